This is an optimization exercise on Yosys and OpenROAD, whose aim is small area, not a production implementation. RTL that was checked went through simulation tests only; none was proved equivalent to the original. The runs stand in the order in which they began. Some may have run side by side, so a run need not build on the results above it, and the first need not be the original design. Some runs may be left out. An edit can pass the tests and still lose a function that they never use. The RTL of run 3 was laid out without a check of its function. In runs 12 to 22 the design's own scripts or RTL, not TritonCTS, make the clock network. The flow treats the clock pin as an ideal source. Dropping or thinning the clock tree relies on that and would not hold on a real chip. Power and IR drop assume default switching activity.

[design/flow/config.mk]
export PLATFORM = sky130hd
export DESIGN_NAME = pixel_source
export DESIGN_NICKNAME = pixel_source
export VERILOG_FILES = /design/flow/design.v
export SDC_FILE = /design/flow/constraint.sdc
export NUM_CORES = 4
export LEC_CHECK = 0
export CAP_MARGIN = 20
export CORE_MARGIN = 2
export CORE_UTILIZATION = 40
export SLEW_MARGIN = 20
[design/flow/constraint.sdc]
create_clock -name core_clock -period 5.0 [get_ports {clk}]
set_input_delay 1.0000 -clock core_clock [delete_from_list [all_inputs] [get_ports {clk}]]
set_output_delay 1.0000 -clock core_clock [all_outputs]
set_load 0.01 [all_outputs]
[design/flow/design.v]
module test_pattern_lcd (
		clk,
		reset,
		vsync,
		hsync,
		active,  
		rgb
	);
	input wire clk;
	input wire reset;
	input wire vsync, hsync, active;
	output wire [4*3*8-1:0] rgb; 
	reg [10:0] x, y, px, py;
	reg del_active, act;
	always @(posedge clk) begin
		del_active <= active;
		act <= del_active; 
		py <= ( vsync ) ? 0 : ( del_active && !active ) ? py + 1 : py;  
		px <= ( hsync ) ? 0 : ( del_active &&  active ) ? px + 4 : px;  
		x <= px;
		y <= py;
	end
	wire [8:0] xl;
	assign xl = x[10:2];  
	smpte_test i_test0( clk, act, {xl,2'd0}, y, rgb[ 7: 0], rgb[15: 8], rgb[23:16] );
	smpte_test i_test1( clk, act, {xl,2'd1}, y, rgb[31:24], rgb[39:32], rgb[47:40] );
	smpte_test i_test2( clk, act, {xl,2'd2}, y, rgb[55:48], rgb[63:56], rgb[71:64] );
	smpte_test i_test3( clk, act, {xl,2'd3}, y, rgb[79:72], rgb[87:80], rgb[95:88] );	
endmodule
module smpte_test(	clk, act, x,	y,	r,	g, b );
	parameter VID_HEIGHT 	= 1600;
	parameter VID_WIDTH		= 1600;
	input wire clk;
	input wire [10:0] x, y;
	output wire [7:0] r, g, b;
	input wire act;
	localparam SMPTE_Argent 		= 24'hc0c0c0;
	localparam SMPTE_Acid_Green 	= 24'hc0c000;
	localparam SMPTE_Turquise_Surf 	= 24'h00c0c0;
	localparam SMPTE_Islamic_Green 	= 24'h00c000;
	localparam SMPTE_Deep_Magenta 	= 24'hc000c0;
	localparam SMPTE_UE_Red 		= 24'hc00000;
	localparam SMPTE_Medium_Blue 	= 24'h0000c0;
	localparam SMPTE_Oxford_Blue 	= 24'h00214c;
	localparam SMPTE_White 			= 24'hffffff;
	localparam SMPTE_Deep_Violet 	= 24'h32006a;
	localparam SMPTE_Eerie_Black 	= 24'h1d1d1d;
	localparam SMPTE_Chineese_Black = 24'h131313;
	localparam SMPTE_Vampire_Black 	= 24'h090909;
	reg [23:0] rgb;
	always @(posedge clk) begin
		if( !act ) begin
			rgb <= 0;
		end else if( x == 0 || y == 0 || x == VID_HEIGHT-1 || y == VID_WIDTH-1 ) begin  
			rgb <= SMPTE_White;
		end else if ( (x == 500 || x == 1099 ) && y >= 500 && y < 1100 ||
		              (y == 500 || y == 1099 ) && x >= 500 && x < 1100 ) begin  
			rgb <= SMPTE_White;
		end else if ( x == y || x == VID_HEIGHT-y-1 ) begin  
			rgb <= SMPTE_White;
		end else if ( y <= ((VID_HEIGHT*3)/4)) begin  
			if( x < ((VID_WIDTH*1)/7)) begin
				rgb <= SMPTE_Argent;
			end else if( x < ((VID_WIDTH*2)/7)) begin
				rgb <= SMPTE_Acid_Green;
			end else if( x < ((VID_WIDTH*3)/7)) begin
				rgb <= SMPTE_Turquise_Surf;
			end else if( x < ((VID_WIDTH*4)/7)) begin
				rgb <= SMPTE_Islamic_Green;
			end else if( x < ((VID_WIDTH*5)/7)) begin
				rgb <= SMPTE_Deep_Magenta;
			end else if( x < ((VID_WIDTH*6)/7)) begin
				rgb <= SMPTE_UE_Red;
			end else begin
				rgb <= SMPTE_Medium_Blue;
			end
		end else begin  
			if( x < ((VID_WIDTH*1)/6) ) begin
				rgb <= SMPTE_Oxford_Blue;
			end else if( x < ((VID_WIDTH*2)/6) ) begin
				rgb <= SMPTE_White;
			end else if( x < ((VID_WIDTH*3)/6) ) begin
				rgb <= SMPTE_Deep_Violet;
			end else if( x < ((VID_WIDTH*4)/6) ) begin
				rgb <= SMPTE_Eerie_Black;
			end else if( x < ((VID_WIDTH*5)/6) ) begin
				rgb <= SMPTE_Chineese_Black;
			end else begin
				rgb <= SMPTE_Vampire_Black;
			end
		end
	end
	assign {r,g,b} = rgb;
endmodule
module hex_font4 (
		clk,
		reset,
		vsync,
		hsync,
		active,  
		char_x, 
		char_y,
		hex_char   
	);
	input wire clk;
	input wire reset;
	input wire vsync, hsync, active;
	output wire [7:0] char_x;
	output wire [7:0] char_y;
	output wire [63:0] hex_char;   
	reg [10:0] x, y;
	reg del_active;
	always @(posedge clk) begin
		del_active <= active;
		y <= ( vsync ) ? 11'd0 : ( del_active && !active ) ? y + 11'd1 : y;
		x <= ( hsync ) ? 11'd0 : ( active ) ? x + 11'd1 : x;
	end
	assign char_x = x[8:1]; 
	assign char_y = { 1'b0, y[10:4]};
	reg [16*5-1:0] hex_char_row;
	always @(y) begin
		case ( y[3:1] ) 
		3'd0: hex_char_row = 80'b01110_00100_01110_11110_10001_11111_01110_11111_01110_01110_01110_11110_01110_11110_11111_11111;
		3'd1: hex_char_row = 80'b10001_01100_10001_00001_10001_10000_10001_00001_10001_10001_10001_10001_10001_10001_10000_10000;
		3'd2: hex_char_row = 80'b10011_00100_00001_00001_10001_10000_10000_00001_10001_10001_10001_10001_10000_10001_10000_10000;
		3'd3: hex_char_row = 80'b10101_00100_00010_01110_11111_11110_11110_00010_01110_01111_10001_11110_10000_10001_11110_11110;
		3'd4: hex_char_row = 80'b11001_00100_00100_00001_00001_00001_10001_00100_10001_00001_11111_10001_10000_10001_10000_10000;
		3'd5: hex_char_row = 80'b10001_00100_01000_00001_00001_00001_10001_00100_10001_10001_10001_10001_10001_10001_10000_10000;
		3'd6: hex_char_row = 80'b01110_01110_11111_11110_00001_11110_01110_00100_01110_01110_10001_11110_01110_11110_11111_10000;
		default: hex_char_row = 80'b0;
		endcase
	end
	reg [16*4-1:0] exp_row;
	integer ii;
	always @(x, hex_char_row) begin
		for( ii = 0; ii < 16; ii = ii + 1 ) begin
			exp_row[ii*4+3-:4] = (!x[0]) ? { hex_char_row[80-ii*5-4], hex_char_row[80-ii*5-5], hex_char_row[80-ii*5-5], 1'b0 } 
			                             : { hex_char_row[80-ii*5-1], hex_char_row[80-ii*5-1], hex_char_row[80-ii*5-2], hex_char_row[80-ii*5-3] };
		end
	end
	reg [63:0] hex_reg;
	always @(posedge clk)
		hex_reg <= exp_row;
	assign hex_char = hex_reg;
endmodule
module hex_overlay4
#( 
	parameter LEN = 1 
)
(
	clk,
	reset,
	char_x,
	char_y,
	hex_char,  
	in,  
	x,
	y,
	out
);	
	input wire clk, reset;
	input wire [7:0] char_x, char_y;
	input wire [63:0] hex_char;  
	input wire [LEN*4-1:0] in;  
	input wire [7:0] x;
	input wire [7:0] y;
	output wire [3:0] out;
	reg [LEN-1:0] cov0, cov1, cov2, cov3;
	integer ii;
	always @(char_x, char_y, hex_char, in, x, y) begin
		for( ii = 0; ii < LEN; ii = ii + 1 ) begin
			{ cov3[ii], cov2[ii], 
			  cov1[ii], cov0[ii] }  = ( char_x != ( x + ii ) ) ? 4'b0000 :
			                           ( char_y !=   y        ) ? 4'b0000 :
									   ( in[(LEN-ii)*4-1-:4] == 4'h0 ) ? hex_char[0*4+3-:4] :
									   ( in[(LEN-ii)*4-1-:4] == 4'h1 ) ? hex_char[1*4+3-:4] :
									   ( in[(LEN-ii)*4-1-:4] == 4'h2 ) ? hex_char[2*4+3-:4] :
									   ( in[(LEN-ii)*4-1-:4] == 4'h3 ) ? hex_char[3*4+3-:4] :
									   ( in[(LEN-ii)*4-1-:4] == 4'h4 ) ? hex_char[4*4+3-:4] :
									   ( in[(LEN-ii)*4-1-:4] == 4'h5 ) ? hex_char[5*4+3-:4] :
									   ( in[(LEN-ii)*4-1-:4] == 4'h6 ) ? hex_char[6*4+3-:4] :
									   ( in[(LEN-ii)*4-1-:4] == 4'h7 ) ? hex_char[7*4+3-:4] :
									   ( in[(LEN-ii)*4-1-:4] == 4'h8 ) ? hex_char[8*4+3-:4] :
									   ( in[(LEN-ii)*4-1-:4] == 4'h9 ) ? hex_char[9*4+3-:4] :
									   ( in[(LEN-ii)*4-1-:4] == 4'hA ) ? hex_char[10*4+3-:4] :
									   ( in[(LEN-ii)*4-1-:4] == 4'hB ) ? hex_char[11*4+3-:4] :
									   ( in[(LEN-ii)*4-1-:4] == 4'hC ) ? hex_char[12*4+3-:4] :
									   ( in[(LEN-ii)*4-1-:4] == 4'hD ) ? hex_char[13*4+3-:4] :
									   ( in[(LEN-ii)*4-1-:4] == 4'hE ) ? hex_char[14*4+3-:4] :
									     hex_char[15*4+3-:4] ;
		end
	end
	reg [3:0] oreg;
	always @(posedge clk)
		oreg <= { |cov3, |cov2, |cov1, |cov0 };  
	assign out = oreg;
endmodule
module commit_overlay
#( 
	parameter R =  29
)
( 
		clk,
		reset,
		vsync,
		hsync,
		active,
		out,
		blink
	);
	input wire clk;
	input wire reset;
	input wire vsync, hsync, active;
	output wire [3:0] out;
	output wire blink;
	reg [10:0] x, y;
	reg del_active;
	always @(posedge clk) begin
		del_active <= active;
		y <= ( vsync ) ? 0 : ( del_active && !active ) ? y + 1 : y;  
		x <= ( hsync ) ? 0 : ( active ) ? x + 1 : x;  
	end 
	reg [7:0] commit_rom [63:0];  
	initial $readmemb("commit.mem", commit_rom );
	wire window;
	assign window = ( y[10:4] == 7'd50 && x[10:4] == 7'd1 ) ? 1'b1 : 1'b0;
	reg [29:0] bcnt;  
	always @(posedge clk)
		bcnt <= ( reset ) ? 30'd0 : bcnt + 1;
	wire [5:0] raddr;
	reg [7:0] rdata;
	assign raddr[5:0] = ( window ) ? { x[3:1], y[3:1] } :  
						              { bcnt[R-:3], 3'b111 };  
	always @(posedge clk) rdata <= commit_rom[ raddr ];  
	reg del_x0;
	reg del_window;
	reg [3:0] oreg;
	always @(posedge clk) begin
		del_window <= window;
		del_x0 <= x[0];
		oreg <= ( !del_window ) ? 4'b0000 :  
				 ( y[3:1] == 3'b111 ) ? 4'b0000 :  
	             ( del_x0 ) ? { rdata[1], {2{rdata[0]}}, 1'b0 } :
	                          { {2{rdata[4]}}, rdata[3:2] };
	end
	assign out = oreg;
	assign blink = ( bcnt[R-:3] == 3'd7 ) ? 1'b0 :  
	               ( bcnt[R-5-:3] == 3'd0 ) ? 1'b1 :
	               ( bcnt[R-5-:3] == 3'd2 ) ? 1'b1 :
	               ( bcnt[R-5-:3] == 3'd3 ) ? 1'b0 :
	               ( bcnt[R-5-:3] == 3'd4 ) ? 1'b0 :
	               ( bcnt[R-5-:3] == 3'd5 ) ? 1'b0 :
	               ( bcnt[R-5-:3] == 3'd6 ) ? 1'b0 :
	               ( bcnt[R-5-:3] == 3'd7 ) ? 1'b0 :
				   ( bcnt[R-3-:2] == 2'd0 ) ? rdata[3] :  
				   ( bcnt[R-3-:2] == 2'd1 ) ? rdata[2] :
				   ( bcnt[R-3-:2] == 2'd2 ) ? rdata[1] :
				     rdata[0] ;
endmodule
module pixel_source (
	clk,
	reset,
	vsync,
	hsync,
	active,
	rgb,
	ovl,
	led0
	);
	input wire clk;
	input wire reset;
	input wire vsync, hsync, active;
	output wire [95:0] rgb;
	output wire [3:0] ovl;
	output wire led0;
	wire [3:0] ovl0, ovl1, ovl2;
	test_pattern_lcd i_test_pat (
		.clk	( clk ),
		.reset  ( reset ),
		.vsync	( vsync ),
		.hsync	( hsync ),
		.active ( active ),
		.rgb( rgb )
	);
	wire [7:0] char_x, char_y;
	wire [63:0] hex_char;
	hex_font4 i_font (
		.clk	( clk ),
		.reset  ( reset ),
		.vsync	( vsync ),
		.hsync	( hsync ),
		.active ( active ),
		.char_x ( char_x ),
		.char_y ( char_y ),
		.hex_char ( hex_char )
	);
	commit_overlay i_com_ovl( clk, reset, vsync, hsync, active, ovl0, led0 );
	reg [31:0] frame_count;
	always @(posedge clk) begin
		frame_count <= ( reset ) ? 0 : ( vsync ) ? frame_count + 1 : frame_count;
	end
	hex_overlay4 #( 8 ) i_hex1( clk, reset, char_x, char_y, hex_char, frame_count, 8'd90, 8'd4, ovl1 );
	reg [31:0] clk_count;
	always @(posedge clk)
		clk_count <= ( reset ) ? 0 : clk_count + 1;
	hex_overlay4 #( 8 ) i_hex2( clk, reset, char_x, char_y, hex_char, clk_count, 8'd90, 8'd6, ovl2 );
	assign ovl = ovl0 | ovl1 | ovl2;
endmodule
[design/flow/commit.mem]
00001110
00010001
00010001
00010001
00011111
00010001
00010001
00001010
00011110
00010001
00010001
00011110
00010001
00010001
00011110
00001011
00001110
00010001
00010000
00010000
00010000
00010001
00001110
00001100
00001110
00010001
00010011
00010101
00011001
00010001
00001110
00000000
00000100
00001100
00000100
00000100
00000100
00000100
00001110
00000001
00001110
00010001
00000001
00000010
00000100
00001000
00011111
00000010
00011110
00000001
00000001
00001110
00000001
00000001
00011110
00000011
00000000
00000000
00000000
00000000
00000000
00000000
00000000
00000000
[design/flow/run.sh]
#!/bin/bash
# synth_recipe.tcl (not shown) runs the flow's synth.tcl, then flattens the netlist and writes it again
# the make line also repeats each setting of config.mk as NAME=value (left out here)
make -C /OpenROAD-flow-scripts/flow DESIGN_CONFIG=/design/flow/config.mk WORK_HOME=/design/flow/orfs CLKGATE_MAP_FILE= SYNTH_SCRIPT=/design/flow/synth_recipe.tcl finish
==> results of run 1 <==
[power by group through the flow]
stage	registers (mW)	clock network [mW]	logic, mW
floorplan	2.70	0	0.725
global route	2.76	3.15	1.36
global placement	2.80	0	1.24
finish	2.76	3.00	1.32
CTS	2.74	3.06	1.25
detailed placement	2.80	0	1.25
[worst max-delay path, stage by stage (launching register included)]
cell and delay (ns):
dfxtp_1 0.41, inv_1 0.18, ha_1 0.42, nor3b_1 0.74, mux2i_1 0.24, a211oi_1 0.46
o21a_1 0.19, o22a_1 0.32, nor3_4 0.09, a221o_1 0.49, o31a_1 0.34
[cell families after synthesis]
logic type | Yosys count | share of synthesized area, %
DFF | 311 | 22.9
and+or+nand+nor | 1431 | 25.4
xor gates and xnor gates | 149 | 4.86
adders and majority gates | 28 | 1.25
muxes | 117 | 5.10
AOI/OAI and AO/OA | 1363 | 32.6
buffers and inverters | 538 | 7.93
[layer usage]
layer	vias up	GRT usage (%)	part of all wire (%)
met4	2	25.9	9.0
met1	14400	41.1	38
met2	2082	47.5	41
li1	14100	-	-
met5	-	0	0.011
met3	632	9.03	12
[worst max-delay path by stage]
stage	cells after the start	slack [ns]	to	startpoint
5_1_grt	10	0.75	i_test_pat.i_test2.rgb[7]	i_test_pat.y[0]
3_3_place_gp	9	1.16	frame_count[27]	vsync
2_1_floorplan	13	1.69	i_test_pat.i_test2.rgb[12]	i_test_pat.y[0]
3_5_place_dp	10	1.12	i_test_pat.i_test2.rgb[7]	i_test_pat.y[0]
4_1_cts	10	1.09	i_test_pat.i_test2.rgb[7]	i_test_pat.y[1]
6_report	10	1.03	i_test_pat.i_test2.rgb[7]	i_test_pat.y[1]
[cell type report]
cell class,instances,area [um2]
well taps,873,1090
multi-input cells,3088,18800
flip-flops and latches,311,6230
inverters,105,394
clock inverters,16,268
repair buffers,232,2000
diodes,8,20.0
fillers,6962,37300
clock buffers,49,1060
[synthesized netlist by cell type (36+ instances only)]
cell type | instances | area share (%)
a211oi_1 | 40 | 1.1
a21oi_1 | 371 | 6.8
a221oi_1 | 43 | 1.4
a22oi_1 | 36 | 0.99
a31oi_1 | 70 | 1.6
and3_1 | 43 | 0.99
buf_1 | 68 | 0.94
clkbuf_1 | 328 | 4.5
dfxtp_1 | 311 | 23
inv_1 | 88 | 1.2
mux2i_1 | 83 | 3.1
nand2_1 | 403 | 5.6
nand2b_1 | 90 | 2.1
nand3_1 | 93 | 1.7
nand4_1 | 52 | 1.2
nor2_1 | 405 | 5.6
nor2b_1 | 79 | 1.8
nor3_1 | 77 | 1.4
o211ai_1 | 42 | 1.2
o21ai_0 | 298 | 5.5
o22ai_1 | 100 | 2.3
or3_1 | 50 | 1.2
xnor2_1 | 66 | 2.1
xor2_1 | 82 | 2.6
[through the flow]
step,worst slack [ns],util [%]
global route,0.752,44.4
global placement,1.16,42.4
floorplan,1.69,-
finish,1.03,44.5
detailed placement,1.12,42.4
CTS,1.09,44.4
==> impl_metrics.tcl, run 1 <==
set metrics [dict create \
    drt_iter0_markers 4996 \
    die_width_um 265 \
    via_count 31200 \
    syn_nets 3966 \
    grt_pass1_vias 28000 \
    drv_cap 0 \
    power_frac_clock_pct 42.4 \
    hpwl_um 76700 \
    pwr-share-seq_pct 38.9 \
    ys_seq_area_share_pct 22.9 \
    relSlewSlack_pct 10.6 \
    hold_path.class "reg2reg" \
    grt_pass1_wl_um 178000 \
    cts_hold_buf 0 \
    place_area_um2 28500 \
    drc_errors 0 \
    gp_congestion 1.00 \
    cts_tree "yes" \
    antenna_found_initial 4 \
    io_pins 106 \
    r2r_start "i_test_pat.y[1]" \
    grt_setup_unrepaired "false" \
    path_class "reg2reg" \
    root_buffer "clkbuf_16" \
    ir_drop_uv 211 \
    routed_wl_um 120000 \
    postCtsResizedCells 0 \
    p_leak_nw 10.3 \
    syn_inst 3937 \
    worst_pin_slew_ns 1.33 \
    fmax_mhz 252 \
    via_per_inst 6.66 \
    finalCriticalPeriod_ns 3.97 \
    layout_commonest_cell "nor2_1" \
    fp.dieH_um 265 \
    power.density_nw_per_um2 237 \
    required_ns 5.46 \
    min-delay-start "i_test_pat.py[10]" \
    ant_nets 0 \
    clkSlewWorstSetupHoldPaths_ns 0.06 \
    end_kind "flip-flop" \
    setup_tns_ns 0 \
    clock_path_buffers 3 \
    worstSetupStartpointType "flip-flop" \
    h-tree-depth 2 \
    synth_edf_count 0 \
    numCtsBuffers 39 \
    skew_ns 0.0343 \
    clock_latency_ns 0.59 \
    final_cells 4682 \
    postCtsSetupBuffers 0 \
    synth_cell_type_count 96 \
    crit_arrival_ns 4.43 \
    core_region_area_um2 67200 \
    combPwrFrac_pct 18.7 \
    numPortBuffers 105 \
    async_reset_ff_share_pct 0 \
    yosys_register_bits 311 \
    yosysWarnings 6 \
    rr_worst_depth 10 \
    whs_path_depth 0 \
    rrSetupSlack_ns 1.03 \
    critPathMaxFanout 13 \
    status "complete, no violations" \
    row_count 95 \
    dieArea_um2 70000 \
    drive_above_1_share_pct 7.16 \
    setup_viol 0 \
    worstHoldEndpoint "i_test_pat.y[10]" \
    total_power_mw 7.09 \
    grt_max_degree 64 \
    nets 3806 \
    fin_crit_sh_pct 79.4 \
    place_inst 4609 \
    finalHoldViolations 0 \
    synth.avg_cell_area_um2 6.90 \
    swShare_pct 31.7 \
    grt_use_total_pct 32.9 \
    r2r_end "i_test_pat.i_test2.rgb[7]" \
    cell_internal_pwr_mw 4.84 \
    most-common-layout-cells "nor2_1, nand2_1, a21oi_1" \
    drt-wirelength-per-cell_um 25.5 \
    synth-main-ff-cell "dfxtp_1" \
    syn_area_um2 27200 \
    start_util_pct 40.5 \
    largest_reg_flops 50 \
    cts.sinks 311 \
    dr.pass1.iters 9 \
    p_switching_mw 2.25 \
    overflow 0 \
    finalInstanceArea_um2 29900 \
    timing.hold.ws_ns 0.363 \
    slew_viol_final 0 \
    synthToLayoutAreaGrowth_pct 9.90 \
]
==> run 2: changes to the inputs <==
==> design/flow/design.v (replaced) <==
module test_pattern4 (
	input  wire        act,
	input  wire [8:0]  xl,
	input  wire [10:0] y,
	output wire [95:0] rgb
);
	wire [8:0] yh = y[10:2];
	wire [1:0] yl = y[1:0];
	wire y_edge  = ( y == 11'd0 ) || ( y == 11'd1599 );
	wire y_sqh   = ( y == 11'd500 ) || ( y == 11'd1099 );
	wire y_sqin  = ( y >= 11'd500 ) && ( y < 11'd1100 );
	wire x_sqin  = ( xl >= 9'd125 ) && ( xl < 9'd275 );
	wire upper   = ( y <= 11'd1200 );
	wire diag    = ( xl == yh );
	localparam [9:0] AD = 10'd399;
	wire [8:0] ap = xl ^ yh;
	wire [8:0] ag = xl & yh;
	wire [9:0] cneed = { 1'b0, ap ^ AD[8:0] };
	wire [8:0] cmade;
	genvar i;
	generate for( i = 0; i < 9; i = i + 1 ) begin : g_ad
		assign cmade[i] = AD[i] ? ag[i] : ( xl[i] | yh[i] );
	end endgenerate
	wire adiag = ( cneed[0] == 1'b0 ) && ( cmade == cneed[9:1] );
	wire lt57 = xl < 9'd57;
	wire lt114 = xl < 9'd114,  eq114 = xl == 9'd114;
	wire lt171 = xl < 9'd171,  eq171 = xl == 9'd171;
	wire lt228 = xl < 9'd228,  eq228 = xl == 9'd228;
	wire lt285 = xl < 9'd285,  eq285 = xl == 9'd285;
	wire lt342 = xl < 9'd342,  eq342 = xl == 9'd342;
	wire lt66  = xl < 9'd66,   eq66  = xl == 9'd66;
	wire lt133 = xl < 9'd133,  eq133 = xl == 9'd133;
	wire lt200 = xl < 9'd200;
	wire lt266 = xl < 9'd266,  eq266 = xl == 9'd266;
	wire lt333 = xl < 9'd333,  eq333 = xl == 9'd333;
	wire wcom = y_edge || ( y_sqh && x_sqin );
	generate for( i = 0; i < 4; i = i + 1 ) begin : g_pix
		localparam [1:0] K = i;
		wire white = wcom ||
		             ( K == 2'd0 && ( xl == 9'd0 || ( xl == 9'd125 && y_sqin ) ) ) ||
		             ( K == 2'd3 && ( xl == 9'd399 || ( xl == 9'd274 && y_sqin ) ) ) ||
		             ( diag && yl == K ) || ( adiag && yl == ~K );
		wire t1 = !( lt57 );
		wire t2 = !( lt114 || ( eq114 && K < 1 ) );
		wire t3 = !( lt171 || ( eq171 && K < 1 ) );
		wire t4 = !( lt228 || ( eq228 && K < 2 ) );
		wire t5 = !( lt285 || ( eq285 && K < 2 ) );
		wire t6 = !( lt342 || ( eq342 && K < 3 ) );
		wire s1 = !( lt66  || ( eq66  && K < 2 ) );
		wire s2 = !( lt133 || ( eq133 && K < 1 ) );
		wire s3 = !( lt200 );
		wire s4 = !( lt266 || ( eq266 && K < 2 ) );
		wire s5 = !( lt333 || ( eq333 && K < 1 ) );
		wire ron = !t2 || ( t4 && !t6 );
		wire gon = !t4;
		wire bon = !t1 || ( t2 && !t3 ) || ( t4 && !t5 ) || t6;
		wire l1 = s1 && !s2;
		wire r7 = upper ? ron : l1;
		wire g7 = upper ? gon : l1;
		wire b7 = upper ? bon : l1;
		wire b6 = upper ? bon : !s3;
		wire r5 = !upper && s1 && !s3;
		wire r4 = !upper && s1 && !s5;
		wire r3 = !upper && ( l1 || ( s3 && !s4 ) || s5 );
		wire r2 = !upper && ( l1 || ( s3 && !s4 ) );
		wire r1 = !upper && ( ( s1 && !s3 ) || ( s4 && !s5 ) );
		wire r0 = !upper && ( l1 || s3 );
		wire g5 = !upper && !s2;
		wire g4 = !upper && ( l1 || ( s3 && !s5 ) );
		wire g1 = !upper && ( l1 || ( s4 && !s5 ) );
		wire g0 = !upper && ( !s2 || s3 );
		wire b3 = !upper && ( !s4 || s5 );
		wire b2 = !upper && ( !s2 || ( s3 && !s4 ) );
		wire [7:0] r = { r7, r7, r5, r4, r3, r2, r1, r0 };
		wire [7:0] g = { g7, g7, g5, g4, r3, r2, g1, g0 };
		wire [7:0] b = { b7, b6, r5, g4, b3, b2, r1, r0 };
		assign rgb[24*i+23:24*i] = {24{ act }} & ( {24{ white }} | { b, g, r } );
	end endgenerate
endmodule
module pixel_source (
	clk,
	reset,
	vsync,
	hsync,
	active,
	rgb,
	ovl,
	led0
	);
	input wire clk;
	input wire reset;
	input wire vsync, hsync, active;
	output wire [95:0] rgb;
	output wire [3:0] ovl;
	output wire led0;
	reg a1, a2, a3, h1, h2, v1, v2, r1;
	always @(posedge clk) begin
		a1 <= active;
		a2 <= a1;
		a3 <= a2;
		h1 <= hsync;
		h2 <= h1;
		v1 <= vsync;
		v2 <= v1;
		r1 <= reset;
	end
	reg [10:0] y2;
	wire inc_m1 = a3 & ~a2;
	wire inc_0  = a2 & ~a1;
	wire [10:0] ym1 = v2 ? 11'd0 : y2 + { 10'd0, inc_m1 };
	wire [10:0] y0  = v1 ? 11'd0 : ym1 + { 10'd0, inc_0 };
	always @(posedge clk) y2 <= ym1;
	reg [8:0] px2;
	always @(posedge clk)
		px2 <= h2 ? 9'd0 : ( a2 & a3 ) ? px2 + 9'd1 : px2;
	test_pattern4 i_test_pat( .act( a3 ), .xl( px2 ), .y( y2 ), .rgb( rgb ) );
	reg [10:0] x1;
	wire [10:0] x0 = h1 ? 11'd0 : a1 ? x1 + 11'd1 : x1;
	always @(posedge clk) x1 <= x0;
	reg [31:0] cc1;
	wire [32:0] ct;
	assign ct[0] = 1'b1;
	genvar i;
	generate for( i = 0; i < 32; i = i + 1 ) begin : g_cc
		assign ct[i+1] = ct[i] & cc1[i];
	end endgenerate
	wire [31:0] cc0 = ~{ 32{ r1 } } & ( cc1 ^ ct[31:0] );
	always @(posedge clk) cc1 <= cc0;
	reg [31:0] frame_count;
	wire [32:0] ft;
	assign ft[0] = vsync;
	generate for( i = 0; i < 32; i = i + 1 ) begin : g_fc
		assign ft[i+1] = ft[i] & frame_count[i];
	end endgenerate
	always @(posedge clk)
		frame_count <= ~{ 32{ reset } } & ( frame_count ^ ft[31:0] );
	reg [7:0] commit_rom [63:0];
	initial $readmemb("commit.mem", commit_rom );
	wire win_m1 = ( ym1[10:4] == 7'd50 ) && ( x1[10:4] == 7'd1 );
	wire [5:0] raddr = win_m1 ? { x1[3:1], ym1[3:1] } : { cc1[29:27], 3'b111 };
	wire [7:0] rdata = commit_rom[ raddr ];
	function [4:0] font;
		input [3:0] d;
		input [2:0] r;
		begin
			case ( { d, r } )
			7'h00: font = 5'b01110;
			7'h01: font = 5'b10001;
			7'h02: font = 5'b10011;
			7'h03: font = 5'b10101;
			7'h04: font = 5'b11001;
			7'h05: font = 5'b10001;
			7'h06: font = 5'b01110;
			7'h07: font = 5'b00000;
			7'h08: font = 5'b00100;
			7'h09: font = 5'b01100;
			7'h0a: font = 5'b00100;
			7'h0b: font = 5'b00100;
			7'h0c: font = 5'b00100;
			7'h0d: font = 5'b00100;
			7'h0e: font = 5'b01110;
			7'h0f: font = 5'b00000;
			7'h10: font = 5'b01110;
			7'h11: font = 5'b10001;
			7'h12: font = 5'b00001;
			7'h13: font = 5'b00010;
			7'h14: font = 5'b00100;
			7'h15: font = 5'b01000;
			7'h16: font = 5'b11111;
			7'h17: font = 5'b00000;
			7'h18: font = 5'b11110;
			7'h19: font = 5'b00001;
			7'h1a: font = 5'b00001;
			7'h1b: font = 5'b01110;
			7'h1c: font = 5'b00001;
			7'h1d: font = 5'b00001;
			7'h1e: font = 5'b11110;
			7'h1f: font = 5'b00000;
			7'h20: font = 5'b10001;
			7'h21: font = 5'b10001;
			7'h22: font = 5'b10001;
			7'h23: font = 5'b11111;
			7'h24: font = 5'b00001;
			7'h25: font = 5'b00001;
			7'h26: font = 5'b00001;
			7'h27: font = 5'b00000;
			7'h28: font = 5'b11111;
			7'h29: font = 5'b10000;
			7'h2a: font = 5'b10000;
			7'h2b: font = 5'b11110;
			7'h2c: font = 5'b00001;
			7'h2d: font = 5'b00001;
			7'h2e: font = 5'b11110;
			7'h2f: font = 5'b00000;
			7'h30: font = 5'b01110;
			7'h31: font = 5'b10001;
			7'h32: font = 5'b10000;
			7'h33: font = 5'b11110;
			7'h34: font = 5'b10001;
			7'h35: font = 5'b10001;
			7'h36: font = 5'b01110;
			7'h37: font = 5'b00000;
			7'h38: font = 5'b11111;
			7'h39: font = 5'b00001;
			7'h3a: font = 5'b00001;
			7'h3b: font = 5'b00010;
			7'h3c: font = 5'b00100;
			7'h3d: font = 5'b00100;
			7'h3e: font = 5'b00100;
			7'h3f: font = 5'b00000;
			7'h40: font = 5'b01110;
			7'h41: font = 5'b10001;
			7'h42: font = 5'b10001;
			7'h43: font = 5'b01110;
			7'h44: font = 5'b10001;
			7'h45: font = 5'b10001;
			7'h46: font = 5'b01110;
			7'h47: font = 5'b00000;
			7'h48: font = 5'b01110;
			7'h49: font = 5'b10001;
			7'h4a: font = 5'b10001;
			7'h4b: font = 5'b01111;
			7'h4c: font = 5'b00001;
			7'h4d: font = 5'b10001;
			7'h4e: font = 5'b01110;
			7'h4f: font = 5'b00000;
			7'h50: font = 5'b01110;
			7'h51: font = 5'b10001;
			7'h52: font = 5'b10001;
			7'h53: font = 5'b10001;
			7'h54: font = 5'b11111;
			7'h55: font = 5'b10001;
			7'h56: font = 5'b10001;
			7'h57: font = 5'b00000;
			7'h58: font = 5'b11110;
			7'h59: font = 5'b10001;
			7'h5a: font = 5'b10001;
			7'h5b: font = 5'b11110;
			7'h5c: font = 5'b10001;
			7'h5d: font = 5'b10001;
			7'h5e: font = 5'b11110;
			7'h5f: font = 5'b00000;
			7'h60: font = 5'b01110;
			7'h61: font = 5'b10001;
			7'h62: font = 5'b10000;
			7'h63: font = 5'b10000;
			7'h64: font = 5'b10000;
			7'h65: font = 5'b10001;
			7'h66: font = 5'b01110;
			7'h67: font = 5'b00000;
			7'h68: font = 5'b11110;
			7'h69: font = 5'b10001;
			7'h6a: font = 5'b10001;
			7'h6b: font = 5'b10001;
			7'h6c: font = 5'b10001;
			7'h6d: font = 5'b10001;
			7'h6e: font = 5'b11110;
			7'h6f: font = 5'b00000;
			7'h70: font = 5'b11111;
			7'h71: font = 5'b10000;
			7'h72: font = 5'b10000;
			7'h73: font = 5'b11110;
			7'h74: font = 5'b10000;
			7'h75: font = 5'b10000;
			7'h76: font = 5'b11111;
			7'h77: font = 5'b00000;
			7'h78: font = 5'b11111;
			7'h79: font = 5'b10000;
			7'h7a: font = 5'b10000;
			7'h7b: font = 5'b11110;
			7'h7c: font = 5'b10000;
			7'h7d: font = 5'b10000;
			7'h7e: font = 5'b10000;
			7'h7f: font = 5'b00000;
			default: font = 5'b00000;
			endcase
		end
	endfunction
	wire [7:0] cx = x0[8:1];
	wire [6:0] cy = y0[10:4];
	wire hexwin = ( cx >= 8'd90 ) && ( cx <= 8'd97 ) && ( cy == 7'd4 || cy == 7'd6 );
	wire [31:0] num = ( cy[1] ) ? cc0 : frame_count;
	wire [2:0] nsel = 3'd1 - cx[2:0];
	wire [3:0] digit = num[ nsel*4 +: 4 ];
	wire [4:0] hglyph = font( digit, ym1[3:1] );
	wire [4:0] hg = hexwin ? hglyph : 5'd0;
	wire cwin = win_m1 && ( y0[3:1] != 3'b111 );
	wire [4:0] cg = cwin ? rdata[4:0] : 5'd0;
	reg [3:0] oreg;
	always @(posedge clk)
		oreg <= x1[0] ? ( { cg[1], cg[0], cg[0], 1'b0 } | { hg[4], hg[4], hg[3], hg[2] } )
		              : ( { cg[4], cg[4], cg[3], cg[2] } | { hg[1], hg[0], hg[0], 1'b0 } );
	assign ovl = oreg;
	wire [29:0] bcnt = cc0[29:0];
	assign led0 = ( bcnt[29:27] == 3'd7 ) ? 1'b0 :
	              ( bcnt[24:22] == 3'd0 ) ? 1'b1 :
	              ( bcnt[24:22] == 3'd2 ) ? 1'b1 :
	              ( bcnt[24:22] != 3'd1 ) ? 1'b0 :
	              ( bcnt[26:25] == 2'd0 ) ? rdata[3] :
	              ( bcnt[26:25] == 2'd1 ) ? rdata[2] :
	              ( bcnt[26:25] == 2'd2 ) ? rdata[1] :
	                                        rdata[0] ;
endmodule
==> run 2 against run 1 <==
Effect of this change:
- the layout now fails its checks (setup timing)
- largest power group is now registers
- maximum frequency shrank 44%
- flip-flop and latch count shrank 204
- hold slack gained 0.083 ns
- combinational power shrank 66%
- highest routed layer is now met4
- critical endpoint is now led0
==> impl_metrics.tcl, run 2 <==
set metrics [dict create \
    status "complete, but fails checks" \
    violations "setup timing" \
    fillers 1920 \
    core_region_area_um2 21000 \
    power.density_nw_per_um2 173 \
    drc_errors 0 \
    path_class "reg2out" \
    wl_met1_um 11700 \
    p_leak_nw 4.82 \
    synth.avg_cell_area_um2 8.08 \
    grt_setup_unrepaired "true" \
    ir_drop_uv 165 \
    synth-main-ff-cell "dfxtp_1" \
    slew_viol_final 0 \
    syn_nets 1155 \
    nets 1334 \
    ant_nets 0 \
    drt-wirelength-per-cell_um 17.4 \
    fp.dieH_um 150 \
    clkSlewWorstSetupHoldPaths_ns 0.07 \
    h-tree-depth 3 \
    die_width_um 150 \
    grt_pass1_vias 8141 \
    route.met3.wl_um 1380 \
    via_per_inst 5.52 \
    synthToLayoutAreaGrowth_pct 39.2 \
    synth_top_area_share_pct 25.0 \
    yosysWarnings 1 \
    finalCriticalPeriod_ns 7.07 \
    ys_seq_area_share_pct 25.0 \
    n_antenna_cell 0 \
    critPathMaxFanout 2 \
    gp_congestion 0.951 \
    numPortBuffers 105 \
    clock_path_buffers 2 \
    most-common-layout-cells "buf_4, nand2_1, dfxtp_1" \
    relSlewSlack_pct 44.7 \
    netlist_top_cells_count "dfxtp_1, nand2_1, nor2_1, ha_1, nor2b_1" \
    worstSetupStartpointType "flip-flop" \
    routed_wl_um 26400 \
    grt_max_degree 34 \
    cts_hold_buf 0 \
    row_count 53 \
    finalHoldViolations 0 \
    dr.pass1.iters 8 \
    hold_path.class "reg2reg" \
    cts.sinks 107 \
    setup_viol 16 \
    syn_area_um2 8570 \
    slowest_stage "dfxtp_2" \
    fmax_mhz 142 \
    clock_latency_ns 0.36 \
    root_buffer "clkbuf_16" \
    synth_cell_type_count 92 \
    start_util_pct 40.8 \
    hpwl_um 20900 \
    async_reset_ff_share_pct 0 \
    drt_iter0_markers 383 \
    worst_pin_slew_ns 0.819 \
    cpPeakStageDelay_ns 0.34 \
    grt_pass1_wl_um 41800 \
    io_pins 106 \
    highest_layer "met4" \
    antenna_found_initial 0 \
    synth_edf_count 0 \
    fin_ws_ns -2.07 \
    syn_inst 1061 \
    end_kind "output port" \
    required_ns 4.00 \
    numCtsBuffers 9 \
    total_power_mw 2.06 \
    yosys.area.top_type "dfxtp_1" \
    setup_tns_ns -14.60 \
    drv_cap 0 \
    synth_area_leaders "dfxtp_1, ha_1, nor2b_1, nand2_1, nor2_1" \
    cts_tree "yes" \
    via_count 8393 \
    fin_crit_sh_pct 141 \
    drive_above_1_share_pct 24.4 \
    skew_ns 0.0117 \
    layout_commonest_cell "buf_4" \
    overflow 0 \
    grt_use_total_pct 23.3 \
    yosys_register_bits 107 \
    yosysMostFrequentCell "dfxtp_1" \
    crit_arrival_ns 6.07 \
    dieArea_um2 22600 \
    wl_met2_um 12600 \
    cp_common_cell "ha_4" \
]
==> run 2: cell types whose count changed in the layout (fill, tap and decap cells not counted), moves of 54 or more <==
cell,delta
nand2b_1,-84
xor2_1,-66
nand2_1,-298
nor2_1,-314
a31oi_1,-54
ha_4,+61
dfxtp_1,-200
o21ai_0,-257
o22ai_1,-97
nand3_1,-63
a21oi_1,-322
mux2i_1,-62
==> run 2: path summary, 6_finish.rpt <==
path	endpoint	cells past startpoint	start	slack [ns]
setup / recovery	led0	33	cc1[0]	-2.07
hold / removal	cc1[0]	1	cc1[0]	0.45
setup reg to reg	oreg[3]	39	cc1[0]	-2.03
hold reg to reg	cc1[0]	1	cc1[0]	0.45
==> run 2: per-layer routing <==
metal / global-route usage [%] / up-vias
met5: 0 / -
met4: 7.55 / 0
met3: 3.06 / 58
met2: 40.5 / 261
met1: 29.6 / 3908
li1: - / 4166
==> run 2: worst max-delay path, delay by kind of cell, from the launching register on <==
family | cells | cell delay, ns
compound gates | 2 | 0.47
fa+ha+maj | 29 | 4.59
buf+inv | 1 | 0.18
simple gates | 1 | 0.12
flops | 1 | 0.34
==> run 2: per-stage QoR <==
step | cells | worst slack, ns | area [um2] | utilization [%] | hold WS (ns)
floorplan | 1061 | -1.77 | 9390 | - | 0.329
CTS | 1517 | -2.11 | 11800 | 56.1 | 0.444
detailed placement | 1498 | -2.22 | 11400 | 54.1 | 0.434
finish | 1520 | -2.07 | 11900 | 56.8 | 0.445
global route | 1520 | -2.25 | 11900 | 56.8 | 0.467
global placement | 1498 | -2.17 | 11400 | 54.1 | 0.427
==> run 2: what timing repair did <==
| action | CTS | global route |
|---|---|---|
| resized for setup | 30 | 26 |
| pin swaps | 38 | 20 |
| endpoints found under the setup margin | 21 | 17 |
| buffers inserted | 4 | 4 |
==> run 2: where the power goes <==
group	internal [mW]	switching [mW]	total (mW)	leakage (nW)
Clock	0.368	0.360	0.728	0.151
Combinational	0.227	0.222	0.449	3.81
Sequential	0.865	0.0204	0.886	0.868
==> run 2: cells by family after synthesis <==
| kind of cell | count (synthesis) | share of synthesized area, % |
|---|---|---|
| and+or+nand+nor | 417 | 24.8 |
| DFF | 107 | 25.0 |
| buffers and inverters | 134 | 8.07 |
| AOI/OAI and AO/OA | 241 | 20.2 |
| xor gates and xnor gates | 34 | 3.47 |
| adders and majority gates | 90 | 13.1 |
| muxes | 38 | 5.33 |
==> run 2: final cells by class <==
cell class	count	area, um2	area share (%)
Inverter	47	176	1.48
Clock inverter	6	70.1	0.587
Timing Repair Buffer	255	2220	18.6
Multi-Input combinational cell	820	6740	56.5
Sequential cell	107	2140	18.0
Clock buffer	10	239	2.00
Tap cell	275	344	2.88
==> run 3: changes to the inputs <==
--- a/design/flow/design.v
+++ b/design/flow/design.v
@@ -107,33 +107,33 @@
 	reg [10:0] y2;
 	wire inc_m1 = a3 & ~a2;
 	wire inc_0  = a2 & ~a1;
-	wire [10:0] ym1 = v2 ? 11'd0 : y2 + { 10'd0, inc_m1 };
-	wire [10:0] y0  = v1 ? 11'd0 : ym1 + { 10'd0, inc_0 };
+	wire [11:0] yp;
+	prefix_and #( 11 ) i_yp( .x( y2 ), .p( yp ) );
+	wire [10:0] ym1 = v2 ? 11'd0 : y2 ^ ( { 11{ inc_m1 } } & yp[10:0] );
+	wire [10:0] y0  = v1 ? 11'd0 :
+	                  v2 ? { 10'd0, inc_0 } : y2 ^ ( { 11{ inc_m1 | inc_0 } } & yp[10:0] );
 	always @(posedge clk) y2 <= ym1;
 	reg [8:0] px2;
+	wire [9:0] pxp;
+	prefix_and #( 9 ) i_pxp( .x( px2 ), .p( pxp ) );
 	always @(posedge clk)
-		px2 <= h2 ? 9'd0 : ( a2 & a3 ) ? px2 + 9'd1 : px2;
+		px2 <= h2 ? 9'd0 : px2 ^ ( { 9{ a2 & a3 } } & pxp[8:0] );
 	test_pattern4 i_test_pat( .act( a3 ), .xl( px2 ), .y( y2 ), .rgb( rgb ) );
 	reg [10:0] x1;
-	wire [10:0] x0 = h1 ? 11'd0 : a1 ? x1 + 11'd1 : x1;
+	wire [11:0] xp;
+	prefix_and #( 11 ) i_xp( .x( x1 ), .p( xp ) );
+	wire [10:0] x0 = h1 ? 11'd0 : x1 ^ ( { 11{ a1 } } & xp[10:0] );
 	always @(posedge clk) x1 <= x0;
 	reg [31:0] cc1;
 	wire [32:0] ct;
-	assign ct[0] = 1'b1;
-	genvar i;
-	generate for( i = 0; i < 32; i = i + 1 ) begin : g_cc
-		assign ct[i+1] = ct[i] & cc1[i];
-	end endgenerate
+	prefix_and #( 32 ) i_ccp( .x( cc1 ), .p( ct ) );
 	wire [31:0] cc0 = ~{ 32{ r1 } } & ( cc1 ^ ct[31:0] );
 	always @(posedge clk) cc1 <= cc0;
 	reg [31:0] frame_count;
 	wire [32:0] ft;
-	assign ft[0] = vsync;
-	generate for( i = 0; i < 32; i = i + 1 ) begin : g_fc
-		assign ft[i+1] = ft[i] & frame_count[i];
-	end endgenerate
+	prefix_and #( 32 ) i_fcp( .x( frame_count ), .p( ft ) );
 	always @(posedge clk)
-		frame_count <= ~{ 32{ reset } } & ( frame_count ^ ft[31:0] );
+		frame_count <= ~{ 32{ reset } } & ( frame_count ^ ( { 32{ vsync } } & ft[31:0] ) );
 	reg [7:0] commit_rom [63:0];
 	initial $readmemb("commit.mem", commit_rom );
 	wire win_m1 = ( ym1[10:4] == 7'd50 ) && ( x1[10:4] == 7'd1 );
@@ -301,3 +301,20 @@
 	              ( bcnt[26:25] == 2'd2 ) ? rdata[1] :
 	                                        rdata[0] ;
 endmodule
+module prefix_and #( parameter N = 32 ) ( input wire [N-1:0] x, output wire [N:0] p );
+	localparam G = ( N + 3 ) / 4;
+	wire [4*G-1:0] xx = { { ( 4*G - N ){ 1'b1 } }, x };
+	wire [G:0] gp;
+	assign gp[0] = 1'b1;
+	wire [4*G:0] pp;
+	genvar j;
+	generate for( j = 0; j < G; j = j + 1 ) begin : g_grp
+		assign gp[j+1] = gp[j] & ( &xx[4*j+3:4*j] );
+		assign pp[4*j]   = gp[j];
+		assign pp[4*j+1] = gp[j] & xx[4*j];
+		assign pp[4*j+2] = gp[j] & ( &xx[4*j+1:4*j] );
+		assign pp[4*j+3] = gp[j] & ( &xx[4*j+2:4*j] );
+	end endgenerate
+	assign pp[4*G] = gp[G];
+	assign p = pp[N:0];
+endmodule
==> run 3 against run 2 <==
Effect of this change:
- the run now finishes clean
- final area is 12% lower
- core utilization fell by 6.7 points
- register-to-register slack improved by 2.3 ns
- hold slack got worse by 0.0020 ns
- routed wire length fell by 1.2%
- global-route usage decreased by 0.12 points
==> impl_metrics.tcl, run 3 <==
set metrics [dict create \
    ys_seq_area_share_pct 25.2 \
    ant_nets 0 \
    r2r_end "oreg[2]" \
    register_area_um2 2140 \
    drive_above_1_share_pct 13.3 \
    drt-wirelength-per-cell_um 17.2 \
    layout_commonest_cell "nor2_1" \
    synth-main-ff-cell "dfxtp_1" \
    required_ns 4.00 \
    yosys.area.top_type "dfxtp_1" \
    status "complete, no violations" \
    pwr-share-seq_pct 43.8 \
    yosys_register_bits 107 \
    io_pins 106 \
    finalHoldViolations 0 \
    routed_wl_um 26100 \
    numCtsBuffers 9 \
    synth_edf_count 0 \
    dieArea_um2 22400 \
    synth_top_area_share_pct 25.2 \
    whs_path_depth 0 \
    async_reset_ff_share_pct 0 \
    multi_input_area_um2 5900 \
    p_leak_nw 4.05 \
    clock_path_buffers 2 \
    combPwrFrac_pct 18.7 \
    drt_iter0_markers 719 \
    hpwl_um 19600 \
    dr.pass1.iters 5 \
    critPathMaxFanout 7 \
    fin_ws_ns 0.0694 \
    crit_arrival_ns 3.93 \
    finalCriticalPeriod_ns 4.93 \
    yosysMostFrequentCell "nor2_1" \
    fin_crit_sh_pct 98.6 \
    netlist_top_cells_count "nor2_1, nand2_1, dfxtp_1, o21ai_0, xnor2_1" \
    synth_cell_type_count 80 \
    syn_area_um2 8510 \
    swShare_pct 30.0 \
    cts.sinks 107 \
    cp_common_cell "buf_4" \
    skew_ns 0.0135 \
    end_kind "output port" \
    row_count 53 \
    slew_viol_final 0 \
    most-common-layout-cells "nor2_1, nand2_1, dfxtp_1" \
    worstSetupStartpointType "flip-flop" \
    rrSetupSlack_ns 0.32 \
    core_region_area_um2 21000 \
    cpPeakStageDelay_ns 0.50 \
    start_util_pct 40.6 \
    worst_pin_slew_ns 0.805 \
    drv_cap 0 \
    hold_path.class "reg2reg" \
    fmax_mhz 203 \
    cts_tree "yes" \
    r2r_start "cc1[0]" \
    n_antenna_cell 0 \
    grt_pass1_wl_um 42200 \
    setup_viol 0 \
    pre_cts_slack_ns -0.0712 \
    synth.avg_cell_area_um2 7.47 \
    worstPathCellList "nand4b_1 -> buf_4 -> or4_4 -> a221oi_4 -> and4b_2 -> nand2_4 -> ha_4 -> buf_4 -> nand3_1 -> a22oi_1 -> a221oi_2 -> a41o_1 -> o221ai_2 -> o21ai_1 -> a21boi_1 -> buf_2" \
    grt_pass1_vias 8079 \
    slowest_stage "or4_4" \
    syn_nets 1179 \
    fillers 2089 \
    overflow 0 \
    power.density_nw_per_um2 193 \
    via_per_inst 5.72 \
    cts_hold_buf 0 \
    synth_area_leaders "dfxtp_1, nor2_1, nand2_1, ha_1, xnor2_1" \
    drc_errors 0 \
    yosysWarnings 1 \
    syn_inst 1138 \
    relSlewSlack_pct 46.3 \
    finalInstanceArea_um2 10500 \
    synthToLayoutAreaGrowth_pct 23.3 \
    grt_max_degree 35 \
    ir_drop_uv 154 \
    place_area_um2 9830 \
    gp_congestion 0.905 \
    h-tree-depth 3 \
    antenna_found_initial 0 \
    clkSlewWorstSetupHoldPaths_ns 0.08 \
    nets 1276 \
    clock_latency_ns 0.37 \
    grt_use_total_pct 23.1 \
    numPortBuffers 105 \
    worstHoldEndpoint "v2" \
    path_class "reg2out" \
    p_switching_mw 0.608 \
    power_frac_clock_pct 37.5 \
    min-delay-start "v1" \
    cell_internal_pwr_mw 1.42 \
    root_buffer "clkbuf_16" \
    fp.dieH_um 150 \
    grt_setup_unrepaired "true" \
    via_count 8664 \
    rr_worst_depth 18 \
    die_width_um 150 \
]
run 3: kinds of logic (layout without fill, tap and decap cells):
family                     Yosys count  count (layout)  share of synthesized area (%)
AOI/OAI and AO/OA                  260             260                           21.4
muxes                               28              28                           3.69
adders and majority gates           36              36                           5.30
buffers and inverters              138             240                           7.97
DFF                                107             107                           25.2
xor gates and xnor gates            75              75                           7.72
and+or+nand+nor                    494             494                           28.8
run 3: timing repair:
action                     CTS  global route
setup endpoints to repair    1            27
gates resized for setup     12            41
pin swaps                    6            15
buffers inserted             9             8
run 3: cell type report:
cell class | instances | share of cell area, %
timing repair buffer | 181 | 15.4
inverter | 43 | 1.54
sequential | 107 | 20.4
tap | 275 | 3.28
clock inverter | 7 | 0.919
multi-input combinational | 893 | 56.2
clock buffer | 9 | 2.15
run 3: worst max-delay path by stage:
stage                     depth (start not counted)  startpoint    to  slack (ns)
after floorplan                                  18       y2[0]  led0         0.1
after detailed placement                         16          a2  led0       -0.07
final                                            16          a2  led0        0.07
after global placement                           14          a2  led0       -0.01
after global routing                             15       y2[6]  led0       -0.11
after CTS                                        17          a2  led0        0.04
run 3: routing by layer:
metal | vias up | routed length (um) | global-route usage [%]
met5 | - | 0 | 0
met4 | 0 | 410 | 6.37
met3 | 37 | 1270 | 2.93
met2 | 271 | 12600 | 39.5
met1 | 4104 | 11800 | 30.6
li1 | 4252 | - | -
run 3: stage by stage:
step	util [%]	power [mW]	instances	hold slack [ns]	TNS (ns)
CTS	48.9	2.04	1507	0.448	0
finish	50.0	2.03	1515	0.443	0
global placement	46.9	1.28	1482	0.414	-0.0106
global route	50.0	2.11	1515	0.458	-0.146
detailed placement	46.9	1.29	1482	0.438	-0.0712
floorplan	-	1.11	1138	0.329	0
run 3: power by group through the flow:
stage | Sequential (mW) | Combinational (mW) | Clock [mW]
after floorplan | 0.894 | 0.219 | 0
after global placement | 0.907 | 0.378 | 0
after detailed placement | 0.907 | 0.378 | 0
after CTS | 0.887 | 0.380 | 0.777
after global routing | 0.890 | 0.410 | 0.813
final | 0.888 | 0.380 | 0.760
run 3: worst max-delay path: cells and delay by family, from the launching register on:
kind	cells	cell delay, ns
AO/OA/AOI/OAI	7	1.27
adder cells (fa/ha/maj)	1	0.27
buffers and inverters	3	0.47
flip-flops	1	0.32
AND/OR/NAND/NOR	5	1.22
==> run 4: changes to the inputs <==
--- a/design/flow/design.v
+++ b/design/flow/design.v
@@ -93,7 +93,7 @@
 	output wire [95:0] rgb;
 	output wire [3:0] ovl;
 	output wire led0;
-	reg a1, a2, a3, h1, h2, v1, v2, r1;
+	reg a1, a2, a3, h1, h2, v1, v2;
 	always @(posedge clk) begin
 		a1 <= active;
 		a2 <= a1;
@@ -102,7 +102,6 @@
 		h2 <= h1;
 		v1 <= vsync;
 		v2 <= v1;
-		r1 <= reset;
 	end
 	reg [10:0] y2;
 	wire inc_m1 = a3 & ~a2;
@@ -119,16 +118,18 @@
 	always @(posedge clk)
 		px2 <= h2 ? 9'd0 : px2 ^ ( { 9{ a2 & a3 } } & pxp[8:0] );
 	test_pattern4 i_test_pat( .act( a3 ), .xl( px2 ), .y( y2 ), .rgb( rgb ) );
-	reg [10:0] x1;
+	reg [10:0] x;
 	wire [11:0] xp;
-	prefix_and #( 11 ) i_xp( .x( x1 ), .p( xp ) );
-	wire [10:0] x0 = h1 ? 11'd0 : x1 ^ ( { 11{ a1 } } & xp[10:0] );
-	always @(posedge clk) x1 <= x0;
-	reg [31:0] cc1;
+	prefix_and #( 11 ) i_xp( .x( x ), .p( xp ) );
+	always @(posedge clk)
+		x <= hsync ? 11'd0 : x ^ ( { 11{ active } } & xp[10:0] );
+	reg del_x0;
+	always @(posedge clk) del_x0 <= x[0];
+	reg [31:0] clk_count;
 	wire [32:0] ct;
-	prefix_and #( 32 ) i_ccp( .x( cc1 ), .p( ct ) );
-	wire [31:0] cc0 = ~{ 32{ r1 } } & ( cc1 ^ ct[31:0] );
-	always @(posedge clk) cc1 <= cc0;
+	prefix_and #( 32 ) i_ccp( .x( clk_count ), .p( ct ) );
+	always @(posedge clk)
+		clk_count <= ~{ 32{ reset } } & ( clk_count ^ ct[31:0] );
 	reg [31:0] frame_count;
 	wire [32:0] ft;
 	prefix_and #( 32 ) i_fcp( .x( frame_count ), .p( ft ) );
@@ -136,9 +137,15 @@
 		frame_count <= ~{ 32{ reset } } & ( frame_count ^ ( { 32{ vsync } } & ft[31:0] ) );
 	reg [7:0] commit_rom [63:0];
 	initial $readmemb("commit.mem", commit_rom );
-	wire win_m1 = ( ym1[10:4] == 7'd50 ) && ( x1[10:4] == 7'd1 );
-	wire [5:0] raddr = win_m1 ? { x1[3:1], ym1[3:1] } : { cc1[29:27], 3'b111 };
-	wire [7:0] rdata = commit_rom[ raddr ];
+	wire window = ( y0[10:4] == 7'd50 ) && ( x[10:4] == 7'd1 );
+	wire [5:0] raddr = window ? { x[3:1], y0[3:1] } : { clk_count[29:27], 3'b111 };
+	wire [7:0] rom_q = commit_rom[ raddr ];
+	reg [4:0] rdata;
+	reg del_window;
+	always @(posedge clk) begin
+		rdata <= rom_q[4:0];
+		del_window <= window;
+	end
 	function [4:0] font;
 		input [3:0] d;
 		input [2:0] r;
@@ -276,22 +283,22 @@
 			endcase
 		end
 	endfunction
-	wire [7:0] cx = x0[8:1];
+	wire [7:0] cx = x[8:1];
 	wire [6:0] cy = y0[10:4];
 	wire hexwin = ( cx >= 8'd90 ) && ( cx <= 8'd97 ) && ( cy == 7'd4 || cy == 7'd6 );
-	wire [31:0] num = ( cy[1] ) ? cc0 : frame_count;
+	wire [31:0] num = ( cy[1] ) ? clk_count : frame_count;
 	wire [2:0] nsel = 3'd1 - cx[2:0];
 	wire [3:0] digit = num[ nsel*4 +: 4 ];
 	wire [4:0] hglyph = font( digit, ym1[3:1] );
 	wire [4:0] hg = hexwin ? hglyph : 5'd0;
-	wire cwin = win_m1 && ( y0[3:1] != 3'b111 );
-	wire [4:0] cg = cwin ? rdata[4:0] : 5'd0;
+	wire cwin = del_window && ( y0[3:1] != 3'b111 );
+	wire [4:0] cg = cwin ? rdata : 5'd0;
 	reg [3:0] oreg;
 	always @(posedge clk)
-		oreg <= x1[0] ? ( { cg[1], cg[0], cg[0], 1'b0 } | { hg[4], hg[4], hg[3], hg[2] } )
-		              : ( { cg[4], cg[4], cg[3], cg[2] } | { hg[1], hg[0], hg[0], 1'b0 } );
+		oreg <= del_x0 ? ( { cg[1], cg[0], cg[0], 1'b0 } | { hg[4], hg[4], hg[3], hg[2] } )
+		               : ( { cg[4], cg[4], cg[3], cg[2] } | { hg[1], hg[0], hg[0], 1'b0 } );
 	assign ovl = oreg;
-	wire [29:0] bcnt = cc0[29:0];
+	wire [29:0] bcnt = clk_count[29:0];
 	assign led0 = ( bcnt[29:27] == 3'd7 ) ? 1'b0 :
 	              ( bcnt[24:22] == 3'd0 ) ? 1'b1 :
 	              ( bcnt[24:22] == 3'd2 ) ? 1'b1 :
==> run 4 against run 3 <==
Effect of this change:
- clock power grew 96%
- maximum frequency grew 5.5%
- final area fell by 2.5%
- register-to-register slack improved by 0.53 ns
- critical path type unchanged
- critical endpoint is now rgb[26]
==> impl_metrics.tcl, run 4 <==
set metrics [dict create \
    status "complete, no violations" \
    hpwl_um 18300 \
    setup_tns_ns 0 \
    antenna_found_initial 0 \
    nets 1211 \
    p_leak_nw 3.89 \
    clock_latency_ns 0.42 \
    cts_tree "yes" \
    ys_seq_area_share_pct 26.8 \
    rr_worst_depth 12 \
    ir_drop_uv 249 \
    setup_viol 0 \
    numCtsBuffers 17 \
    dieArea_um2 22300 \
    grt_setup_unrepaired "false" \
    synthToLayoutAreaGrowth_pct 21.2 \
    overflow 0 \
    routed_wl_um 23900 \
    register_area_um2 2270 \
    die_width_um 149 \
    synth_cell_type_count 80 \
    fin_crit_sh_pct 93.5 \
    slew_viol_final 0 \
    clkSlewWorstSetupHoldPaths_ns 0.05 \
    postCtsResizedCells 0 \
    yosysMostFrequentCell "nand2_1" \
    syn_area_um2 8430 \
    postCtsSetupBuffers 0 \
    finalCriticalPeriod_ns 4.67 \
    whs_path_depth 0 \
    multi_input_area_um2 5500 \
    path_class "reg2out" \
    via_per_inst 5.55 \
    grt_pass1_wl_um 38200 \
    via_count 8086 \
    synth_area_leaders "dfxtp_1, nand2_1, xnor2_1, nor2_1, ha_1" \
    async_reset_ff_share_pct 0 \
    syn_nets 1158 \
    synth_top_area_share_pct 26.8 \
    drt-wirelength-per-cell_um 16.4 \
    worstHoldEndpoint "h2" \
    cts.sinks 113 \
    worst_pin_slew_ns 0.710 \
    root_buffer "clkbuf_16" \
    finalHoldViolations 0 \
    required_ns 4.00 \
    relSlewSlack_pct 51.3 \
    io_pins 106 \
    synth-main-ff-cell "dfxtp_1" \
    crit_arrival_ns 3.67 \
    yosysWarnings 1 \
    end_kind "output port" \
    rrSetupSlack_ns 0.85 \
    syn_inst 1118 \
    h-tree-depth 4 \
    r2r_end "rdata[3]" \
    fp.dieH_um 149 \
    drive_above_1_share_pct 7.61 \
    yosys.area.top_type "dfxtp_1" \
    drc_errors 0 \
    r2r_start "y2[2]" \
    n_antenna_cell 0 \
    grt_pass1_vias 7338 \
    fillers 2058 \
    cts_hold_buf 0 \
    min-delay-start "h1" \
    hold_path.class "reg2reg" \
    gp_congestion 0.890 \
    grt_use_total_pct 21.5 \
    skew_ns 0.0135 \
    timing.hold.ws_ns 0.324 \
    core_region_area_um2 20900 \
    worstSetupStartpointType "flip-flop" \
    start_util_pct 40.4 \
    critPathMaxFanout 9 \
    dr.pass1.iters 7 \
    fmax_mhz 214 \
    synth.avg_cell_area_um2 7.54 \
    numPortBuffers 105 \
    row_count 53 \
    netlist_top_cells_count "nand2_1, nor2_1, dfxtp_1, xnor2_1, a21oi_1" \
    drv_cap 0 \
    layout_commonest_cell "nand2_1" \
    drt_iter0_markers 603 \
    yosys_register_bits 113 \
    clock_path_buffers 2 \
    power.density_nw_per_um2 275 \
    grt_max_degree 66 \
    ant_nets 0 \
    most-common-layout-cells "nand2_1, nor2_1, dfxtp_1" \
    synth_edf_count 0 \
]
run 4: cell count changes after synthesis, moves of 6 or more:
cell / delta
dfxtp_1: +6
inv_1: +8
mux4_2: +7
or4_1: -7
a21boi_0: -7
xnor2_1: +13
a22oi_1: -9
o21ai_0: -11
a21oi_1: +15
nand2_1: +16
and4_1: -14
nand2b_1: -11
run 4: worst max-delay path by stage:
stage | start | to | slack [ns]
after floorplan | px2[6] | rgb[31] | 1.03
after global placement | px2[5] | rgb[31] | 0.59
after detailed placement | px2[5] | rgb[30] | 0.51
after CTS | px2[5] | rgb[30] | 0.06
after global routing | px2[5] | rgb[30] | 0.03
final | y2[10] | rgb[26] | 0.33
run 4: final cells by class:
cell class                      count  area share [%]
Clock buffer                       21            4.50
Clock inverter                     10            2.48
Inverter                           53            1.98
Multi-Input combinational cell    861            53.8
Sequential cell                   113            22.2
Tap cell                          275            3.36
Timing Repair Buffer              125            11.7
run 4: power breakdown:
part / total (mW) / internal (mW) / switching [mW]
Combinational: 0.388 / 0.189 / 0.199
Clock: 1.49 / 1.06 / 0.427
Sequential: 0.937 / 0.915 / 0.0221
Total: 2.81 / 2.16 / 0.648
run 4: metrics by stage:
step	instances	worst slack [ns]	instance area [um2]	power, mW	util, %
floorplan	1118	1.03	8430	1.18	-
global placement	1427	0.592	9490	1.34	45.4
detailed placement	1427	0.510	9490	1.35	45.4
CTS	1458	0.0575	10200	2.84	48.8
global route	1458	0.0284	10200	2.91	49.0
finish	1458	0.325	10200	2.81	49.0
run 4: per-layer routing:
metal / global-route usage [%] / share of wire, %
met3: 3.64 / 5.3
met4: 7.19 / 2.4
met5: 0 / 0
met2: 36.8 / 48
met1: 27.3 / 45
run 4: cells by family after synthesis:
kind of cell	count (synthesis)	synth area share [%]
AOI/OAI and AO/OA	222	18.1
and+or+nand+nor	480	27.0
buffers and inverters	144	8.17
muxes	32	5.19
xor gates and xnor gates	92	9.55
adders and majority gates	35	5.19
DFF	113	26.8
run 4: worst max-delay path, stage by stage, from the launching register on:
cell and delay (ns):
dfxtp_1 0.52, ha_1 0.33, xnor2_1 0.15, nor4_1 0.31, nand4b_1 0.20, nor4_4 0.24
nand2_1 0.09, o211ai_1 0.25, nand2_1 0.17, a21boi_1 0.27, nand2_1 0.20, clkdlybuf4s50_1 0.56
==> run 5: changes to the inputs <==
==> design/flow/flow/run.sh (new file) <==
#!/bin/bash
# Own layout flow: the standard synthesis, then an area re-mapping of its
# combinational logic (registers untouched), then the standard layout steps
# with 1x port buffers. Each tool's output goes to a log file here.
set -euo pipefail
W=$(pwd)
R=$W/orfs/results/$FLOW_PLATFORM/pixel_source/base
LIB=$FLOW_HOME/platforms/$FLOW_PLATFORM/lib/sky130_fd_sc_hd__tt_025C_1v80.lib
YOSYS=$FLOW_HOME/../tools/install/yosys/bin/yosys
[[ -x $YOSYS ]] || YOSYS=$(command -v yosys)

# 1. standard synthesis
bash standard.sh synth > $W/log_1_standard_synth.log 2>&1

# 2. re-map the combinational logic for area
python3 $W/flow/gen_models.py $LIB > $W/cell_models.v 2> $W/log_2_gen_models.log
cp $R/1_2_yosys.v $W/standard_1_2_yosys.v
DU="-dont_use *probe* -dont_use *lpflow* -dont_use *clkdly* -dont_use *dlygate* -dont_use *dlymetal* -dont_use *ebufn* -dont_use *einv* -dont_use *conb*"
SCRIPT='+strash;\&get -n;\&deepsyn -T 60;\&put;dch;amap;topo'
sed -e "s#@MODELS@#$W/cell_models.v#" -e "s#@IN@#$W/standard_1_2_yosys.v#" -e "s#@TOP@#$FLOW_TOP#" \
    -e "s#@LIB@#$LIB#g" -e "s#@DONTUSE@#$DU#" -e "s#@SCRIPT@#$SCRIPT#" -e "s#@OUT@#$W/remapped.v#" \
    $W/flow/post_opt.ys.in > $W/post_opt.ys
$YOSYS -s $W/post_opt.ys > $W/log_3_post_opt.log 2>&1
cp $W/remapped.v $R/1_2_yosys.v
rm -f $R/1_synth.odb

# 3. the standard layout from the re-mapped netlist, with 1x port buffers
export BUFFER_PORTS_ARGS="-buffer_cell sky130_fd_sc_hd__buf_1"
bash standard.sh > $W/log_4_standard_layout.log 2>&1
==> design/flow/flow/gen_models.py (new file) <==
# Write Verilog models of the sky130hd cells: combinational cells as assigns,
# sequential cells as blackboxes (kept as they are by the re-mapping).
import re, sys
lib = open(sys.argv[1]).read()
out = []
pos = 0
cells = re.split(r'\n\s*cell\s*\(\s*"?', lib)[1:]
for c in cells:
    name = re.match(r'(\w+)', c).group(1)
    body = c
    seq = re.search(r'\n\s*(ff|latch|statetable)\s*\(', body) is not None
    pins = []
    for m in re.finditer(r'\n\s*pin\s*\(\s*"?(\w+)"?\s*\)\s*\{', body):
        pname = m.group(1)
        # the pin's own attributes up to its first nested group end is enough for direction/function
        seg = body[m.end():m.end() + 4000]
        d = re.search(r'direction\s*:\s*"?(\w+)"?', seg)
        f = re.search(r'function\s*:\s*"([^"]*)"', seg.split('timing')[0].split('internal_power')[0])
        if pname not in [p[0] for p in pins]:
            pins.append((pname, d.group(1) if d else 'input', f.group(1) if f else None))
    if not pins:
        continue
    ports = ", ".join(p[0] for p in pins)
    decl = "".join("  %s %s;\n" % ("output" if p[1] == 'output' else ("inout" if p[1] == 'inout' else "input"), p[0]) for p in pins)
    outs = [p for p in pins if p[1] == 'output']
    comb = (not seq) and outs and all(p[2] for p in outs)
    if comb:
        body_v = "".join("  assign %s = %s;\n" % (p[0], p[2].replace('!', '~')) for p in outs)
        out.append("module %s(%s);\n%s%sendmodule\n" % (name, ports, decl, body_v))
    else:
        out.append("(* blackbox *)\nmodule %s(%s);\n%sendmodule\n" % (name, ports, decl))
print("\n".join(out))
==> design/flow/flow/post_opt.ys.in (new file) <==
# Re-map the combinational logic of the standard synthesis for area.
# The flip-flops stay as they are (same instances, names and cells).
read_verilog @MODELS@
read_verilog @IN@
hierarchy -top @TOP@
flatten
hierarchy -top @TOP@
read_liberty -lib -overwrite @LIB@
techmap
opt -purge
abc -liberty @LIB@ @DONTUSE@ -script "@SCRIPT@"
opt_clean -purge
splitnets
opt_clean -purge
hilomap -singleton -hicell sky130_fd_sc_hd__conb_1 HI -locell sky130_fd_sc_hd__conb_1 LO
insbuf -buf sky130_fd_sc_hd__buf_4 A X
stat -liberty @LIB@
check -assert -mapped
write_verilog -noattr -nohex -nodec @OUT@
==> design/flow/standard.sh (new file) <==
#!/bin/bash
# synth_recipe.tcl (not shown) runs the flow's synth.tcl, then flattens the netlist and writes it again
# the make line also repeats each setting of config.mk as NAME=value (left out here)
make -C /OpenROAD-flow-scripts/flow DESIGN_CONFIG=/design/flow/config.mk WORK_HOME=/design/flow/orfs CLKGATE_MAP_FILE= SYNTH_SCRIPT=/design/flow/synth_recipe.tcl "${@:-finish}"
removed: design/flow/run.sh
==> run 5 against run 4 <==
Effect of this change:
- critical path type unchanged
- total power is 12% lower
- critical endpoint is now rgb[11]
- still clean
- largest power group unchanged
- clock power is 15% lower
- cell count is 9.1% lower
==> impl_metrics.tcl, run 5 <==
set metrics [dict create \
    status "complete, no violations" \
    utilization_pct 46.7 \
    drv_cap 0 \
    setup_viol 0 \
    grt_pass1_wl_um 31600 \
    slew_viol_final 0 \
    ant_nets 0 \
    register_area_um2 2270 \
    ir_drop_uv 251 \
    relSlewSlack_pct 35.2 \
    drive_above_1_share_pct 8.54 \
    grt_max_degree 45 \
    place_inst 1290 \
    drt-wirelength-per-cell_um 15.0 \
    layout_commonest_cell "nor2_1" \
    clock_latency_ns 0.41 \
    fp.dieH_um 138 \
    worstPathCellList "clkinv_1 -> o22ai_1 -> clkinv_1 -> or2_0 -> or4_1 -> or3_1 -> o22ai_1 -> or3_1 -> o21bai_1 -> nor2_1 -> o21ai_0 -> buf_1" \
    clkSlewWorstSetupHoldPaths_ns 0.05 \
    gp_congestion 0.912 \
    fin_crit_sh_pct 94.3 \
    overflow 0 \
    finalHoldViolations 0 \
    worstSetupStartpointType "flip-flop" \
    cts_tree "yes" \
    synth.avg_cell_area_um2 7.02 \
    hold_path.class "reg2reg" \
    synthToLayoutAreaGrowth_pct 13.3 \
    critical_path.top_delay_family "simple AND/OR/NAND/NOR gates" \
    required_ns 4.00 \
    syn_area_um2 7180 \
    end_kind "output port" \
    syn_inst 1023 \
    fillers 1806 \
    die_width_um 138 \
    path_class "reg2out" \
    numCtsBuffers 17 \
    dieArea_um2 19000 \
    via_per_inst 5.51 \
    final_cells 1326 \
    drt_iter0_markers 486 \
    critPathMaxFanout 9 \
    critPathBufInv 3 \
    grt_use_total_pct 21.0 \
    routed_wl_um 19900 \
    most-common-layout-cells "nor2_1, clkinv_1, dfxtp_1" \
    antenna_found_initial 0 \
    multi_input_area_um2 3840 \
    io_pins 106 \
    yosysWarnings 1 \
    drc_errors 0 \
    start_util_pct 41.2 \
    worst_pin_slew_ns 0.962 \
    n_antenna_cell 0 \
    power.density_nw_per_um2 303 \
    via_count 7307 \
    hpwl_um 15100 \
    finalCriticalPeriod_ns 4.72 \
    root_buffer "clkbuf_16" \
    syn_nets 1028 \
    cpPeakStageDelay_ns 0.50 \
    h-tree-depth 4 \
    dr.pass1.iters 5 \
    fmax_mhz 212 \
    core_region_area_um2 17400 \
    row_count 48 \
    grt_pass1_vias 6580 \
    skew_ns 0.00981 \
    cts.sinks 113 \
    numPortBuffers 105 \
    clock_path_buffers 2 \
    slowest_stage "dfxtp_1" \
    p_leak_nw 2.71 \
    crit_arrival_ns 3.72 \
    nets 1093 \
]
## run 5: power breakdown
group / internal [mW] / total (mW) / leakage [nW] / switching [mW]
logic: 0.0934 / 0.269 / 1.50 / 0.176
registers: 0.912 / 0.924 / 0.917 / 0.0118
clock network: 0.856 / 1.27 / 0.296 / 0.415
## run 5: metal layers
layer  routed length, um  vias to the layer above  GRT usage [%]  share of wire, %
met5                   0                        -              0                 0
met4                 605                        0           10.1               3.0
met2                9500                      303           36.8                48
met1                8740                     3272           25.3                44
met3                1090                       53           3.07               5.4
li1                    -                     3679              -                 -
## run 5: area by class of cell
type                    count  area share (%)
clock buffers              22            5.71
inverters                 117            5.54
multi-input cells         697            47.2
repair buffers            142            8.28
flip-flops and latches    113            27.9
clock inverters            10            1.94
well taps                 225            3.46
## run 5: what timing repair did
action                                  in CTS  in global routing
resized for setup                            0                 29
hold endpoints to repair                     0                  0
endpoints found under the setup margin       0                 57
buffers inserted                             0                  4
hold buffers                                 0                  0
## run 5: worst paths after layout
check	start	cells after the start	endpoint	slack, ns
setup / recovery	y2[4]	12	rgb[11]	0.28
hold / removal	h1	0	h2	0.32
setup reg to reg	clk_count[0]	26	clk_count[31]	0.52
hold reg to reg	h1	0	h2	0.32
## run 5: stage by stage
stage / total power, mW / hold slack, ns / setup slack (ns) / cell area, um2 / setup TNS [ns]
after floorplan: 1.20 / 0.310 / 0.0194 / 7190 / 0
after global placement: 1.21 / 0.312 / 0.145 / 7390 / 0
after detailed placement: 1.21 / 0.312 / 0.0562 / 7390 / 0
after CTS: 2.49 / 0.324 / 0.104 / 8020 / 0
after global routing: 2.57 / 0.329 / -0.0280 / 8130 / -0.0379
final: 2.46 / 0.324 / 0.284 / 8130 / 0
==> run 6: changes to the inputs <==
--- a/design/flow/flow/run.sh
+++ b/design/flow/flow/run.sh
@@ -26,4 +26,5 @@
 
 # 3. the standard layout from the re-mapped netlist, with 1x port buffers
 export BUFFER_PORTS_ARGS="-buffer_cell sky130_fd_sc_hd__buf_1"
+export CTS_ARGS="-sink_clustering_enable -repair_clock_nets -dont_use_dummy_load"
 bash standard.sh > $W/log_4_standard_layout.log 2>&1
--- a/design/flow/config.mk
+++ b/design/flow/config.mk
@@ -8,4 +8,5 @@
 export CAP_MARGIN = 20
 export CORE_MARGIN = 2
 export CORE_UTILIZATION = 40
+export GPL_TIMING_DRIVEN = 0
 export SLEW_MARGIN = 20
==> run 6 against run 5 <==
Effect of this change:
- flip-flop and latch count stayed put
- via count increased by 1.4%
- critical path type is now reg2reg
- first-iteration DRC count increased by 8.6%
- highest routed layer unchanged
- setup slack got worse by 0.022 ns
- sequential share of layout area shrank 1.8 points
- sequential power increased by 0.4%
- cell count up 4.4%
- still clean
- synthesized cell count stayed put
- area after synthesis unchanged
- routed wire length rose by 4.4%
- critical endpoint is now oreg[3]
- count of clock-buffer cells in the layout is 5 lower
==> impl_metrics.tcl, run 6 <==
set metrics [dict create \
    worstSetupStartpointType "flip-flop" \
    worst_pin_slew_ns 1.12 \
    most-common-layout-cells "nor2_1, clkinv_1, buf_4" \
    dr.pass1.iters 5 \
    crit_arrival_ns 5.04 \
    syn_area_um2 7180 \
    clkSlewWorstSetupHoldPaths_ns 0.05 \
    via_per_inst 5.35 \
    relSlewSlack_pct 24.7 \
    end_kind "flip-flop" \
    multi_input_area_um2 4040 \
    h-tree-depth 4 \
    status "complete, no violations" \
    grt_pass1_wl_um 33100 \
    slowest_stage "o32ai_2" \
    yosysWarnings 1 \
    skew_ns 0.0160 \
    hpwl_um 15900 \
    fillers 1781 \
    power.density_nw_per_um2 258 \
    start_util_pct 41.2 \
    clock_latency_ns 0.42 \
    fmax_mhz 211 \
    overflow 0 \
    required_ns 5.30 \
    via_count 7408 \
    cts_hold_buf 0 \
    die_width_um 138 \
    nets 1166 \
    setup_viol 0 \
    syn_inst 1023 \
    finalHoldViolations 0 \
    fin_crit_sh_pct 94.7 \
    ir_drop_uv 196 \
    cpPeakStageDelay_ns 0.58 \
    p_leak_nw 3.00 \
    fin_ws_ns 0.263 \
    row_count 48 \
    cts_tree "yes" \
    drive_above_1_share_pct 17.2 \
    synthToLayoutAreaGrowth_pct 21.3 \
    register_area_um2 2270 \
    ant_nets 0 \
    routed_wl_um 20800 \
    layout_commonest_cell "nor2_1" \
    numCtsBuffers 17 \
    path_class "reg2reg" \
    grt_max_degree 34 \
    slew_viol_final 0 \
    worstPathCellList "nor2_1 -> clkinv_1 -> o21ai_0 -> a2111oi_0 -> o32ai_2 -> clkinv_1 -> a311oi_1 -> clkinv_1 -> a31oi_1 -> nor2_1 -> o221ai_1 -> o2111a_1 -> o32a_1 -> o22ai_1 -> a211o_1" \
    gp_congestion 0.930 \
    io_pins 106 \
    drc_errors 0 \
    total_power_mw 2.24 \
    fp.dieH_um 138 \
    grt_use_total_pct 22.0 \
    numPortBuffers 105 \
    critPathBufInv 3 \
    core_region_area_um2 17400 \
    cp_common_cell "clkinv_1" \
    critPathMaxFanout 12 \
    antenna_found_initial 0 \
    drt-wirelength-per-cell_um 15.0 \
    drv_cap 0 \
    hold_path.class "reg2reg" \
    critical_path.top_delay_family "compound AO/OA/AOI/OAI gates" \
    synth.avg_cell_area_um2 7.02 \
    finalCriticalPeriod_ns 4.74 \
    dieArea_um2 19000 \
    pre_cts_slack_ns -0.903 \
    syn_nets 1028 \
    grt_pass1_vias 6607 \
    cts.sinks 113 \
    drt_iter0_markers 528 \
    n_antenna_cell 0 \
    clock_path_buffers 2 \
    root_buffer "clkbuf_16" \
]
run 6: cell count changes in the layout (fill, tap and decap cells not counted), moves of 4 or more:
cell       previous run  this run
nor2_4                2        13
nand2_2               2        11
nand2_1              63        54
buf_4                37       109
and3_1                6         2
bufinv_16             4         0
nor2_1              183       171
run 6: worst register-to-register path, delay by kind of cell, from the launching register on:
family	cells	cell delay (ns)
compound gates	10	2.81
flops	1	0.40
simple gates	2	0.46
buf+inv	3	0.96
run 6: timing repair:
action                                  4_1_cts  5_1_grt
buffers inserted                              2       11
pin swaps                                     2       14
endpoints found under the setup margin       55       74
resized for setup                            30       57
run 6: final cells by class:
type | count | share of cell area, %
plain buffers | 96 | 8.27
well taps | 225 | 3.23
multi-input cells | 697 | 46.4
repair buffers | 119 | 5.90
inverters | 117 | 5.21
flip-flops and latches | 113 | 26.1
clock buffers | 17 | 4.88
run 6: routing by layer:
metal  vias to the layer above  wire [um]  track usage, %
met2                       291       9920            38.4
li1                       3795          -               -
met5                         -          0               0
met4                         0        550            9.52
met3                        51       1270            4.61
met1                      3271       9070            26.0
run 6: stage by stage:
stage                     TNS [ns]  hold WS (ns)  utilization, %  instance area [um2]  std cells
final                            0         0.323            50.0                 8710       1384
after global routing      -0.00681         0.337            50.0                 8710       1384
after CTS                        0         0.322            48.5                 8440       1373
after detailed placement     -6.26         0.317            45.3                 7900       1354
after global placement       -6.58         0.311            45.2                 7870       1353
after floorplan                  0         0.310               -                 7190       1023
run 6: path summary, 6_finish.rpt:
path | from | end | slack [ns] | cells past startpoint
setup / recovery | x[3] | oreg[3] | 0.26 | 15
hold / removal | h1 | h2 | 0.32 | 0
setup reg to reg | x[3] | oreg[3] | 0.26 | 15
hold reg to reg | h1 | h2 | 0.32 | 0
run 6: report_power, final:
part,total (mW),switching (mW),internal [mW]
clock network,0.941,0.357,0.583
logic,0.376,0.198,0.178
registers,0.928,0.0140,0.914
==> run 7: changes to the inputs <==
--- a/design/flow/flow/run.sh
+++ b/design/flow/flow/run.sh
@@ -23,8 +23,14 @@
 $YOSYS -s $W/post_opt.ys > $W/log_3_post_opt.log 2>&1
 cp $W/remapped.v $R/1_2_yosys.v
 rm -f $R/1_synth.odb
+bash standard.sh synth > $W/log_4_standard_synth_odb.log 2>&1
+TECH_LEF=$FLOW_HOME/platforms/$FLOW_PLATFORM/lef/sky130_fd_sc_hd.tlef \
+SC_LEF=$FLOW_HOME/platforms/$FLOW_PLATFORM/lef/sky130_fd_sc_hd_merged.lef \
+LIB=$LIB ODB=$R/1_synth.odb openroad -no_init -exit $W/flow/remove_buffers.tcl > $W/log_5_remove_buffers.log 2>&1
 
-# 3. the standard layout from the re-mapped netlist, with 1x port buffers
+# 3. remove the synthesis buffers
+
+# 4. the standard layout from the re-mapped netlist, with 1x port buffers
 export BUFFER_PORTS_ARGS="-buffer_cell sky130_fd_sc_hd__buf_1"
 export CTS_ARGS="-sink_clustering_enable -repair_clock_nets -dont_use_dummy_load"
-bash standard.sh > $W/log_4_standard_layout.log 2>&1
+bash standard.sh > $W/log_6_standard_layout.log 2>&1
==> design/flow/flow/remove_buffers.tcl (new file) <==
# Drop the buffers synthesis put between the logic and the ports; port
# buffering adds one buffer per port later, as in the timing-driven flow.
read_lef $::env(TECH_LEF)
read_lef $::env(SC_LEF)
read_liberty $::env(LIB)
read_db $::env(ODB)
remove_buffers
write_db $::env(ODB)
==> run 7 against run 6 <==
Effect of this change:
- critical endpoint is now rgb[26]
- count of clock-buffer cells in the layout did not move
- cell count shrank 7.6%
- first-iteration DRC count down 17%
- non-clock buffer count shrank 96
- largest power group unchanged
- combinational power fell by 28%
- final area decreased by 8.6%
- hold slack worse by 0.0014 ns
- area after synthesis decreased by 10%
- via count down 3.1%
==> impl_metrics.tcl, run 7 <==
set metrics [dict create \
    status "complete, no violations" \
    fin_crit_sh_pct 94.7 \
    worstPathCellList "clkinvlp_4 -> o22ai_1 -> clkinv_1 -> or2_0 -> or4_1 -> or3_1 -> o221ai_2 -> o21bai_2 -> or2_0 -> buf_1" \
    drt_iter0_markers 437 \
    skew_ns 0.0152 \
    slowest_stage "or4_1" \
    grt_pass1_wl_um 31300 \
    synth.avg_cell_area_um2 6.97 \
    n_antenna_cell 0 \
    power.density_nw_per_um2 268 \
    cts.sinks 113 \
    setup_viol 0 \
    gp_congestion 0.955 \
    cp_common_cell "or2_0" \
    via_count 7178 \
    crit_arrival_ns 3.73 \
    via_per_inst 5.61 \
    p_leak_nw 2.56 \
    h-tree-depth 4 \
    ir_drop_uv 189 \
    drt-wirelength-per-cell_um 15.8 \
    hpwl_um 15200 \
    synthToLayoutAreaGrowth_pct 23.2 \
    clock_path_buffers 2 \
    worstSetupPathDepth 10 \
    overflow 0 \
    cpPeakStageDelay_ns 0.49 \
    syn_area_um2 6460 \
    rr_worst_depth 18 \
    r2r_end "oreg[3]" \
    path_class "reg2out" \
    relSlewSlack_pct 32.9 \
    numPortBuffers 105 \
    nets 1070 \
    ant_nets 0 \
    fillers 1646 \
    critPathBufInv 3 \
    syn_inst 927 \
    fmax_mhz 211 \
    layout_commonest_cell "nor2_1" \
    numCtsBuffers 17 \
    start_util_pct 40.8 \
    cts_tree "yes" \
    io_pins 106 \
    end_kind "output port" \
    clkSlewWorstSetupHoldPaths_ns 0.05 \
    r2r_start "x[1]" \
    fp.dieH_um 131 \
    slew_viol_final 0 \
    grt_pass1_vias 6435 \
    routed_wl_um 20200 \
    startpoint "px2[2]" \
    clock_latency_ns 0.41 \
    hold_path.class "reg2reg" \
    drv_cap 0 \
    finalInstanceArea_um2 7960 \
    antenna_found_initial 0 \
    finalHoldViolations 0 \
    finalCriticalPeriod_ns 4.73 \
    yosysWarnings 1 \
    dr.pass1.iters 5 \
    worstSetupStartpointType "flip-flop" \
    most-common-layout-cells "nor2_1, clkinv_1, dfxtp_1" \
    die_width_um 131 \
    root_buffer "clkbuf_16" \
    row_count 46 \
    drive_above_1_share_pct 9.03 \
    place_area_um2 7160 \
    core_region_area_um2 15800 \
    drc_errors 0 \
    critPathMaxFanout 9 \
    rrSetupSlack_ns 0.28 \
    required_ns 4.00 \
    syn_nets 932 \
    critical_path.top_delay_family "simple AND/OR/NAND/NOR gates" \
    dieArea_um2 17200 \
    worst_pin_slew_ns 1.00 \
    grt_max_degree 32 \
    utilization_pct 50.3 \
    grt_use_total_pct 23.3 \
    crit_end "rgb[26]" \
]
## run 7: worst min-delay path by stage
stage | slack (ns) | depth (start not counted) | end | startpoint
floorplan | 0.31 | 0 | h2 | h1
global placement | 0.31 | 0 | h2 | h1
detailed placement | 0.31 | 0 | h2 | h1
CTS | 0.32 | 0 | h2 | h1
global route | 0.34 | 0 | h2 | h1
finish | 0.32 | 0 | h2 | h1
## run 7: layout make-up
cell class,instances,area (um2),share of cell area (%)
clock buffer,17,425,5.34
inverter,117,458,5.75
multi-input combinational,697,4030,50.6
sequential,113,2270,28.5
tap,216,270,3.40
timing repair buffer,119,513,6.44
## run 7: power by group
group	switching, mW	total, mW	internal, mW
Sequential	0.0143	0.928	0.914
Clock	0.350	0.933	0.583
Combinational	0.181	0.272	0.0907
## run 7: per-stage QoR
stage / setup slack, ns / power (mW) / std cells / TNS (ns) / hold WS [ns]
2_1_floorplan: 0.0194 / 1.10 / 927 / 0 / 0.310
3_3_place_gp: -0.921 / 1.20 / 1248 / -6.18 / 0.311
3_5_place_dp: -0.848 / 1.21 / 1249 / -5.74 / 0.312
4_1_cts: 0.0117 / 2.14 / 1266 / 0 / 0.323
5_1_grt: -0.0620 / 2.22 / 1279 / -0.0782 / 0.345
6_report: 0.266 / 2.13 / 1279 / 0 / 0.322
## run 7: repair_timing
action                                 4_1_cts  5_1_grt
endpoints found under the hold margin        0        0
buffers inserted                             0       13
setup endpoints to repair                   48       70
hold buffers                                 0        0
pin swaps                                    0       14
gates resized for setup                     22       58
## run 7: metal layers
layer  routed length [um]  share of wire, %  global-route usage, %
met5                    0                 0                      0
met4                  400               2.0                   9.01
met3                 1070               5.3                   4.67
met2                 9990                50                   42.6
met1                 8690                43                   26.6
## run 7: worst register-to-register path, delay by kind of cell (launching register included)
family	cells	cell delay, ns
AO/OA/AOI/OAI	10	2.54
buffers and inverters	4	0.84
AND/OR/NAND/NOR	4	0.76
flip-flops	1	0.50
==> run 8: changes to the inputs <==
--- a/design/flow/flow/run.sh
+++ b/design/flow/flow/run.sh
@@ -32,5 +32,5 @@
 
 # 4. the standard layout from the re-mapped netlist, with 1x port buffers
 export BUFFER_PORTS_ARGS="-buffer_cell sky130_fd_sc_hd__buf_1"
-export CTS_ARGS="-sink_clustering_enable -repair_clock_nets -dont_use_dummy_load"
+export CTS_ARGS="-sink_clustering_enable -repair_clock_nets -dont_use_dummy_load -buf_list sky130_fd_sc_hd__clkbuf_8 -sink_clustering_size 30 -sink_clustering_max_diameter 150"
 bash standard.sh > $W/log_6_standard_layout.log 2>&1
==> run 8 against run 7 <==
Effect of this change:
- still clean on timing, DRC and antenna
- clock power fell by 34%
- total power fell by 15%
- die area did not move
- routed wire length fell by 0.13%
- critical path depth rose by 8
- via count barely moved
- critical path type is now reg2reg
- highest routed layer unchanged
==> impl_metrics.tcl, run 8 <==
set metrics [dict create \
    ant_nets 0 \
    numCtsBuffers 17 \
    layout_commonest_cell "nor2_1" \
    die_width_um 131 \
    drt-wirelength-per-cell_um 15.7 \
    fmax_mhz 213 \
    place_inst 1249 \
    overflow 0 \
    nets 1071 \
    total_power_mw 1.81 \
    drive_above_1_share_pct 8.93 \
    grt_pass1_vias 6417 \
    ir_drop_uv 155 \
    end_kind "flip-flop" \
    slew_viol_final 0 \
    clock_latency_ns 0.44 \
    cpPeakStageDelay_ns 0.63 \
    gp_congestion 0.955 \
    io_pins 106 \
    cts.sinks 113 \
    finalInstanceArea_um2 7770 \
    antenna_found_initial 0 \
    hold_path.class "reg2reg" \
    via_per_inst 5.60 \
    synth.avg_cell_area_um2 6.97 \
    via_count 7172 \
    h-tree-depth 4 \
    routed_wl_um 20100 \
    syn_inst 927 \
    row_count 46 \
    timing.hold.ws_ns 0.324 \
    start_util_pct 40.8 \
    critPathBufInv 4 \
    cts_tree "yes" \
    crit_arrival_ns 5.03 \
    fin_crit_sh_pct 94.1 \
    numPortBuffers 105 \
    status "complete, no violations" \
    drc_errors 0 \
    critical_path.top_delay_family "compound AO/OA/AOI/OAI gates" \
    worst_pin_slew_ns 0.985 \
    grt_use_total_pct 23.2 \
    worstPathCellList "clkinvlp_4 -> nor2_4 -> clkinvlp_4 -> o21ai_0 -> a2111oi_0 -> o32ai_2 -> nand2_1 -> nor2_1 -> clkinv_1 -> a311oi_1 -> clkinv_1 -> a31oi_1 -> nor2_1 -> o221ai_1 -> o2111a_1 -> o32a_1 -> o22ai_1 -> a211o_1" \
    critPathMaxFanout 10 \
    relSlewSlack_pct 33.9 \
    syn_area_um2 6460 \
    dr.pass1.iters 5 \
    grt_setup_unrepaired "true" \
    clock_path_buffers 2 \
    finalCriticalPeriod_ns 4.70 \
    dieArea_um2 17200 \
    synthToLayoutAreaGrowth_pct 20.3 \
    worstSetupStartpointType "flip-flop" \
    path_class "reg2reg" \
    p_leak_nw 2.47 \
    clkSlewWorstSetupHoldPaths_ns 0.06 \
    register_area_um2 2270 \
    n_antenna_cell 0 \
    skew_ns 0.0211 \
    root_buffer "clkbuf_8" \
    grt_pass1_wl_um 31400 \
    syn_nets 932 \
    fp.dieH_um 131 \
    yosysWarnings 1 \
    final_cells 1280 \
    fillers 1667 \
    power.density_nw_per_um2 233 \
    grt_max_degree 32 \
    drt_iter0_markers 554 \
    most-common-layout-cells "nor2_1, clkinv_1, dfxtp_1" \
    setup_viol 0 \
    hpwl_um 15200 \
    place_area_um2 7160 \
    slowest_stage "o32ai_2" \
    finalHoldViolations 0 \
    utilization_pct 49.1 \
    drv_cap 0 \
    multi_input_area_um2 4020 \
    cts_hold_buf 0 \
    core_region_area_um2 15800 \
    required_ns 5.33 \
]
run 8: path summary, 6_finish.rpt:
path	from	depth (start not counted)	endpoint	slack, ns
setup / recovery	x[1]	18	oreg[3]	0.30
hold / removal	h1	0	h2	0.32
setup reg to reg	x[1]	18	oreg[3]	0.30
hold reg to reg	h1	0	h2	0.32
run 8: power breakdown:
part	switching, mW	total (mW)	internal, mW	leakage, nW
sequential	0.0141	0.926	0.911	0.917
combinational	0.181	0.272	0.0908	1.43
clock	0.316	0.613	0.297	0.122
run 8: timing repair:
action | 4_1_cts | 5_1_grt
buffers inserted | 0 | 14
endpoints found under the setup margin | 52 | 71
pin swaps | 0 | 13
gates resized for setup | 22 | 56
run 8: worst register-to-register path: stages (launching register included):
cell,delay (ns)
dfxtp_1,0.50
clkinvlp_4,0.27
nor2_4,0.32
clkinvlp_4,0.28
o21ai_0,0.18
a2111oi_0,0.11
o32ai_2,0.63
nand2_1,0.17
nor2_1,0.16
clkinv_1,0.12
a311oi_1,0.33
clkinv_1,0.17
a31oi_1,0.26
nor2_1,0.10
o221ai_1,0.30
o2111a_1,0.25
o32a_1,0.15
o22ai_1,0.08
a211o_1,0.23
run 8: cell type report:
| cell class | instances | area share, % |
|---|---|---|
| flip-flops and latches | 113 | 29.2 |
| clock buffers | 17 | 3.01 |
| repair buffers | 120 | 6.70 |
| well taps | 216 | 3.48 |
| inverters | 117 | 5.89 |
| multi-input cells | 697 | 51.8 |
run 8: stage by stage:
stage	setup TNS, ns	worst slack [ns]
after global routing	-0.207	-0.127
after CTS	0	0.00604
after global placement	-6.18	-0.921
final	0	0.296
after detailed placement	-5.74	-0.848
after floorplan	0	0.0194
run 8: per-layer routing:
metal | part of all wire [%] | track usage [%] | routed length [um]
met2 | 50 | 42.8 | 10000
met1 | 43 | 26.9 | 8630
met5 | 0 | 0 | 0
met4 | 2.0 | 8.39 | 399
met3 | 5.3 | 4.10 | 1060
==> run 9: changes to the inputs <==
--- a/design/flow/flow/run.sh
+++ b/design/flow/flow/run.sh
@@ -32,5 +32,5 @@
 
 # 4. the standard layout from the re-mapped netlist, with 1x port buffers
 export BUFFER_PORTS_ARGS="-buffer_cell sky130_fd_sc_hd__buf_1"
-export CTS_ARGS="-sink_clustering_enable -repair_clock_nets -dont_use_dummy_load -buf_list sky130_fd_sc_hd__clkbuf_8 -sink_clustering_size 30 -sink_clustering_max_diameter 150"
+export CTS_ARGS="-sink_clustering_enable -repair_clock_nets -dont_use_dummy_load -buf_list {sky130_fd_sc_hd__clkbuf_4 sky130_fd_sc_hd__clkbuf_8} -sink_clustering_size 20"
 bash standard.sh > $W/log_6_standard_layout.log 2>&1
==> run 9 against run 8 <==
Effect of this change:
- die area is the same
- register-to-register slack is essentially flat
- cell count is the same
- highest routed layer unchanged
- flip-flop and latch count is the same
==> impl_metrics.tcl, run 9 <==
set metrics [dict create \
    place_area_um2 7160 \
    fillers 1667 \
    ir_drop_uv 155 \
    grt_setup_unrepaired "true" \
    synth.avg_cell_area_um2 6.97 \
    drt-wirelength-per-cell_um 15.7 \
    relSlewSlack_pct 33.9 \
    hold_path.class "reg2reg" \
    cpPeakStageDelay_ns 0.63 \
    cts.sinks 113 \
    drive_above_1_share_pct 8.93 \
    syn_area_um2 6460 \
    antenna_found_initial 0 \
    timing.hold.ws_ns 0.324 \
    clock_latency_ns 0.44 \
    r2r_end "oreg[3]" \
    nets 1071 \
    yosysWarnings 1 \
    via_count 7172 \
    cts_hold_buf 0 \
    grt_max_degree 32 \
    finalHoldViolations 0 \
    gp_congestion 0.955 \
    path_class "reg2reg" \
    n_antenna_cell 0 \
    dr.pass1.iters 5 \
    end_kind "flip-flop" \
    grt_pass1_wl_um 31400 \
    cell_internal_pwr_mw 1.30 \
    worstHoldEndpoint "h2" \
    r2r_start "x[1]" \
    clock_path_buffers 2 \
    swShare_pct 28.2 \
    power_frac_clock_pct 33.9 \
    fp.dieH_um 131 \
    h-tree-depth 4 \
    numPortBuffers 105 \
    p_leak_nw 2.47 \
    clkSlewWorstSetupHoldPaths_ns 0.06 \
    finalCriticalPeriod_ns 4.70 \
    synthToLayoutAreaGrowth_pct 20.3 \
    fin_crit_sh_pct 94.1 \
    multi_input_area_um2 4020 \
    worstSetupStartpointType "flip-flop" \
    drv_cap 0 \
    routed_wl_um 20100 \
    start_util_pct 40.8 \
    ant_nets 0 \
    overflow 0 \
    final_cells 1280 \
    setup_tns_ns 0 \
    p_switching_mw 0.511 \
    root_buffer "clkbuf_8" \
    io_pins 106 \
    fmax_mhz 213 \
    die_width_um 131 \
    grt_use_total_pct 23.2 \
    drc_errors 0 \
    dieArea_um2 17200 \
    via_per_inst 5.60 \
    crit_arrival_ns 5.03 \
    critical_path.top_delay_family "compound AO/OA/AOI/OAI gates" \
    worstPathCellList "clkinvlp_4 -> nor2_4 -> clkinvlp_4 -> o21ai_0 -> a2111oi_0 -> o32ai_2 -> nand2_1 -> nor2_1 -> clkinv_1 -> a311oi_1 -> clkinv_1 -> a31oi_1 -> nor2_1 -> o221ai_1 -> o2111a_1 -> o32a_1 -> o22ai_1 -> a211o_1" \
    most-common-layout-cells "nor2_1, clkinv_1, dfxtp_1" \
    rr_worst_depth 18 \
    rrSetupSlack_ns 0.30 \
    power.density_nw_per_um2 233 \
    core_region_area_um2 15800 \
    combPwrFrac_pct 15.0 \
    slew_viol_final 0 \
    whs_path_depth 0 \
    status "complete, no violations" \
    cts_tree "yes" \
    place_inst 1249 \
    min-delay-start "h1" \
    skew_ns 0.0211 \
    critPathMaxFanout 10 \
    worst_pin_slew_ns 0.985 \
    finalInstanceArea_um2 7770 \
    setup_viol 0 \
    row_count 46 \
    pwr-share-seq_pct 51.1 \
    grt_pass1_vias 6417 \
    required_ns 5.33 \
    register_area_um2 2270 \
    critPathBufInv 4 \
    drt_iter0_markers 554 \
    syn_inst 927 \
    layout_commonest_cell "nor2_1" \
    numCtsBuffers 17 \
    hpwl_um 15200 \
    syn_nets 932 \
    slowest_stage "o32ai_2" \
]
[run 9: cell counts in the layout (fill, tap and decap cells not counted)]
Identical to the previous run, type by type.
[run 9: metrics by stage]
stage	utilization (%)	setup WS [ns]	power, mW
finish	49.1	0.296	1.81
global route	49.1	-0.127	1.89
CTS	47.2	0.00604	1.82
detailed placement	45.2	-0.848	1.21
global placement	45.1	-0.921	1.20
floorplan	-	0.0194	1.10
[run 9: final cells by class]
class,instances,share of cell area (%)
clock buffer,17,3.01
inverter,117,5.89
multi-input combinational,697,51.8
tap,216,3.48
sequential,113,29.2
timing repair buffer,120,6.70
[run 9: how the worst max path moves through the flow]
stage / from / to / slack (ns) / cells past startpoint
detailed placement: vsync / frame_count[31] / -0.85 / 31
floorplan: vsync / frame_count[31] / 0.02 / 30
global placement: x[1] / oreg[3] / -0.92 / 18
finish: x[1] / oreg[3] / 0.30 / 18
CTS: vsync / frame_count[31] / 0.006 / 31
global route: vsync / frame_count[31] / -0.13 / 31
[run 9: power groups by stage]
stage	Combinational [mW]	Sequential [mW]	Clock, mW
after floorplan	0.161	0.939	0
after global placement	0.260	0.944	0
after detailed placement	0.261	0.945	0
after CTS	0.264	0.925	0.627
after global routing	0.306	0.927	0.656
final	0.272	0.926	0.613
[run 9: per-layer routing]
| layer | global-route usage, % | routed length (um) | up-vias |
|---|---|---|---|
| met5 | 0 | 0 | - |
| met4 | 8.39 | 399 | 0 |
| met3 | 4.10 | 1060 | 35 |
| met2 | 42.8 | 10000 | 233 |
| met1 | 26.9 | 8630 | 3291 |
| li1 | - | - | 3613 |
[run 9: repair_timing]
action                                  CTS  global route
gates resized for setup                  22            56
buffers inserted                          0            14
endpoints found under the setup margin   52            71
hold endpoints to repair                  0             0
pin swaps                                 0            13
[run 9: worst register-to-register path, delay by kind of cell, from the launching register on]
family | cells | cell delay (ns)
compound gates | 10 | 2.52
buf+inv | 4 | 0.84
simple gates | 4 | 0.75
flops | 1 | 0.50
==> run 10: changes to the inputs <==
--- a/design/flow/flow/run.sh
+++ b/design/flow/flow/run.sh
@@ -23,13 +23,13 @@
 $YOSYS -s $W/post_opt.ys > $W/log_3_post_opt.log 2>&1
 cp $W/remapped.v $R/1_2_yosys.v
 rm -f $R/1_synth.odb
+
+# 3. rebuild the database and remove the synthesis buffers
 bash standard.sh synth > $W/log_4_standard_synth_odb.log 2>&1
 TECH_LEF=$FLOW_HOME/platforms/$FLOW_PLATFORM/lef/sky130_fd_sc_hd.tlef \
 SC_LEF=$FLOW_HOME/platforms/$FLOW_PLATFORM/lef/sky130_fd_sc_hd_merged.lef \
 LIB=$LIB ODB=$R/1_synth.odb openroad -no_init -exit $W/flow/remove_buffers.tcl > $W/log_5_remove_buffers.log 2>&1
 
-# 3. remove the synthesis buffers
-
 # 4. the standard layout from the re-mapped netlist, with 1x port buffers
 export BUFFER_PORTS_ARGS="-buffer_cell sky130_fd_sc_hd__buf_1"
 export CTS_ARGS="-sink_clustering_enable -repair_clock_nets -dont_use_dummy_load -buf_list {sky130_fd_sc_hd__clkbuf_4 sky130_fd_sc_hd__clkbuf_8} -sink_clustering_size 20"
==> run 10 against run 9 <==
Effect of this change:
- sequential power about the same
- routed wire length unchanged
- final area unchanged
- clock skew unchanged
- combinational power about the same
- synthesized cell count unchanged
- setup slack unchanged
- clock power about the same
- area after synthesis unchanged
- critical path type unchanged
- largest power group unchanged
- highest routed layer unchanged
==> impl_metrics.tcl, run 10 <==
set metrics [dict create \
    grt_use_total_pct 23.2 \
    layout_commonest_cell "nor2_1" \
    syn_area_um2 6460 \
    fin_crit_sh_pct 94.1 \
    pwr-share-seq_pct 51.1 \
    antenna_found_initial 0 \
    cts_hold_buf 0 \
    status "complete, no violations" \
    cts_tree "yes" \
    drc_errors 0 \
    core_region_area_um2 15800 \
    most-common-layout-cells "nor2_1, clkinv_1, dfxtp_1" \
    row_count 46 \
    syn_inst 927 \
    swShare_pct 28.2 \
    via_count 7172 \
    syn_nets 932 \
    hpwl_um 15200 \
    finalCriticalPeriod_ns 4.70 \
    fin_ws_ns 0.296 \
    synth.avg_cell_area_um2 6.97 \
    via_per_inst 5.60 \
    end_kind "flip-flop" \
    combPwrFrac_pct 15.0 \
    io_pins 106 \
    cts.sinks 113 \
    critPathMaxFanout 10 \
    skew_ns 0.0211 \
    ant_nets 0 \
    finalHoldViolations 0 \
    worstSetupStartpointType "flip-flop" \
    grt_max_degree 32 \
    worst_pin_slew_ns 0.985 \
    nets 1071 \
    slew_viol_final 0 \
    synthToLayoutAreaGrowth_pct 20.3 \
    power.density_nw_per_um2 233 \
    crit_arrival_ns 5.03 \
    dr.pass1.iters 5 \
    cell_internal_pwr_mw 1.30 \
    rrSetupSlack_ns 0.30 \
    hold_path.class "reg2reg" \
    power_frac_clock_pct 33.9 \
    p_switching_mw 0.511 \
    clock_path_buffers 2 \
    routed_wl_um 20100 \
    required_ns 5.33 \
    yosysWarnings 1 \
    timing.hold.ws_ns 0.324 \
    dieArea_um2 17200 \
    relSlewSlack_pct 33.9 \
    numCtsBuffers 17 \
    setup_viol 0 \
    die_width_um 131 \
    grt_setup_unrepaired "true" \
    n_antenna_cell 0 \
    overflow 0 \
    drt-wirelength-per-cell_um 15.7 \
    fmax_mhz 213 \
    start_util_pct 40.8 \
    utilization_pct 49.1 \
    gp_congestion 0.955 \
    clkSlewWorstSetupHoldPaths_ns 0.06 \
    ir_drop_uv 155 \
    drv_cap 0 \
    setup_tns_ns 0 \
    grt_pass1_wl_um 31400 \
    path_class "reg2reg" \
    p_leak_nw 2.47 \
    pre_cts_slack_ns -0.848 \
    final_cells 1280 \
    numPortBuffers 105 \
    place_inst 1249 \
    drive_above_1_share_pct 8.93 \
    h-tree-depth 4 \
    root_buffer "clkbuf_8" \
    clock_latency_ns 0.44 \
    grt_pass1_vias 6417 \
    drt_iter0_markers 554 \
    fp.dieH_um 131 \
]
[run 10: cell counts in the layout (fill, tap and decap cells not counted)]
No cell type changed its count.
[run 10: repair_timing]
action / CTS / global route
pin swaps: 0 / 13
endpoints found under the setup margin: 52 / 71
buffers inserted: 0 / 14
gates resized for setup: 22 / 56
[run 10: per-stage QoR]
stage / power [mW] / cell area, um2
after floorplan: 1.10 / 6470
after global placement: 1.20 / 7130
after detailed placement: 1.21 / 7160
after CTS: 1.82 / 7470
after global routing: 1.89 / 7770
final: 1.81 / 7770
[run 10: final timing paths]
| kind | start | to | cells after the start |
|---|---|---|---|
| setup / recovery | x[1] | oreg[3] | 18 |
| hold / removal | h1 | h2 | 0 |
| setup reg to reg | x[1] | oreg[3] | 18 |
| hold reg to reg | h1 | h2 | 0 |
[run 10: critical path, cell delays in order, from the launching register on]
cell and delay (ns):
dfxtp_1 0.50, clkinvlp_4 0.27, nor2_4 0.32, clkinvlp_4 0.27, o21ai_0 0.18, a2111oi_0 0.11, o32ai_2 0.63, nand2_1 0.17
nor2_1 0.16, clkinv_1 0.12, a311oi_1 0.33, clkinv_1 0.17, a31oi_1 0.26, nor2_1 0.10, o221ai_1 0.30, o2111a_1 0.25
o32a_1 0.15, o22ai_1 0.08, a211o_1 0.23
[run 10: per-layer routing]
layer | share of wire [%] | track usage, %
met1 | 43 | 26.9
met3 | 5.3 | 4.10
met4 | 2.0 | 8.39
met2 | 50 | 42.8
met5 | 0 | 0
[run 10: area by class of cell]
| class | count | area, um2 |
|---|---|---|
| Tap cell | 216 | 270 |
| Clock buffer | 17 | 234 |
| Inverter | 117 | 458 |
| Fill cell | 1667 | 8060 |
| Multi-Input combinational cell | 697 | 4020 |
| Sequential cell | 113 | 2270 |
| Timing Repair Buffer | 120 | 520 |
[run 10: power by group through the flow]
stage / Clock (mW) / Sequential [mW] / Combinational, mW
3_5_place_dp: 0 / 0.945 / 0.261
5_1_grt: 0.656 / 0.927 / 0.306
6_report: 0.613 / 0.926 / 0.272
4_1_cts: 0.627 / 0.925 / 0.264
3_3_place_gp: 0 / 0.944 / 0.260
2_1_floorplan: 0 / 0.939 / 0.161
==> run 11: changes to the inputs <==
--- a/design/flow/config.mk
+++ b/design/flow/config.mk
@@ -7,6 +7,6 @@
 export LEC_CHECK = 0
 export CAP_MARGIN = 20
 export CORE_MARGIN = 2
-export CORE_UTILIZATION = 40
+export CORE_UTILIZATION = 60
 export GPL_TIMING_DRIVEN = 0
 export SLEW_MARGIN = 20
==> run 11 against run 10 <==
Effect of this change:
- critical path type is now in2reg
- largest power group unchanged
- clock skew down 0.0043 ns
- core utilization rose by 25 points
- largest cell class unchanged
- setup slack got worse by 0.10 ns
- synthesized cell count did not move
==> impl_metrics.tcl, run 11 <==
set metrics [dict create \
    syn_inst 927 \
    setup_tns_ns 0 \
    drt_iter0_markers 612 \
    syn_area_um2 6460 \
    fmax_mhz 208 \
    setup_viol 0 \
    gp_congestion 0.995 \
    critPathMaxFanout 4 \
    dieArea_um2 11600 \
    cts_tree "yes" \
    end_kind "flip-flop" \
    utilization_pct 74.0 \
    synthToLayoutAreaGrowth_pct 18.8 \
    relSlewSlack_pct 28.6 \
    h-tree-depth 4 \
    via_count 7383 \
    finalCriticalPeriod_ns 4.81 \
    numCtsBuffers 17 \
    grt_pass1_wl_um 30500 \
    grt_use_total_pct 32.6 \
    fp.dieH_um 108 \
    worstSetupStartpointType "input port" \
    start_util_pct 62.3 \
    ant_nets 0 \
    grt_max_degree 35 \
    finalInstanceArea_um2 7670 \
    cp_common_cell "nor2_4" \
    via_per_inst 6.14 \
    cpPeakStageDelay_ns 0.21 \
    root_buffer "clkbuf_8" \
    register_area_um2 2270 \
    drt-wirelength-per-cell_um 16.0 \
    most-common-layout-cells "nor2_1, clkinv_1, dfxtp_1" \
    place_area_um2 7060 \
    clock_path_buffers 2 \
    final_cells 1202 \
    clock_latency_ns 0.43 \
    skew_ns 0.0169 \
    required_ns 5.35 \
    power.density_nw_per_um2 234 \
    fillers 873 \
    drv_cap 0 \
    layout_commonest_cell "nor2_1" \
    die_width_um 108 \
    multi_input_area_um2 4010 \
    core_region_area_um2 10400 \
    fin_crit_sh_pct 96.1 \
    worst_pin_slew_ns 1.06 \
    io_pins 106 \
    cts.sinks 113 \
    slowest_stage "and3_4" \
    numPortBuffers 105 \
    status "complete, no violations" \
    drc_errors 0 \
    n_antenna_cell 0 \
    path_class "in2reg" \
    synth.avg_cell_area_um2 6.97 \
    slew_viol_final 0 \
    drive_above_1_share_pct 9.01 \
    min-delay-start "h1" \
    clkSlewWorstSetupHoldPaths_ns 0.06 \
    routed_wl_um 19200 \
    hold_path.class "reg2reg" \
    dr.pass1.iters 6 \
    hpwl_um 14100 \
    yosysWarnings 1 \
    grt_pass1_vias 6456 \
    r2r_start "x[1]" \
    crit_arrival_ns 5.15 \
    cts_hold_buf 0 \
    startpoint "vsync" \
    finalHoldViolations 0 \
    row_count 37 \
    ir_drop_uv 201 \
    antenna_found_initial 0 \
    syn_nets 932 \
    total_power_mw 1.80 \
    nets 1073 \
    overflow 0 \
    place_inst 1169 \
    p_leak_nw 2.48 \
]
## run 11: per-stage QoR
stage	hold slack, ns	worst slack, ns
floorplan	0.310	0.0194
global placement	0.311	-0.894
detailed placement	0.313	-0.859
CTS	0.323	0.00835
global route	0.347	-0.155
finish	0.324	0.195
## run 11: power breakdown
part           internal [mW]  leakage [nW]  switching [mW]
sequential             0.912         0.916          0.0144
clock                  0.297         0.122           0.304
combinational         0.0914          1.44           0.177
total                   1.30          2.48           0.496
## run 11: path summary, 6_finish.rpt
path,to,slack [ns],depth (start not counted)
min,h2,0.32,0
min reg2reg,h2,0.32,0
max reg2reg,oreg[3],0.20,20
max,frame_count[31],0.19,31
## run 11: timing repair
| action | 4_1_cts | 5_1_grt |
|---|---|---|
| endpoints found under the setup margin | 38 | 62 |
| resized for setup | 22 | 54 |
| gates cloned | 0 | 0 |
| pin swaps | 1 | 14 |
| setup buffers | 2 | 14 |
## run 11: area by class of cell
type                    instances  area share [%]
multi-input cells             697            52.2
flip-flops and latches        113            29.5
repair buffers                122            6.99
inverters                     117            5.97
clock buffers                  17            3.05
well taps                     136            2.22
## run 11: layer usage
| metal | vias up | routed length (um) | track usage [%] |
|---|---|---|---|
| li1 | 3614 | - | - |
| met1 | 3337 | 7970 | 40.7 |
| met2 | 382 | 9240 | 55.0 |
| met3 | 50 | 1510 | 7.45 |
| met4 | 0 | 518 | 11.5 |
| met5 | - | 0 | 0 |
## run 11: worst max-delay path, delay by kind of cell
kind                   cells  cell delay (ns)
AOI/OAI and AO/OA          1             0.15
buffers and inverters      1             0.10
and+or+nand+nor           29             3.88
==> run 12: changes to the inputs <==
--- a/design/flow/flow/run.sh
+++ b/design/flow/flow/run.sh
@@ -32,5 +32,7 @@
 
 # 4. the standard layout from the re-mapped netlist, with 1x port buffers
 export BUFFER_PORTS_ARGS="-buffer_cell sky130_fd_sc_hd__buf_1"
-export CTS_ARGS="-sink_clustering_enable -repair_clock_nets -dont_use_dummy_load -buf_list {sky130_fd_sc_hd__clkbuf_4 sky130_fd_sc_hd__clkbuf_8} -sink_clustering_size 20"
+# clock tree: 4 clock buffers, one per quarter of the flip-flops (flow/my_cts.tcl)
+export PRE_CTS_TCL=$W/flow/my_cts.tcl
+export MY_CTS_LEAVES=4 MY_CTS_CELL=sky130_fd_sc_hd__clkbuf_16 MY_CTS_ROOT=
 bash standard.sh > $W/log_6_standard_layout.log 2>&1
==> design/flow/flow/my_cts.tcl (new file) <==
# Clock tree: the clock port drives NLEAF clock buffers, each driving the
# clock pins of one cluster of flip-flops (split by position). Replaces
# TritonCTS's H-tree, which is oversized for ~110 flip-flops.
set nleaf [expr { [info exists ::env(MY_CTS_LEAVES)] ? $::env(MY_CTS_LEAVES) : 4 }]
set leafcell [expr { [info exists ::env(MY_CTS_CELL)] ? $::env(MY_CTS_CELL) : "sky130_fd_sc_hd__clkbuf_8" }]
set block [ord::get_db_block]
set clkpins {}
foreach pin [get_pins -of_objects [get_nets clk]] {
  set iterm [sta::sta_to_db_pin $pin]
  if { $iterm != "NULL" && [$iterm isInputSignal] } {
    set loc [[$iterm getInst] getLocation]
    lappend clkpins [list $pin [lindex $loc 0] [lindex $loc 1]]
  }
}
puts "my_cts: [llength $clkpins] clock pins, $nleaf leaves of $leafcell"
# recursive bisection into nleaf groups (nleaf a power of two)
proc bisect { pins n axis } {
  if { $n <= 1 } { return [list $pins] }
  set idx [expr { $axis == 0 ? 1 : 2 }]
  set s [lsort -integer -index $idx $pins]
  set h [expr { [llength $s] / 2 }]
  set a [lrange $s 0 [expr { $h - 1 }]]
  set b [lrange $s $h end]
  return [concat [bisect $a [expr { $n / 2 }] [expr { 1 - $axis }]] [bisect $b [expr { $n / 2 }] [expr { 1 - $axis }]]]
}
set groups [bisect $clkpins $nleaf 0]
set dbu [$block getDbUnitsPerMicron]
set k 0
foreach g $groups {
  set sx 0; set sy 0; set names {}
  foreach p $g { set sx [expr { $sx + [lindex $p 1] }]; set sy [expr { $sy + [lindex $p 2] }]; lappend names [lindex $p 0] }
  set cx [expr { double($sx) / [llength $g] / $dbu }]
  set cy [expr { double($sy) / [llength $g] / $dbu }]
  insert_buffer -buffer_cell $leafcell -net clk -load_pins $names -location [list $cx $cy] -buffer_name clkleaf_$k -net_name clknet_leaf_$k
  puts "my_cts: leaf $k at ($cx, $cy) drives [llength $g] pins"
  incr k
}
if { [info exists ::env(MY_CTS_ROOT)] && $::env(MY_CTS_ROOT) != "" } {
  set loads {}
  foreach pin [get_pins -of_objects [get_nets clk]] {
    set iterm [sta::sta_to_db_pin $pin]
    if { $iterm != "NULL" && [$iterm isInputSignal] } { lappend loads $pin }
  }
  set core [$block getCoreArea]
  set rx [expr { ([$core xMin] + [$core xMax]) / 2.0 / $dbu }]
  set ry [expr { ([$core yMin] + [$core yMax]) / 2.0 / $dbu }]
  insert_buffer -buffer_cell $::env(MY_CTS_ROOT) -net clk -load_pins $loads -location [list $rx $ry] -buffer_name clkroot -net_name clknet_root
  puts "my_cts: root $::env(MY_CTS_ROOT) drives [llength $loads] leaves"
}
set_propagated_clock [all_clocks]
# the standard step's own CTS call is not needed any more
rename clock_tree_synthesis {}
proc clock_tree_synthesis { args } { puts "my_cts: skipped clock_tree_synthesis $args" }
--- a/design/flow/config.mk
+++ b/design/flow/config.mk
@@ -7,6 +7,6 @@
 export LEC_CHECK = 0
 export CAP_MARGIN = 20
 export CORE_MARGIN = 2
-export CORE_UTILIZATION = 60
+export CORE_UTILIZATION = 40
 export GPL_TIMING_DRIVEN = 0
 export SLEW_MARGIN = 20
==> run 12 against run 11 <==
Effect of this change:
- critical endpoint is now rgb[68]
- clock power fell by 36%
- cell count increased by 5.7%
- flip-flop and latch count unchanged
- still clean
- largest power group unchanged
- maximum frequency increased by 2.4%
- largest cell class unchanged
- core utilization down 26 points
- sequential share of layout area increased by 0.19 points
==> impl_metrics.tcl, run 12 <==
set metrics [dict create \
    clock_latency_ns 0.17 \
    top_usage_layer "met2" \
    clkSlewWorstSetupHoldPaths_ns 0.11 \
    die_width_um 131 \
    relSlewSlack_pct 32.7 \
    total_power_mw 1.58 \
    via_count 7128 \
    skew_ns 0.0166 \
    dr.pass1.iters 5 \
    gp_congestion 0.955 \
    n_antenna_cell 0 \
    grt_use_total_pct 22.0 \
    setup_viol 0 \
    min-delay-start "h1" \
    ir_drop_uv 163 \
    cts_hold_buf 0 \
    grt_pass1_wl_um 31100 \
    fillers 1672 \
    crit_arrival_ns 3.69 \
    syn_inst 927 \
    overflow 0 \
    drive_above_1_share_pct 7.78 \
    drt_iter0_markers 541 \
    row_count 46 \
    grt_pass1_vias 6346 \
    use_met3_pct 1.22 \
    yosysWarnings 1 \
    fp.dieH_um 131 \
    syn_area_um2 6460 \
    required_ns 4.00 \
    power.density_nw_per_um2 207 \
    critPathMaxFanout 9 \
    numPortBuffers 105 \
    drt-wirelength-per-cell_um 15.7 \
    worst_pin_slew_ns 1.00 \
    io_pins 106 \
    synth.avg_cell_area_um2 6.97 \
    utilization_pct 48.2 \
    ant_nets 0 \
    use_met1_pct 27.3 \
    worstSetupStartpointType "flip-flop" \
    nets 1061 \
    most-common-layout-cells "nor2_1, clkinv_1, dfxtp_1" \
    hpwl_um 15200 \
    p_leak_nw 2.43 \
    fin_crit_sh_pct 93.8 \
    fmax_mhz 213 \
    syn_nets 932 \
    grt_max_degree 32 \
    antenna_found_initial 0 \
    drc_errors 0 \
    finalCriticalPeriod_ns 4.69 \
    use_met2_pct 42.5 \
    hold_path.class "reg2reg" \
    synthToLayoutAreaGrowth_pct 18.2 \
    layout_commonest_cell "nor2_1" \
    r2r_start "x[1]" \
    start_util_pct 40.8 \
    slew_viol_final 0 \
    status "complete, no violations" \
    dieArea_um2 17200 \
    routed_wl_um 19900 \
    end_kind "output port" \
    drv_cap 0 \
    via_per_inst 5.61 \
    finalHoldViolations 0 \
    path_class "reg2out" \
    startpoint "px2[2]" \
    core_region_area_um2 15800 \
]
==> run 12: timing repair <==
action / CTS / global route
buffers inserted: 7 / 10
pin swaps: 6 / 16
resized for setup: 23 / 51
endpoints found under the setup margin: 38 / 58
==> run 12: worst paths after layout <==
check,to,slack (ns),depth (start not counted)
hold reg to reg,h2,0.34,0
setup / recovery,rgb[68],0.31,10
hold / removal,h2,0.34,0
setup reg to reg,oreg[3],0.36,18
==> run 12: layout make-up, clock buffers not listed <==
type | instances | area (um2) | share of cell area [%]
multi-input cells | 697 | 4000 | 52.4
well taps | 216 | 270 | 3.54
flip-flops and latches | 113 | 2270 | 29.7
inverters | 117 | 452 | 5.92
repair buffers | 123 | 544 | 7.13
==> run 12: worst max-delay path, stage by stage (launching register included) <==
cell        delay (ns)
dfxtp_1           0.49
clkinvlp_4        0.27
o22ai_1           0.28
clkinv_1          0.11
or2_0             0.21
or4_1             0.49
or3_1             0.39
o221ai_1          0.67
nor2_2            0.18
o21ai_0           0.22
buf_1             0.19
==> run 12: per-layer routing <==
| layer | wire length, um | part of all wire, % |
|---|---|---|
| met5 | 0 | 0 |
| met4 | 333 | 1.7 |
| met3 | 1010 | 5.1 |
| met2 | 9860 | 49 |
| met1 | 8740 | 44 |
==> run 12: where the power goes <==
part | internal (mW) | leakage, nW | switching (mW)
clock | 0.149 | 0.0493 | 0.238
combinational | 0.0900 | 1.46 | 0.180
sequential | 0.910 | 0.917 | 0.0142
total | 1.15 | 2.43 | 0.433
==> run 12: per-stage QoR <==
| step | TNS (ns) | hold WS [ns] | worst slack [ns] | cells | instance area (um2) |
|---|---|---|---|---|---|
| 2_1_floorplan | 0 | 0.310 | 0.0194 | 927 | 6470 |
| 3_3_place_gp | -6.18 | 0.311 | -0.921 | 1248 | 7130 |
| 3_5_place_dp | -5.74 | 0.312 | -0.848 | 1249 | 7160 |
| 4_1_cts | 0 | 0.339 | 0.00345 | 1260 | 7390 |
| 5_1_grt | -0.0915 | 0.359 | -0.0472 | 1270 | 7630 |
| 6_report | 0 | 0.341 | 0.309 | 1270 | 7630 |
==> run 13: changes to the inputs <==
--- a/design/flow/flow/run.sh
+++ b/design/flow/flow/run.sh
@@ -32,7 +32,7 @@
 
 # 4. the standard layout from the re-mapped netlist, with 1x port buffers
 export BUFFER_PORTS_ARGS="-buffer_cell sky130_fd_sc_hd__buf_1"
-# clock tree: 4 clock buffers, one per quarter of the flip-flops (flow/my_cts.tcl)
+# clock tree: a root clock buffer and 8 leaf buffers, one per eighth of the flip-flops (flow/my_cts.tcl)
 export PRE_CTS_TCL=$W/flow/my_cts.tcl
-export MY_CTS_LEAVES=4 MY_CTS_CELL=sky130_fd_sc_hd__clkbuf_16 MY_CTS_ROOT=
+export MY_CTS_LEAVES=8 MY_CTS_CELL=sky130_fd_sc_hd__clkbuf_8 MY_CTS_ROOT=sky130_fd_sc_hd__clkbuf_8
 bash standard.sh > $W/log_6_standard_layout.log 2>&1
==> run 13 against run 12 <==
Effect of this change:
- still clean on timing, DRC and antenna
- clock power rose by 17%
- register-to-register slack improved by 0.05 ns
- global-route usage rose by 0.31 points
- critical path type unchanged
==> impl_metrics.tcl, run 13 <==
set metrics [dict create \
    cell_internal_pwr_mw 1.16 \
    most-common-layout-cells "nor2_1, clkinv_1, dfxtp_1" \
    pre_cts_slack_ns -0.848 \
    p_switching_mw 0.484 \
    n_antenna_cell 0 \
    combPwrFrac_pct 16.6 \
    drc_errors 0 \
    via_per_inst 5.61 \
    syn_nets 932 \
    overflow 0 \
    layout_commonest_cell "nor2_1" \
    required_ns 4.00 \
    drt_iter0_markers 431 \
    drive_above_1_share_pct 8.61 \
    power_frac_clock_pct 27.4 \
    clkSlewWorstSetupHoldPaths_ns 0.10 \
    die_width_um 131 \
    skew_ns 0.0186 \
    synth.avg_cell_area_um2 6.97 \
    pwr-share-seq_pct 56.0 \
    multi_input_area_um2 4030 \
    numPortBuffers 105 \
    finalHoldViolations 0 \
    hold_path.class "reg2reg" \
    hpwl_um 15200 \
    start_util_pct 40.8 \
    timing.hold.ws_ns 0.321 \
    setup_viol 0 \
    critPathMaxFanout 9 \
    dieArea_um2 17200 \
    antenna_found_initial 0 \
    via_count 7141 \
    drv_cap 0 \
    fin_ws_ns 0.274 \
    row_count 46 \
    worst_pin_slew_ns 0.972 \
    relSlewSlack_pct 34.8 \
    cts_hold_buf 0 \
    swShare_pct 29.4 \
    slew_viol_final 0 \
    register_area_um2 2270 \
    dr.pass1.iters 6 \
    end_kind "output port" \
    power.density_nw_per_um2 215 \
    path_class "reg2out" \
    gp_congestion 0.955 \
    synthToLayoutAreaGrowth_pct 18.8 \
    core_region_area_um2 15800 \
    fin_crit_sh_pct 94.5 \
    nets 1064 \
    fp.dieH_um 131 \
    clock_latency_ns 0.39 \
    crit_arrival_ns 3.73 \
    fillers 1672 \
    final_cells 1273 \
    syn_inst 927 \
    grt_pass1_vias 6349 \
    io_pins 106 \
    ir_drop_uv 236 \
    routed_wl_um 20100 \
    yosysWarnings 1 \
    status "complete, no violations" \
    fmax_mhz 212 \
    ant_nets 0 \
    worstSetupStartpointType "flip-flop" \
    grt_pass1_wl_um 31400 \
    place_inst 1249 \
    syn_area_um2 6460 \
    grt_use_total_pct 22.3 \
    p_leak_nw 2.42 \
    grt_max_degree 32 \
    drt-wirelength-per-cell_um 15.8 \
    finalCriticalPeriod_ns 4.73 \
]
-- run 13: critical path, stage by stage, from the launching register on --
cell        delay [ns]
dfxtp_1           0.48
clkinvlp_4        0.27
o22ai_1           0.27
clkinv_1          0.12
or2_0             0.21
or4_1             0.49
or3_1             0.40
o221ai_2          0.40
o21bai_2          0.30
or2_0             0.23
buf_1             0.17
-- run 13: layer usage --
metal	GRT usage (%)	part of all wire (%)
met5	0	0
met4	4.01	1.8
met3	2.31	6.1
met2	43.1	50
met1	26.9	43
-- run 13: cell type report, clock buffers not listed --
| type | count | share of cell area, % |
|---|---|---|
| Timing Repair Buffer | 121 | 6.88 |
| Sequential cell | 113 | 29.5 |
| Multi-Input combinational cell | 697 | 52.5 |
| Inverter | 117 | 5.96 |
| Tap cell | 216 | 3.52 |
-- run 13: through the flow --
stage / area, um2 / setup TNS (ns) / power (mW) / utilization [%]
after floorplan: 6470 / 0 / 1.10 / -
after global placement: 7130 / -6.18 / 1.20 / 45.1
after detailed placement: 7160 / -5.74 / 1.21 / 45.2
after CTS: 7360 / 0 / 1.66 / 46.5
after global routing: 7680 / -0.121 / 1.74 / 48.5
final: 7680 / 0 / 1.65 / 48.5
-- run 13: power groups by stage --
| stage | Sequential, mW | Clock, mW | Combinational [mW] |
|---|---|---|---|
| detailed placement | 0.945 | 0 | 0.261 |
| floorplan | 0.939 | 0 | 0.161 |
| global route | 0.927 | 0.502 | 0.308 |
| global placement | 0.944 | 0 | 0.260 |
| finish | 0.924 | 0.451 | 0.274 |
| CTS | 0.924 | 0.473 | 0.263 |
-- run 13: path summary, 6_finish.rpt --
| check | startpoint | endpoint | cells after the start | slack, ns |
|---|---|---|---|---|
| max | px2[2] | rgb[26] | 10 | 0.27 |
| min | h1 | h2 | 0 | 0.32 |
| max reg2reg | x[1] | oreg[3] | 15 | 0.41 |
| min reg2reg | h1 | h2 | 0 | 0.32 |
-- run 13: timing repair --
| action | in CTS | in global routing |
|---|---|---|
| hold endpoints to repair | 0 | 0 |
| gates resized for setup | 22 | 59 |
| setup buffers | 0 | 15 |
| pin swaps | 0 | 14 |
| gates cloned | 0 | 0 |
| endpoints found under the setup margin | 48 | 70 |
==> run 14: changes to the inputs <==
--- a/design/flow/flow/run.sh
+++ b/design/flow/flow/run.sh
@@ -16,7 +16,7 @@
 python3 $W/flow/gen_models.py $LIB > $W/cell_models.v 2> $W/log_2_gen_models.log
 cp $R/1_2_yosys.v $W/standard_1_2_yosys.v
 DU="-dont_use *probe* -dont_use *lpflow* -dont_use *clkdly* -dont_use *dlygate* -dont_use *dlymetal* -dont_use *ebufn* -dont_use *einv* -dont_use *conb*"
-SCRIPT='+strash;\&get -n;\&deepsyn -T 60;\&put;dch;amap;topo'
+SCRIPT='+strash;\&get -n;\&deepsyn -T 60;\&put;dch;map -D 3500;topo'
 sed -e "s#@MODELS@#$W/cell_models.v#" -e "s#@IN@#$W/standard_1_2_yosys.v#" -e "s#@TOP@#$FLOW_TOP#" \
     -e "s#@LIB@#$LIB#g" -e "s#@DONTUSE@#$DU#" -e "s#@SCRIPT@#$SCRIPT#" -e "s#@OUT@#$W/remapped.v#" \
     $W/flow/post_opt.ys.in > $W/post_opt.ys
@@ -32,7 +32,7 @@
 
 # 4. the standard layout from the re-mapped netlist, with 1x port buffers
 export BUFFER_PORTS_ARGS="-buffer_cell sky130_fd_sc_hd__buf_1"
-# clock tree: a root clock buffer and 8 leaf buffers, one per eighth of the flip-flops (flow/my_cts.tcl)
+# clock tree: 4 clock buffers, one per quarter of the flip-flops (flow/my_cts.tcl)
 export PRE_CTS_TCL=$W/flow/my_cts.tcl
-export MY_CTS_LEAVES=8 MY_CTS_CELL=sky130_fd_sc_hd__clkbuf_8 MY_CTS_ROOT=sky130_fd_sc_hd__clkbuf_8
+export MY_CTS_LEAVES=4 MY_CTS_CELL=sky130_fd_sc_hd__clkbuf_16 MY_CTS_ROOT=
 bash standard.sh > $W/log_6_standard_layout.log 2>&1
==> run 14 against run 13 <==
Effect of this change:
- total power down 5.6%
- sequential power about the same
- setup slack worse by 0.030 ns
- final area down 2.2%
- register-to-register slack better by 0.02 ns
- cell count up 9.4%
- sequential share of layout area up 0.60 points
- routed wire length about the same
- critical endpoint is now frame_count[31]
- largest cell class unchanged
- largest power group unchanged
==> impl_metrics.tcl, run 14 <==
set metrics [dict create \
    ant_nets 0 \
    drive_above_1_share_pct 4.59 \
    numPortBuffers 105 \
    hpwl_um 15700 \
    hold_path.class "reg2reg" \
    dr.pass1.iters 5 \
    critical_path.top_delay_family "simple AND/OR/NAND/NOR gates" \
    critPathMaxFanout 3 \
    grt_setup_unrepaired "true" \
    row_count 46 \
    crit_arrival_ns 4.81 \
    skew_ns 0.0114 \
    final_cells 1393 \
    via_per_inst 5.37 \
    clock_latency_ns 0.17 \
    total_power_mw 1.56 \
    grt_pass1_vias 6722 \
    layout_commonest_cell "nor2_1" \
    finalCriticalPeriod_ns 4.76 \
    most-common-layout-cells "nor2_1, clkinv_1, nand2_1" \
    slowest_stage "nor2_2" \
    cpPeakStageDelay_ns 0.18 \
    synth.avg_cell_area_um2 6.16 \
    drc_errors 0 \
    core_region_area_um2 15900 \
    syn_inst 1064 \
    fin_crit_sh_pct 95.1 \
    setup_viol 0 \
    p_leak_nw 2.75 \
    fmax_mhz 210 \
    fin_ws_ns 0.244 \
    relSlewSlack_pct 52.1 \
    r2r_start "y2[4]" \
    n_antenna_cell 0 \
    io_pins 106 \
    startpoint "vsync" \
    drv_cap 0 \
    fillers 1698 \
    worst_pin_slew_ns 0.700 \
    ir_drop_uv 200 \
    worstSetupStartpointType "input port" \
    grt_max_degree 62 \
    slew_viol_final 0 \
    power.density_nw_per_um2 207 \
    routed_wl_um 20200 \
    fp.dieH_um 132 \
    status "complete, no violations" \
    drt_iter0_markers 578 \
    drt-wirelength-per-cell_um 14.5 \
    clkSlewWorstSetupHoldPaths_ns 0.10 \
    synthToLayoutAreaGrowth_pct 14.5 \
    yosysWarnings 1 \
    start_util_pct 41.1 \
    timing.hold.ws_ns 0.338 \
    gp_congestion 0.957 \
    setup_tns_ns 0 \
    grt_use_total_pct 21.9 \
    syn_area_um2 6560 \
    pre_cts_slack_ns -0.556 \
    min-delay-start "h1" \
    die_width_um 132 \
    required_ns 5.06 \
    via_count 7474 \
    dieArea_um2 17400 \
    grt_pass1_wl_um 32700 \
    end_kind "flip-flop" \
    cts_hold_buf 0 \
    path_class "in2reg" \
    cp_common_cell "nand2_1" \
    critPathBufInv 6 \
    place_inst 1385 \
    overflow 0 \
    finalHoldViolations 0 \
    syn_nets 1069 \
    nets 1184 \
    antenna_found_initial 0 \
]
-- run 14: layer usage --
layer | track usage (%) | part of all wire (%) | vias to the layer above
li1 | - | - | 3796
met1 | 26.8 | 43 | 3315
met2 | 40.9 | 49 | 314
met3 | 1.08 | 4.7 | 49
met4 | 7.49 | 3.4 | 0
met5 | 0 | 0 | -
-- run 14: worst reg2reg max path, stage by stage (launching register included) --
cell	delay, ns
dfxtp_1	0.46
nor2_1	0.09
nor2_1	0.56
clkinv_1	0.43
o221ai_1	0.21
o221ai_1	0.17
nand2_2	0.24
clkinv_1	0.18
nor2_1	0.19
clkinv_1	0.12
nor2_1	0.10
clkinv_1	0.12
nor3_1	0.34
clkinv_1	0.14
a22oi_1	0.17
o22ai_1	0.13
a21oi_1	0.16
a2111oi_0	0.11
nand2_1	0.10
a221oi_1	0.07
nor2_1	0.13
nor2_1	0.05
a21oi_1	0.15
nand2_1	0.07
-- run 14: layout make-up, clock buffers not listed --
cell class / instances / area [um2] / area share, %
inverters: 184 / 703 / 9.36
multi-input cells: 767 / 3750 / 49.9
flip-flops and latches: 113 / 2260 / 30.2
well taps: 216 / 270 / 3.60
repair buffers: 109 / 425 / 5.66
-- run 14: worst paths after layout --
kind                           to  cells past startpoint  slack, ns
hold / removal                 h2                      0       0.34
setup / recovery  frame_count[31]                     38       0.24
hold reg to reg                h2                      0       0.34
setup reg to reg          oreg[2]                     23       0.43
-- run 14: where the power goes --
group	switching [mW]	internal, mW
sequential	0.0128	0.910
combinational	0.184	0.0713
clock	0.229	0.149
-- run 14: stage by stage --
| step | instance area [um2] | utilization [%] |
|---|---|---|
| 6_report | 7510 | 47.1 |
| 5_1_grt | 7510 | 47.1 |
| 4_1_cts | 7350 | 46.1 |
| 3_5_place_dp | 7220 | 45.3 |
| 3_3_place_gp | 7220 | 45.3 |
| 2_1_floorplan | 6560 | - |
-- run 14: what timing repair did --
action	CTS	global route
resized for setup	11	39
gates cloned	0	0
buffers inserted	0	4
pin swaps	0	10
endpoints found under the setup margin	6	15
==> run 15: changes to the inputs <==
--- a/design/flow/flow/run.sh
+++ b/design/flow/flow/run.sh
@@ -16,7 +16,7 @@
 python3 $W/flow/gen_models.py $LIB > $W/cell_models.v 2> $W/log_2_gen_models.log
 cp $R/1_2_yosys.v $W/standard_1_2_yosys.v
 DU="-dont_use *probe* -dont_use *lpflow* -dont_use *clkdly* -dont_use *dlygate* -dont_use *dlymetal* -dont_use *ebufn* -dont_use *einv* -dont_use *conb*"
-SCRIPT='+strash;\&get -n;\&deepsyn -T 60;\&put;dch;map -D 3500;topo'
+SCRIPT='+strash;\&get -n;\&deepsyn -J 20 -T 300;\&put;\&get -n;\&dch;\&nf -p -D 4500;\&put;topo'
 sed -e "s#@MODELS@#$W/cell_models.v#" -e "s#@IN@#$W/standard_1_2_yosys.v#" -e "s#@TOP@#$FLOW_TOP#" \
     -e "s#@LIB@#$LIB#g" -e "s#@DONTUSE@#$DU#" -e "s#@SCRIPT@#$SCRIPT#" -e "s#@OUT@#$W/remapped.v#" \
     $W/flow/post_opt.ys.in > $W/post_opt.ys
==> run 15 against run 14 <==
Effect of this change:
- still clean on timing, DRC and antenna
- hold slack hardly changed
- die area up 0.63%
- clock power increased by 3%
- global-route usage down 1.1 points
- flip-flop and latch count is the same
- cell count is 14% lower
- combinational power decreased by 5%
- total power up 0.38%
- synthesized cell count down 18%
- sequential power up 1%
- largest cell class unchanged
==> impl_metrics.tcl, run 15 <==
set metrics [dict create \
    grt_pass1_vias 6210 \
    n_antenna_cell 0 \
    final_cells 1199 \
    finalHoldViolations 0 \
    die_width_um 132 \
    most-common-layout-cells "dfxtp_1, buf_1, nand2_1" \
    gp_congestion 0.888 \
    critical_path.top_delay_family "compound AO/OA/AOI/OAI gates" \
    cell_internal_pwr_mw 1.14 \
    fillers 1676 \
    cts_hold_buf 0 \
    drt_iter0_markers 616 \
    setup_viol 0 \
    drv_cap 0 \
    total_power_mw 1.56 \
    combPwrFrac_pct 15.5 \
    rrSetupSlack_ns 0.41 \
    p_leak_nw 2.71 \
    syn_inst 869 \
    worstPathCellList "nor2b_1 -> a222oi_1 -> a21o_1 -> o21ai_1 -> o21ai_0 -> a211oi_1 -> nor2_1 -> a221o_1 -> a31oi_1 -> o21a_1 -> a2bb2oi_1 -> nand3_1" \
    finalCriticalPeriod_ns 4.59 \
    fmax_mhz 218 \
    drt-wirelength-per-cell_um 16.2 \
    ir_drop_uv 191 \
    worstHoldEndpoint "h2" \
    status "complete, no violations" \
    r2r_start "x[1]" \
    clkSlewWorstSetupHoldPaths_ns 0.11 \
    io_pins 106 \
    dr.pass1.iters 5 \
    fin_crit_sh_pct 91.8 \
    timing.hold.ws_ns 0.338 \
    startpoint "x[1]" \
    hold_path.class "reg2reg" \
    place_inst 1195 \
    swShare_pct 27.1 \
    grt_pass1_wl_um 31400 \
    row_count 46 \
    power.density_nw_per_um2 211 \
    worst_pin_slew_ns 0.889 \
    overflow 0 \
    antenna_found_initial 0 \
    required_ns 5.06 \
    path_class "reg2reg" \
    min-delay-start "h1" \
    power_frac_clock_pct 24.8 \
    critPathBufInv 0 \
    synthToLayoutAreaGrowth_pct 12.4 \
    pwr-share-seq_pct 59.7 \
    critPathMaxFanout 25 \
    via_per_inst 5.85 \
    syn_area_um2 6600 \
    whs_path_depth 0 \
    drc_errors 0 \
    dieArea_um2 17500 \
    slew_viol_final 0 \
    cpPeakStageDelay_ns 0.92 \
    numPortBuffers 105 \
    ant_nets 0 \
    start_util_pct 41.2 \
    relSlewSlack_pct 40.7 \
    fp.dieH_um 132 \
    multi_input_area_um2 4300 \
    syn_nets 874 \
    yosysWarnings 1 \
    nets 990 \
    drive_above_1_share_pct 1.63 \
    setup_tns_ns 0 \
    clock_latency_ns 0.17 \
    utilization_pct 46.4 \
    via_count 7014 \
    hpwl_um 14500 \
    rr_worst_depth 12 \
    register_area_um2 2260 \
    end_kind "flip-flop" \
    grt_setup_unrepaired "false" \
    routed_wl_um 19500 \
    r2r_end "oreg[3]" \
    grt_use_total_pct 20.9 \
    p_switching_mw 0.423 \
    core_region_area_um2 16000 \
    crit_arrival_ns 4.65 \
    skew_ns 0.00832 \
    grt_max_degree 42 \
    layout_commonest_cell "dfxtp_1" \
    slowest_stage "dfxtp_1" \
    synth.avg_cell_area_um2 7.60 \
    worstSetupStartpointType "flip-flop" \
]
run 15: cell count changes in the layout (fill, tap and decap cells not counted), sizes merged, moves of 11 or more:
| cell | before | now |
|---|---|---|
| a21oi | 51 | 65 |
| a22oi | 12 | 1 |
| and2 | 0 | 33 |
| and3 | 2 | 36 |
| clkinv | 180 | 13 |
| nand2 | 174 | 101 |
| nand2b | 0 | 18 |
| nor2 | 236 | 92 |
| nor2b | 0 | 20 |
| nor3 | 40 | 81 |
| o21a | 1 | 23 |
| o21ai | 116 | 40 |
run 15: final cells by class, clock buffers not listed:
| class | count | share of cell area (%) |
|---|---|---|
| multi-input cells | 743 | 58.0 |
| flip-flops and latches | 113 | 30.5 |
| repair buffers | 110 | 5.90 |
| well taps | 216 | 3.64 |
| inverters | 13 | 0.658 |
run 15: worst reg2reg max path: stages, from the launching register on:
cell       delay [ns]
dfxtp_1          0.92
nor2b_1          0.65
a222oi_1         0.26
a21o_1           0.23
o21ai_1          0.50
o21ai_0          0.23
a211oi_1         0.53
nor2_1           0.14
a221o_1          0.38
a31oi_1          0.19
o21a_1           0.15
a2bb2oi_1        0.21
nand3_1          0.09
run 15: what timing repair did:
item / CTS / global route
endpoints found under the setup margin: 0 / 3
hold endpoints to repair: 0 / 0
gates resized for setup: 0 / 2
setup buffers: 0 / 0
run 15: worst max path at each step:
stage,slack (ns),depth (start not counted),to
floorplan,0.46,11,rdata[3]
global placement,-0.88,11,rdata[3]
detailed placement,0.45,12,oreg[3]
CTS,0.43,12,rdata[3]
global route,0.03,12,oreg[3]
finish,0.41,12,oreg[3]
run 15: layer usage:
metal / part of all wire, % / GRT usage, % / wire [um] / up-vias
met2: 47 / 36.9 / 9190 / 249
met3: 5.3 / 1.46 / 1030 / 28
met1: 45 / 27.8 / 8800 / 3232
met5: 0 / 0 / 0 / -
li1: - / - / - / 3505
met4: 2.3 / 4.72 / 457 / 0
run 15: per-stage QoR:
stage,instance area [um2],worst slack (ns)
2_1_floorplan,6600,0.460
3_3_place_gp,7260,-0.884
3_5_place_dp,7310,0.449
4_1_cts,7410,0.432
5_1_grt,7420,0.0269
6_report,7420,0.411
run 15: power by group through the flow:
| stage | Clock (mW) | Combinational (mW) | Sequential [mW] |
|---|---|---|---|
| 6_report | 0.388 | 0.242 | 0.933 |
| 3_3_place_gp | 0 | 0.238 | 0.953 |
| 4_1_cts | 0.402 | 0.241 | 0.933 |
| 2_1_floorplan | 0 | 0.148 | 0.945 |
| 3_5_place_dp | 0 | 0.241 | 0.953 |
| 5_1_grt | 0.430 | 0.265 | 0.936 |
==> run 16: changes to the inputs <==
--- a/design/flow/flow/run.sh
+++ b/design/flow/flow/run.sh
@@ -16,7 +16,7 @@
 python3 $W/flow/gen_models.py $LIB > $W/cell_models.v 2> $W/log_2_gen_models.log
 cp $R/1_2_yosys.v $W/standard_1_2_yosys.v
 DU="-dont_use *probe* -dont_use *lpflow* -dont_use *clkdly* -dont_use *dlygate* -dont_use *dlymetal* -dont_use *ebufn* -dont_use *einv* -dont_use *conb*"
-SCRIPT='+strash;\&get -n;\&deepsyn -J 20 -T 300;\&put;\&get -n;\&dch;\&nf -p -D 4500;\&put;topo'
+SCRIPT='+strash;\&get -n;\&deepsyn -J 20 -T 300;\&put;\&get -n;\&dch;\&nf -p -R 100;\&put;topo'
 sed -e "s#@MODELS@#$W/cell_models.v#" -e "s#@IN@#$W/standard_1_2_yosys.v#" -e "s#@TOP@#$FLOW_TOP#" \
     -e "s#@LIB@#$LIB#g" -e "s#@DONTUSE@#$DU#" -e "s#@SCRIPT@#$SCRIPT#" -e "s#@OUT@#$W/remapped.v#" \
     $W/flow/post_opt.ys.in > $W/post_opt.ys
==> run 16 against run 15 <==
Effect of this change:
- critical path type is now in2reg
- routed wire length down 4.3%
- core utilization about the same
- critical path depth grew 10
- register-to-register slack worse by 0.03 ns
- synthesized cell count fell by 1.5%
- area after synthesis is 3.7% lower
- still clean
- sequential power about the same
- via count fell by 3.3%
- critical endpoint is now frame_count[31]
- highest routed layer unchanged
- die area fell by 3.6%
- cell count decreased by 1.4%
- global-route usage about the same
- hold slack worse by 0.0028 ns
==> impl_metrics.tcl, run 16 <==
set metrics [dict create \
    critPathMaxFanout 5 \
    startpoint "vsync" \
    antenna_found_initial 0 \
    required_ns 5.07 \
    setup_viol 0 \
    dieArea_um2 16900 \
    p_switching_mw 0.411 \
    syn_nets 861 \
    cell_internal_pwr_mw 1.14 \
    drive_above_1_share_pct 3.93 \
    r2r_start "x[1]" \
    io_pins 106 \
    core_region_area_um2 15700 \
    numPortBuffers 105 \
    grt_pass1_wl_um 29500 \
    grt_setup_unrepaired "false" \
    power.density_nw_per_um2 213 \
    combPwrFrac_pct 15.3 \
    drt_iter0_markers 528 \
    timing.hold.ws_ns 0.335 \
    end_kind "flip-flop" \
    min-delay-start "h1" \
    fin_ws_ns 0.230 \
    path_class "in2reg" \
    slew_viol_final 0 \
    synth.avg_cell_area_um2 7.43 \
    overflow 0 \
    via_per_inst 5.74 \
    hpwl_um 13600 \
    pwr-share-seq_pct 60.1 \
    skew_ns 0.0129 \
    p_leak_nw 2.67 \
    cts_hold_buf 0 \
    fin_crit_sh_pct 95.4 \
    nets 973 \
    die_width_um 130 \
    total_power_mw 1.55 \
    finalCriticalPeriod_ns 4.77 \
    clkSlewWorstSetupHoldPaths_ns 0.11 \
    dr.pass1.iters 7 \
    crit_arrival_ns 4.84 \
    worst_pin_slew_ns 0.934 \
    finalHoldViolations 0 \
    ir_drop_uv 179 \
    gp_congestion 0.872 \
    synthToLayoutAreaGrowth_pct 14.5 \
    swShare_pct 26.5 \
    ant_nets 0 \
    fp.dieH_um 130 \
    syn_inst 856 \
    grt_pass1_vias 5809 \
    drv_cap 0 \
    start_util_pct 40.5 \
    power_frac_clock_pct 24.6 \
    routed_wl_um 18600 \
    via_count 6783 \
    fmax_mhz 210 \
    clock_latency_ns 0.17 \
    syn_area_um2 6360 \
    pre_cts_slack_ns -0.679 \
    grt_max_degree 38 \
    row_count 46 \
    layout_commonest_cell "nand2_1" \
    drt-wirelength-per-cell_um 15.8 \
    most-common-layout-cells "nand2_1, dfxtp_1, buf_1" \
    relSlewSlack_pct 37.8 \
    hold_path.class "reg2reg" \
    status "complete, no violations" \
    worstSetupStartpointType "input port" \
    yosysWarnings 1 \
    n_antenna_cell 0 \
    drc_errors 0 \
    grt_use_total_pct 20.9 \
]
run 16: worst paths after layout:
kind,end,slack (ns),cells past startpoint
worst max-delay path,frame_count[31],0.23,22
worst min-delay path,h2,0.33,0
worst max register to register,oreg[3],0.38,17
worst min register to register,h2,0.33,0
run 16: per-stage QoR:
stage                     instance area (um2)  TNS (ns)  instances  utilization (%)
after floorplan                          6370         0        856                -
after global placement                   7040     -3.97       1177             44.8
after detailed placement                 7070     -3.96       1178             45.0
after CTS                                7210         0       1182             45.9
after global routing                     7280         0       1182             46.3
final                                    7280         0       1182             46.3
run 16: metal layers:
layer	routed length, um	GRT usage (%)
met5	0	0
met1	8980	31.3
met4	159	2.34
met2	8600	34.7
met3	895	0.615
run 16: what timing repair did:
item,CTS,global route
setup buffers,0,0
setup endpoints to repair,12,14
gates cloned,0,0
pin swaps,0,2
resized for setup,15,23
run 16: power by group through the flow:
stage | Clock [mW] | Combinational [mW] | Sequential, mW
after floorplan | 0 | 0.146 | 0.943
after global placement | 0 | 0.234 | 0.950
after detailed placement | 0 | 0.235 | 0.950
after CTS | 0.396 | 0.236 | 0.929
after global routing | 0.426 | 0.268 | 0.933
final | 0.381 | 0.237 | 0.930
run 16: worst max-delay path, cell delays in order:
cell    delay (ns)
buf_2         0.12
and3_4        0.20
and2_4        0.16
and3_4        0.21
and3_4        0.20
and2_4        0.17
and3_4        0.19
and2_4        0.16
and3_4        0.20
and2_4        0.17
and3_4        0.20
and2_4        0.17
and3_4        0.19
and2_4        0.16
and3_4        0.20
and2_4        0.16
and3_4        0.19
and2_4        0.16
and3_4        0.20
and3_4        0.21
and3_1        0.15
nor3_1        0.04
run 16: final cells by class, clock buffers not listed:
type / instances / area, um2
Inverter: 14 / 52.6
Multi-Input combinational cell: 729 / 4170
Fill cell: 1614 / 8430
Timing Repair Buffer: 106 / 424
Sequential cell: 113 / 2270
Tap cell: 216 / 270
==> run 17: changes to the inputs <==
--- a/design/flow/config.mk
+++ b/design/flow/config.mk
@@ -8,5 +8,5 @@
 export CAP_MARGIN = 20
 export CORE_MARGIN = 2
 export CORE_UTILIZATION = 40
-export GPL_TIMING_DRIVEN = 0
+export GPL_TIMING_DRIVEN = 1
 export SLEW_MARGIN = 20
==> run 17 against run 16 <==
Effect of this change:
- sequential power hardly changed
- via count is 2.1% higher
- area after synthesis stayed put
- flip-flop and latch count stayed put
- critical path depth stayed put
==> impl_metrics.tcl, run 17 <==
set metrics [dict create \
    critical_path.top_delay_family "simple AND/OR/NAND/NOR gates" \
    p_leak_nw 2.80 \
    ir_drop_uv 181 \
    swShare_pct 26.5 \
    setup_tns_ns 0 \
    relSlewSlack_pct 35.6 \
    antenna_found_initial 0 \
    numPortBuffers 105 \
    pre_cts_slack_ns 0.0140 \
    hpwl_um 13800 \
    grt_use_total_pct 20.8 \
    dr.pass1.iters 8 \
    routed_wl_um 18500 \
    drv_cap 0 \
    hold_path.class "reg2reg" \
    postCtsSetupBuffers 0 \
    start_util_pct 40.5 \
    via_per_inst 5.72 \
    grt_pass1_vias 5763 \
    finalHoldViolations 0 \
    path_class "in2reg" \
    pwr-share-seq_pct 59.9 \
    fp.dieH_um 130 \
    cpPeakStageDelay_ns 0.22 \
    slowest_stage "and2_2" \
    clkSlewWorstSetupHoldPaths_ns 0.11 \
    whs_path_depth 0 \
    clock_latency_ns 0.17 \
    most-common-layout-cells "dfxtp_1, nand2_1, buf_1" \
    worst_pin_slew_ns 0.967 \
    utilization_pct 46.9 \
    required_ns 5.10 \
    slew_viol_final 0 \
    dieArea_um2 16900 \
    worstSetupStartpointType "input port" \
    drt_iter0_markers 675 \
    syn_area_um2 6360 \
    worstPathCellList "buf_1 -> and3_1 -> and2_1 -> and3_4 -> and3_1 -> and2_1 -> and3_1 -> and2_1 -> and3_1 -> and2_1 -> and3_1 -> and2_1 -> and3_1 -> and2_1 -> and3_1 -> and2_4 -> and3_1 -> and2_2 -> and3_4 -> and3_4 -> and3_1 -> nor3_2" \
    status "complete, no violations" \
    synthToLayoutAreaGrowth_pct 15.9 \
    synth.avg_cell_area_um2 7.43 \
    cell_internal_pwr_mw 1.14 \
    finalCriticalPeriod_ns 4.78 \
    io_pins 106 \
    syn_nets 861 \
    skew_ns 0.00963 \
    gp_congestion 0.872 \
    grt_max_degree 65 \
    rr_worst_depth 20 \
    nets 1001 \
    critPathMaxFanout 5 \
    p_switching_mw 0.409 \
    ant_nets 0 \
    n_antenna_cell 0 \
    worstSetupPathDepth 22 \
    power_frac_clock_pct 24.5 \
    cts_hold_buf 0 \
    setup_viol 0 \
    row_count 46 \
    critPathBufInv 1 \
    core_region_area_um2 15700 \
    postCtsResizedCells 0 \
    via_count 6923 \
    overflow 0 \
    yosysWarnings 1 \
    cp_common_cell "and3_1" \
    drt-wirelength-per-cell_um 15.3 \
    fin_ws_ns 0.218 \
    grt_pass1_wl_um 29400 \
    crit_arrival_ns 4.88 \
    die_width_um 130 \
    power.density_nw_per_um2 210 \
    end_kind "flip-flop" \
    syn_inst 856 \
    layout_commonest_cell "dfxtp_1" \
    drive_above_1_share_pct 4.23 \
    combPwrFrac_pct 15.5 \
    drc_errors 0 \
    fin_crit_sh_pct 95.6 \
    fmax_mhz 209 \
]
==> run 17: worst paths after layout <==
path	startpoint	endpoint	slack [ns]
max	vsync	frame_count[31]	0.22
min	h1	h2	0.35
max reg2reg	clk_count[0]	clk_count[31]	0.49
min reg2reg	h1	h2	0.35
==> run 17: power groups by stage <==
stage	Sequential (mW)	Clock [mW]	Combinational [mW]
3_3_place_gp	0.948	0	0.239
2_1_floorplan	0.943	0	0.146
4_1_cts	0.928	0.395	0.240
6_report	0.928	0.380	0.240
5_1_grt	0.931	0.422	0.271
3_5_place_dp	0.948	0	0.239
==> run 17: layout make-up, clock buffers not listed <==
type	instances	area [um2]
fillers	1645	8340
flip-flops and latches	113	2260
repair buffers	134	613
multi-input cells	729	4070
well taps	216	270
inverters	14	52.6
==> run 17: stage by stage <==
step	instance area, um2	power, mW	hold slack [ns]	instances
floorplan	6370	1.09	0.310	856
global placement	7260	1.19	0.312	1206
detailed placement	7260	1.19	0.315	1206
CTS	7360	1.56	0.347	1210
global route	7370	1.62	0.356	1210
finish	7370	1.55	0.345	1210
==> run 17: worst register-to-register path: stages (launching register included) <==
cell	delay (ns)
dfxtp_1	0.42
and3_1	0.21
and2_1	0.21
and3_1	0.25
and3_1	0.22
and2_0	0.24
and3_1	0.22
and2_1	0.22
and3_1	0.21
and2_1	0.21
and3_1	0.21
and2_1	0.21
and3_1	0.21
and2_0	0.15
and3_1	0.20
and2_0	0.16
and3_1	0.19
and2_1	0.23
and3_1	0.22
xnor2_1	0.12
nor2_1	0.05
==> run 17: layer usage <==
layer	part of all wire [%]	up-vias	track usage, %
li1	-	3483	-
met3	5.0	18	0.738
met2	45	223	33.5
met5	0	-	0
met4	1.4	0	2.91
met1	49	3199	31.7
==> run 18: changes to the inputs <==
--- a/design/flow/flow/run.sh
+++ b/design/flow/flow/run.sh
@@ -16,7 +16,7 @@
 python3 $W/flow/gen_models.py $LIB > $W/cell_models.v 2> $W/log_2_gen_models.log
 cp $R/1_2_yosys.v $W/standard_1_2_yosys.v
 DU="-dont_use *probe* -dont_use *lpflow* -dont_use *clkdly* -dont_use *dlygate* -dont_use *dlymetal* -dont_use *ebufn* -dont_use *einv* -dont_use *conb*"
-SCRIPT='+strash;\&get -n;\&deepsyn -J 20 -T 300;\&put;\&get -n;\&dch;\&nf -p -R 100;\&put;topo'
+SCRIPT='+strash;\&get -n;\&deepsyn -J 20 -T 300;\&put;\&get -n;\&dch -f;\&nf -p -R 100 -F 8 -A 4 -C 32;\&put;topo'
 sed -e "s#@MODELS@#$W/cell_models.v#" -e "s#@IN@#$W/standard_1_2_yosys.v#" -e "s#@TOP@#$FLOW_TOP#" \
     -e "s#@LIB@#$LIB#g" -e "s#@DONTUSE@#$DU#" -e "s#@SCRIPT@#$SCRIPT#" -e "s#@OUT@#$W/remapped.v#" \
     $W/flow/post_opt.ys.in > $W/post_opt.ys
--- a/design/flow/config.mk
+++ b/design/flow/config.mk
@@ -8,5 +8,5 @@
 export CAP_MARGIN = 20
 export CORE_MARGIN = 2
 export CORE_UTILIZATION = 40
-export GPL_TIMING_DRIVEN = 1
+export GPL_TIMING_DRIVEN = 0
 export SLEW_MARGIN = 20
==> run 18 against run 17 <==
Effect of this change:
- core utilization up 0.31 points
- routed wire length shrank 2.4%
- area after synthesis shrank 1.7%
- sequential share of layout area grew 0.77 points
- sequential power about the same
- total power hardly changed
- clock power about the same
- still clean on timing, DRC and antenna
- highest routed layer unchanged
- hold slack worse by 0.0082 ns
- combinational power about the same
- setup slack lost 0.069 ns
- maximum frequency down 1.4%
- clock skew increased by 0.00090 ns
==> impl_metrics.tcl, run 18 <==
set metrics [dict create \
    drive_above_1_share_pct 5.59 \
    cp_common_cell "and3_4" \
    layout_commonest_cell "dfxtp_1" \
    drc_errors 0 \
    cell_internal_pwr_mw 1.14 \
    overflow 0 \
    clock_latency_ns 0.17 \
    slew_viol_final 0 \
    n_antenna_cell 0 \
    combPwrFrac_pct 15.3 \
    syn_area_um2 6250 \
    timing.hold.ws_ns 0.337 \
    antenna_found_initial 0 \
    wl_met2_um 8670 \
    numPortBuffers 105 \
    gp_congestion 0.902 \
    cpPeakStageDelay_ns 0.21 \
    drv_cap 0 \
    grt_pass1_vias 5762 \
    pwr-share-seq_pct 60.1 \
    fp.dieH_um 129 \
    nets 955 \
    drt_iter0_markers 558 \
    setup_viol 0 \
    syn_inst 834 \
    finalCriticalPeriod_ns 4.85 \
    ant_nets 0 \
    finalInstanceArea_um2 7200 \
    worst_pin_slew_ns 0.903 \
    hold_path.class "reg2reg" \
    final_cells 1159 \
    yosysWarnings 1 \
    grt_pass1_wl_um 28500 \
    crit_arrival_ns 4.92 \
    grt_max_degree 41 \
    fillers 1587 \
    power_frac_clock_pct 24.5 \
    drt-wirelength-per-cell_um 15.6 \
    relSlewSlack_pct 39.8 \
    clkSlewWorstSetupHoldPaths_ns 0.11 \
    power.density_nw_per_um2 215 \
    grt_use_total_pct 20.4 \
    slowest_stage "and3_4" \
    place_area_um2 6960 \
    core_region_area_um2 15300 \
    status "complete, no violations" \
    skew_ns 0.0105 \
    syn_nets 839 \
    wl_met1_um 8200 \
    highest_layer "met4" \
    finalHoldViolations 0 \
    end_kind "flip-flop" \
    hpwl_um 13400 \
    place_inst 1151 \
    via_count 6650 \
    swShare_pct 26.5 \
    via_per_inst 5.74 \
    cts_hold_buf 0 \
    io_pins 106 \
    p_switching_mw 0.410 \
    synthToLayoutAreaGrowth_pct 15.2 \
    path_class "in2reg" \
    required_ns 5.07 \
    worstSetupStartpointType "input port" \
    route.met3.wl_um 738 \
    most-common-layout-cells "dfxtp_1, nand2_1, buf_1" \
    ir_drop_uv 191 \
    fin_crit_sh_pct 97.0 \
    critPathMaxFanout 5 \
    row_count 45 \
    die_width_um 129 \
    synth.avg_cell_area_um2 7.50 \
    routed_wl_um 18100 \
    start_util_pct 41.0 \
    worstPathCellList "buf_2 -> and3_4 -> and2_4 -> and3_4 -> and3_4 -> and2_4 -> and3_4 -> and2_4 -> and3_4 -> and2_4 -> and3_4 -> and2_4 -> and3_4 -> and2_4 -> and3_4 -> and2_4 -> and3_4 -> and2_4 -> and3_4 -> and2_4 -> and3_4 -> xnor2_2 -> nor2_1" \
    p_leak_nw 2.57 \
    dieArea_um2 16600 \
    fmax_mhz 206 \
    dr.pass1.iters 7 \
]
## run 18: worst paths after layout
| path | from | end | slack, ns | cells after the start |
|---|---|---|---|---|
| setup / recovery | vsync | frame_count[31] | 0.15 | 23 |
| hold / removal | h1 | h2 | 0.34 | 0 |
| setup reg to reg | x[3] | oreg[3] | 0.32 | 19 |
| hold reg to reg | h1 | h2 | 0.34 | 0 |
## run 18: power by group through the flow
stage | registers (mW) | clock network, mW | logic [mW]
detailed placement | 0.949 | 0 | 0.235
global route | 0.933 | 0.422 | 0.263
finish | 0.930 | 0.379 | 0.237
floorplan | 0.943 | 0 | 0.145
global placement | 0.949 | 0 | 0.234
CTS | 0.929 | 0.394 | 0.236
## run 18: worst max-delay path: cells and delay by family
kind | cells | cell delay [ns]
XOR/XNOR | 1 | 0.10
AND/OR/NAND/NOR | 21 | 3.69
buffers and inverters | 1 | 0.12
## run 18: per-stage QoR
step / setup WS [ns] / utilization, % / TNS [ns] / total power [mW]
3_3_place_gp: -0.617 / 45.4 / -4.09 / 1.18
5_1_grt: -0.00850 / 47.2 / -0.00850 / 1.62
3_5_place_dp: -0.608 / 45.6 / -3.80 / 1.18
6_report: 0.149 / 47.2 / 0 / 1.55
4_1_cts: 0.0222 / 46.5 / 0 / 1.56
2_1_floorplan: 0.0177 / - / 0 / 1.09
## run 18: final cells by class, clock buffers not listed
| cell class | instances | area (um2) | share of cell area (%) |
|---|---|---|---|
| Multi-Input combinational cell | 699 | 4040 | 56.1 |
| Sequential cell | 113 | 2270 | 31.5 |
| Timing Repair Buffer | 110 | 447 | 6.20 |
| Tap cell | 211 | 264 | 3.67 |
| Inverter | 22 | 82.6 | 1.15 |
## run 18: layer usage
layer / up-vias / global-route usage (%)
li1: 3360 / -
met1: 3066 / 26.3
met2: 198 / 37.6
met3: 26 / 1.07
met4: 0 / 4.60
met5: - / 0
## run 18: repair_timing
action	4_1_cts	5_1_grt
buffers inserted	0	4
resized for setup	22	23
pin swaps	0	0
endpoints found under the setup margin	10	36
==> run 19: changes to the inputs <==
--- a/design/flow/flow/run.sh
+++ b/design/flow/flow/run.sh
@@ -16,7 +16,7 @@
 python3 $W/flow/gen_models.py $LIB > $W/cell_models.v 2> $W/log_2_gen_models.log
 cp $R/1_2_yosys.v $W/standard_1_2_yosys.v
 DU="-dont_use *probe* -dont_use *lpflow* -dont_use *clkdly* -dont_use *dlygate* -dont_use *dlymetal* -dont_use *ebufn* -dont_use *einv* -dont_use *conb*"
-SCRIPT='+strash;\&get -n;\&deepsyn -J 20 -T 300;\&put;\&get -n;\&dch -f;\&nf -p -R 100 -F 8 -A 4 -C 32;\&put;topo'
+SCRIPT='+strash;\&get -n;\&deepsyn -J 20 -T 300;\&put;\&get -n;\&dch -f;\&nf -p -R 20 -F 8 -A 4 -C 32;\&put;topo'
 sed -e "s#@MODELS@#$W/cell_models.v#" -e "s#@IN@#$W/standard_1_2_yosys.v#" -e "s#@TOP@#$FLOW_TOP#" \
     -e "s#@LIB@#$LIB#g" -e "s#@DONTUSE@#$DU#" -e "s#@SCRIPT@#$SCRIPT#" -e "s#@OUT@#$W/remapped.v#" \
     $W/flow/post_opt.ys.in > $W/post_opt.ys
==> run 19 against run 18 <==
Effect of this change:
- still clean
- hold slack improved by 0.0010 ns
- global-route usage is 0.94 points higher
- clock skew up 0.0012 ns
==> impl_metrics.tcl, run 19 <==
set metrics [dict create \
    status "complete, no violations" \
    setup_viol 0 \
    numPortBuffers 105 \
    ir_drop_uv 198 \
    cts_hold_buf 0 \
    clock_latency_ns 0.17 \
    hold_path.class "reg2reg" \
    place_area_um2 7010 \
    yosysWarnings 1 \
    relSlewSlack_pct 38.0 \
    required_ns 4.00 \
    path_class "reg2out" \
    top_usage_layer "met2" \
    syn_inst 831 \
    grt_setup_unrepaired "false" \
    pre_cts_slack_ns 0.183 \
    setup_tns_ns 0 \
    drt-wirelength-per-cell_um 16.1 \
    slew_viol_final 0 \
    worst_pin_slew_ns 0.928 \
    p_leak_nw 2.56 \
    fp.dieH_um 130 \
    start_util_pct 41.3 \
    grt_max_degree 36 \
    worstSetupStartpointType "flip-flop" \
    most-common-layout-cells "dfxtp_1, nand2_1, buf_1" \
    finalHoldViolations 0 \
    synth.avg_cell_area_um2 7.61 \
    grt_pass1_wl_um 29900 \
    gp_congestion 0.870 \
    via_per_inst 5.87 \
    overflow 0 \
    drt_iter0_markers 463 \
    layout_commonest_cell "dfxtp_1" \
    use_met2_pct 38.5 \
    io_pins 106 \
    antenna_found_initial 0 \
    die_width_um 130 \
    fmax_mhz 217 \
    grt_pass1_vias 5926 \
    nets 948 \
    hpwl_um 13900 \
    finalInstanceArea_um2 7130 \
    use_met3_pct 0.943 \
    crit_arrival_ns 3.61 \
    final_cells 1152 \
    dieArea_um2 16800 \
    syn_area_um2 6320 \
    critPathMaxFanout 10 \
    drv_cap 0 \
    finalCriticalPeriod_ns 4.61 \
    fin_crit_sh_pct 92.2 \
    use_met1_pct 28.1 \
    fin_ws_ns 0.388 \
    clkSlewWorstSetupHoldPaths_ns 0.11 \
    fillers 1586 \
    via_count 6763 \
    ant_nets 0 \
    row_count 45 \
    place_inst 1148 \
    core_region_area_um2 15300 \
    grt_use_total_pct 21.3 \
    timing.hold.ws_ns 0.338 \
    drc_errors 0 \
    dr.pass1.iters 7 \
    synthToLayoutAreaGrowth_pct 12.7 \
    n_antenna_cell 0 \
    drive_above_1_share_pct 1.70 \
    routed_wl_um 18600 \
    syn_nets 836 \
    power.density_nw_per_um2 218 \
    skew_ns 0.0117 \
    end_kind "output port" \
]
-- run 19: power breakdown --
part	internal (mW)	leakage (nW)	switching, mW
logic	0.0790	1.60	0.161
clock network	0.149	0.0493	0.234
registers	0.910	0.915	0.0212
-- run 19: final timing paths --
path	startpoint	end	slack [ns]	cells past startpoint
setup / recovery	y2[1]	rgb[83]	0.39	10
hold / removal	h1	h2	0.34	0
setup reg to reg	x[1]	oreg[3]	0.39	13
hold reg to reg	h1	h2	0.34	0
-- run 19: layer usage --
layer / routed length [um] / up-vias
met2: 8850 / 252
met3: 956 / 32
met1: 8280 / 3102
li1: - / 3377
met5: 0 / -
met4: 473 / 0
-- run 19: per-stage QoR --
stage	util, %	power [mW]
after detailed placement	45.8	1.19
final	46.6	1.55
after floorplan	-	1.09
after global placement	45.6	1.19
after global routing	46.6	1.62
after CTS	46.4	1.56
-- run 19: critical path: stages, from the launching register on --
cell	delay, ns
dfxtp_1	0.43
or2_0	0.35
o311a_1	0.39
o31ai_1	0.55
nor2b_2	0.22
o21ai_0	0.18
a31o_1	0.26
nand2b_1	0.14
and2_0	0.46
nand3_1	0.27
buf_1	0.19
-- run 19: final cells by class, clock buffers not listed --
| type | instances | area [um2] | share of cell area (%) |
|---|---|---|---|
| Tap cell | 211 | 264 | 3.70 |
| Sequential cell | 113 | 2260 | 31.7 |
| Timing Repair Buffer | 106 | 415 | 5.83 |
| Inverter | 21 | 78.8 | 1.11 |
| Multi-Input combinational cell | 697 | 4010 | 56.2 |
-- run 19: what timing repair did --
item / 4_1_cts / 5_1_grt
resized for setup: 0 / 6
setup endpoints to repair: 0 / 21
buffers inserted: 0 / 0
==> run 20: changes to the inputs <==
--- a/design/flow/flow/run.sh
+++ b/design/flow/flow/run.sh
@@ -16,7 +16,7 @@
 python3 $W/flow/gen_models.py $LIB > $W/cell_models.v 2> $W/log_2_gen_models.log
 cp $R/1_2_yosys.v $W/standard_1_2_yosys.v
 DU="-dont_use *probe* -dont_use *lpflow* -dont_use *clkdly* -dont_use *dlygate* -dont_use *dlymetal* -dont_use *ebufn* -dont_use *einv* -dont_use *conb*"
-SCRIPT='+strash;\&get -n;\&deepsyn -J 20 -T 300;\&put;\&get -n;\&dch -f;\&nf -p -R 20 -F 8 -A 4 -C 32;\&put;topo'
+SCRIPT='+strash;\&get -n;\&deepsyn -J 20 -T 300;\&put;\&get -n;\&dch -f;\&nf -p -R 35 -F 8 -A 4 -C 32;\&put;topo'
 sed -e "s#@MODELS@#$W/cell_models.v#" -e "s#@IN@#$W/standard_1_2_yosys.v#" -e "s#@TOP@#$FLOW_TOP#" \
     -e "s#@LIB@#$LIB#g" -e "s#@DONTUSE@#$DU#" -e "s#@SCRIPT@#$SCRIPT#" -e "s#@OUT@#$W/remapped.v#" \
     $W/flow/post_opt.ys.in > $W/post_opt.ys
==> run 20 against run 19 <==
Effect of this change:
- still clean
- register-to-register slack improved by 0.08 ns
- combinational power rose by 2%
- clock power barely moved
- first-iteration DRC count rose by 52%
- synthesized cell count rose by 0.96%
- critical path depth rose by 7
- core utilization rose by 0.32 points
- via count fell by 1.1%
- hold slack improved by 0.00084 ns
==> impl_metrics.tcl, run 20 <==
set metrics [dict create \
    syn_area_um2 6310 \
    worst_pin_slew_ns 1.06 \
    setup_viol 0 \
    critical_path.top_delay_family "simple AND/OR/NAND/NOR gates" \
    drt_iter0_markers 706 \
    grt_pass1_wl_um 29600 \
    crit_end "frame_count[31]" \
    slowest_stage "and4_2" \
    drc_errors 0 \
    grt_setup_unrepaired "false" \
    rr_worst_depth 14 \
    worstSetupPathDepth 17 \
    finalCriticalPeriod_ns 4.62 \
    io_pins 106 \
    hpwl_um 13500 \
    syn_inst 839 \
    r2r_start "x[1]" \
    fp.dieH_um 130 \
    worstPathCellList "clkbuf_2 -> and4_4 -> and4_2 -> and4_1 -> and3_2 -> and4_2 -> and4_2 -> and4_2 -> and3_1 -> and2_1 -> and3_1 -> and2_2 -> and3_1 -> and2_2 -> and3_1 -> xnor2_1 -> nor2_1" \
    cpPeakStageDelay_ns 0.31 \
    p_leak_nw 2.61 \
    drv_cap 0 \
    die_width_um 130 \
    clkSlewWorstSetupHoldPaths_ns 0.11 \
    status "complete, no violations" \
    via_per_inst 5.76 \
    finalHoldViolations 0 \
    fmax_mhz 216 \
    hold_path.class "reg2reg" \
    power.density_nw_per_um2 217 \
    clock_latency_ns 0.17 \
    numPortBuffers 105 \
    nets 957 \
    fin_crit_sh_pct 92.5 \
    syn_nets 844 \
    layout_commonest_cell "dfxtp_1" \
    ir_drop_uv 220 \
    critPathBufInv 1 \
    yosysWarnings 1 \
    n_antenna_cell 0 \
    ant_nets 0 \
    drive_above_1_share_pct 2.63 \
    synth.avg_cell_area_um2 7.52 \
    end_kind "flip-flop" \
    crit_arrival_ns 4.70 \
    critPathMaxFanout 6 \
    skew_ns 0.0103 \
    antenna_found_initial 0 \
    core_region_area_um2 15300 \
    routed_wl_um 18100 \
    r2r_end "oreg[3]" \
    pre_cts_slack_ns -0.239 \
    rrSetupSlack_ns 0.47 \
    startpoint "vsync" \
    gp_congestion 0.865 \
    path_class "in2reg" \
    required_ns 5.07 \
    timing.hold.ws_ns 0.339 \
    start_util_pct 41.2 \
    via_count 6690 \
    synthToLayoutAreaGrowth_pct 13.7 \
    drt-wirelength-per-cell_um 15.6 \
    relSlewSlack_pct 29.3 \
    grt_max_degree 30 \
    slew_viol_final 0 \
    fin_ws_ns 0.375 \
    grt_use_total_pct 20.9 \
    postCtsSetupBuffers 0 \
    worstSetupStartpointType "input port" \
    most-common-layout-cells "dfxtp_1, buf_1, nand2_1" \
    overflow 0 \
    dr.pass1.iters 5 \
    dieArea_um2 16800 \
    row_count 45 \
    grt_pass1_vias 5944 \
]
run 20: routing by layer:
metal / up-vias / part of all wire, % / GRT usage [%]
met5: - / 0 / 0
met2: 251 / 48 / 37.7
li1: 3375 / - / -
met3: 18 / 5.0 / 0.867
met1: 3046 / 46 / 28.4
met4: 0 / 1.7 / 2.72
run 20: worst register-to-register path, delay by kind of cell, from the launching register on:
| family | cells | cell delay (ns) |
|---|---|---|
| simple gates | 3 | 1.18 |
| compound gates | 11 | 2.51 |
| flops | 1 | 0.70 |
run 20: area by class of cell, clock buffers not listed:
cell class	instances	area [um2]
inverter	19	71.3
timing repair buffer	107	452
fill	1592	8140
tap	211	264
multi-input combinational	707	4030
sequential	113	2260
run 20: power by group:
part	leakage, nW	total, mW	internal (mW)	switching, mW
sequential	0.915	0.931	0.910	0.0206
clock	0.0493	0.382	0.149	0.233
combinational	1.65	0.244	0.0815	0.162
total	2.61	1.56	1.14	0.416
run 20: per-stage QoR:
step	instances	TNS (ns)	util (%)	cell area (um2)	total power, mW
floorplan	839	0	-	6310	1.09
global placement	1155	-0.699	45.5	6970	1.19
detailed placement	1157	-0.403	46.0	7040	1.19
CTS	1161	0	46.6	7140	1.57
global route	1161	0	46.9	7180	1.63
finish	1161	0	46.9	7180	1.56
run 20: how the worst min path moves through the flow:
stage / startpoint / to / slack, ns / cells past startpoint
floorplan: h1 / h2 / 0.31 / 0
global placement: h1 / h2 / 0.31 / 0
detailed placement: h1 / h2 / 0.31 / 0
CTS: h1 / h2 / 0.34 / 0
global route: h1 / h2 / 0.35 / 0
finish: h1 / h2 / 0.34 / 0
run 20: what timing repair did:
| action | 4_1_cts | 5_1_grt |
|---|---|---|
| setup endpoints to repair | 1 | 9 |
| hold buffers | 0 | 0 |
| gates resized for setup | 2 | 16 |
==> run 21: changes to the inputs <==
--- a/design/flow/flow/run.sh
+++ b/design/flow/flow/run.sh
@@ -1,7 +1,9 @@
 #!/bin/bash
 # Own layout flow: the standard synthesis, then an area re-mapping of its
-# combinational logic (registers untouched), then the standard layout steps
-# with 1x port buffers. Each tool's output goes to a log file here.
+# combinational logic (registers untouched: same instances, names and cells),
+# then the standard layout steps, with 1x port buffers and a small clock tree
+# of four clock buffers in place of TritonCTS's H-tree.
+# Each tool's output goes to a log file here (log_*.log).
 set -euo pipefail
 W=$(pwd)
 R=$W/orfs/results/$FLOW_PLATFORM/pixel_source/base
@@ -16,7 +18,7 @@
 python3 $W/flow/gen_models.py $LIB > $W/cell_models.v 2> $W/log_2_gen_models.log
 cp $R/1_2_yosys.v $W/standard_1_2_yosys.v
 DU="-dont_use *probe* -dont_use *lpflow* -dont_use *clkdly* -dont_use *dlygate* -dont_use *dlymetal* -dont_use *ebufn* -dont_use *einv* -dont_use *conb*"
-SCRIPT='+strash;\&get -n;\&deepsyn -J 20 -T 300;\&put;\&get -n;\&dch -f;\&nf -p -R 35 -F 8 -A 4 -C 32;\&put;topo'
+SCRIPT='+strash;\&get -n;\&deepsyn -J 20 -T 300;\&put;\&get -n;\&dch -f;\&nf -p -R 20 -F 8 -A 4 -C 32;\&put;topo'
 sed -e "s#@MODELS@#$W/cell_models.v#" -e "s#@IN@#$W/standard_1_2_yosys.v#" -e "s#@TOP@#$FLOW_TOP#" \
     -e "s#@LIB@#$LIB#g" -e "s#@DONTUSE@#$DU#" -e "s#@SCRIPT@#$SCRIPT#" -e "s#@OUT@#$W/remapped.v#" \
     $W/flow/post_opt.ys.in > $W/post_opt.ys
==> run 21 against run 20 <==
Effect of this change:
- still clean
- synthesized cell count decreased by 0.95%
- sequential power hardly changed
- die area rose by 0.19%
==> impl_metrics.tcl, run 21 <==
set metrics [dict create \
    row_count 45 \
    use_met2_pct 38.5 \
    finalHoldViolations 0 \
    io_pins 106 \
    slew_viol_final 0 \
    finalCriticalPeriod_ns 4.61 \
    drt-wirelength-per-cell_um 16.1 \
    final_cells 1152 \
    status "complete, no violations" \
    power_frac_clock_pct 24.6 \
    rr_worst_depth 13 \
    fp.dieH_um 130 \
    grt_pass1_wl_um 29900 \
    via_count 6763 \
    ir_drop_uv 198 \
    crit_end "rgb[83]" \
    core_region_area_um2 15300 \
    start_util_pct 41.3 \
    grt_setup_unrepaired "false" \
    syn_area_um2 6320 \
    grt_use_total_pct 21.3 \
    p_switching_mw 0.416 \
    grt_max_degree 36 \
    fmax_mhz 217 \
    fin_ws_ns 0.388 \
    cts_hold_buf 0 \
    fillers 1586 \
    drt_iter0_markers 463 \
    required_ns 4.00 \
    power.density_nw_per_um2 218 \
    r2r_end "oreg[3]" \
    p_leak_nw 2.56 \
    grt_pass1_vias 5926 \
    n_antenna_cell 0 \
    hold_path.class "reg2reg" \
    routed_wl_um 18600 \
    crit_arrival_ns 3.61 \
    worst_pin_slew_ns 0.928 \
    syn_nets 836 \
    overflow 0 \
    end_kind "output port" \
    clkSlewWorstSetupHoldPaths_ns 0.11 \
    die_width_um 130 \
    layout_commonest_cell "dfxtp_1" \
    yosysWarnings 1 \
    startpoint "y2[1]" \
    setup_tns_ns 0 \
    combPwrFrac_pct 15.5 \
    gp_congestion 0.870 \
    pre_cts_slack_ns 0.183 \
    dieArea_um2 16800 \
    fin_crit_sh_pct 92.2 \
    numPortBuffers 105 \
    antenna_found_initial 0 \
    synthToLayoutAreaGrowth_pct 12.7 \
    register_area_um2 2260 \
    dr.pass1.iters 7 \
    drive_above_1_share_pct 1.70 \
    via_per_inst 5.87 \
    use_met3_pct 0.943 \
    top_usage_layer "met2" \
    r2r_start "x[1]" \
    ant_nets 0 \
    use_met1_pct 28.1 \
    pwr-share-seq_pct 59.9 \
    drv_cap 0 \
    critPathMaxFanout 10 \
    path_class "reg2out" \
    syn_inst 831 \
    setup_viol 0 \
    most-common-layout-cells "dfxtp_1, nand2_1, buf_1" \
    skew_ns 0.0117 \
    postCtsResizedCells 0 \
    hpwl_um 13900 \
    clock_latency_ns 0.17 \
    swShare_pct 26.8 \
    multi_input_area_um2 4010 \
    rrSetupSlack_ns 0.39 \
    postCtsSetupBuffers 0 \
    drc_errors 0 \
    worstSetupStartpointType "flip-flop" \
    nets 948 \
    relSlewSlack_pct 38.0 \
    cell_internal_pwr_mw 1.14 \
    place_inst 1148 \
    synth.avg_cell_area_um2 7.61 \
]
[run 21: layer usage]
layer	vias up	share of wire, %
met1	3102	45
met3	32	5.2
li1	3377	-
met2	252	48
met5	-	0
met4	0	2.5
[run 21: layout make-up, clock buffers not listed]
cell class | count | area share, %
inverter | 21 | 1.11
multi-input combinational | 697 | 56.2
sequential | 113 | 31.7
tap | 211 | 3.70
timing repair buffer | 106 | 5.83
[run 21: worst min path at each step]
stage	from	end	slack, ns	cells after the start
2_1_floorplan	h1	h2	0.31	0
5_1_grt	h1	h2	0.34	0
6_report	h1	h2	0.34	0
3_5_place_dp	h1	h2	0.31	0
3_3_place_gp	h1	h2	0.31	0
4_1_cts	h1	h2	0.34	0
[run 21: metrics by stage]
stage	power [mW]	hold WS, ns	util (%)	instance area (um2)
6_report	1.55	0.338	46.6	7130
3_3_place_gp	1.19	0.310	45.6	6980
4_1_cts	1.56	0.338	46.4	7110
2_1_floorplan	1.09	0.310	-	6320
3_5_place_dp	1.19	0.312	45.8	7010
5_1_grt	1.62	0.343	46.6	7130
[run 21: worst max-delay path, stage by stage, from the launching register on]
cell and delay [ns]:
dfxtp_1 0.43, or2_0 0.35, o311a_1 0.39, o31ai_1 0.55, nor2b_2 0.22, o21ai_0 0.18, a31o_1 0.26, nand2b_1 0.14
and2_0 0.46, nand3_1 0.27, buf_1 0.19
[run 21: power by group through the flow]
stage | logic, mW | clock network [mW] | registers, mW
after global placement | 0.237 | 0 | 0.952
final | 0.240 | 0.383 | 0.931
after CTS | 0.238 | 0.394 | 0.931
after floorplan | 0.148 | 0 | 0.944
after global routing | 0.269 | 0.420 | 0.934
after detailed placement | 0.238 | 0 | 0.952
==> run 22: changes to the inputs <==
--- a/design/flow/flow/run.sh
+++ b/design/flow/flow/run.sh
@@ -18,7 +18,7 @@
 python3 $W/flow/gen_models.py $LIB > $W/cell_models.v 2> $W/log_2_gen_models.log
 cp $R/1_2_yosys.v $W/standard_1_2_yosys.v
 DU="-dont_use *probe* -dont_use *lpflow* -dont_use *clkdly* -dont_use *dlygate* -dont_use *dlymetal* -dont_use *ebufn* -dont_use *einv* -dont_use *conb*"
-SCRIPT='+strash;\&get -n;\&deepsyn -J 20 -T 300;\&put;\&get -n;\&dch -f;\&nf -p -R 20 -F 8 -A 4 -C 32;\&put;topo'
+SCRIPT='+strash;\&get -n;\&deepsyn -I 4 -J 20 -T 900;\&put;\&get -n;\&dch -f;\&nf -p -R 20 -F 8 -A 4 -C 32;\&put;topo'
 sed -e "s#@MODELS@#$W/cell_models.v#" -e "s#@IN@#$W/standard_1_2_yosys.v#" -e "s#@TOP@#$FLOW_TOP#" \
     -e "s#@LIB@#$LIB#g" -e "s#@DONTUSE@#$DU#" -e "s#@SCRIPT@#$SCRIPT#" -e "s#@OUT@#$W/remapped.v#" \
     $W/flow/post_opt.ys.in > $W/post_opt.ys
==> run 22 against run 21 <==
Effect of this change:
- total power grew 7.8%
- largest cell class unchanged
- highest routed layer unchanged
- die area is 0.31% lower
- via count rose by 0.61%
- maximum frequency decreased by 0.78%
==> impl_metrics.tcl, run 22 <==
set metrics [dict create \
    path_class "reg2out" \
    start_util_pct 41.2 \
    gp_congestion 0.905 \
    ir_drop_uv 213 \
    critPathMaxFanout 17 \
    routed_wl_um 18500 \
    ant_nets 0 \
    dr.pass1.iters 6 \
    setup_viol 0 \
    fmax_mhz 215 \
    via_count 6804 \
    n_antenna_cell 0 \
    io_pins 106 \
    slew_viol_final 0 \
    power.density_nw_per_um2 236 \
    clock_latency_ns 0.17 \
    core_region_area_um2 15300 \
    hold_path.class "reg2reg" \
    grt_pass1_wl_um 29000 \
    dieArea_um2 16800 \
    finalCriticalPeriod_ns 4.65 \
    clkSlewWorstSetupHoldPaths_ns 0.11 \
    antenna_found_initial 0 \
    layout_commonest_cell "nand2_1" \
    hpwl_um 13700 \
    syn_nets 850 \
    syn_inst 845 \
    synth.avg_cell_area_um2 7.46 \
    status "complete, no violations" \
    relSlewSlack_pct 25.4 \
    drt-wirelength-per-cell_um 15.9 \
    grt_pass1_vias 5722 \
    whs_path_depth 0 \
    fillers 1615 \
    drc_errors 0 \
    synthToLayoutAreaGrowth_pct 12.7 \
    end_kind "output port" \
    rr_worst_depth 11 \
    syn_area_um2 6300 \
    utilization_pct 46.4 \
    crit_arrival_ns 3.65 \
    overflow 0 \
    grt_setup_unrepaired "false" \
    cts_hold_buf 0 \
    yosysWarnings 1 \
    numPortBuffers 105 \
    finalHoldViolations 0 \
    drive_above_1_share_pct 1.26 \
    nets 962 \
    postCtsResizedCells 0 \
    row_count 45 \
    total_power_mw 1.68 \
    worst_pin_slew_ns 1.11 \
    die_width_um 130 \
    drv_cap 0 \
    p_leak_nw 2.59 \
    drt_iter0_markers 848 \
    worstSetupStartpointType "flip-flop" \
    postCtsSetupBuffers 0 \
    required_ns 4.00 \
    fin_crit_sh_pct 93.0 \
    grt_use_total_pct 20.4 \
    most-common-layout-cells "nand2_1, dfxtp_1, buf_1" \
    skew_ns 0.00787 \
    via_per_inst 5.84 \
    fp.dieH_um 130 \
    grt_max_degree 38 \
]
==> run 22: path summary, 6_finish.rpt <==
path / slack (ns) / from / to
worst max-delay path: 0.35 / y2[3] / rgb[54]
worst min-delay path: 0.33 / h1 / h2
worst max register to register: 0.45 / x[2] / oreg[1]
worst min register to register: 0.33 / h1 / h2
==> run 22: per-stage QoR <==
stage               TNS [ns]  std cells  worst slack [ns]  hold WS (ns)  instance area, um2
floorplan                  0        845             0.883         0.310                6300
global placement      -0.117       1161           -0.0588         0.312                6960
detailed placement         0       1162             0.126         0.312                6990
CTS                        0       1166            0.0211         0.337                7090
global route               0       1166           0.00282         0.335                7110
finish                     0       1166             0.352         0.332                7110
==> run 22: critical path, cell delays in order, from the launching register on <==
cell and delay [ns]:
dfxtp_1 0.74, and2_0 0.46, o31ai_1 0.11, nand3_1 0.13
o21ai_0 0.10, a21oi_1 0.18, nor2b_1 0.12, a221oi_2 0.54
nor2b_1 0.62, o21ai_0 0.27, buf_1 0.19
==> run 22: final cells by class, clock buffers not listed <==
class	instances	area [um2]	share of cell area, %
Sequential cell	113	2260	31.8
Timing Repair Buffer	106	417	5.86
Tap cell	211	264	3.72
Inverter	13	48.8	0.687
Multi-Input combinational cell	719	4010	56.5
==> run 22: per-layer routing <==
| metal | vias up | part of all wire, % | GRT usage, % |
|---|---|---|---|
| li1 | 3398 | - | - |
| met1 | 3187 | 49 | 31.6 |
| met2 | 202 | 46 | 31.9 |
| met3 | 17 | 4.5 | 1.28 |
| met4 | 0 | 1.0 | 2.59 |
| met5 | - | 0 | 0 |
==> run 22: power by group <==
group | leakage [nW] | switching, mW | internal (mW)
Sequential | 0.915 | 0.0264 | 0.910
Clock | 0.0493 | 0.236 | 0.149
Combinational | 1.62 | 0.240 | 0.114

[re-timing with driven ports]
The flow's constraints put no driver on any port. The routed layouts listed below were extracted and timed again, unchanged, in two steps. Step 1 assumes that a clkbuf_16 drives the clock port and a buf_2 every other input. Step 2, shift: input delay + t, output delay - t, t = (earliest + latest rising clock arrival at the registers) / 2. This alone moves slack from input paths to output paths. Three values: no drivers, after step 1, after step 2; two values: the first two.
run | t (ns) | setup slack, ns | worst setup path after step 2 | worst data-port slew with drivers (ns)
run 1 | 0.643 | 1.029 / 1.029 / 1.029 | register to register | 0.04
run 2 | 0.395 | -2.067 / -2.110 / -2.032 | register to register | 0.05
run 3 | 0.407 | 0.069 / 0.022 / 0.323 | register to register | 0.03
run 4 | 0.454 | 0.325 / 0.280 / 0.734 | register to output | 0.03
run 5 | 0.451 | 0.284 / 0.242 / 0.078 | input to register | 0.03
run 6 | 0.448 | 0.263 / 0.229 / -0.131 | input to register | 0.03
run 7 | 0.447 | 0.266 / 0.222 / -0.053 | input to register | 0.03
run 8 | 0.468 | 0.296 / 0.267 / -0.140 | input to register | 0.03
run 9 | 0.468 | 0.296 / 0.267 / -0.140 | input to register | 0.03
run 10 | 0.468 | 0.296 / 0.267 / -0.140 | input to register | 0.03
run 11 | 0.454 | 0.195 / 0.175 / -0.257 | input to register | 0.03
run 12 | 0.253 | 0.309 / 0.223 / 0.169 | input to register | 0.03
run 13 | 0.419 | 0.274 / 0.239 / -0.059 | input to register | 0.03
run 14 | 0.256 | 0.244 / 0.304 / 0.048 | input to register | 0.03
run 15 | 0.254 | 0.411 / 0.332 / 0.411 | register to register | 0.03
run 16 | 0.253 | 0.230 / 0.285 / 0.044 | input to register | 0.03
run 17 | 0.247 | 0.218 / 0.279 / 0.032 | input to register | 0.03
run 18 | 0.252 | 0.149 / 0.204 / -0.047 | input to register | 0.03
run 19 | 0.246 | 0.388 / 0.306 / 0.284 | input to register | 0.03
run 20 | 0.251 | 0.375 / 0.307 / 0.177 | input to register | 0.03
run 21 | 0.246 | 0.388 / 0.306 / 0.284 | input to register | 0.03
run 22 | 0.248 | 0.352 / 0.270 / 0.298 | input to register | 0.05
With both steps, setup timing fails in 8 of these runs, where it was met with ideal ports. The setup slack of run 11, which loses most, moves by -0.020 ns with the drivers and by -0.452 ns with both steps.
